Background: an optimization exercise with open tools, aiming at small area. Do not read the settings as production practice.
Where RTL was checked, it was by simulation tests only, not by an equivalence proof against the original.
Order is by start time. A run may have started before the one above it ended, and the first run may already hold edits.
Not every run is shown, and edits may drop behaviour that the tests do not exercise.
Only the layout flow was run in run 6; the RTL was not checked for function there.
Power figures rest on the tool's default switching activity, not on a simulated workload.

--- config.mk ---
export PLATFORM = sky130hd
export DESIGN_NAME = uart_codec
export DESIGN_NICKNAME = uart_codec
export VERILOG_FILES = /design/flow/design.v
export SDC_FILE = /design/flow/constraint.sdc
export NUM_CORES = 4
export LEC_CHECK = 0
export CAP_MARGIN = 20
export CORE_MARGIN = 2
export CORE_UTILIZATION = 40
export PLACE_DENSITY = 0.6
export SLEW_MARGIN = 20
--- constraint.sdc ---
create_clock -name core_clock -period 10.0 [get_ports {clk}]
set_input_delay 2.0000 -clock core_clock [delete_from_list [all_inputs] [get_ports {clk}]]
set_output_delay 2.0000 -clock core_clock [all_outputs]
set_load 0.01 [all_outputs]
--- design.v ---
module ascii2hex
(
    input 	rst,  
    input 	clk,   
    input 	[7:0] pd0,pd1,pd2,pd3,
    output 	[15:0] rpd
);
reg [3:0] nb0,nb1,nb2,nb3;
assign rpd = {nb0,nb1,nb2,nb3};
always@(negedge rst, posedge clk)
begin
	if (rst == 0)    
		begin
			nb0 <= 0;	nb1 <= 0;	nb2 <= 0;	nb3 <= 0;
		end
	else
		begin
			if ((pd0[7:4] == 3) & (pd0[3:0] < 10))
				nb0 <= pd0[3:0];
			else if ((pd0[7:4] == 4) & (pd0[3:0] > 0) & (pd0[3:0] < 7))
				nb0 <= pd0[3:0] + 9;
			if ((pd1[7:4] == 3) & (pd1[3:0] < 10))
				nb1 <= pd1[3:0];
			else if ((pd1[7:4] == 4) & (pd1[3:0] > 0) & (pd1[3:0] < 7))
				nb1 <= pd1[3:0] + 9;
			if ((pd2[7:4] == 3) & (pd2[3:0] < 10))
				nb2 <= pd2[3:0];
			else if ((pd2[7:4] == 4) & (pd2[3:0] > 0) & (pd2[3:0] < 7))
				nb2 <= pd2[3:0] + 9;
			if ((pd3[7:4] == 3) & (pd3[3:0] < 10))
				nb3 <= pd3[3:0];
			else if ((pd3[7:4] == 4) & (pd3[3:0] > 0) & (pd3[3:0] < 7))
				nb3 <= pd3[3:0] + 9;
		end
end
endmodule
module hex2ascii
(
    input 	rst,  
    input 	clk,   
    input 	[15:0] sw,
    output 	reg [7:0] pd0,pd1,pd2,pd3
);
wire [3:0] nb0,nb1,nb2,nb3;
assign nb0 = sw[15:12];
assign nb1 = sw[11:08];
assign nb2 = sw[07:04];
assign nb3 = sw[03:00];
always@(negedge rst, posedge clk)
begin
	if (rst == 0)    
		begin
			pd0 <= 8'hff;	pd1 <= 8'hff;	pd2 <= 8'hff;	pd3 <= 8'hff;
		end
	else
		begin
			if (nb0 < 10)	
				pd0 <= {4'h3, nb0};
			else
				begin
					pd0[7:4] <= 4'h4; 
					pd0[3:0] <= (nb0 - 9);
				end
			if (nb1 < 10)	
				pd1 <= {4'h3, nb1};
			else	
				begin
					pd1[7:4] <= 4'h4; 
					pd1[3:0] <= (nb1 - 9);
				end
			if (nb2 < 10)	
				pd2 <= {4'h3, nb2};
			else
				begin
					pd2[7:4] <= 4'h4; 
					pd2[3:0] <= (nb2 - 9);
				end
			if (nb3 < 10)	
				pd3 <= {4'h3, nb3};
			else			
				begin
					pd3[7:4] <= 4'h4; 
					pd3[3:0] <= (nb3 - 9);
				end
		end
end
endmodule
module debounce(
    input rst,clk,
    input btnr,
    output reg key
    );
reg [15:0] cnt;  
reg pls_1k0,pls_1k1;
reg btn0,btn1;
reg [4:0] btn_cnt;  
always@(negedge rst, posedge clk)
begin
    if (rst == 0)
        begin
            btn0 <= 0;  btn1 <= 0;  btn_cnt <= 0;   key <= 0;         
        end
    else if (pls_1k0 & ~pls_1k1)
        begin
            btn0 <= btnr;   btn1 <= btn0;
            if (btn0 ^ btn1)
                btn_cnt <= 0;
            else if (btn_cnt < 30)
                btn_cnt <= btn_cnt + 1;
            if (btn_cnt == 29)
                key <= btn1;
        end
end
always@(negedge rst, posedge clk)
begin
    if (rst == 0)
        begin
            cnt <= 60000;   pls_1k0 <= 0; pls_1k1 <= 0;
        end
    else 
        begin
            pls_1k1 <= pls_1k0;
            if (cnt < 49)    
                cnt <= cnt + 1;
            else
                begin
                    cnt <= 0;
                    pls_1k0 <= ~pls_1k0;    
                end   
        end         
end    
endmodule
module tx232(
    input   rst,clk,
    input   txck,tstart,
    input   [7:0] txpd,
    output  reg txsd
    );
reg [7:0] tpd;
reg [3:0] bcnt;
reg tc0,tc1;
wire tcenr,tcenf;
reg st0,st1;
wire sten;
always@(negedge rst, posedge clk)
begin
    if (rst == 0)
        begin
            tc0 <= 0;   tc1 <= 0;
        end
    else
        begin
            tc0 <= txck;   tc1 <= tc0;
        end
end        
assign tcenr = (tc0 & ~tc1);     
assign tcenf = (tc1 & ~tc0);         
always@(negedge rst, posedge clk)
begin
    if (rst == 0)
        begin
            st0 <= 0;   st1 <= 0;
        end
    else if (tcenf)
        begin
            st0 <= tstart;   st1 <= st0;
        end
end        
assign sten = (st0 & ~st1);
always@(negedge rst, posedge clk)
begin
    if (rst == 0)
        tpd <= 8'hff;
    else if (tcenr & sten)
        tpd <= txpd;
end
always@(negedge rst, posedge clk)
begin
    if (rst == 0)
        bcnt <= 4'hf;
    else if (tcenr)
        if (sten)
            bcnt <= 0;
        else if (bcnt < 9)
            bcnt <= bcnt + 1;
        else
            bcnt <= 4'hf;
end
always@(negedge rst, posedge clk)
begin
    if (rst == 0)
        txsd <= 1;
    else if (tcenf)
        case (bcnt)
        4'd0    :   txsd <= 0;
        4'd1    :   txsd <= tpd[0];
        4'd2    :   txsd <= tpd[1];
        4'd3    :   txsd <= tpd[2];
        4'd4    :   txsd <= tpd[3];
        4'd5    :   txsd <= tpd[4];
        4'd6    :   txsd <= tpd[5];
        4'd7    :   txsd <= tpd[6];
        4'd8    :   txsd <= tpd[7];
        default :   txsd <= 1;
        endcase
end       
endmodule
module tx232_ctl(
    input   rst,clk,
    input   txck,start,
    input   [7:0] pd0,pd1,pd2,pd3,
    output  reg tstart,
    output  reg [7:0] txpd
    );
reg [3:0] bcnt;
reg [2:0] bycnt;
reg tc0,tc1;
wire tcenf,tcenr;
reg st0,st1;
wire sten;
always@(negedge rst, posedge clk)
begin
    if (rst == 0)
        begin
            tc0 <= 0;   tc1 <= 0;
        end
    else
        begin
            tc0 <= txck;   tc1 <= tc0;
        end
end        
assign tcenr = (tc0 & ~tc1);     
assign tcenf = (tc1 & ~tc0);         
always@(negedge rst, posedge clk)
begin
    if (rst == 0)
        begin
            st0 <= 0;   st1 <= 0;
        end
    else if (tcenf)
        begin
            st0 <= start;   st1 <= st0;
        end
end        
assign sten = (st0 & ~st1);  
always@(negedge rst, posedge clk)
begin
    if (rst == 0)
        begin
            bcnt <= 4'hf;   bycnt <= 3'h7;
        end
    else if (tcenr)
        if (sten)
            begin
                bcnt <= 4'h0;   bycnt <= 3'h0;
            end
        else if (bcnt < 9)
            bcnt <= bcnt + 1;
        else
            if (bycnt < 3)
                begin
                    bcnt <= 0;  bycnt <= bycnt + 1;
                end
            else
                begin
                    bcnt <= 4'hf;   bycnt <= 3'h7;
                end                
end
always@(negedge rst, posedge clk)
begin
    if (rst == 0)
        begin
            txpd <= 8'hff;  tstart <= 0;
        end
    else if (tcenf)
        begin
            case (bycnt)
            3'h0    : txpd <= pd0;
            3'h1    : txpd <= pd1;
            3'h2    : txpd <= pd2;
            3'h3    : txpd <= pd3;
            default : txpd <= 8'hff;
            endcase
            if ((bcnt >= 4) & (bcnt <= 5))
                tstart <= 1;
            else
                tstart <= 0;
        end
end
endmodule
module uart_tx(
    input   rst,clk,
    input   txck,start,
    input   [7:0] pd0,pd1,pd2,pd3,
    output  txsd
    );
wire tstart;
wire [7:0] txpd;
tx232_ctl u_tx232_ctl
(
.rst    (rst    ),
.clk    (clk    ),
.txck   (txck   ),
.start  (start  ),
.pd0    (pd0    ),
.pd1    (pd1    ),
.pd2    (pd2    ),
.pd3    (pd3    ),
.tstart (tstart ),
.txpd   (txpd   )
);
tx232 u_tx232
(
.rst    (rst    ),
.clk    (clk    ),
.txck   (txck   ),
.tstart (tstart ),
.txpd   (txpd   ),
.txsd   (txsd   )
);
endmodule
module rx232_pd
    (
    input   rst,clk,
    input   rxck,rxsd,
    output  reg rxen,rnpd,
    output  reg [7:0] rxpd
    );
reg [7:0] pd;
reg rxc0,rxc1;
reg [3:0] bcnt,rcnt;
reg rxsdi;
always@(negedge rst, posedge clk)
begin
    if (rst == 0)
        begin
            rxc0 <= 0;   rxc1 <= 0;
        end
    else
        begin
            rxc0 <= rxck;   rxc1 <= rxc0;
        end
end          
always@(negedge rst, posedge clk)
begin
    if (rst == 0)
        begin
            bcnt <= 4'hf;   rxsdi <= 1;
        end
    else if (rxc0 & ~rxc1)
        begin
            rxsdi <= rxsd;
            if ((bcnt >= 9) & (rxsd == 0))
                bcnt <= 0;
            else if (bcnt < 15)
                bcnt <= bcnt + 1;
        end
end
always@(negedge rst, posedge clk)
begin
    if (rst == 0)
        pd <= 8'hff;
    else if (rxc1 & ~rxc0)
        case (bcnt)
        4'd1    :   pd[0] <= rxsdi;
        4'd2    :   pd[1] <= rxsdi;
        4'd3    :   pd[2] <= rxsdi;
        4'd4    :   pd[3] <= rxsdi;
        4'd5    :   pd[4] <= rxsdi;
        4'd6    :   pd[5] <= rxsdi;
        4'd7    :   pd[6] <= rxsdi;
        4'd8    :   pd[7] <= rxsdi;
        endcase
end     
always@(negedge rst, posedge clk)
begin
    if (rst == 0)
        rcnt <= 4'hf;   
    else if (rxc1 & ~rxc0)
        if ((bcnt == 9) & (rxsd == 1))   
            rcnt <= 0;
        else if (rcnt < 15)
            rcnt <= rcnt + 1;
end
always@(negedge rst, posedge clk)
begin
    if (rst == 0)
        begin
            rxen <= 0;   
            rnpd <= 0;   
            rxpd <= 8'hff;
        end
    else if (rxc0 & ~rxc1)
        begin
            if (rcnt < 10)  
                rxen <= 1;
            else  
                rxen <= 0;
            if ((rcnt >= 3) & (rcnt <= 4))
                rnpd <= 1;
            else
                rnpd <= 0;
            if (rcnt == 0)
                rxpd <= pd;
            else if (rcnt > 9)
                rxpd <= 8'hff;
        end 
end
endmodule
module rx232_rcv
    (
    input   rst,clk,
    input   rxen,rnpd,
    input   [7:0] rxpd,
    output  reg rcv_done,
    output  reg [7:0] rpd0,rpd1,rpd2,rpd3
    );
reg [7:0] pd0,pd1,pd2;
reg rx0,rx1;
reg rn0,rn1;
reg [2:0] bycnt;
always@(negedge rst, posedge clk)
begin
    if (rst == 0)
        begin
            rx0 <= 0;   rx1 <= 0;
            rn0 <= 0;   rn1 <= 0;            
        end
    else
        begin
            rx0 <= rxen;   rx1 <= rx0;
            rn0 <= rnpd;   rn1 <= rn0;
        end
end          
always@(negedge rst, posedge clk)
begin
    if (rst == 0)
        bycnt <= 3'h7;
    else 
        if (rx0 & ~rx1)
            bycnt <= 0;
        else if (rn1 & ~rn0)
            bycnt <= bycnt + 1;
        else if (rxen == 0)
            bycnt <= 3'h7;
end
always@(negedge rst, posedge clk)
begin
    if (rst == 0)
        begin
            pd0 <= 8'hff;   pd1 <= 8'hff;   pd2 <= 8'hff;   
        end
    else 
        if (rn0 & ~rn1)
            case (bycnt)
            3'd0    : pd0 <= rxpd;
            3'd1    : pd1 <= rxpd;
            3'd2    : pd2 <= rxpd;
            endcase
end     
always@(negedge rst, posedge clk)
begin
    if (rst == 0)
        begin
            rpd0 <= 8'hff;   rpd1 <= 8'hff;   rpd2 <= 8'hff;   rpd3 <= 8'hff;    
        end
    else 
        if ((rn0 & ~rn1) & (bycnt == 3))
            begin
                rpd0 <= pd0;   
                rpd1 <= pd1;   
                rpd2 <= pd2;   
                rpd3 <= rxpd; 
            end
end     
always@(negedge rst, posedge clk)
begin
    if (rst == 0)
        rcv_done <= 0;   
    else if (bycnt == 4)
        rcv_done <= 1;
    else 
        rcv_done <= 0; 
end     
endmodule
module uart_rx(
    input   rst,clk,
    input   rxck,rxsd,
    output  rcv_done,
    output  [7:0] rpd0,rpd1,rpd2,rpd3
    );
wire rxen,rnpd;
wire [7:0] rxpd;
rx232_pd u_rx232_pd
(
.rst    (rst    ),
.clk    (clk    ),
.rxck   (rxck   ),
.rxsd   (rxsd   ),
.rxen   (rxen   ),
.rnpd   (rnpd   ),
.rxpd   (rxpd   )
);
rx232_rcv u_rx232_rcv
(
.rst        (rst    ),
.clk        (clk    ),
.rxen       (rxen   ),
.rnpd       (rnpd   ),
.rxpd       (rxpd   ),
.rcv_done   (rcv_done   ),
.rpd0       (rpd0       ),
.rpd1       (rpd1       ),
.rpd2       (rpd2       ),
.rpd3       (rpd3       )
);
endmodule
module uart_codec
    (    input 	btnl,  
    input 	clk,   
    input 	btnr,  
    input 	btnd,  
    input 	[15:0] sw,
    input	rxsd,rxck,
    output  reg txck,
    output  txsd,
    output	[6:0] seg,
    output  dp,
    output	[3:0] an,
    output 	reg [15:0] led
    );
wire 	rst;
wire 	key;
reg 	k0,k1,lsel;
wire   [7:0] pd0,pd1,pd2,pd3;
reg   	[5:0] cnt;	 
wire 	rcv_done;
wire 	start;
wire 	[7:0]	rlength,rpd0,rpd1,rpd2,rpd3;
wire 	[15:0]	rpd;
assign seg = 7'b1111111;	 
assign dp = 0;	 
assign an = {lsel,~lsel,~lsel,lsel};
always@(negedge rst, posedge clk)
begin
	if (rst == 0)
		led <= 0;	
	else if (lsel == 0)
		led <= sw;
	else
		led = rpd;
end
always@(negedge rst, posedge clk)
begin
	if (rst == 0)
		begin
			cnt <= 0;	txck <= 0;
		end
	else 
		if (cnt < 49)
			cnt <= cnt + 1;
		else	
			begin	
				cnt <= 0;
				txck <= ~txck;
			end
end
always@(negedge rst, posedge clk)
begin
	if (rst == 0)
		begin
			lsel <= 0;	k0 <= 0;	k1 <= 0;
		end
	else 
		begin
			k0 <= key;	k1 <= k0;
			if (k0 & ~k1)
				lsel <= ~lsel;
		end
end
ascii2hex u_ascii2hex
(
.rst		(rst		),
.clk		(clk		),
.pd0		(rpd0		),
.pd1		(rpd1		),
.pd2		(rpd2		),
.pd3		(rpd3		),
.rpd		(rpd		)
);
uart_rx u_uart_rx
(
.rst    (rst    ),
.clk    (clk    ),
.rxck   (rxck   ),
.rxsd   (rxsd   ),
.rcv_done   (rcv_done   ),
.rpd0       (rpd0       ),
.rpd1       (rpd1       ),
.rpd2       (rpd2       ),
.rpd3       (rpd3       )
);
hex2ascii u_hex2ascii
(
.rst		(rst		),
.clk		(clk		),
.sw	    	(sw	    	),
.pd0		(pd0		),
.pd1		(pd1		),
.pd2		(pd2		),
.pd3		(pd3		)
);
uart_tx u_uart_tx
(
.rst    (rst    ),
.clk    (clk    ),
.txck   (txck   ),
.start  (start  ),
.pd0    (pd0    ),
.pd1    (pd1    ),
.pd2    (pd2    ),
.pd3    (pd3    ),
.txsd   (txsd   )
);
debounce u_debounce0
(
.rst        (rst        ),
.clk        (clk        ),
.btnr  		(btnr  		),
.key  		(start  	)
);
debounce u_debounce1
(
.rst        (rst        ),
.clk        (clk        ),
.btnr  		(btnd  		),
.key  		(key	  	)
);
assign rst = ~btnl;
endmodule
--- run.sh ---
#!/bin/bash
# synth_recipe.tcl (not shown) runs the flow's synth.tcl, then flattens the netlist and writes it again
# the make line also repeats each setting of config.mk as NAME=value (left out here)
make -C /OpenROAD-flow-scripts/flow DESIGN_CONFIG=/design/flow/config.mk WORK_HOME=/design/flow/orfs CLKGATE_MAP_FILE= SYNTH_SCRIPT=/design/flow/synth_recipe.tcl finish
==> out/metrics.yaml, run 1 <==
final_layout:
  register_area_mm2: 0.00629
  fill_cells: 2443
  drive_above_1_share_pct: 29.5
  final_nets: 1036
  diodes: 0
  syn_to_final_growth_pct: 15.4
  multi_input_area_mm2: 0.00421
clock_network:
  cts_htree_levels: 1
  ctsResizeCount: 0
  tritoncts: "built"
  clock_tree.root_cell: "clkbuf_16"
  numCtsBuffers: 26
  numClockSinks: 244
  cts_max_path_buffers: 3
  ctsHoldBuffers: 0
  cts_setup_buffers: 0
  clk_pin_slew_ns: 0.06
  clk_latency_ns: 0.53
global_routing:
  grtUsageTotal_pct: 14.2
  grt_use_met3_pct: 2.17
  grt_pass1_vias: 6693
  antenna_found_initial: 0
  grt_max_degree: 113
  grtUsageMet2_pct: 23.7
  grt_pass1_wl_mm: 33.6
  overflow: 0
  top_usage_layer: "met2"
  grt_use_met1_pct: 19.8
drt:
  vias_per_cell: 5.03
  antenna_left: 0
  post_drt_wl_per_cell_um: 14.8
  firstDrtPassIters: 5
  vias: 6674
  drt-total-wl_mm: 19.7
  drc: 0
  drtIter0Drc: 302
floorplanning:
  start_util_pct: 40.4
  die_h_um: 169
  die_w_um: 169
  core_area_mm2: 0.0268
  rows: 60
  boundaryPins: 52
  die_area_mm2: 0.0284
place:
  dpl.hpwl_mm: 13.1
  post-place-ws_ns: 5.90
  gp_congestion: 0.746
  io_buffers: 43
sta:
  worst_slack_ns: 5.79
  setup_viol: 0
  worst_pin_slew_ns: 0.926
  tns_ns: 0
  period_share_pct: 42.1
  fin_crit_ns: 4.21
  final_hold_viol_count: 0
  relSlewSlack_pct: 38.2
  drv_slew: 0
  fin_skew_ns: 0.0136
  rsz0062_at_grt: "false"
  fmax_ghz: 0.238
synthesis:
  seq_area_frac_synth_pct: 58.1
  synth_commonest_cells: "dfstp_2, dfrtp_1, mux2_2"
  synth.distinct_cells: 57
  synthFlopType: "dfstp_2"
  synth_warnings: 8
  yosysTopAreaCell: "dfstp_2"
  synthTopCellsByArea: "dfstp_2, dfrtp_1, mux2_2"
  ys_ff_latch: 244
  synth_most_common_cell: "dfstp_2"
  postSynth.asyncResetShare_pct: 100
  syn_inst: 895
  syn_area_per_cell_um2: 12.1
  syn_area_mm2: 0.0108
  synth_edf_count: 0
  synth_top_area_share_pct: 36.2
power_and_ir_drop:
  combPwrFrac_pct: 14.7
  p_leak_nw: 5.20
  p_sw_mw: 0.744
  pwr_density_cell_mw_per_mm2: 223
  p_int_mw: 2.04
  ir_drop_v: 0.000131
  seqPwrFrac_pct: 51.4
  p_sw_share_pct: 26.7
  p_clk_share_pct: 33.9
flow_run:
  drv_cap: 0
run_status:
  status: "complete, no violations"
critical_path:
  worstSetupEndpointType: "output pin"
  reg2reg_depth: 5
  cp.arrival_ns: 2.21
  crit_type: "reg2out"
  crit_fanout: 27
  startpoint_type: "register"
  worst_ep_required_time_ns: 8.00
hold_path:
  hold_path_class: "reg2reg"
  whs_path_depth: 0
critical path, cell delays in order (launching register included):
cell	delay [ns]
dfrtp_1	0.95
inv_1	0.20
clkdlybuf4s50_1	0.53
power by group through the flow:
stage	Sequential (mW)	Clock, mW	Combinational (mW)
6_report	1.43	0.945	0.410
5_1_grt	1.47	1.02	0.472
4_1_cts	1.44	0.975	0.418
3_5_place_dp	1.45	0	0.414
3_3_place_gp	1.45	0	0.402
2_1_floorplan	1.38	0	0.349
state kept, by name, indices dropped and copies added (netlist names), 6 cells and up:
signal                      count
u_uart_tx.u_tx232_ctl.txpd      7
u_hex2ascii.pd1                 6
u_uart_rx.u_rx232_rcv.rpd3      8
u_uart_rx.u_rx232_pd.pd         8
u_debounce0.cnt                16
u_uart_rx.u_rx232_pd.rxpd       8
cnt                             6
u_uart_rx.u_rx232_rcv.pd0       8
u_debounce1.cnt                16
u_uart_rx.u_rx232_rcv.pd2       8
u_uart_rx.u_rx232_rcv.pd1       8
u_hex2ascii.pd0                 7
u_uart_tx.u_tx232.tpd           7
u_uart_rx.u_rx232_rcv.rpd1      8
u_hex2ascii.pd3                 6
led                            16
u_hex2ascii.pd2                 6
u_uart_rx.u_rx232_rcv.rpd2      8
u_uart_rx.u_rx232_rcv.rpd0      8
logic make-up after synthesis:
logic type,Yosys count,share of synthesized area (%)
xor+xnor,27,2.18
simple gates,220,10.0
compound gates,165,10.4
other cells,2,0.0694
buf+inv,95,3.94
mux,94,9.72
flops,244,58.1
fa+ha+maj,48,5.55
metal layers:
metal	wire length [um]	part of all wire [%]
met5	0	0
met2	9360	48
met3	586	3.0
met1	9290	47
met4	427	2.2
per-stage QoR:
stage	util (%)	power (mW)	hold WS [ns]	instance area [um^2]	instances
floorplan	-	1.73	0.347	10900	922
global placement	43.4	1.85	0.354	11600	1279
detailed placement	43.4	1.86	0.358	11600	1279
CTS	46.6	2.83	0.366	12500	1327
global route	46.6	2.95	0.386	12500	1327
finish	46.6	2.79	0.360	12500	1327
worst paths after layout:
path | startpoint | endpoint | slack, ns
worst max-delay path | lsel | an[1] | 5.79
worst min-delay path | u_uart_rx.u_rx232_rcv.rx0 | u_uart_rx.u_rx232_rcv.rx1 | 0.36
worst max register to register | u_uart_rx.u_rx232_rcv.rpd0[0] | u_ascii2hex.nb0[0] | 8.21
worst min register to register | u_uart_rx.u_rx232_rcv.rx0 | u_uart_rx.u_rx232_rcv.rx1 | 0.36
max in group asynchronous | btnl | u_ascii2hex.nb0[0] | 6.55
min in group asynchronous | btnl | led[2] | 2.03
placed cells by master, fill, tap and decap left out, types with 11 or more instances in the layout:
cell type,synthesis,final
a21oi_1,51,51
clkbuf_16,0,27
clkdlybuf4s50_1,0,43
conb_1,2,29
dfrtp_1,95,95
dfstp_2,149,149
ha_1,48,48
inv_1,63,62
mux2_2,85,85
nand2_1,60,60
nand3_1,23,23
nor2_1,63,63
nor2b_1,21,21
o21ai_0,32,32
o22a_1,12,12
o31ai_1,11,11
xnor2_1,18,18
layout make-up:
cell class | instances | area share, %
tap | 341 | 3.41
inverter | 63 | 1.95
clock buffer | 40 | 6.20
clock inverter | 8 | 0.641
timing repair buffer | 48 | 3.75
sequential | 244 | 50.4
multi-input combinational | 583 | 33.7
==> run 2: changes to the inputs <==
==> design.v (replaced) <==
module uart_codec
    (    input 	btnl,  
    input 	clk,   
    input 	btnr,  
    input 	btnd,  
    input 	[15:0] sw,
    input	rxsd,rxck,
    output  reg txck,
    output  reg txsd,
    output	[6:0] seg,
    output  dp,
    output	[3:0] an,
    output 	reg [15:0] led
    );
wire rst = btnl;
reg [5:0] cnt;
wire tick_g = (cnt == 6'd0) & ~txck;    
wire tick_f = (cnt == 6'd1) & ~txck;    
wire tick_r = (cnt == 6'd1) &  txck;    
wire tick_l = (cnt == 6'd3) & ~txck;    
always @(posedge clk or posedge rst)
    if (rst) begin
        cnt <= 0; txck <= 0;
    end else if (cnt == 6'd49) begin
        cnt <= 0; txck <= ~txck;
    end else
        cnt <= cnt + 1'b1;
reg r0, r1, rkey; reg [4:0] rbc;
reg d0, d1, dkey; reg [4:0] dbc;
always @(posedge clk or posedge rst)
    if (rst) begin
        r0 <= 0; r1 <= 0; rbc <= 0; rkey <= 0;
        d0 <= 0; d1 <= 0; dbc <= 0; dkey <= 0;
    end else if (tick_f) begin
        r0 <= btnr; r1 <= r0;
        if (r0 ^ r1) rbc <= 0; else if (rbc != 5'd29) rbc <= rbc + 1'b1;
        if (rbc == 5'd29) rkey <= r1;
        d0 <= btnd; d1 <= d0;
        if (d0 ^ d1) dbc <= 0; else if (dbc != 5'd29) dbc <= dbc + 1'b1;
        if (dbc == 5'd29) dkey <= d1;
    end
reg k0, k1, lsel;
always @(posedge clk or posedge rst)
    if (rst) begin
        k0 <= 0; k1 <= 0; lsel <= 0;
    end else begin
        k0 <= dkey; k1 <= k0;
        if (k0 & ~k1) lsel <= ~lsel;
    end
assign seg = 7'b1111111;
assign dp  = 1'b0;
assign an  = {lsel, ~lsel, ~lsel, lsel};
reg st0, st1;
always @(posedge clk or posedge rst)
    if (rst) begin
        st0 <= 0; st1 <= 0;
    end else if (tick_f) begin
        st0 <= rkey; st1 <= st0;
    end
wire sten = st0 & ~st1;
reg [3:0] tb; reg [1:0] tby;
wire tld = (tb == 4'd5) | (tb == 4'd10);
always @(posedge clk or posedge rst)
    if (rst) begin
        tb <= 4'd15; tby <= 0;
    end else if (tick_r) begin
        if (sten) begin
            tb <= (tb == 4'd4) ? 4'd10 : 4'd0; tby <= 0;
        end else if (tb == 4'd10)
            tb <= 4'd1;
        else if (tb < 4'd9)
            tb <= tb + 1'b1;
        else if (tb == 4'd9) begin
            if (tby != 2'd3) begin
                tb <= 0; tby <= tby + 1'b1;
            end else
                tb <= 4'd15;
        end
    end
reg [3:0] tc;       
reg [3:0] tnib;
reg tnx;
wire [3:0] sw_nib = (tby == 2'd0) ? sw[15:12] : (tby == 2'd1) ? sw[11:8] :
                    (tby == 2'd2) ? sw[7:4] : sw[3:0];
wire       tlet = (tnib > 4'd9);
wire [3:0] tlo  = tlet ? (tnib - 4'd9) : tnib;
wire [7:0] tch  = {1'b0, tlet, ~tlet, ~tlet, tlo};
reg tbit;
always @* begin
    case (tc)
    4'd0: tbit = 1'b0;
    4'd1: tbit = tch[0];
    4'd2: tbit = tch[1];
    4'd3: tbit = tch[2];
    4'd4: tbit = tch[3];
    4'd5: tbit = tch[4];
    4'd6: tbit = tch[5];
    4'd7: tbit = tch[6];
    4'd8: tbit = tch[7];
    default: tbit = 1'b1;
    endcase
end
always @(posedge clk)
    if (tick_g) begin
        tnx <= tbit;
        if (tld) tnib <= sw_nib;
    end
always @(posedge clk or posedge rst)
    if (rst) begin
        tc <= 4'd9; txsd <= 1'b1;
    end else begin
        if (tick_f) txsd <= tnx;
        if (tick_r) begin
            if (tld) tc <= 0;
            else if (tc != 4'd9) tc <= tc + 1'b1;
        end
    end
reg rxc0, rxc1, rxsdi;
reg [3:0] rb;       
reg [3:0] rc;       
reg [7:0] pd;
reg rxen, rnpd;
reg rxv; reg [3:0] rxn;    
wire rrise = rxc0 & ~rxc1;
wire rfall = rxc1 & ~rxc0;
wire pd_dig = (pd[7:4] == 4'd3) & (pd[3:0] < 4'd10);
wire pd_let = (pd[7:4] == 4'd4) & (pd[3:0] > 4'd0) & (pd[3:0] < 4'd7);
always @(posedge clk or posedge rst)
    if (rst) begin
        rxc0 <= 0; rxc1 <= 0;
        rxsdi <= 1; rb <= 4'd10; rc <= 4'd10;
        rxen <= 0; rnpd <= 0; rxv <= 0;
    end else begin
        rxc0 <= rxck; rxc1 <= rxc0;
        if (rrise) begin
            rxsdi <= rxsd;
            if ((rb >= 4'd9) & ~rxsd) rb <= 0;
            else if (rb != 4'd10) rb <= rb + 1'b1;
            rxen <= (rc < 4'd10);
            rnpd <= (rc == 4'd3) | (rc == 4'd4);
            if (rc == 4'd0) rxv <= pd_dig | pd_let;
            else if (rc == 4'd10) rxv <= 1'b0;
        end
        if (rfall) begin
            if ((rb == 4'd9) & rxsd) rc <= 0;
            else if (rc != 4'd10) rc <= rc + 1'b1;
        end
    end
always @(posedge clk) begin
    if (rfall)
        case (rb)
        4'd1: pd[0] <= rxsdi;
        4'd2: pd[1] <= rxsdi;
        4'd3: pd[2] <= rxsdi;
        4'd4: pd[3] <= rxsdi;
        4'd5: pd[4] <= rxsdi;
        4'd6: pd[5] <= rxsdi;
        4'd7: pd[6] <= rxsdi;
        4'd8: pd[7] <= rxsdi;
        default: ;
        endcase
    if (rrise & (rc == 4'd0))
        rxn <= pd_let ? (pd[3:0] + 4'd9) : pd[3:0];
end
reg rx0, rx1, rn0, rn1, upd;
reg [2:0] rby;
reg v0, v1, v2;
reg [3:0] n0, n1, n2;
reg [3:0] nb0, nb1, nb2, nb3;
wire rnr = rn0 & ~rn1;
always @(posedge clk or posedge rst)
    if (rst) begin
        rx0 <= 0; rx1 <= 0; rn0 <= 0; rn1 <= 0; upd <= 0;
        rby <= 3'd7; v0 <= 0; v1 <= 0; v2 <= 0;
        nb0 <= 0; nb1 <= 0; nb2 <= 0; nb3 <= 0;
    end else begin
        rx0 <= rxen; rx1 <= rx0; rn0 <= rnpd; rn1 <= rn0;
        if (rx0 & ~rx1) rby <= 0;
        else if (rn1 & ~rn0) rby <= rby + 1'b1;
        else if (~rxen) rby <= 3'd7;
        if (rnr) begin
            if (rby == 3'd0) v0 <= rxv;
            if (rby == 3'd1) v1 <= rxv;
            if (rby == 3'd2) v2 <= rxv;
        end
        upd <= rnr & (rby == 3'd3);
        if (upd) begin
            if (v0) nb0 <= n0;
            if (v1) nb1 <= n1;
            if (v2) nb2 <= n2;
            if (rxv) nb3 <= rxn;
        end
    end
always @(posedge clk)
    if (rnr) begin
        if (rby == 3'd0) n0 <= rxn;
        if (rby == 3'd1) n1 <= rxn;
        if (rby == 3'd2) n2 <= rxn;
    end
always @(posedge clk or posedge rst)
    if (rst) led <= 0;
    else if (lsel) led <= {nb0, nb1, nb2, nb3};
    else led <= sw;
endmodule
--- a/config.mk
+++ b/config.mk
@@ -7,6 +7,6 @@
 export LEC_CHECK = 0
 export CAP_MARGIN = 20
 export CORE_MARGIN = 2
-export CORE_UTILIZATION = 40
-export PLACE_DENSITY = 0.6
+export CORE_UTILIZATION = 85
+export PLACE_DENSITY = 0.9
 export SLEW_MARGIN = 20
==> out/metrics.yaml, run 2 <==
synthesis:
  synthTopCellsByArea: "dfrtp_1, edfxtp_1, mux2_2"
  seq_area_frac_synth_pct: 54.4  # -3.7 points
  synth_top_area_share_pct: 33.5  # -2.6 points
  postSynth.asyncResetShare_pct: 76.8  # -23 points
  synth.distinct_cells: 65  # +14%
  syn_inst: 523  # -42%
  synth_warnings: 1  # -7
  synth_most_common_cell: "dfrtp_1"
  syn_area_mm2: 0.00605  # -44%
  syn_area_per_cell_um2: 11.6  # -4.4%
  synthFlopType: "dfrtp_1"
  synth_edf_count: 29  # +29
  ys_ff_latch: 125  # -49%
  synth_commonest_cells: "dfrtp_1, nand2_1, mux2_2"
  yosysTopAreaCell: "dfrtp_1"
run_status:
  error: "[ERROR GPL-0301] Utilization 100.683 % exceeds 100%."
  status: "stopped before the end"
  lastStage: "global placement"
floorplanning:
  rows: 30  # -50%
  die_w_um: 88.3  # -48%
  die_h_um: 88.3  # -48%
  boundaryPins: 52  # unchanged
  start_util_pct: 88.5  # +48 points
place:
  io_buffers: 43  # unchanged
[run 2: cell types whose count changed after synthesis, sizes merged, moves of 13 or more]
cell and delta:
dfrtp -14, ha -13, mux2 -47, nor2 -48, inv -29, edfxtp +29, dfstp -134, xnor2 -13
buf -13, nand2 -17, a21oi -28
[run 2: cells by family after synthesis]
| kind of cell | share of synthesized area, % |
|---|---|
| multiplexers | 8.98 |
| AO/OA/AOI/OAI | 9.81 |
| XOR/XNOR | 1.30 |
| AND/OR/NAND/NOR | 13.7 |
| adder cells (fa/ha/maj) | 7.24 |
| other | 0.124 |
| flip-flops | 54.4 |
| buffers and inverters | 4.37 |
==> run 3: changes to the inputs <==
--- a/config.mk
+++ b/config.mk
@@ -7,6 +7,6 @@
 export LEC_CHECK = 0
 export CAP_MARGIN = 20
 export CORE_MARGIN = 2
-export CORE_UTILIZATION = 85
-export PLACE_DENSITY = 0.9
+export CORE_UTILIZATION = 70
+export PLACE_DENSITY = 0.8
 export SLEW_MARGIN = 20
==> out/metrics.yaml, run 3 <==
hold_path:
  hold_path_class: "reg2reg"
sta:
  worst_pin_slew_ns: 0.868
  tns_ns: 0
  setup_viol: 0
  worst_slack_ns: 5.82
  period_share_pct: 41.8
  drv_slew: 0
  relSlewSlack_pct: 42.1
  fin_crit_ns: 4.18
  fmax_ghz: 0.239
  rsz0062_at_grt: "false"
  hold_ws_ns: 0.374
  final_hold_viol_count: 0
  fin_skew_ns: 0.00579
critical_path:
  cp.depth: 2
  crit_type: "reg2out"
  worst_ep_required_time_ns: 8.00
  critPathSlowestCell: "dfrtp_1"
  worstSetupEndpointType: "output pin"
  r2r-end: "tby[0]"
  crit_fanout: 19
  reg2reg_slack_ns: 7.86
  endpoint: "an[1]"
  cp_slowest_stage_delay_ns: 0.86
  crit_path_cell_trace: "inv_1 > clkdlybuf4s50_1"
  reg2reg_depth: 5
  cp.arrival_ns: 2.18
  startpoint_type: "register"
  reg2reg_from: "tb[0]"
  cp.buffers_inverters: 2
  crit_family: "flip-flops"
  worstSetupStartpoint: "lsel"
place:
  gp_congestion: 0.890
  io_buffers: 43  # unchanged
  place_inst: 654
  post-place-ws_ns: 6.34
  placed_area_mm2: 0.00651
  dpl.hpwl_mm: 7.71
floorplanning:
  core_area_mm2: 0.00830
  die_h_um: 96.9  # +9.7%
  die_area_mm2: 0.00940
  start_util_pct: 72.8  # -16 points
  die_w_um: 96.9  # +9.7%
  boundaryPins: 52  # unchanged
  rows: 33  # +10%
clock_network:
  numClockSinks: 125
  ctsResizeCount: 0
  numCtsBuffers: 17
  clk_pin_slew_ns: 0.06
  cts_htree_levels: 4
  ctsHoldBuffers: 0
  tritoncts: "built"
  clock_tree.root_cell: "clkbuf_8"
  cts_max_path_buffers: 2
  cts_setup_buffers: 0
  clk_latency_ns: 0.51
synthesis:
  synth_commonest_cells: "dfrtp_1, nand2_1, mux2_2"
  seq_area_frac_synth_pct: 54.4  # unchanged
  synth_top_area_share_pct: 33.5  # unchanged
  ys_ff_latch: 125  # unchanged
  synth_warnings: 1  # unchanged
  synthTopCellsByArea: "dfrtp_1, edfxtp_1, mux2_2"
  synth_most_common_cell: "dfrtp_1"
  syn_area_per_cell_um2: 11.6  # unchanged
  synth.distinct_cells: 65  # unchanged
  yosysTopAreaCell: "dfrtp_1"
  synthFlopType: "dfrtp_1"
  postSynth.asyncResetShare_pct: 76.8  # unchanged
  synth_edf_count: 29  # unchanged
  syn_inst: 523  # unchanged
  syn_area_mm2: 0.00605  # unchanged
final_layout:
  drive_above_1_share_pct: 16.9
  final_nets: 625
  syn_to_final_growth_pct: 17.8
  fill_cells: 418
  largest_register_ffs: 16
  final_common_cell: "dfrtp_1"
  regMostFlops: "led"
  final_cells: 685
  top_regs: "led: 16 flops, pd: 8 flops, cnt: 6 flops"
  final_cell_mix: "dfrtp_1, nand2_1, clkdlybuf4s50_1"
  diodes: 0
  fin_util_pct: 85.8
  design_area_mm2: 0.00712
power_and_ir_drop:
  ir_drop_v: 0.000144
  pwr_density_cell_mw_per_mm2: 192
  power_mw: 1.37
  p_leak_nw: 3.07
drt:
  firstDrtPassIters: 4
  antenna_left: 0
  post_drt_wl_per_cell_um: 17.0
  vias_per_cell: 5.99
  drt-total-wl_mm: 11.6
  vias: 4101
  drc: 0
  drtIter0Drc: 220
global_routing:
  antenna_found_initial: 0
  grt_max_degree: 51
  grtUsageTotal_pct: 26.5
  overflow: 0
  grt_pass1_wl_mm: 19.9
  grt_pass1_vias: 4276
run_status:
  status: "complete, no violations"
flow_run:
  drv_cap: 0
-- run 3: cell counts after synthesis --
No cell type changed its count.
-- run 3: worst min path at each step --
stage               start  end  slack, ns  cells past startpoint
floorplan              k0   k1       0.35                      0
global placement       k0   k1       0.35                      0
detailed placement   rnpd  rn0       0.36                      0
CTS                   rx0  rx1       0.37                      0
global route          rx0  rx1       0.39                      0
finish                 k0   k1       0.37                      0
-- run 3: logic make-up (layout without fill, tap and decap cells) --
group | after synthesis | in the layout | synth area share (%)
simple gates | 152 | 152 | 13.7
flops | 125 | 125 | 54.4
fa+ha+maj | 35 | 35 | 7.24
xor+xnor | 9 | 9 | 1.30
buf+inv | 58 | 109 | 4.37
other cells | 2 | 8 | 0.124
mux | 49 | 49 | 8.98
compound gates | 93 | 93 | 9.81
-- run 3: layout make-up --
cell class / count / area (um^2) / area share (%)
well taps: 105 / 131 / 1.85
clock buffers: 19 / 453 / 6.36
repair buffers: 44 / 438 / 6.15
flip-flops and latches: 125 / 3290 / 46.2
inverters: 34 / 129 / 1.81
clock inverters: 12 / 158 / 2.21
multi-input cells: 346 / 2520 / 35.4
-- run 3: power by group --
part | total, mW | internal [mW] | switching [mW] | leakage, nW
clock network | 0.626 | 0.402 | 0.224 | 0.301
logic | 0.137 | 0.0648 | 0.0725 | 1.31
registers | 0.606 | 0.566 | 0.0402 | 1.46
total | 1.37 | 1.03 | 0.336 | 3.07
-- run 3: metal layers --
layer,track usage (%),vias to the layer above,routed length (um)
met5,0,-,0
met2,45.2,121,5920
met3,5.78,33,478
met1,32.4,2011,4890
met4,12.0,0,342
li1,-,1936,-
==> run 4: changes to the inputs <==
--- a/config.mk
+++ b/config.mk
@@ -8,5 +8,8 @@
 export CAP_MARGIN = 20
 export CORE_MARGIN = 2
 export CORE_UTILIZATION = 70
+export CTS_BUF_LIST = sky130_fd_sc_hd__clkbuf_8
+export CTS_CLUSTER_DIAMETER = 300
+export CTS_CLUSTER_SIZE = 60
 export PLACE_DENSITY = 0.8
 export SLEW_MARGIN = 20
==> out/metrics.yaml, run 4 <==
run_status:
  status: "complete, no violations"
global_routing:
  top_usage_layer: "met2"
  grtUsageMet2_pct: 43.1  # -2.2 points
  grt_use_met3_pct: 6.36  # +0.58 points
  grt_pass1_vias: 4205  # -1.7%
  grtUsageTotal_pct: 25.6  # -0.94 points
  grt_use_met1_pct: 31.5  # -0.87 points
  overflow: 0  # unchanged
  grt_max_degree: 51  # unchanged
  antenna_found_initial: 0  # unchanged
  grt_pass1_wl_mm: 19.2  # -3.3%
final_layout:
  diodes: 0  # unchanged
  largest_register_ffs: 16  # unchanged
  drive_above_1_share_pct: 16.9  # unchanged
  final_common_cell: "dfrtp_1"
  regMostFlops: "led"
  final_cell_mix: "dfrtp_1, nand2_1, clkdlybuf4s50_1"
  syn_to_final_growth_pct: 14.9
  fin_util_pct: 83.7  # -2.1 points
  final_nets: 625  # unchanged
  top_regs: "led: 16 flops, pd: 8 flops, cnt: 6 flops"
clock_network:
  numClockSinks: 125  # unchanged
  ctsHoldBuffers: 0  # unchanged
  tritoncts: "built"
  clk_pin_slew_ns: 0.07  # about the same
  clk_latency_ns: 0.43  # -0.08 ns
  cts_max_path_buffers: 2  # unchanged
  cts_htree_levels: 4  # unchanged
  numCtsBuffers: 17  # unchanged
  ctsResizeCount: 0  # unchanged
  clock_tree.root_cell: "clkbuf_8"
  cts_setup_buffers: 0  # unchanged
drt:
  firstDrtPassIters: 5  # +1
  drt-total-wl_mm: 11.2  # -3.8%
  antenna_left: 0  # unchanged
  vias: 4038  # -1.5%
  post_drt_wl_per_cell_um: 16.3  # -3.8%
  drtIter0Drc: 207  # -5.9%
  drc: 0  # unchanged
  vias_per_cell: 5.89  # -1.5%
sta:
  fmax_ghz: 0.248  # +3.6%
  worst_pin_slew_ns: 0.851  # -0.0166 ns
  worst_slack_ns: 5.97  # +0.145 ns
  tns_ns: 0  # unchanged
  fin_crit_ns: 4.03  # -0.145 ns
  relSlewSlack_pct: 43.2  # +1.0 points
  fin_skew_ns: 0.00873  # +0.00295 ns
  setup_viol: 0  # unchanged
  final_hold_viol_count: 0  # unchanged
  period_share_pct: 40.3  # -1.4 points
  drv_slew: 0  # unchanged
  rsz0062_at_grt: "false"
place:
  dpl.hpwl_mm: 7.71  # unchanged
  io_buffers: 43  # unchanged
  post-place-ws_ns: 6.34  # unchanged
  gp_congestion: 0.890  # unchanged
synthesis:
  yosysTopAreaCell: "dfrtp_1"
  ys_ff_latch: 125  # unchanged
  syn_inst: 523  # unchanged
  synthFlopType: "dfrtp_1"
  synthTopCellsByArea: "dfrtp_1, edfxtp_1, mux2_2"
  synth.distinct_cells: 65  # unchanged
  seq_area_frac_synth_pct: 54.4  # unchanged
  synth_edf_count: 29  # unchanged
  synth_most_common_cell: "dfrtp_1"
  syn_area_per_cell_um2: 11.6  # unchanged
  synth_commonest_cells: "dfrtp_1, nand2_1, mux2_2"
  synth_top_area_share_pct: 33.5  # unchanged
  postSynth.asyncResetShare_pct: 76.8  # unchanged
  syn_area_mm2: 0.00605  # unchanged
  synth_warnings: 1  # unchanged
critical_path:
  worstSetupStartpoint: "lsel"
  reg2reg_from: "tb[0]"
  reg2reg_slack_ns: 7.82  # -0.04 ns
  cp.arrival_ns: 2.03  # -0.15 ns
  critPathSlowestCell: "dfrtp_1"
  cp.buffers_inverters: 2  # unchanged
  crit_family: "flip-flops"
  crit_fanout: 19  # unchanged
  worst_ep_required_time_ns: 8.00  # about the same
  cp_slowest_stage_delay_ns: 0.83  # -0.03 ns
  worstSetupEndpointType: "output pin"
  startpoint_type: "register"
  cp.depth: 2  # unchanged
  crit_type: "reg2out"
  r2r-end: "tby[1]"
  crit_path_cell_trace: "inv_1 > clkdlybuf4s50_1"
  reg2reg_depth: 5  # unchanged
  endpoint: "an[1]"
floorplanning:
  core_area_mm2: 0.00830  # unchanged
  die_area_mm2: 0.00940  # unchanged
  die_w_um: 96.9  # unchanged
  die_h_um: 96.9  # unchanged
  boundaryPins: 52  # unchanged
  rows: 33  # unchanged
  start_util_pct: 72.8  # unchanged
power_and_ir_drop:
  p_int_mw: 0.908  # -12%
  combPwrFrac_pct: 10.9  # +0.9 points
  p_sw_share_pct: 25.4  # +0.80 points
  pwr_density_cell_mw_per_mm2: 175  # -8.9%
  p_sw_mw: 0.309  # -8.2%
  ir_drop_v: 0.000127  # -12%
  p_clk_share_pct: 39.5  # -6.2 points
  seqPwrFrac_pct: 49.6  # +5.3 points
  p_leak_nw: 2.99  # -2.6%
hold_path:
  hold_path_class: "reg2reg"
flow_run:
  drv_cap: 0  # unchanged
[run 4: cell counts after synthesis]
Identical to the previous run, type by type.
[run 4: logic make-up (layout without fill, tap and decap cells)]
family                     after synthesis  in the layout  synth area share [%]
adders and majority gates               35             35                  7.24
DFF                                    125            125                  54.4
muxes                                   49             49                  8.98
buffers and inverters                   58            109                  4.37
and+or+nand+nor                        152            152                  13.7
xor gates and xnor gates                 9              9                  1.30
AOI/OAI and AO/OA                       93             93                  9.81
other                                    2              8                 0.124
[run 4: layer usage]
| layer | up-vias | wire length [um] |
|---|---|---|
| met5 | - | 0 |
| met3 | 30 | 484 |
| met1 | 1965 | 4750 |
| met4 | 0 | 309 |
| met2 | 116 | 5640 |
| li1 | 1927 | - |
[run 4: layout make-up]
type | count | area (um^2)
well taps | 105 | 131
flip-flops and latches | 125 | 3290
clock buffers | 18 | 248
clock inverters | 13 | 188
repair buffers | 44 | 438
inverters | 34 | 129
multi-input cells | 346 | 2520
fillers | 456 | 1360
[run 4: per-stage QoR]
step                      hold slack, ns  power, mW  cells  cell area (um^2)
after floorplan                    0.347      0.699    529              6070
after global placement             0.354      0.733    654              6500
after detailed placement           0.364      0.747    654              6510
after CTS                          0.380       1.22    685              6940
after global routing               0.389       1.27    685              6940
final                              0.375       1.22    685              6940
[run 4: how the worst min path moves through the flow]
stage	startpoint	endpoint	cells after the start	slack [ns]
global route	rx0	rx1	0	0.39
global placement	k0	k1	0	0.35
CTS	k0	k1	0	0.38
detailed placement	rnpd	rn0	0	0.36
finish	rx0	rx1	0	0.37
floorplan	k0	k1	0	0.35
[run 4: power groups by stage]
stage	registers, mW	clock network, mW	logic (mW)
6_report	0.603	0.481	0.133
5_1_grt	0.609	0.506	0.156
4_1_cts	0.603	0.487	0.135
3_5_place_dp	0.613	0	0.134
3_3_place_gp	0.608	0	0.125
2_1_floorplan	0.598	0	0.101
[run 4: worst reg2reg max path, stage by stage, from the launching register on]
cell	delay, ns
dfstp_2	0.58
inv_1	0.09
ha_1	0.30
or4_1	0.55
or3b_1	0.40
o22ai_1	0.17
==> run 5: changes to the inputs <==
--- a/config.mk
+++ b/config.mk
@@ -8,8 +8,8 @@
 export CAP_MARGIN = 20
 export CORE_MARGIN = 2
 export CORE_UTILIZATION = 70
-export CTS_BUF_LIST = sky130_fd_sc_hd__clkbuf_8
-export CTS_CLUSTER_DIAMETER = 300
-export CTS_CLUSTER_SIZE = 60
+export CTS_BUF_LIST = sky130_fd_sc_hd__clkbuf_4
+export CTS_CLUSTER_DIAMETER = 150
+export CTS_CLUSTER_SIZE = 30
 export PLACE_DENSITY = 0.8
 export SLEW_MARGIN = 20
==> out/metrics.yaml, run 5 <==
sta:
  fin_skew_ns: 0.0173  # +0.00859 ns
  period_share_pct: 41.2  # +0.91 points
  fmax_ghz: 0.243  # -2.2%
  rsz0062_at_grt: "false"
  worst_pin_slew_ns: 0.860  # +0.00821 ns
  final_hold_viol_count: 0  # unchanged
  relSlewSlack_pct: 42.6  # -0.55 points
  fin_crit_ns: 4.12  # +0.0914 ns
  tns_ns: 0  # unchanged
  drv_slew: 0  # unchanged
  setup_viol: 0  # unchanged
synthesis:
  synth.distinct_cells: 65  # unchanged
  synth_commonest_cells: "dfrtp_1, nand2_1, mux2_2"
  synth_warnings: 1  # unchanged
  synth_edf_count: 29  # unchanged
  synthFlopType: "dfrtp_1"
  synth_most_common_cell: "dfrtp_1"
  seq_area_frac_synth_pct: 54.4  # unchanged
  ys_ff_latch: 125  # unchanged
  postSynth.asyncResetShare_pct: 76.8  # unchanged
  syn_area_mm2: 0.00605  # unchanged
  yosysTopAreaCell: "dfrtp_1"
  syn_inst: 523  # unchanged
  synth_top_area_share_pct: 33.5  # unchanged
  syn_area_per_cell_um2: 11.6  # unchanged
  synthTopCellsByArea: "dfrtp_1, edfxtp_1, mux2_2"
place:
  dpl.hpwl_mm: 7.71  # unchanged
  io_buffers: 43  # unchanged
  gp_congestion: 0.890  # unchanged
critical_path:
  worstSetupEndpointType: "output pin"
  cp.arrival_ns: 2.12  # +0.09 ns
  crit_family: "flip-flops"
  crit_type: "reg2out"
  critPathSlowestCell: "dfrtp_1"
  crit_path_cell_trace: "inv_1 > clkdlybuf4s50_1"
  worst_ep_required_time_ns: 8.00  # about the same
  cp.buffers_inverters: 2  # unchanged
  startpoint_type: "register"
  crit_fanout: 19  # unchanged
  cp_slowest_stage_delay_ns: 0.83  # about the same
clock_network:
  tritoncts: "built"
  cts_htree_levels: 4  # unchanged
  cts_max_path_buffers: 2  # unchanged
  clock_tree.root_cell: "clkbuf_4"
  ctsResizeCount: 0  # unchanged
  numCtsBuffers: 17  # unchanged
  clk_latency_ns: 0.51  # +0.08 ns
  numClockSinks: 125  # unchanged
  cts_setup_buffers: 0  # unchanged
  ctsHoldBuffers: 0  # unchanged
  clk_pin_slew_ns: 0.11  # +0.04 ns
floorplanning:
  die_w_um: 96.9  # unchanged
  rows: 33  # unchanged
  core_area_mm2: 0.00830  # unchanged
  start_util_pct: 72.8  # unchanged
  die_h_um: 96.9  # unchanged
  boundaryPins: 52  # unchanged
  die_area_mm2: 0.00940  # unchanged
drt:
  drtIter0Drc: 205  # -0.97%
  antenna_left: 0  # unchanged
  vias_per_cell: 5.91  # +0.27%
  drc: 0  # unchanged
  top_layer: "met4"
  vias: 4049  # +0.27%
  drt-total-wl_mm: 10.9  # -2.1%
  firstDrtPassIters: 5  # unchanged
  drt-met1-wl_mm: 4.74  # -0.21%
  post_drt_wl_per_cell_um: 16.0  # -2.1%
  wl_met3_um: 495  # +2.3%
  route.met2.wl_mm: 5.44  # -3.6%
final_layout:
  drive_above_1_share_pct: 16.7  # -0.17 points
  regMostFlops: "led"
  syn_to_final_growth_pct: 12.9
  top_regs: "led: 16 flops, pd: 8 flops, cnt: 6 flops"
  final_nets: 625  # unchanged
  final_cell_mix: "dfrtp_1, nand2_1, clkdlybuf4s50_1"
  fin_util_pct: 82.3  # -1.4 points
  final_common_cell: "dfrtp_1"
  largest_register_ffs: 16  # unchanged
  diodes: 0  # unchanged
power_and_ir_drop:
  pwr_density_cell_mw_per_mm2: 165  # -5.8%
  ir_drop_v: 0.000128  # +0.75%
  p_leak_nw: 2.94  # -1.7%
  power_mw: 1.13  # -7.4%
global_routing:
  overflow: 0  # unchanged
  grt_pass1_wl_mm: 18.9  # -1.6%
  grt_pass1_vias: 4108  # -2.3%
  grt_max_degree: 51  # unchanged
  antenna_found_initial: 0  # unchanged
  grtUsageTotal_pct: 25.0  # -0.55 points
flow_run:
  drv_cap: 0  # unchanged
hold_path:
  hold_path_class: "reg2reg"
run_status:
  status: "complete, no violations"
==> run 5: changes by cell type in the layout (fill, tap and decap cells not counted) <==
cell      change
clkbuf_4     +17
clkinv_1      +1
clkbuf_8     -18
==> run 5: area by class of cell <==
cell class,count,area (um^2)
clock buffers,17,128
multi-input cells,346,2520
flip-flops and latches,125,3290
well taps,105,131
clock inverters,14,191
repair buffers,44,438
fillers,498,1470
inverters,34,129
==> run 5: cell families (layout without fill, tap and decap cells) <==
group | after synthesis | count (layout) | share of synthesized area, %
adder cells (fa/ha/maj) | 35 | 35 | 7.24
other | 2 | 8 | 0.124
XOR/XNOR | 9 | 9 | 1.30
AND/OR/NAND/NOR | 152 | 152 | 13.7
flip-flops | 125 | 125 | 54.4
buffers and inverters | 58 | 109 | 4.37
multiplexers | 49 | 49 | 8.98
AO/OA/AOI/OAI | 93 | 93 | 9.81
==> run 5: routing by layer <==
layer | up-vias | global-route usage [%]
met5 | - | 0
met4 | 0 | 10.9
met3 | 29 | 6.14
met2 | 115 | 40.8
met1 | 1972 | 32.1
li1 | 1933 | -
==> run 5: worst paths after layout <==
kind | start | endpoint | slack [ns] | cells past startpoint
worst max register to register | tb[0] | tby[1] | 7.81 | 5
worst min-delay path | k0 | k1 | 0.37 | 0
max in group asynchronous | btnl | st1 | 6.96 | 3
worst max-delay path | lsel | an[1] | 5.88 | 2
worst min register to register | k0 | k1 | 0.37 | 0
min in group asynchronous | btnl | rc[0] | 1.94 | 2
==> run 5: power breakdown <==
group          switching (mW)  internal [mW]
registers              0.0382          0.565
clock network           0.191          0.199
logic                  0.0700         0.0645
total                   0.299          0.828
==> run 5: through the flow <==
step	hold slack (ns)	worst slack, ns	std cells	instance area (um^2)
finish	0.367	5.88	685	6830
global route	0.400	5.72	685	6830
CTS	0.377	5.82	685	6830
detailed placement	0.364	6.34	654	6510
global placement	0.354	6.41	654	6500
floorplan	0.347	5.52	529	6070
==> run 6: changes to the inputs <==
--- a/design.v
+++ b/design.v
@@ -1,61 +1,33 @@
-module uart_codec
-    (    input 	btnl,  
-    input 	clk,   
-    input 	btnr,  
-    input 	btnd,  
-    input 	[15:0] sw,
-    input	rxsd,rxck,
-    output  reg txck,
-    output  reg txsd,
-    output	[6:0] seg,
-    output  dp,
-    output	[3:0] an,
-    output 	reg [15:0] led
-    );
-wire rst = btnl;
-reg [5:0] cnt;
-wire tick_g = (cnt == 6'd0) & ~txck;    
-wire tick_f = (cnt == 6'd1) & ~txck;    
-wire tick_r = (cnt == 6'd1) &  txck;    
-wire tick_l = (cnt == 6'd3) & ~txck;    
-always @(posedge clk or posedge rst)
-    if (rst) begin
-        cnt <= 0; txck <= 0;
-    end else if (cnt == 6'd49) begin
-        cnt <= 0; txck <= ~txck;
-    end else
-        cnt <= cnt + 1'b1;
-reg r0, r1, rkey; reg [4:0] rbc;
-reg d0, d1, dkey; reg [4:0] dbc;
-always @(posedge clk or posedge rst)
-    if (rst) begin
-        r0 <= 0; r1 <= 0; rbc <= 0; rkey <= 0;
-        d0 <= 0; d1 <= 0; dbc <= 0; dkey <= 0;
-    end else if (tick_f) begin
-        r0 <= btnr; r1 <= r0;
-        if (r0 ^ r1) rbc <= 0; else if (rbc != 5'd29) rbc <= rbc + 1'b1;
-        if (rbc == 5'd29) rkey <= r1;
-        d0 <= btnd; d1 <= d0;
-        if (d0 ^ d1) dbc <= 0; else if (dbc != 5'd29) dbc <= dbc + 1'b1;
-        if (dbc == 5'd29) dkey <= d1;
-    end
-reg k0, k1, lsel;
-always @(posedge clk or posedge rst)
-    if (rst) begin
-        k0 <= 0; k1 <= 0; lsel <= 0;
-    end else begin
-        k0 <= dkey; k1 <= k0;
-        if (k0 & ~k1) lsel <= ~lsel;
-    end
-assign seg = 7'b1111111;
-assign dp  = 1'b0;
-assign an  = {lsel, ~lsel, ~lsel, lsel};
+module debounce(
+    input  rst, clk, tick,
+    input  btn,
+    output reg key
+    );
+reg b0, b1;
+reg [4:0] cnt;
+always @(posedge clk or posedge rst)
+    if (rst) begin
+        b0 <= 0; b1 <= 0; cnt <= 0; key <= 0;
+    end else if (tick) begin
+        b0 <= btn; b1 <= b0;
+        if (b0 ^ b1) cnt <= 0;
+        else if (cnt != 5'd29) cnt <= cnt + 1'b1;
+        if (cnt == 5'd29) key <= b1;
+    end
+endmodule
+module uart_tx(
+    input  rst, clk,
+    input  tick_g, tick_f, tick_r,
+    input  start,
+    input  [15:0] sw,
+    output reg txsd
+    );
 reg st0, st1;
 always @(posedge clk or posedge rst)
     if (rst) begin
         st0 <= 0; st1 <= 0;
     end else if (tick_f) begin
-        st0 <= rkey; st1 <= st0;
+        st0 <= start; st1 <= st0;
     end
 wire sten = st0 & ~st1;
 reg [3:0] tb; reg [1:0] tby;
@@ -77,7 +49,7 @@
                 tb <= 4'd15;
         end
     end
-reg [3:0] tc;       
+reg [3:0] tc;
 reg [3:0] tnib;
 reg tnx;
 wire [3:0] sw_nib = (tby == 2'd0) ? sw[15:12] : (tby == 2'd1) ? sw[11:8] :
@@ -115,35 +87,43 @@
             else if (tc != 4'd9) tc <= tc + 1'b1;
         end
     end
+endmodule
+module uart_rx(
+    input  rst, clk,
+    input  rxck, rxsd,
+    output [15:0] rpd
+    );
 reg rxc0, rxc1, rxsdi;
 reg [3:0] rb;       
-reg [3:0] rc;       
+reg [3:0] rc;
 reg [7:0] pd;
-reg rxen, rnpd;
 reg rxv; reg [3:0] rxn;    
 wire rrise = rxc0 & ~rxc1;
 wire rfall = rxc1 & ~rxc0;
+wire rc_z  = (rc == 4'd0) | (rc == 4'd12);
+wire rc_hi = (rc == 4'd10) | (rc == 4'd11);
+wire rxen  = rxc1 ? ~rc_hi : ~((rc == 4'd11) | (rc == 4'd12));
+wire rnpd  = rxc1 ? ((rc == 4'd3) | (rc == 4'd4)) : ((rc == 4'd4) | (rc == 4'd5));
 wire pd_dig = (pd[7:4] == 4'd3) & (pd[3:0] < 4'd10);
 wire pd_let = (pd[7:4] == 4'd4) & (pd[3:0] > 4'd0) & (pd[3:0] < 4'd7);
 always @(posedge clk or posedge rst)
     if (rst) begin
         rxc0 <= 0; rxc1 <= 0;
-        rxsdi <= 1; rb <= 4'd10; rc <= 4'd10;
-        rxen <= 0; rnpd <= 0; rxv <= 0;
+        rxsdi <= 1; rb <= 4'd10; rc <= 4'd11;
+        rxv <= 0;
     end else begin
         rxc0 <= rxck; rxc1 <= rxc0;
         if (rrise) begin
             rxsdi <= rxsd;
             if ((rb >= 4'd9) & ~rxsd) rb <= 0;
             else if (rb != 4'd10) rb <= rb + 1'b1;
-            rxen <= (rc < 4'd10);
-            rnpd <= (rc == 4'd3) | (rc == 4'd4);
-            if (rc == 4'd0) rxv <= pd_dig | pd_let;
-            else if (rc == 4'd10) rxv <= 1'b0;
+            if (rc_z) rxv <= pd_dig | pd_let;
+            else if (rc_hi) rxv <= 1'b0;
         end
         if (rfall) begin
-            if ((rb == 4'd9) & rxsd) rc <= 0;
-            else if (rc != 4'd10) rc <= rc + 1'b1;
+            if ((rb == 4'd9) & rxsd) rc <= rc_hi ? 4'd12 : 4'd0;
+            else if (rc_z) rc <= 4'd1;
+            else if (rc != 4'd11) rc <= rc + 1'b1;
         end
     end
 always @(posedge clk) begin
@@ -159,7 +139,7 @@
         4'd8: pd[7] <= rxsdi;
         default: ;
         endcase
-    if (rrise & (rc == 4'd0))
+    if (rrise & rc_z)
         rxn <= pd_let ? (pd[3:0] + 4'd9) : pd[3:0];
 end
 reg rx0, rx1, rn0, rn1, upd;
@@ -197,8 +177,55 @@
         if (rby == 3'd1) n1 <= rxn;
         if (rby == 3'd2) n2 <= rxn;
     end
+assign rpd = {nb0, nb1, nb2, nb3};
+endmodule
+module uart_codec
+    (    input 	btnl,  
+    input 	clk,   
+    input 	btnr,  
+    input 	btnd,  
+    input 	[15:0] sw,
+    input	rxsd,rxck,
+    output  reg txck,
+    output  txsd,
+    output	[6:0] seg,
+    output  dp,
+    output	[3:0] an,
+    output 	reg [15:0] led
+    );
+wire rst = btnl;
+reg [5:0] cnt;
+wire tick_g = (cnt == 6'd0) & ~txck;    
+wire tick_f = (cnt == 6'd1) & ~txck;    
+wire tick_r = (cnt == 6'd1) &  txck;    
+wire tick_l = (cnt == 6'd3) & ~txck;    
+always @(posedge clk or posedge rst)
+    if (rst) begin
+        cnt <= 0; txck <= 0;
+    end else if (cnt == 6'd49) begin
+        cnt <= 0; txck <= ~txck;
+    end else
+        cnt <= cnt + 1'b1;
+wire start, key;
+debounce u_debounce0 (.rst(rst), .clk(clk), .tick(tick_f), .btn(btnr), .key(start));
+debounce u_debounce1 (.rst(rst), .clk(clk), .tick(tick_f), .btn(btnd), .key(key));
+reg kp, lsel;
+always @(posedge clk or posedge rst)
+    if (rst) begin
+        kp <= 0; lsel <= 0;
+    end else if (tick_l) begin
+        kp <= key;
+        if (key & ~kp) lsel <= ~lsel;
+    end
+assign seg = 7'b1111111;
+assign dp  = 1'b0;
+assign an  = {lsel, ~lsel, ~lsel, lsel};
+uart_tx u_uart_tx (.rst(rst), .clk(clk), .tick_g(tick_g), .tick_f(tick_f), .tick_r(tick_r),
+                   .start(start), .sw(sw), .txsd(txsd));
+wire [15:0] rpd;
+uart_rx u_uart_rx (.rst(rst), .clk(clk), .rxck(rxck), .rxsd(rxsd), .rpd(rpd));
 always @(posedge clk or posedge rst)
     if (rst) led <= 0;
-    else if (lsel) led <= {nb0, nb1, nb2, nb3};
+    else if (lsel) led <= rpd;
     else led <= sw;
 endmodule
==> flow/run.sh (new file) <==
#!/bin/bash
# Standard layout, with two changes: ports buffered with the smallest
# buffer, and clock tree synthesis without dummy balancing loads.
set -euo pipefail
bash standard.sh finish \
  "BUFFER_PORTS_ARGS=-buffer_cell sky130_fd_sc_hd__buf_1" \
  "CTS_ARGS=-sink_clustering_enable -repair_clock_nets -dont_use_dummy_load -sink_clustering_size 30 -sink_clustering_max_diameter 150 -buf_list sky130_fd_sc_hd__clkbuf_8" \
  > standard_flow.log 2>&1
==> standard.sh (new file) <==
#!/bin/bash
# synth_recipe.tcl (not shown) runs the flow's synth.tcl, then flattens the netlist and writes it again
# the make line also repeats each setting of config.mk as NAME=value (left out here)
make -C /OpenROAD-flow-scripts/flow DESIGN_CONFIG=/design/flow/config.mk WORK_HOME=/design/flow/orfs CLKGATE_MAP_FILE= SYNTH_SCRIPT=/design/flow/synth_recipe.tcl "${@:-finish}"
removed: run.sh
==> out/metrics.yaml, run 6 <==
synthesis:
  synth_commonest_cells: "dfrtp_1, mux2_2, inv_1"
  synth_edf_count: 29  # unchanged
  synth.distinct_cells: 69  # +6.2%
  syn_area_per_cell_um2: 11.7  # +1.3%
  ys_ff_latch: 122  # -2.4%
  synthFlopType: "dfrtp_1"
  seq_area_frac_synth_pct: 52.8  # -1.6 points
  synth_most_common_cell: "dfrtp_1"
  syn_inst: 520  # -0.57%
  synth_warnings: 4  # +3
  syn_area_mm2: 0.00609  # +0.75%
  synth_top_area_share_pct: 31.6  # -1.9 points
  yosysTopAreaCell: "dfrtp_1"
  synthTopCellsByArea: "dfrtp_1, edfxtp_1, mux2_2"
  postSynth.asyncResetShare_pct: 76.2  # -0.57 points
drt:
  drtIter0Drc: 189  # -7.8%
  drt-met1-wl_mm: 4.72  # -0.27%
  wl_met3_um: 456  # -7.9%
  post_drt_wl_per_cell_um: 15.7  # -1.8%
  drc: 0  # unchanged
  firstDrtPassIters: 7  # +2
  vias_per_cell: 5.93  # +0.30%
  vias: 3984  # -1.6%
  top_layer: "met4"
  drt-total-wl_mm: 10.6  # -3.6%
  route.met2.wl_mm: 5.16  # -5.1%
  antenna_left: 0  # unchanged
clock_network:
  clk_latency_ns: 0.43  # -0.08 ns
  clk_pin_slew_ns: 0.05  # -0.06 ns
  clock_tree.root_cell: "clkbuf_8"
  cts_htree_levels: 4  # unchanged
  cts_setup_buffers: 0  # unchanged
  ctsHoldBuffers: 0  # unchanged
  tritoncts: "built"
  numClockSinks: 122  # -2.4%
  ctsResizeCount: 0  # unchanged
  numCtsBuffers: 17  # unchanged
  cts_max_path_buffers: 2  # unchanged
hold_path:
  hold_path_end: "u_uart_rx.rx1"
  whs_path_depth: 0  # unchanged
  worstHoldStart: "u_uart_rx.rx0"
  hold_path_class: "reg2reg"
place:
  dpl.hpwl_mm: 7.75  # +0.55%
  place_inst: 655  # +0.15%
  gp_congestion: 0.858  # -3.7%
  io_buffers: 43  # unchanged
global_routing:
  overflow: 0  # unchanged
  grt_max_degree: 54  # +5.9%
  grt_pass1_vias: 3862  # -6.0%
  antenna_found_initial: 0  # unchanged
  grt_pass1_wl_mm: 17.7  # -6.3%
  grtUsageTotal_pct: 23.5  # -1.5 points
floorplanning:
  core_area_mm2: 0.00859  # +3.5%
  rows: 34  # +3.0%
  die_area_mm2: 0.00946  # +0.71%
  start_util_pct: 70.9  # -2.0 points
  die_w_um: 97.3  # +0.36%
  die_h_um: 97.3  # +0.36%
  boundaryPins: 52  # unchanged
final_layout:
  final_common_cell: "dfrtp_1"
  diodes: 0  # unchanged
  final_cells: 672  # -1.9%
  largest_register_ffs: 16  # unchanged
  final_nets: 623  # -0.32%
  syn_to_final_growth_pct: 6.84
  regMostFlops: "led"
  top_regs: "led: 16 flops, u_uart_rx.pd: 8 flops, cnt: 6 flops"
  fin_util_pct: 75.7  # -6.5 points
  final_cell_mix: "dfrtp_1, mux2_2, buf_1"
  drive_above_1_share_pct: 16.8  # +0.12 points
sta:
  final_hold_viol_count: 0  # unchanged
  drv_slew: 0  # unchanged
  fin_skew_ns: 0.0291  # +0.0118 ns
  hold_ws_ns: 0.378  # +0.0112 ns
  worst_pin_slew_ns: 0.779  # -0.0801 ns
  setup_viol: 0  # unchanged
  fmax_ghz: 0.271  # +12%
  tns_ns: 0  # unchanged
  fin_crit_ns: 3.69  # -0.429 ns
  period_share_pct: 36.9  # -4.3 points
  relSlewSlack_pct: 48.0  # +5.4 points
  rsz0062_at_grt: "false"
critical_path:
  worst_ep_required_time_ns: 8.00  # about the same
  reg2reg_depth: 6  # +1
  crit_type: "reg2out"
  crit_fanout: 19  # unchanged
  reg2reg_slack_ns: 7.67  # -0.14 ns
  cp_slowest_stage_delay_ns: 0.84  # about the same
  critPathSlowestCell: "dfrtp_1"
  reg2reg_from: "cnt[1]"
  worstSetupEndpointType: "output pin"
  crit_family: "flip-flops"
  cp.arrival_ns: 1.69  # -0.43 ns
  startpoint_type: "register"
  cp.buffers_inverters: 2  # unchanged
  crit_path_cell_trace: "inv_1 > buf_1"
  r2r-end: "u_uart_tx.tby[0]"
power_and_ir_drop:
  p_sw_mw: 0.287  # -3.9%
  p_sw_share_pct: 26.8  # +0.28 points
  p_clk_share_pct: 28.0  # -6.6 points
  power_mw: 1.07  # -5.0%
  seqPwrFrac_pct: 57.4  # +3.9 points
  combPwrFrac_pct: 14.6  # +2.7 points
  ir_drop_v: 0.000132  # +2.9%
  p_leak_nw: 2.79  # -5.2%
  p_int_mw: 0.784  # -5.3%
  pwr_density_cell_mw_per_mm2: 165  # -0.27%
run_status:
  status: "complete, no violations"
flow_run:
  drv_cap: 0  # unchanged
run 6: routing by layer:
metal,track usage [%],vias to the layer above
li1,-,1929
met1,30.5,1936
met2,38.0,102
met3,5.83,17
met4,10.1,0
met5,0,-
run 6: how the worst max path moves through the flow:
| stage | start | cells past startpoint | slack [ns] | to |
|---|---|---|---|---|
| CTS | lsel | 2 | 6.26 | an[1] |
| detailed placement | lsel | 2 | 6.71 | an[1] |
| global route | lsel | 2 | 6.18 | an[1] |
| finish | lsel | 2 | 6.31 | an[1] |
| floorplan | btnl | 1 | 5.61 | cnt[0] |
| global placement | lsel | 2 | 6.74 | an[2] |
run 6: kinds of logic after synthesis:
family / after synthesis / synth area share [%]
compound gates: 99 / 11.0
xor+xnor: 11 / 1.58
fa+ha+maj: 35 / 7.19
buf+inv: 60 / 4.66
flops: 122 / 52.8
mux: 55 / 10.0
other cells: 2 / 0.123
simple gates: 136 / 12.6
run 6: area by class of cell:
class	instances	area [um^2]
multi-input combinational	344	2610
clock buffer	17	234
sequential	122	3220
tap	108	135
fill	588	2090
timing repair buffer	44	169
inverter	37	140
run 6: power by group through the flow:
stage	combinational (mW)	sequential (mW)	clock (mW)
4_1_cts	0.158	0.615	0.307
3_3_place_gp	0.151	0.619	0
3_5_place_dp	0.156	0.623	0
6_report	0.157	0.615	0.299
5_1_grt	0.183	0.622	0.329
2_1_floorplan	0.127	0.608	0
run 6: per-stage QoR:
stage	cell area, um^2	setup WS, ns
after floorplan	6110	5.61
after global placement	6270	6.74
after detailed placement	6270	6.71
after CTS	6510	6.26
after global routing	6510	6.18
final	6510	6.31
==> run 7: changes to the inputs <==
--- a/design.v
+++ b/design.v
@@ -5,14 +5,15 @@
     );
 reg b0, b1;
 reg [4:0] cnt;
+wire c29 = (cnt == 5'b11000);
 always @(posedge clk or posedge rst)
     if (rst) begin
         b0 <= 0; b1 <= 0; cnt <= 0; key <= 0;
     end else if (tick) begin
         b0 <= btn; b1 <= b0;
         if (b0 ^ b1) cnt <= 0;
-        else if (cnt != 5'd29) cnt <= cnt + 1'b1;
-        if (cnt == 5'd29) key <= b1;
+        else if (~c29) cnt <= {cnt[3:0], ~(cnt[4] ^ cnt[2])};
+        if (c29) key <= b1;
     end
 endmodule
 module uart_tx(
@@ -93,7 +94,7 @@
     input  rxck, rxsd,
     output [15:0] rpd
     );
-reg rxc0, rxc1, rxsdi;
+reg rxc0, rxc1;
 reg [3:0] rb;       
 reg [3:0] rc;
 reg [7:0] pd;
@@ -109,16 +110,12 @@
 always @(posedge clk or posedge rst)
     if (rst) begin
         rxc0 <= 0; rxc1 <= 0;
-        rxsdi <= 1; rb <= 4'd10; rc <= 4'd11;
-        rxv <= 0;
+        rb <= 4'd10; rc <= 4'd11;
     end else begin
         rxc0 <= rxck; rxc1 <= rxc0;
         if (rrise) begin
-            rxsdi <= rxsd;
             if ((rb >= 4'd9) & ~rxsd) rb <= 0;
             else if (rb != 4'd10) rb <= rb + 1'b1;
-            if (rc_z) rxv <= pd_dig | pd_let;
-            else if (rc_hi) rxv <= 1'b0;
         end
         if (rfall) begin
             if ((rb == 4'd9) & rxsd) rc <= rc_hi ? 4'd12 : 4'd0;
@@ -127,20 +124,14 @@
         end
     end
 always @(posedge clk) begin
-    if (rfall)
-        case (rb)
-        4'd1: pd[0] <= rxsdi;
-        4'd2: pd[1] <= rxsdi;
-        4'd3: pd[2] <= rxsdi;
-        4'd4: pd[3] <= rxsdi;
-        4'd5: pd[4] <= rxsdi;
-        4'd6: pd[5] <= rxsdi;
-        4'd7: pd[6] <= rxsdi;
-        4'd8: pd[7] <= rxsdi;
-        default: ;
-        endcase
+    if (rrise & (rb < 4'd8))
+        pd <= {rxsd, pd[7:1]};
     if (rrise & rc_z)
         rxn <= pd_let ? (pd[3:0] + 4'd9) : pd[3:0];
+    if (rrise & rc_z)
+        rxv <= pd_dig | pd_let;
+    else if (rrise & rc_hi)
+        rxv <= 1'b0;
 end
 reg rx0, rx1, rn0, rn1, upd;
 reg [2:0] rby;
@@ -195,17 +186,18 @@
     );
 wire rst = btnl;
 reg [5:0] cnt;
-wire tick_g = (cnt == 6'd0) & ~txck;    
-wire tick_f = (cnt == 6'd1) & ~txck;    
-wire tick_r = (cnt == 6'd1) &  txck;    
-wire tick_l = (cnt == 6'd3) & ~txck;    
+wire c49 = (cnt == 6'b100000);
+wire tick_g = (cnt == 6'b000000) & ~txck;    
+wire tick_f = (cnt == 6'b000001) & ~txck;    
+wire tick_r = (cnt == 6'b000001) &  txck;    
+wire tick_l = (cnt == 6'b000111) & ~txck;    
 always @(posedge clk or posedge rst)
     if (rst) begin
         cnt <= 0; txck <= 0;
-    end else if (cnt == 6'd49) begin
-        cnt <= 0; txck <= ~txck;
-    end else
-        cnt <= cnt + 1'b1;
+    end else begin
+        cnt <= {cnt[4:0], ~(cnt[5] ^ cnt[4]) ^ (cnt == 6'b110001)};
+        if (c49) txck <= ~txck;
+    end
 wire start, key;
 debounce u_debounce0 (.rst(rst), .clk(clk), .tick(tick_f), .btn(btnr), .key(start));
 debounce u_debounce1 (.rst(rst), .clk(clk), .tick(tick_f), .btn(btnd), .key(key));
==> flow/run.sh (replaced) <==
#!/bin/bash
# The standard layout (standard.sh), with three changes:
#  - synthesis maps combinational logic with an area-oriented ABC script
#    (flow/my_synth.tcl; otherwise the standard synthesis script),
#  - every port is buffered with the smallest buffer, sky130_fd_sc_hd__buf_1,
#  - clock tree synthesis inserts no dummy balancing loads.
# Output of the whole run goes to standard_flow.log; each tool's own log is
# under orfs/logs/.
set -euo pipefail
bash standard.sh finish \
  "SYNTH_SCRIPT=$PWD/flow/my_synth.tcl" \
  "BUFFER_PORTS_ARGS=-buffer_cell sky130_fd_sc_hd__buf_1" \
  "CTS_ARGS=${CTS_ARGS_OVERRIDE:--sink_clustering_enable -repair_clock_nets -dont_use_dummy_load -buf_list sky130_fd_sc_hd__clkbuf_4 sky130_fd_sc_hd__clkbuf_8}" \
  > standard_flow.log 2>&1
==> flow/my_synth.tcl (new file) <==
# synth_recipe.tcl (the standard synthesis) with one change: the combinational
# mapping uses an area-oriented ABC script. Flip-flop mapping is unchanged.
proc synth {args} { yosys synth -nofsm -noshare {*}$args }
proc abc {args} {
  set out {}
  set skip 0
  foreach a $args {
    if {$skip} { set skip 0; continue }
    if {$a in {-script -D -constr}} { set skip 1; continue }
    lappend out $a
  }
  yosys abc -script "+strash;dc2;dch,-f;amap" {*}$out
}
source $::env(SCRIPTS_DIR)/synth.tcl
# left out here: clear keep_hierarchy, flatten, clean up, hide names made inside functions, write 1_2_yosys.v
==> config.mk (replaced) <==
export PLATFORM = sky130hd
export DESIGN_NAME = uart_codec
export DESIGN_NICKNAME = uart_codec
export VERILOG_FILES = /design/flow/design.v
export SDC_FILE = /design/flow/constraint.sdc
export NUM_CORES = 4
export LEC_CHECK = 0
export CAP_MARGIN = 20
export CORE_MARGIN = 2
export CORE_UTILIZATION = 60
export PLACE_DENSITY = 0.7
export SLEW_MARGIN = 20
==> out/metrics.yaml, run 7 <==
run_status:
  status: "stopped before the end"
  error: "[ERROR STA-0564] clock_tree_synthesis positional arguments not supported."
  lastStage: "clock tree synthesis"
place:
  io_buffers: 43  # unchanged
  placed_area_mm2: 0.00575  # -8.3%
  dpl.hpwl_mm: 6.84  # -12%
  place_inst: 689  # +5.2%
  gp_congestion: 0.919  # +7.2%
synthesis:
  synth_warnings: 4  # unchanged
  yosysTopAreaCell: "dfrtp_1"
  synth_fa_ha_area_share_pct: 7.05  # -0.14 points
  synth_xor_area_share_pct: 0  # -1.6 points
  synth_top_family_by_area: "compound AO/OA/AOI/OAI gates"
  syn_area_mm2: 0.00551  # -9.6%
  synth_top_area_share_pct: 34.5  # +2.9 points
  synth_most_common_cell: "clkinv_1"
  syn_area_per_cell_um2: 10.2  # -13%
  ys_ff_latch: 121  # -0.82%
  synth_simple_gate_area_share_pct: 11.3  # -1.3 points
  seq_area_frac_synth_pct: 58.1  # +5.2 points
  synth_commonest_cells: "clkinv_1, dfrtp_1, nor2_1"
  muxShareOfSynthArea_pct: 0  # -10 points
  synth_compound_area_share_pct: 15.6  # +4.7 points
  synth_edf_count: 30  # +3.4%
  synth.distinct_cells: 38  # -45%
  syn_inst: 542  # +4.2%
  synthFlopType: "dfrtp_1"
  postSynth.asyncResetShare_pct: 75.2  # -1.0 points
  synthTopCellsByArea: "dfrtp_1, edfxtp_1, dfstp_2"
floorplanning:
  die_w_um: 99.8  # +2.6%
  rows: 34  # unchanged
  die_h_um: 99.8  # +2.6%
  boundaryPins: 52  # unchanged
  start_util_pct: 62.5  # -8.4 points
-- run 7: through the flow --
| step | hold WS, ns | setup slack, ns |
|---|---|---|
| detailed placement | 0.374 | 6.50 |
| global placement | 0.356 | 6.67 |
| floorplan | 0.347 | 6.49 |
-- run 7: kinds of logic after synthesis --
family	after synthesis
AND/OR/NAND/NOR	146
AO/OA/AOI/OAI	139
other	2
flip-flops	121
buffers and inverters	103
adder cells (fa/ha/maj)	31
-- run 7: power groups by stage --
stage,clock (mW),sequential [mW],combinational [mW]
floorplan,0,0.633,0.151
global placement,0,0.640,0.184
detailed placement,0,0.643,0.193
-- run 7: worst min-delay path by stage --
stage | end | depth (start not counted)
detailed placement | u_uart_rx.rx1 | 0
global placement | u_uart_rx.rx1 | 0
floorplan | u_uart_rx.rx1 | 0
==> run 8: changes to the inputs <==
--- a/flow/run.sh
+++ b/flow/run.sh
@@ -10,5 +10,5 @@
 bash standard.sh finish \
   "SYNTH_SCRIPT=$PWD/flow/my_synth.tcl" \
   "BUFFER_PORTS_ARGS=-buffer_cell sky130_fd_sc_hd__buf_1" \
-  "CTS_ARGS=${CTS_ARGS_OVERRIDE:--sink_clustering_enable -repair_clock_nets -dont_use_dummy_load -buf_list sky130_fd_sc_hd__clkbuf_4 sky130_fd_sc_hd__clkbuf_8}" \
+  "CTS_ARGS=${CTS_ARGS_OVERRIDE:--sink_clustering_enable -repair_clock_nets -dont_use_dummy_load -buf_list sky130_fd_sc_hd__clkbuf_4 -sink_buffer_max_cap_derate 0.7}" \
   > standard_flow.log 2>&1
==> out/metrics.yaml, run 8 <==
clock_network:
  numCtsBuffers: 17
  cts_max_path_buffers: 2
  cts_htree_levels: 4
  clk_pin_slew_ns: 0.08
  clock_tree.root_cell: "clkbuf_4"
  ctsHoldBuffers: 0
  tritoncts: "built"
  clk_latency_ns: 0.49
  numClockSinks: 121
  cts_setup_buffers: 0
  ctsResizeCount: 0
synthesis:
  ys_ff_latch: 121  # unchanged
  yosysTopAreaCell: "dfrtp_1"
  synth_top_area_share_pct: 34.5  # unchanged
  synth_commonest_cells: "clkinv_1, dfrtp_1, nor2_1"
  seq_area_frac_synth_pct: 58.1  # unchanged
  synthFlopType: "dfrtp_1"
  synth_warnings: 4  # unchanged
  syn_inst: 542  # unchanged
  synthTopCellsByArea: "dfrtp_1, edfxtp_1, dfstp_2"
  synth_edf_count: 30  # unchanged
  synth.distinct_cells: 38  # unchanged
  synth_most_common_cell: "clkinv_1"
  postSynth.asyncResetShare_pct: 75.2  # unchanged
  syn_area_per_cell_um2: 10.2  # unchanged
  syn_area_mm2: 0.00551  # unchanged
place:
  gp_congestion: 0.919  # unchanged
  dpl.hpwl_mm: 6.84  # unchanged
  placed_area_mm2: 0.00575  # unchanged
  io_buffers: 43  # unchanged
floorplanning:
  start_util_pct: 62.5  # unchanged
  die_w_um: 99.8  # unchanged
  die_h_um: 99.8  # unchanged
  boundaryPins: 52  # unchanged
  core_area_mm2: 0.00881
  die_area_mm2: 0.00996
  rows: 34  # unchanged
hold_path:
  hold_path_class: "reg2reg"
power_and_ir_drop:
  p_clk_share_pct: 21.2
  pwr_density_cell_mw_per_mm2: 178
  power_mw: 1.05
  p_sw_mw: 0.309
  seqPwrFrac_pct: 60.5
  p_sw_share_pct: 29.5
  combPwrFrac_pct: 18.2
  p_leak_nw: 2.39
  ir_drop_v: 0.000112
  p_int_mw: 0.738
sta:
  final_hold_viol_count: 0
  rsz0062_at_grt: "false"
  drv_slew: 0
  fin_skew_ns: 0.0344
  fmax_ghz: 0.255
  fin_crit_ns: 3.92
  relSlewSlack_pct: 47.8
  period_share_pct: 39.2
  setup_viol: 0
  worst_pin_slew_ns: 0.779
  tns_ns: 0
drt:
  antenna_left: 0
  post_drt_wl_per_cell_um: 13.3
  drt-total-wl_mm: 9.42
  drtIter0Drc: 156
  drc: 0
  vias_per_cell: 5.47
  firstDrtPassIters: 4
  vias: 3863
critical_path:
  crit_path_cell_trace: "clkinv_1 > buf_1"
  worstSetupEndpointType: "output pin"
  reg2reg_slack_ns: 7.47
  cp.arrival_ns: 1.92
  crit_type: "reg2out"
  worst_ep_required_time_ns: 8.00
  crit_fanout: 32
  cp_slowest_stage_delay_ns: 0.66
  startpoint_type: "register"
  critPathSlowestCell: "clkinv_1"
final_layout:
  drive_above_1_share_pct: 5.69
  largest_register_ffs: 16
  final_nets: 653
  syn_to_final_growth_pct: 6.77
  final_cell_mix: "clkinv_1, dfrtp_1, nor2_1"
  diodes: 0
  final_common_cell: "clkinv_1"
  regMostFlops: "led"
  design_area_mm2: 0.00588
  top_regs: "led: 16 flops, u_uart_rx.pd: 8 flops, cnt: 6 flops"
flow_run:
  drv_cap: 0
global_routing:
  antenna_found_initial: 0
  overflow: 0
  grt_max_degree: 63
  grtUsageTotal_pct: 21.2
  grt_pass1_wl_mm: 16.8
  grt_pass1_vias: 3798
run_status:
  status: "complete, no violations"
## run 8: cell counts after synthesis
No cell type changed its count.
## run 8: per-stage QoR
stage / util [%] / cells / hold WS [ns] / setup slack (ns)
after CTS: 66.8 / 706 / 0.379 / 6.05
after detailed placement: 65.3 / 689 / 0.374 / 6.50
after floorplan: - / 548 / 0.347 / 6.49
final: 66.8 / 706 / 0.377 / 6.08
after global placement: 65.3 / 689 / 0.356 / 6.67
after global routing: 66.8 / 706 / 0.395 / 5.88
## run 8: area by class of cell
cell class	instances	area (um^2)
inverter	92	347
fill	738	2930
timing repair buffer	44	169
clock buffer	17	128
sequential	121	3200
multi-input combinational	324	1900
tap	108	135
## run 8: cell families (layout without fill, tap and decap cells)
family                     count (synthesis)  count (layout)  share of synthesized area (%)
buffers and inverters                    103             153                           7.77
adders and majority gates                 31              31                           7.05
and+or+nand+nor                          146             146                           11.3
DFF                                      121             121                           58.1
other                                      2               8                          0.136
AOI/OAI and AO/OA                        139             139                           15.6
## run 8: critical path: cells and delay by family (launching register included)
kind	cells	cell delay [ns]
buf+inv	2	0.98
flops	1	0.45
## run 8: power groups by stage
stage | Combinational, mW | Clock (mW) | Sequential, mW
finish | 0.191 | 0.222 | 0.634
global route | 0.226 | 0.248 | 0.643
CTS | 0.194 | 0.229 | 0.633
detailed placement | 0.193 | 0 | 0.643
global placement | 0.184 | 0 | 0.640
floorplan | 0.151 | 0 | 0.633
## run 8: path summary, 6_finish.rpt
kind,start,endpoint,cells past startpoint
max in group asynchronous,btnl,u_uart_rx.upd,3
hold reg to reg,u_uart_rx.rx0,u_uart_rx.rx1,0
setup / recovery,lsel,an[2],2
min in group asynchronous,btnl,u_debounce1.cnt[4],2
hold / removal,u_uart_rx.rx0,u_uart_rx.rx1,0
setup reg to reg,cnt[3],u_debounce1.cnt[2],5
## run 8: routing by layer
| metal | track usage (%) | up-vias | wire length, um |
|---|---|---|---|
| li1 | - | 1962 | - |
| met1 | 28.3 | 1788 | 4440 |
| met2 | 34.0 | 103 | 4420 |
| met3 | 5.57 | 10 | 446 |
| met4 | 7.90 | 0 | 106 |
| met5 | 0 | - | 0 |
==> run 9: changes to the inputs <==
--- a/flow/run.sh
+++ b/flow/run.sh
@@ -10,5 +10,5 @@
 bash standard.sh finish \
   "SYNTH_SCRIPT=$PWD/flow/my_synth.tcl" \
   "BUFFER_PORTS_ARGS=-buffer_cell sky130_fd_sc_hd__buf_1" \
-  "CTS_ARGS=${CTS_ARGS_OVERRIDE:--sink_clustering_enable -repair_clock_nets -dont_use_dummy_load -buf_list sky130_fd_sc_hd__clkbuf_4 -sink_buffer_max_cap_derate 0.7}" \
+  "CTS_ARGS=-sink_clustering_enable -repair_clock_nets -dont_use_dummy_load -buf_list sky130_fd_sc_hd__clkbuf_4 -sink_buffer_max_cap_derate 0.7" \
   > standard_flow.log 2>&1
--- a/flow/my_synth.tcl
+++ b/flow/my_synth.tcl
@@ -9,7 +9,7 @@
     if {$a in {-script -D -constr}} { set skip 1; continue }
     lappend out $a
   }
-  yosys abc -script "+strash;dc2;dch,-f;amap" {*}$out
+  yosys abc -script "+strash;dc2;dch,-f;amap;strash;dc2;dch,-f;amap" {*}$out
 }
 source $::env(SCRIPTS_DIR)/synth.tcl
 # left out here: clear keep_hierarchy, flatten, clean up, hide names made inside functions, write 1_2_yosys.v
==> out/metrics.yaml, run 9 <==
run_status:
  status: "complete, no violations"
synthesis:
  synth_most_common_cell: "clkinv_1"
  synthFlopType: "dfrtp_1"
  synth_warnings: 4  # unchanged
  synth_commonest_cells: "clkinv_1, dfrtp_1, nand2_1, nor2_1, o21ai_0"
  syn_area_mm2: 0.00546  # -0.80%
  yosysTopAreaCell: "dfrtp_1"
  syn_area_per_cell_um2: 10.9  # +6.9%
  muxShareOfSynthArea_pct: 0  # unchanged
  synth_top_family_by_area: "compound AO/OA/AOI/OAI gates"
  synth_edf_count: 30  # unchanged
  ys_ff_latch: 121  # unchanged
  syn_inst: 503  # -7.2%
  synthTopCellsByArea: "dfrtp_1, edfxtp_1, dfstp_2"
  seq_area_frac_synth_pct: 58.5  # +0.47 points
  synth_compound_area_share_pct: 17.1  # +1.5 points
  synth_xor_area_share_pct: 0  # unchanged
  synth_simple_gate_area_share_pct: 9.81  # -1.5 points
  synth_top_area_share_pct: 34.8  # +0.28 points
  postSynth.asyncResetShare_pct: 75.2  # unchanged
  synth_fa_ha_area_share_pct: 7.10  # +0.056 points
  synth.distinct_cells: 40  # +5.3%
clock_network:
  clk_latency_ns: 0.49  # about the same
  cts_setup_buffers: 0  # unchanged
  ctsResizeCount: 0  # unchanged
  clk_pin_slew_ns: 0.10  # +0.02 ns
  tritoncts: "built"
  cts_htree_levels: 4  # unchanged
  numClockSinks: 121  # unchanged
  cts_max_path_buffers: 2  # unchanged
  clock_tree.root_cell: "clkbuf_4"
  numCtsBuffers: 17  # unchanged
  ctsHoldBuffers: 0  # unchanged
drt:
  drc: 0  # unchanged
  firstDrtPassIters: 4  # unchanged
  drt-total-wl_mm: 10.1  # +7.4%
  post_drt_wl_per_cell_um: 15.2  # +14%
  antenna_left: 0  # unchanged
  vias_per_cell: 5.69  # +4.0%
  drtIter0Drc: 147  # -5.8%
  vias: 3797  # -1.7%
global_routing:
  grt_max_degree: 62  # -1.6%
  grtUsageMet2_pct: 37.0  # +3.0 points
  grt_use_met3_pct: 6.18  # +0.61 points
  grt_pass1_vias: 3779  # -0.50%
  overflow: 0  # unchanged
  antenna_found_initial: 0  # unchanged
  grt_pass1_wl_mm: 17.2  # +2.6%
  top_usage_layer: "met2"
  grt_use_met1_pct: 28.6  # +0.33 points
  grtUsageTotal_pct: 22.2  # +0.98 points
place:
  gp_congestion: 0.880  # -4.3%
  placed_area_mm2: 0.00571  # -0.76%
  post-place-ws_ns: 6.52  # +0.0147 ns
  place_inst: 650  # -5.7%
  dpl.hpwl_mm: 7.74  # +13%
  io_buffers: 43  # unchanged
sta:
  setup_viol: 0  # unchanged
  tns_ns: 0  # unchanged
  worst_slack_ns: 6.04  # -0.0391 ns
  drv_slew: 0  # unchanged
  relSlewSlack_pct: 37.9  # -9.8 points
  rsz0062_at_grt: "false"
  fin_skew_ns: 0.0529  # +0.0185 ns
  worst_pin_slew_ns: 0.919  # +0.140 ns
  period_share_pct: 39.6  # +0.39 points
  fin_crit_ns: 3.96  # +0.0391 ns
  fmax_ghz: 0.252  # -0.99%
  final_hold_viol_count: 0  # unchanged
power_and_ir_drop:
  p_leak_nw: 2.37  # -0.84%
  pwr_density_cell_mw_per_mm2: 179  # +0.32%
  power_mw: 1.04  # -0.43%
  ir_drop_v: 0.000110  # -1.6%
final_layout:
  design_area_mm2: 0.00583  # -0.74%
  diodes: 0  # unchanged
  drive_above_1_share_pct: 6.08  # +0.40 points
  top_regs: "led: 16 flops, u_uart_rx.pd: 8 flops, cnt: 6 flops"
  syn_to_final_growth_pct: 6.83  # about the same
  regMostFlops: "led"
  final_cells: 667  # -5.5%
  final_cell_mix: "clkinv_1, dfrtp_1, buf_1"
  final_common_cell: "clkinv_1"
  final_nets: 614  # -6.0%
  largest_register_ffs: 16  # unchanged
critical_path:
  cp.arrival_ns: 1.96  # +0.04 ns
  worstSetupEndpointType: "output pin"
  crit_type: "reg2out"
  worstSetupStartpoint: "lsel"
  worst_ep_required_time_ns: 8.00  # about the same
  startpoint_type: "register"
  reg2reg_from: "u_uart_tx.tb[0]"
  crit_fanout: 23  # -28%
floorplanning:
  die_h_um: 99.4  # -0.39%
  boundaryPins: 52  # unchanged
  start_util_pct: 62.3  # -0.20 points
  die_w_um: 99.4  # -0.39%
  die_area_mm2: 0.00988  # -0.77%
  rows: 34  # unchanged
  core_area_mm2: 0.00876  # -0.48%
hold_path:
  worstHoldStart: "u_uart_rx.rx0"
  hold_path_class: "reg2reg"
flow_run:
  drv_cap: 0  # unchanged
run 9: changes by cell type in the layout (fill, tap and decap cells not counted), moves of 3 or more:
cell | before | now
nand2_1 | 44 | 37
a22o_1 | 1 | 13
a32o_1 | 4 | 0
clkinv_1 | 91 | 83
o32ai_1 | 11 | 6
o22a_1 | 2 | 20
a31oi_1 | 7 | 4
nor2_1 | 68 | 37
nand3_1 | 9 | 5
a21oi_1 | 42 | 17
nor3_1 | 4 | 12
nand4_1 | 2 | 5
run 9: through the flow:
stage	utilization (%)	hold WS (ns)
floorplan	-	0.347
global placement	65.1	0.354
detailed placement	65.1	0.358
CTS	66.6	0.402
global route	66.6	0.424
finish	66.6	0.398
run 9: path summary, 6_finish.rpt:
check                                      to  slack (ns)  cells after the start
setup / recovery                        an[1]        6.04                      2
hold / removal                  u_uart_rx.rx1        0.40                      0
setup reg to reg              u_uart_tx.tc[3]        7.21                      7
hold reg to reg                 u_uart_rx.rx1        0.40                      0
max in group asynchronous              led[8]        7.34                      3
min in group asynchronous  u_debounce1.cnt[2]        1.51                      2
run 9: layout make-up:
type                       instances  area, um^2
sequential                       121        3200
fill                             682        2930
multi-input combinational        293        1890
inverter                          84         317
timing repair buffer              44         169
tap                              108         135
clock buffer                      17         128
run 9: logic make-up after synthesis:
group | Yosys count
other | 2
AO/OA/AOI/OAI | 137
AND/OR/NAND/NOR | 117
flip-flops | 121
adder cells (fa/ha/maj) | 31
buffers and inverters | 95
run 9: critical path: stages, from the launching register on:
cell,delay (ns)
dfrtp_1,0.74
clkinv_1,0.53
buf_1,0.25
run 9: layer usage:
| layer | up-vias | share of wire, % |
|---|---|---|
| met5 | - | 0 |
| li1 | 1878 | - |
| met3 | 7 | 3.6 |
| met2 | 76 | 50 |
| met1 | 1836 | 45 |
| met4 | 0 | 0.86 |
run 9: report_power, final:
group | switching (mW) | leakage (nW) | internal (mW)
sequential | 0.0540 | 1.39 | 0.588
clock | 0.140 | 0.0782 | 0.0778
combinational | 0.103 | 0.893 | 0.0783
==> run 10: changes to the inputs <==
--- a/design.v
+++ b/design.v
@@ -23,71 +23,56 @@
     input  [15:0] sw,
     output reg txsd
     );
-reg st0, st1;
-always @(posedge clk or posedge rst)
-    if (rst) begin
-        st0 <= 0; st1 <= 0;
-    end else if (tick_f) begin
-        st0 <= start; st1 <= st0;
-    end
-wire sten = st0 & ~st1;
-reg [3:0] tb; reg [1:0] tby;
-wire tld = (tb == 4'd5) | (tb == 4'd10);
-always @(posedge clk or posedge rst)
-    if (rst) begin
-        tb <= 4'd15; tby <= 0;
+reg st0;
+localparam [3:0] S0 = 4'b0000, S4 = 4'b1110, S5 = 4'b1101, S6 = 4'b1011,
+                 S7 = 4'b0110, S8 = 4'b1100, S9 = 4'b1001,
+                 S1 = 4'b0001, S2 = 4'b0011, S3 = 4'b0111,
+                 TB_P = 4'b1000, TB_I = 4'b1111;
+reg [3:0] tb;
+reg [2:0] tby;
+always @(posedge clk or posedge rst)
+    if (rst) begin
+        st0 <= 0; tb <= TB_I; tby <= 0;
     end else if (tick_r) begin
-        if (sten) begin
-            tb <= (tb == 4'd4) ? 4'd10 : 4'd0; tby <= 0;
-        end else if (tb == 4'd10)
-            tb <= 4'd1;
-        else if (tb < 4'd9)
-            tb <= tb + 1'b1;
-        else if (tb == 4'd9) begin
-            if (tby != 2'd3) begin
-                tb <= 0; tby <= tby + 1'b1;
-            end else
-                tb <= 4'd15;
-        end
-    end
-reg [3:0] tc;
+        st0 <= start;
+        if (tb == TB_I) begin
+            if (start & ~st0) tb <= TB_P;
+        end else if (tb == TB_P) begin
+            tb <= S0; tby <= 0;
+        end else if (tb == S9) begin
+            tb <= S0; tby <= tby + 1'b1;
+        end else if ((tb == S5) & (tby == 3'd4))
+            tb <= TB_I;
+        else
+            tb <= {tb[2:0], ~(tb[3] ^ tb[2])};
+    end
 reg [3:0] tnib;
-reg tnx;
-wire [3:0] sw_nib = (tby == 2'd0) ? sw[15:12] : (tby == 2'd1) ? sw[11:8] :
-                    (tby == 2'd2) ? sw[7:4] : sw[3:0];
+wire [3:0] sw_nib = (tby == 3'd0) ? sw[15:12] : (tby == 3'd1) ? sw[11:8] :
+                    (tby == 3'd2) ? sw[7:4] : sw[3:0];
+always @(posedge clk)
+    if (tick_g & (tb == S5)) tnib <= sw_nib;
 wire       tlet = (tnib > 4'd9);
 wire [3:0] tlo  = tlet ? (tnib - 4'd9) : tnib;
 wire [7:0] tch  = {1'b0, tlet, ~tlet, ~tlet, tlo};
+wire       tdat = (tby != 3'd0);    
 reg tbit;
 always @* begin
-    case (tc)
-    4'd0: tbit = 1'b0;
-    4'd1: tbit = tch[0];
-    4'd2: tbit = tch[1];
-    4'd3: tbit = tch[2];
-    4'd4: tbit = tch[3];
-    4'd5: tbit = tch[4];
-    4'd6: tbit = tch[5];
-    4'd7: tbit = tch[6];
-    4'd8: tbit = tch[7];
+    case (tb)
+    S6: tbit = 1'b0;
+    S7: tbit = tch[0];
+    S8: tbit = tch[1];
+    S9: tbit = tch[2];
+    S0: tbit = ~tdat | tch[3];
+    S1: tbit = ~tdat | tch[4];
+    S2: tbit = ~tdat | tch[5];
+    S3: tbit = ~tdat | tch[6];
+    S4: tbit = ~tdat | tch[7];
     default: tbit = 1'b1;
     endcase
 end
-always @(posedge clk)
-    if (tick_g) begin
-        tnx <= tbit;
-        if (tld) tnib <= sw_nib;
-    end
-always @(posedge clk or posedge rst)
-    if (rst) begin
-        tc <= 4'd9; txsd <= 1'b1;
-    end else begin
-        if (tick_f) txsd <= tnx;
-        if (tick_r) begin
-            if (tld) tc <= 0;
-            else if (tc != 4'd9) tc <= tc + 1'b1;
-        end
-    end
+always @(posedge clk or posedge rst)
+    if (rst) txsd <= 1'b1;
+    else if (tick_f) txsd <= tbit;
 endmodule
 module uart_rx(
     input  rst, clk,
@@ -97,7 +82,8 @@
 reg rxc0, rxc1;
 reg [3:0] rb;       
 reg [3:0] rc;
-reg [7:0] pd;
+reg [3:0] lo;        
+reg h0, h1;          
 reg rxv; reg [3:0] rxn;    
 wire rrise = rxc0 & ~rxc1;
 wire rfall = rxc1 & ~rxc0;
@@ -105,8 +91,8 @@
 wire rc_hi = (rc == 4'd10) | (rc == 4'd11);
 wire rxen  = rxc1 ? ~rc_hi : ~((rc == 4'd11) | (rc == 4'd12));
 wire rnpd  = rxc1 ? ((rc == 4'd3) | (rc == 4'd4)) : ((rc == 4'd4) | (rc == 4'd5));
-wire pd_dig = (pd[7:4] == 4'd3) & (pd[3:0] < 4'd10);
-wire pd_let = (pd[7:4] == 4'd4) & (pd[3:0] > 4'd0) & (pd[3:0] < 4'd7);
+wire pd_dig = h1 &  h0 & (lo < 4'd10);
+wire pd_let = h1 & ~h0 & (lo > 4'd0) & (lo < 4'd7);
 always @(posedge clk or posedge rst)
     if (rst) begin
         rxc0 <= 0; rxc1 <= 0;
@@ -124,10 +110,16 @@
         end
     end
 always @(posedge clk) begin
-    if (rrise & (rb < 4'd8))
-        pd <= {rxsd, pd[7:1]};
+    if (rrise & (rb < 4'd4))
+        lo <= {rxsd, lo[3:1]};
+    if (rrise & (rb == 4'd4)) begin
+        h0 <= rxsd; h1 <= 1'b1;
+    end
+    if (rrise & (rb == 4'd5)) h1 <= h1 & (rxsd == h0);
+    if (rrise & (rb == 4'd6)) h1 <= h1 & (rxsd != h0);
+    if (rrise & (rb == 4'd7)) h1 <= h1 & ~rxsd;
     if (rrise & rc_z)
-        rxn <= pd_let ? (pd[3:0] + 4'd9) : pd[3:0];
+        rxn <= pd_let ? (lo + 4'd9) : lo;
     if (rrise & rc_z)
         rxv <= pd_dig | pd_let;
     else if (rrise & rc_hi)
==> flow/run.sh (replaced) <==
#!/bin/bash
# The standard layout (standard.sh), with three changes:
#  - synthesis maps combinational logic for area (no adder cells, an
#    area-oriented ABC script)
#    (flow/my_synth.tcl; otherwise the standard synthesis script),
#  - every port is buffered with the smallest buffer, sky130_fd_sc_hd__buf_1,
#  - clock tree synthesis inserts no dummy balancing loads.
# Output of the whole run goes to standard_flow.log; each tool's own log is
# under orfs/logs/.
set -euo pipefail
bash standard.sh finish \
  "SYNTH_SCRIPT=$PWD/flow/my_synth.tcl" \
  "BUFFER_PORTS_ARGS=-buffer_cell sky130_fd_sc_hd__buf_1" \
  "CTS_ARGS=-sink_clustering_enable -repair_clock_nets -dont_use_dummy_load -buf_list sky130_fd_sc_hd__clkbuf_8" \
  > standard_flow.log 2>&1
==> flow/my_synth.tcl (replaced) <==
# synth_recipe.tcl (the standard synthesis) with area-oriented changes to the
# combinational mapping only; flip-flop mapping, names and flattening are as in
# the standard synthesis:
#  - adders are left to ABC instead of being mapped to half/full adder cells
#    (no ADDER_MAP_FILE, no Kogge-Stone carry map),
#  - ABC maps with an area-oriented script.
proc synth {args} { yosys synth -nofsm -noshare {*}$args }
proc abc {args} {
  set out {}
  set skip 0
  foreach a $args {
    if {$skip} { set skip 0; continue }
    if {$a in {-script -D -constr}} { set skip 1; continue }
    lappend out $a
  }
  yosys abc -script "+strash;dc2;dch,-f;amap;strash;dc2;dch,-f;amap" {*}$out
}
set ::env(ADDER_MAP_FILE) ""
set ::env(SYNTH_OPERATIONS_ARGS) "-noshare"
source $::env(SCRIPTS_DIR)/synth.tcl
# left out here: clear keep_hierarchy, flatten, clean up, hide names made inside functions, write 1_2_yosys.v
==> out/metrics.yaml, run 10 <==
run_status:
  status: "complete, no violations"
final_layout:
  fin_util_pct: 68.1  # +1.5 points
  fill_cells: 613  # -10%
  final_cells: 619  # -7.2%
  final_nets: 541  # -12%
  syn_to_final_growth_pct: 9.93
  regMostFlops: "led"
  final_common_cell: "dfrtp_1"
  final_cell_mix: "dfrtp_1, clkinv_1, nor2_1"
  design_area_mm2: 0.00526  # -9.8%
  multi_input_area_mm2: 0.00146  # -23%
  diodes: 0  # unchanged
  largest_register_ffs: 16  # unchanged
  drive_above_1_share_pct: 6.19  # +0.11 points
  register_area_mm2: 0.00300  # -6.0%
  top_regs: "led: 16 flops, cnt: 6 flops"
clock_network:
  tritoncts: "built"
  clk_pin_slew_ns: 0.05  # -0.05 ns
  clock_tree.root_cell: "clkbuf_8"
  cts_max_path_buffers: 2  # unchanged
  cts_htree_levels: 4  # unchanged
  numCtsBuffers: 17  # unchanged
  cts_setup_buffers: 0  # unchanged
  ctsHoldBuffers: 0  # unchanged
  clk_latency_ns: 0.41  # -0.08 ns
  numClockSinks: 114  # -5.8%
  ctsResizeCount: 0  # unchanged
synthesis:
  synth_warnings: 4  # unchanged
  syn_inst: 461  # -8.3%
  ys_ff_latch: 114  # -5.8%
  postSynth.asyncResetShare_pct: 76.3  # +1.1 points
  synth_commonest_cells: "dfrtp_1, clkinv_1, nor2_1"
  yosysTopAreaCell: "dfrtp_1"
  seq_area_frac_synth_pct: 62.8  # +4.2 points
  syn_area_per_cell_um2: 10.4  # -4.4%
  synth.distinct_cells: 39  # -2.5%
  syn_area_mm2: 0.00479  # -12%
  synthTopCellsByArea: "dfrtp_1, edfxtp_1, dfstp_2"
  synth_most_common_cell: "dfrtp_1"
  synthFlopType: "dfrtp_1"
  synth_edf_count: 27  # -10%
  synth_top_area_share_pct: 38.7  # +3.9 points
power_and_ir_drop:
  pwr_density_cell_mw_per_mm2: 208  # +16%
  seqPwrFrac_pct: 56.9  # -4.7 points
  p_int_mw: 0.788  # +5.9%
  p_clk_share_pct: 26.8  # +5.9 points
  ir_drop_v: 0.000132  # +20%
  p_leak_nw: 2.07  # -12%
  power_mw: 1.09  # +4.8%
  p_sw_share_pct: 27.8  # -0.74 points
  p_sw_mw: 0.304  # +2.1%
  combPwrFrac_pct: 16.3  # -1.1 points
hold_path:
  worstHoldStart: "u_uart_rx.rx0"
  hold_path_class: "reg2reg"
  hold_path_end: "u_uart_rx.rx1"
  whs_path_depth: 0  # unchanged
critical_path:
  cp.buffers_inverters: 2  # unchanged
  crit_family: "buffers and inverters"
  crit_type: "reg2out"
  cp_slowest_stage_delay_ns: 0.68  # -0.06 ns
  startpoint_type: "register"
  crit_fanout: 20  # -13%
  worstSetupEndpointType: "output pin"
  crit_path_cell_trace: "clkinv_1 > buf_1"
  reg2reg_slack_ns: 7.32  # +0.11 ns
  cp.arrival_ns: 1.93  # -0.03 ns
  reg2reg_from: "cnt[3]"
  critPathSlowestCell: "dfrtp_1"
  r2r-end: "u_uart_tx.tb[2]"
  worst_ep_required_time_ns: 8.00  # about the same
  reg2reg_depth: 7  # unchanged
global_routing:
  grt_pass1_vias: 3192  # -16%
  antenna_found_initial: 0  # unchanged
  grtUsageTotal_pct: 20.9  # -1.3 points
  overflow: 0  # unchanged
  grt_pass1_wl_mm: 14.1  # -18%
  grt_max_degree: 88  # +42%
sta:
  fin_skew_ns: 0.0201  # -0.0328 ns
  fin_crit_ns: 3.93  # -0.0357 ns
  worst_slack_ns: 6.07  # +0.0357 ns
  worst_pin_slew_ns: 0.812  # -0.107 ns
  fmax_ghz: 0.255  # +0.91%
  relSlewSlack_pct: 45.5  # +7.6 points
  rsz0062_at_grt: "false"
  tns_ns: 0  # unchanged
  drv_slew: 0  # unchanged
  hold_ws_ns: 0.370  # -0.0278 ns
  final_hold_viol_count: 0  # unchanged
  setup_viol: 0  # unchanged
  period_share_pct: 39.3  # -0.36 points
drt:
  post_drt_wl_per_cell_um: 13.5  # -11%
  drc: 0  # unchanged
  firstDrtPassIters: 4  # unchanged
  drtIter0Drc: 183  # +24%
  vias_per_cell: 5.47  # -3.9%
  antenna_left: 0  # unchanged
  vias: 3386  # -11%
  drt-total-wl_mm: 8.38  # -17%
floorplanning:
  rows: 32  # -5.9%
  die_w_um: 93.3  # -6.1%
  die_h_um: 93.3  # -6.1%
  boundaryPins: 52  # unchanged
  core_area_mm2: 0.00773  # -12%
  die_area_mm2: 0.00871  # -12%
  start_util_pct: 61.9  # -0.37 points
place:
  dpl.hpwl_mm: 6.09  # -21%
  io_buffers: 43  # unchanged
  post-place-ws_ns: 5.93  # -0.590 ns
  placed_area_mm2: 0.00502  # -12%
  gp_congestion: 0.940  # +6.7%
  place_inst: 602  # -7.4%
flow_run:
  drv_cap: 0  # unchanged
run 10: worst max-delay path by stage:
stage	start	end	slack (ns)	depth (start not counted)
CTS	lsel	an[2]	6.08	2
floorplan	rxsd	u_uart_rx.rc[2]	6.43	8
global placement	rxsd	u_uart_rx.rc[2]	6.04	9
global route	lsel	an[1]	5.87	2
detailed placement	rxsd	u_uart_rx.rc[2]	5.93	9
finish	lsel	an[2]	6.07	2
run 10: per-layer routing:
layer	track usage [%]	vias to the layer above	part of all wire, %	wire length [um]
met5	0	-	0	0
met4	8.46	0	2.1	173
met2	33.0	78	47	3950
met3	6.53	15	4.4	366
met1	27.1	1586	46	3890
li1	-	1707	-	-
run 10: power groups by stage:
stage | sequential (mW) | clock, mW | combinational [mW]
after global placement | 0.625 | 0 | 0.170
after CTS | 0.621 | 0.299 | 0.180
after detailed placement | 0.629 | 0 | 0.179
after global routing | 0.630 | 0.320 | 0.202
final | 0.622 | 0.292 | 0.178
after floorplan | 0.613 | 0 | 0.144
run 10: cell families (layout without fill, tap and decap cells):
group / Yosys count / count (layout) / synth area share [%]
buffers and inverters: 81 / 131 / 7.21
other: 2 / 8 / 0.157
AOI/OAI and AO/OA: 126 / 126 / 17.2
and+or+nand+nor: 138 / 138 / 12.7
DFF: 114 / 114 / 62.8
run 10: worst register-to-register path: cells and delay by family, from the launching register on:
kind	cells	cell delay, ns
buffers and inverters	1	0.18
flip-flops	1	0.38
AO/OA/AOI/OAI	2	0.72
AND/OR/NAND/NOR	4	1.33
run 10: layout make-up:
type | instances | share of cell area [%]
sequential | 114 | 57.1
inverter | 70 | 5.02
clock buffer | 17 | 4.45
multi-input combinational | 272 | 27.7
tap | 102 | 2.43
timing repair buffer | 44 | 3.28
==> run 11: changes to the inputs <==
--- a/flow/run.sh
+++ b/flow/run.sh
@@ -11,5 +11,5 @@
 bash standard.sh finish \
   "SYNTH_SCRIPT=$PWD/flow/my_synth.tcl" \
   "BUFFER_PORTS_ARGS=-buffer_cell sky130_fd_sc_hd__buf_1" \
-  "CTS_ARGS=-sink_clustering_enable -repair_clock_nets -dont_use_dummy_load -buf_list sky130_fd_sc_hd__clkbuf_8" \
+  "CTS_ARGS=-sink_clustering_enable -repair_clock_nets -dont_use_dummy_load -buf_list sky130_fd_sc_hd__clkbuf_4 -sink_buffer_max_cap_derate 0.3" \
   > standard_flow.log 2>&1
==> out/metrics.yaml, run 11 <==
floorplanning:
  boundaryPins: 52  # unchanged
  die_w_um: 93.3  # unchanged
  start_util_pct: 61.9  # unchanged
  rows: 32  # unchanged
  die_area_mm2: 0.00871  # unchanged
  core_area_mm2: 0.00773  # unchanged
  die_h_um: 93.3  # unchanged
sta:
  worst_pin_slew_ns: 0.841  # +0.0293 ns
  drv_slew: 0  # unchanged
  fmax_ghz: 0.250  # -1.7%
  relSlewSlack_pct: 43.5  # -2.0 points
  setup_viol: 0  # unchanged
  fin_crit_ns: 3.99  # +0.0679 ns
  tns_ns: 0  # unchanged
  final_hold_viol_count: 0  # unchanged
  rsz0062_at_grt: "false"
  worst_slack_ns: 6.01  # -0.0679 ns
  fin_skew_ns: 0.0324  # +0.0124 ns
  period_share_pct: 39.9  # +0.68 points
global_routing:
  grtUsageTotal_pct: 20.6  # -0.33 points
  overflow: 0  # unchanged
  grt_use_met1_pct: 27.0  # -0.11 points
  grt_pass1_wl_mm: 13.9  # -1.0%
  grt_max_degree: 88  # unchanged
  grt_pass1_vias: 3162  # -0.94%
  antenna_found_initial: 0  # unchanged
  grtUsageMet2_pct: 32.6  # -0.42 points
  grt_use_met3_pct: 5.56  # -0.97 points
  top_usage_layer: "met2"
flow_run:
  drv_cap: 0  # unchanged
synthesis:
  ys_ff_latch: 114  # unchanged
  synth.distinct_cells: 39  # unchanged
  synth_most_common_cell: "dfrtp_1"
  synthTopCellsByArea: "dfrtp_1, edfxtp_1, dfstp_2"
  postSynth.asyncResetShare_pct: 76.3  # unchanged
  synth_compound_area_share_pct: 17.2  # unchanged
  synth_warnings: 4  # unchanged
  synth_top_area_share_pct: 38.7  # unchanged
  syn_area_mm2: 0.00479  # unchanged
  syn_area_per_cell_um2: 10.4  # unchanged
  synth_xor_area_share_pct: 0  # unchanged
  synth_edf_count: 27  # unchanged
  synthFlopType: "dfrtp_1"
  synth_simple_gate_area_share_pct: 12.7  # unchanged
  syn_inst: 461  # unchanged
  muxShareOfSynthArea_pct: 0  # unchanged
  synth_top_family_by_area: "compound AO/OA/AOI/OAI gates"
  synth_commonest_cells: "dfrtp_1, clkinv_1, nor2_1"
  seq_area_frac_synth_pct: 62.8  # unchanged
  yosysTopAreaCell: "dfrtp_1"
  synth_fa_ha_area_share_pct: 0  # unchanged
drt:
  post_drt_wl_per_cell_um: 13.4  # -0.82%
  drt-total-wl_mm: 8.31  # -0.82%
  antenna_left: 0  # unchanged
  vias_per_cell: 5.47  # about the same
  drc: 0  # unchanged
  vias: 3389  # +0.089%
  drtIter0Drc: 192  # +4.9%
  firstDrtPassIters: 4  # unchanged
critical_path:
  crit_fanout: 20  # unchanged
  crit_type: "reg2out"
  startpoint_type: "register"
  cp.arrival_ns: 1.99  # +0.06 ns
  worst_ep_required_time_ns: 8.00  # about the same
  worstSetupEndpointType: "output pin"
power_and_ir_drop:
  p_leak_nw: 2.03  # -2.1%
  p_sw_share_pct: 28.9  # +1.1 points
  seqPwrFrac_pct: 61.6  # +4.7 points
  combPwrFrac_pct: 17.7  # +1.4 points
  p_int_mw: 0.716  # -9.2%
  ir_drop_v: 0.000123  # -6.8%
  p_clk_share_pct: 20.7  # -6.1 points
  pwr_density_cell_mw_per_mm2: 195  # -5.9%
  p_sw_mw: 0.291  # -4.3%
final_layout:
  final_cell_mix: "dfrtp_1, clkinv_1, nor2_1"
  design_area_mm2: 0.00516  # -2.0%
  regMostFlops: "led"
  syn_to_final_growth_pct: 7.71
  drive_above_1_share_pct: 6.19  # unchanged
  final_cells: 619  # unchanged
  final_nets: 541  # unchanged
  largest_register_ffs: 16  # unchanged
  top_regs: "led: 16 flops, cnt: 6 flops"
  final_common_cell: "dfrtp_1"
  diodes: 0  # unchanged
clock_network:
  clk_latency_ns: 0.48  # +0.07 ns
  clock_tree.root_cell: "clkbuf_4"
  ctsResizeCount: 0  # unchanged
  tritoncts: "built"
  numCtsBuffers: 17  # unchanged
  cts_htree_levels: 4  # unchanged
  cts_max_path_buffers: 2  # unchanged
  clk_pin_slew_ns: 0.07  # +0.02 ns
  numClockSinks: 114  # unchanged
  cts_setup_buffers: 0  # unchanged
  ctsHoldBuffers: 0  # unchanged
place:
  dpl.hpwl_mm: 6.09  # unchanged
  place_inst: 602  # unchanged
  placed_area_mm2: 0.00502  # unchanged
  post-place-ws_ns: 5.93  # unchanged
  io_buffers: 43  # unchanged
  gp_congestion: 0.940  # unchanged
run_status:
  status: "complete, no violations"
hold_path:
  hold_path_class: "reg2reg"
-- run 11: cell counts after synthesis --
Identical to the previous run, type by type.
-- run 11: area by class of cell --
type | instances | area (um^2)
Sequential cell | 114 | 3000
Fill cell | 631 | 2570
Multi-Input combinational cell | 272 | 1460
Inverter | 70 | 264
Timing Repair Buffer | 44 | 173
Clock buffer | 17 | 128
Tap cell | 102 | 128
-- run 11: final timing paths --
| check | from | end | slack [ns] | depth (start not counted) |
|---|---|---|---|---|
| max | lsel | an[2] | 6.01 | 2 |
| min | u_uart_rx.rx0 | u_uart_rx.rx1 | 0.38 | 0 |
| max reg2reg | cnt[3] | u_uart_tx.tb[2] | 7.31 | 7 |
| min reg2reg | u_uart_rx.rx0 | u_uart_rx.rx1 | 0.38 | 0 |
| max in group asynchronous | btnl | u_uart_rx.v1 | 7.75 | 3 |
| min in group asynchronous | btnl | u_uart_rx.rb[2] | 1.71 | 3 |
-- run 11: kinds of logic (layout without fill, tap and decap cells) --
kind of cell	after synthesis	in the layout
AOI/OAI and AO/OA	126	126
buffers and inverters	81	131
DFF	114	114
other	2	8
and+or+nand+nor	138	138
-- run 11: through the flow --
stage | utilization (%) | hold WS (ns) | power (mW)
floorplan | - | 0.347 | 0.756
global placement | 65.0 | 0.357 | 0.795
detailed placement | 65.0 | 0.362 | 0.808
CTS | 66.7 | 0.380 | 1.01
global route | 66.7 | 0.399 | 1.07
finish | 66.7 | 0.376 | 1.01
-- run 11: per-layer routing --
metal,part of all wire [%],up-vias
met2,47,84
met5,0,-
li1,-,1713
met3,4.3,20
met1,46,1572
met4,2.4,0
-- run 11: power by group through the flow --
| stage | Combinational (mW) | Sequential (mW) | Clock [mW] |
|---|---|---|---|
| after floorplan | 0.144 | 0.613 | 0 |
| after global placement | 0.170 | 0.625 | 0 |
| after detailed placement | 0.179 | 0.629 | 0 |
| after CTS | 0.180 | 0.619 | 0.216 |
| after global routing | 0.202 | 0.629 | 0.236 |
| final | 0.178 | 0.620 | 0.209 |
-- run 11: worst max-delay path: stages, from the launching register on --
cell and delay (ns):
dfrtp_1 0.68, clkinv_1 0.58, buf_1 0.27
==> run 12: changes to the inputs <==
--- a/flow/run.sh
+++ b/flow/run.sh
@@ -11,5 +11,5 @@
 bash standard.sh finish \
   "SYNTH_SCRIPT=$PWD/flow/my_synth.tcl" \
   "BUFFER_PORTS_ARGS=-buffer_cell sky130_fd_sc_hd__buf_1" \
-  "CTS_ARGS=-sink_clustering_enable -repair_clock_nets -dont_use_dummy_load -buf_list sky130_fd_sc_hd__clkbuf_4 -sink_buffer_max_cap_derate 0.3" \
+  "CTS_ARGS=-sink_clustering_enable -repair_clock_nets -dont_use_dummy_load -buf_list {sky130_fd_sc_hd__clkbuf_4 sky130_fd_sc_hd__clkbuf_8}" \
   > standard_flow.log 2>&1
==> out/metrics.yaml, run 12 <==
sta:
  fmax_ghz: 0.255  # +1.7%
  rsz0062_at_grt: "false"
  worst_pin_slew_ns: 0.812  # -0.0293 ns
  drv_slew: 0  # unchanged
  final_hold_viol_count: 0  # unchanged
  fin_crit_ns: 3.93  # -0.0679 ns
  period_share_pct: 39.3  # -0.68 points
  tns_ns: 0  # unchanged
  setup_viol: 0  # unchanged
  relSlewSlack_pct: 45.5  # +2.0 points
  fin_skew_ns: 0.0201  # -0.0124 ns
critical_path:
  reg2reg_depth: 7  # unchanged
  crit_fanout: 20  # unchanged
  r2r-end: "u_uart_tx.tb[2]"
  worstSetupStartpoint: "lsel"
  worstSetupEndpointType: "output pin"
  endpoint: "an[2]"
  cp.arrival_ns: 1.93  # -0.06 ns
  startpoint_type: "register"
  crit_type: "reg2out"
  reg2reg_slack_ns: 7.32  # about the same
  worst_ep_required_time_ns: 8.00  # about the same
  reg2reg_from: "cnt[3]"
final_layout:
  largest_register_ffs: 16  # unchanged
  syn_to_final_growth_pct: 9.93
  multi_input_area_mm2: 0.00146  # unchanged
  register_area_mm2: 0.00300  # unchanged
  fin_util_pct: 68.1  # +1.4 points
  diodes: 0  # unchanged
  final_cell_mix: "dfrtp_1, clkinv_1, nor2_1"
  regMostFlops: "led"
  drive_above_1_share_pct: 6.19  # unchanged
  final_nets: 541  # unchanged
  fill_cells: 613  # -2.9%
  design_area_mm2: 0.00526  # +2.1%
  final_cells: 619  # unchanged
  top_regs: "led: 16 flops, cnt: 6 flops"
  final_common_cell: "dfrtp_1"
synthesis:
  seq_area_frac_synth_pct: 62.8  # unchanged
  postSynth.asyncResetShare_pct: 76.3  # unchanged
  synth_top_area_share_pct: 38.7  # unchanged
  synth_edf_count: 27  # unchanged
  synth_warnings: 4  # unchanged
  yosysTopAreaCell: "dfrtp_1"
  syn_area_per_cell_um2: 10.4  # unchanged
  syn_area_mm2: 0.00479  # unchanged
  synth.distinct_cells: 39  # unchanged
  synthFlopType: "dfrtp_1"
  syn_inst: 461  # unchanged
  synthTopCellsByArea: "dfrtp_1, edfxtp_1, dfstp_2"
  synth_commonest_cells: "dfrtp_1, clkinv_1, nor2_1"
  synth_most_common_cell: "dfrtp_1"
  ys_ff_latch: 114  # unchanged
hold_path:
  hold_path_class: "reg2reg"
place:
  placed_area_mm2: 0.00502  # unchanged
  dpl.hpwl_mm: 6.09  # unchanged
  gp_congestion: 0.940  # unchanged
  place_inst: 602  # unchanged
  io_buffers: 43  # unchanged
drt:
  post_drt_wl_per_cell_um: 13.5  # +0.83%
  drc: 0  # unchanged
  firstDrtPassIters: 4  # unchanged
  vias_per_cell: 5.47  # about the same
  vias: 3386  # -0.089%
  drtIter0Drc: 183  # -4.7%
  drt-total-wl_mm: 8.38  # +0.83%
  antenna_left: 0  # unchanged
global_routing:
  grt_pass1_wl_mm: 14.1  # +1.0%
  antenna_found_initial: 0  # unchanged
  grt_max_degree: 88  # unchanged
  grt_pass1_vias: 3192  # +0.95%
  overflow: 0  # unchanged
  grtUsageTotal_pct: 20.9  # +0.33 points
clock_network:
  ctsResizeCount: 0  # unchanged
  tritoncts: "built"
  numClockSinks: 114  # unchanged
  clk_latency_ns: 0.41  # -0.07 ns
  clk_pin_slew_ns: 0.05  # -0.02 ns
  ctsHoldBuffers: 0  # unchanged
  numCtsBuffers: 17  # unchanged
  cts_setup_buffers: 0  # unchanged
  cts_htree_levels: 4  # unchanged
  cts_max_path_buffers: 2  # unchanged
  clock_tree.root_cell: "clkbuf_8"
floorplanning:
  rows: 32  # unchanged
  boundaryPins: 52  # unchanged
  die_area_mm2: 0.00871  # unchanged
  start_util_pct: 61.9  # unchanged
  die_h_um: 93.3  # unchanged
  core_area_mm2: 0.00773  # unchanged
  die_w_um: 93.3  # unchanged
power_and_ir_drop:
  p_leak_nw: 2.07  # +2.2%
  pwr_density_cell_mw_per_mm2: 208  # +6.3%
  ir_drop_v: 0.000132  # +7.3%
flow_run:
  drv_cap: 0  # unchanged
run_status:
  status: "complete, no violations"
[run 12: how the worst min path moves through the flow]
stage,slack (ns),depth (start not counted),endpoint,from
3_3_place_gp,0.36,0,u_uart_rx.rx1,u_uart_rx.rx0
6_report,0.37,0,u_uart_rx.rx1,u_uart_rx.rx0
5_1_grt,0.39,0,u_uart_rx.rx1,u_uart_rx.rx0
3_5_place_dp,0.36,0,u_uart_rx.rx1,u_uart_rx.rx0
2_1_floorplan,0.35,0,u_uart_rx.rx1,u_uart_rx.rx0
4_1_cts,0.37,0,u_uart_rx.rx1,u_uart_rx.rx0
[run 12: metrics by stage]
| step | hold slack, ns | total power [mW] | setup slack, ns |
|---|---|---|---|
| 2_1_floorplan | 0.347 | 0.756 | 6.43 |
| 3_3_place_gp | 0.357 | 0.795 | 6.04 |
| 3_5_place_dp | 0.362 | 0.808 | 5.93 |
| 4_1_cts | 0.374 | 1.10 | 6.08 |
| 5_1_grt | 0.393 | 1.15 | 5.87 |
| 6_report | 0.370 | 1.09 | 6.07 |
[run 12: routing by layer]
metal	part of all wire, %	wire [um]	GRT usage (%)
met5	0	0	0
met4	2.1	173	8.46
met3	4.4	366	6.53
met2	47	3950	33.0
met1	46	3890	27.1
[run 12: worst max-delay path, cell delays in order (launching register included)]
cell,delay [ns]
dfrtp_1,0.68
clkinv_1,0.58
buf_1,0.27
[run 12: where the power goes]
group	internal [mW]	switching, mW
combinational	0.0740	0.104
sequential	0.566	0.0561
clock	0.149	0.144
total	0.788	0.304
[run 12: layout make-up]
class | count | area share (%)
clock buffers | 17 | 4.45
repair buffers | 44 | 3.28
flip-flops and latches | 114 | 57.1
well taps | 102 | 2.43
multi-input cells | 272 | 27.7
inverters | 70 | 5.02
[run 12: kinds of logic (layout without fill, tap and decap cells)]
family / after synthesis / after routing / share of synthesized area [%]
AO/OA/AOI/OAI: 126 / 126 / 17.2
buffers and inverters: 81 / 131 / 7.21
flip-flops: 114 / 114 / 62.8
other: 2 / 8 / 0.157
AND/OR/NAND/NOR: 138 / 138 / 12.7
==> run 13: changes to the inputs <==
--- a/flow/run.sh
+++ b/flow/run.sh
@@ -11,5 +11,5 @@
 bash standard.sh finish \
   "SYNTH_SCRIPT=$PWD/flow/my_synth.tcl" \
   "BUFFER_PORTS_ARGS=-buffer_cell sky130_fd_sc_hd__buf_1" \
-  "CTS_ARGS=-sink_clustering_enable -repair_clock_nets -dont_use_dummy_load -buf_list {sky130_fd_sc_hd__clkbuf_4 sky130_fd_sc_hd__clkbuf_8}" \
+  "CTS_ARGS=-sink_clustering_enable -repair_clock_nets -dont_use_dummy_load -buf_list sky130_fd_sc_hd__clkbuf_8 -sink_clustering_size 40 -sink_clustering_max_diameter 300 -sink_clustering_levels 1" \
   > standard_flow.log 2>&1
==> out/metrics.yaml, run 13 <==
hold_path:
  whs_path_depth: 0  # unchanged
  hold_path_class: "reg2reg"
  worstHoldStart: "u_uart_rx.rx0"
final_layout:
  fill_cells: 613  # unchanged
  final_cell_mix: "dfrtp_1, clkinv_1, nor2_1"
  diodes: 0  # unchanged
  final_nets: 541  # unchanged
  syn_to_final_growth_pct: 9.93  # unchanged
  regMostFlops: "led"
  largest_register_ffs: 16  # unchanged
  final_common_cell: "dfrtp_1"
  fin_util_pct: 68.1  # unchanged
  design_area_mm2: 0.00526  # unchanged
  drive_above_1_share_pct: 6.19  # unchanged
  top_regs: "led: 16 flops, cnt: 6 flops"
critical_path:
  crit_family: "buffers and inverters"
  cp.depth: 2  # unchanged
  worst_ep_required_time_ns: 8.00  # about the same
  r2r-end: "u_uart_tx.tb[2]"
  critPathSlowestCell: "dfrtp_1"
  crit_path_cell_trace: "clkinv_1 > buf_1"
  worstSetupEndpointType: "output pin"
  cp_slowest_stage_delay_ns: 0.68  # about the same
  startpoint_type: "register"
  cp.buffers_inverters: 2  # unchanged
  reg2reg_depth: 7  # unchanged
  reg2reg_slack_ns: 7.32  # about the same
  endpoint: "an[2]"
  reg2reg_from: "cnt[3]"
  crit_type: "reg2out"
  worstSetupStartpoint: "lsel"
  cp.arrival_ns: 1.93  # about the same
  crit_fanout: 20  # unchanged
clock_network:
  cts_max_path_buffers: 2  # unchanged
  numClockSinks: 114  # unchanged
  numCtsBuffers: 17  # unchanged
  cts_htree_levels: 4  # unchanged
  tritoncts: "built"
  ctsHoldBuffers: 0  # unchanged
  cts_setup_buffers: 0  # unchanged
  clock_tree.root_cell: "clkbuf_8"
  ctsResizeCount: 0  # unchanged
  clk_pin_slew_ns: 0.05  # about the same
  clk_latency_ns: 0.41  # about the same
drt:
  top_layer: "met4"
  vias_per_cell: 5.47  # unchanged
  firstDrtPassIters: 4  # unchanged
  drt-total-wl_mm: 8.38  # unchanged
  post_drt_wl_per_cell_um: 13.5  # unchanged
  drt-met1-wl_mm: 3.89  # unchanged
  route.met2.wl_mm: 3.95  # unchanged
  drc: 0  # unchanged
  vias: 3386  # unchanged
  drtIter0Drc: 183  # unchanged
  wl_met3_um: 366  # unchanged
  antenna_left: 0  # unchanged
synthesis:
  syn_area_per_cell_um2: 10.4  # unchanged
  syn_inst: 461  # unchanged
  syn_area_mm2: 0.00479  # unchanged
  synth_most_common_cell: "dfrtp_1"
  synth.distinct_cells: 39  # unchanged
  ys_ff_latch: 114  # unchanged
  synth_top_area_share_pct: 38.7  # unchanged
  seq_area_frac_synth_pct: 62.8  # unchanged
  yosysTopAreaCell: "dfrtp_1"
  synthFlopType: "dfrtp_1"
  synth_commonest_cells: "dfrtp_1, clkinv_1, nor2_1"
  postSynth.asyncResetShare_pct: 76.3  # unchanged
  synth_warnings: 4  # unchanged
  synth_edf_count: 27  # unchanged
  synthTopCellsByArea: "dfrtp_1, edfxtp_1, dfstp_2"
floorplanning:
  core_area_mm2: 0.00773  # unchanged
  die_h_um: 93.3  # unchanged
  rows: 32  # unchanged
  start_util_pct: 61.9  # unchanged
  die_area_mm2: 0.00871  # unchanged
  die_w_um: 93.3  # unchanged
  boundaryPins: 52  # unchanged
power_and_ir_drop:
  pwr_density_cell_mw_per_mm2: 208  # unchanged
  p_leak_nw: 2.07  # unchanged
  ir_drop_v: 0.000132  # unchanged
global_routing:
  grtUsageTotal_pct: 20.9  # unchanged
  overflow: 0  # unchanged
  grt_pass1_vias: 3192  # unchanged
  grt_max_degree: 88  # unchanged
  antenna_found_initial: 0  # unchanged
  grt_pass1_wl_mm: 14.1  # unchanged
place:
  gp_congestion: 0.940  # unchanged
  dpl.hpwl_mm: 6.09  # unchanged
  placed_area_mm2: 0.00502  # unchanged
  io_buffers: 43  # unchanged
sta:
  worst_pin_slew_ns: 0.812  # unchanged
  fin_crit_ns: 3.93  # unchanged
  tns_ns: 0  # unchanged
  period_share_pct: 39.3  # unchanged
  drv_slew: 0  # unchanged
  fin_skew_ns: 0.0201  # unchanged
  rsz0062_at_grt: "false"
  relSlewSlack_pct: 45.5  # unchanged
  fmax_ghz: 0.255  # unchanged
  final_hold_viol_count: 0  # unchanged
  setup_viol: 0  # unchanged
run_status:
  status: "complete, no violations"
flow_run:
  drv_cap: 0  # unchanged
==> run 13: cell counts after synthesis <==
Identical to the previous run, type by type.
==> run 13: how the worst min path moves through the flow <==
stage / endpoint / slack, ns
after global routing: u_uart_rx.rx1 / 0.39
after CTS: u_uart_rx.rx1 / 0.37
after global placement: u_uart_rx.rx1 / 0.36
after detailed placement: u_uart_rx.rx1 / 0.36
after floorplan: u_uart_rx.rx1 / 0.35
final: u_uart_rx.rx1 / 0.37
==> run 13: per-layer routing <==
layer / GRT usage (%) / up-vias
met5: 0 / -
met4: 8.46 / 0
met3: 6.53 / 15
met2: 33.0 / 78
met1: 27.1 / 1586
li1: - / 1707
==> run 13: area by class of cell <==
class	count	area, um^2	area share, %
clock buffers	17	234	4.45
inverters	70	264	5.02
multi-input cells	272	1460	27.7
flip-flops and latches	114	3000	57.1
well taps	102	128	2.43
repair buffers	44	173	3.28
==> run 13: metrics by stage <==
step,hold WS [ns],instances,setup WS [ns],total power [mW]
2_1_floorplan,0.347,467,6.43,0.756
3_3_place_gp,0.357,602,6.04,0.795
3_5_place_dp,0.362,602,5.93,0.808
4_1_cts,0.374,619,6.08,1.10
5_1_grt,0.393,619,5.87,1.15
6_report,0.370,619,6.07,1.09
==> run 13: power breakdown <==
group / internal, mW / switching, mW
clock: 0.149 / 0.144
combinational: 0.0740 / 0.104
sequential: 0.566 / 0.0561
==> run 13: cells by family after synthesis <==
group	synth area share, %
compound gates	17.2
buf+inv	7.21
flops	62.8
other cells	0.157
simple gates	12.7
==> run 14: changes to the inputs <==
--- a/flow/run.sh
+++ b/flow/run.sh
@@ -11,5 +11,5 @@
 bash standard.sh finish \
   "SYNTH_SCRIPT=$PWD/flow/my_synth.tcl" \
   "BUFFER_PORTS_ARGS=-buffer_cell sky130_fd_sc_hd__buf_1" \
-  "CTS_ARGS=-sink_clustering_enable -repair_clock_nets -dont_use_dummy_load -buf_list sky130_fd_sc_hd__clkbuf_8 -sink_clustering_size 40 -sink_clustering_max_diameter 300 -sink_clustering_levels 1" \
+  "CTS_ARGS=-sink_clustering_enable -repair_clock_nets -dont_use_dummy_load -buf_list sky130_fd_sc_hd__clkbuf_16 -sink_clustering_size 40 -sink_clustering_max_diameter 300" \
   > standard_flow.log 2>&1
==> out/metrics.yaml, run 14 <==
power_and_ir_drop:
  ir_drop_v: 0.000159  # +20%
  p_leak_nw: 2.16  # +4.2%
  pwr_density_cell_mw_per_mm2: 232  # +12%
  power_mw: 1.26  # +16%
critical_path:
  startpoint_type: "register"
  endpoint: "an[2]"
  worstSetupStartpoint: "lsel"
  reg2reg_slack_ns: 7.28  # -0.04 ns
  reg2reg_depth: 7  # unchanged
  worstSetupEndpointType: "output pin"
  reg2reg_from: "cnt[3]"
  worst_ep_required_time_ns: 8.00  # about the same
  r2r-end: "u_uart_tx.tb[2]"
  cp.arrival_ns: 1.96  # +0.03 ns
  crit_fanout: 20  # unchanged
  crit_type: "reg2out"
drt:
  firstDrtPassIters: 4  # unchanged
  drt-total-wl_mm: 9.01  # +7.5%
  post_drt_wl_per_cell_um: 14.6  # +7.5%
  vias_per_cell: 5.60  # +2.4%
  vias: 3467  # +2.4%
  drc: 0  # unchanged
  drtIter0Drc: 188  # +2.7%
  antenna_left: 0  # unchanged
synthesis:
  syn_area_per_cell_um2: 10.4  # unchanged
  synth_commonest_cells: "dfrtp_1, clkinv_1, nor2_1"
  synth.distinct_cells: 39  # unchanged
  synthTopCellsByArea: "dfrtp_1, edfxtp_1, dfstp_2"
  seq_area_frac_synth_pct: 62.8  # unchanged
  yosysTopAreaCell: "dfrtp_1"
  synth_top_area_share_pct: 38.7  # unchanged
  postSynth.asyncResetShare_pct: 76.3  # unchanged
  ys_ff_latch: 114  # unchanged
  syn_area_mm2: 0.00479  # unchanged
  synth_edf_count: 27  # unchanged
  synth_warnings: 4  # unchanged
  syn_inst: 461  # unchanged
  synthFlopType: "dfrtp_1"
  synth_most_common_cell: "dfrtp_1"
place:
  gp_congestion: 0.940  # unchanged
  post-place-ws_ns: 5.93  # unchanged
  io_buffers: 43  # unchanged
  placed_area_mm2: 0.00502  # unchanged
  dpl.hpwl_mm: 6.09  # unchanged
clock_network:
  numClockSinks: 114  # unchanged
  clk_pin_slew_ns: 0.04  # about the same
  clock_tree.root_cell: "clkbuf_16"
  cts_setup_buffers: 0  # unchanged
  numCtsBuffers: 17  # unchanged
  tritoncts: "built"
  cts_htree_levels: 4  # unchanged
  ctsResizeCount: 0  # unchanged
  clk_latency_ns: 0.40  # about the same
  cts_max_path_buffers: 2  # unchanged
  ctsHoldBuffers: 0  # unchanged
global_routing:
  grtUsageMet2_pct: 36.4  # +3.4 points
  grtUsageTotal_pct: 22.7  # +1.8 points
  top_usage_layer: "met2"
  grt_max_degree: 88  # unchanged
  antenna_found_initial: 0  # unchanged
  overflow: 0  # unchanged
  grt_pass1_wl_mm: 15.1  # +7.3%
  grt_use_met3_pct: 6.61  # +0.081 points
  grt_use_met1_pct: 29.1  # +1.9 points
  grt_pass1_vias: 3311  # +3.7%
final_layout:
  syn_to_final_growth_pct: 13.9
  fin_util_pct: 70.6  # +2.5 points
  final_nets: 541  # unchanged
  final_common_cell: "dfrtp_1"
  design_area_mm2: 0.00545  # +3.6%
  top_regs: "led: 16 flops, cnt: 6 flops"
  largest_register_ffs: 16  # unchanged
  drive_above_1_share_pct: 6.19  # unchanged
  final_cell_mix: "dfrtp_1, clkinv_1, nor2_1"
  fill_cells: 571  # -6.9%
  diodes: 0  # unchanged
  regMostFlops: "led"
sta:
  drv_slew: 0  # unchanged
  fmax_ghz: 0.253  # -0.77%
  fin_skew_ns: 0.0176  # -0.00249 ns
  fin_crit_ns: 3.96  # +0.0306 ns
  worst_slack_ns: 6.04  # -0.0306 ns
  rsz0062_at_grt: "false"
  tns_ns: 0  # unchanged
  relSlewSlack_pct: 43.1  # -2.4 points
  final_hold_viol_count: 0  # unchanged
  period_share_pct: 39.6  # +0.31 points
  setup_viol: 0  # unchanged
  worst_pin_slew_ns: 0.848  # +0.0360 ns
floorplanning:
  die_h_um: 93.3  # unchanged
  rows: 32  # unchanged
  core_area_mm2: 0.00773  # unchanged
  start_util_pct: 61.9  # unchanged
  die_w_um: 93.3  # unchanged
  boundaryPins: 52  # unchanged
  die_area_mm2: 0.00871  # unchanged
hold_path:
  worstHoldStart: "u_uart_rx.rx0"
  hold_path_class: "reg2reg"
flow_run:
  drv_cap: 0  # unchanged
run_status:
  status: "complete, no violations"
## run 14: final cells by class
type,count,area (um^2),area share (%)
flip-flops and latches,114,3000,55.1
multi-input cells,272,1460,26.8
repair buffers,44,173,3.17
clock buffers,17,425,7.80
well taps,102,128,2.34
inverters,70,264,4.84
## run 14: cell families (layout without fill, tap and decap cells)
group	count (synthesis)	count (layout)	synth area share [%]
compound gates	126	126	17.2
buf+inv	81	131	7.21
flops	114	114	62.8
simple gates	138	138	12.7
other cells	2	8	0.157
## run 14: power breakdown
group	switching [mW]	internal, mW
combinational	0.107	0.0742
clock	0.168	0.292
sequential	0.0575	0.567
total	0.332	0.933
## run 14: worst min-delay path by stage
stage	to	cells after the start
floorplan	u_uart_rx.rx1	0
global placement	u_uart_rx.rx1	0
detailed placement	u_uart_rx.rx1	0
CTS	u_uart_rx.rx1	0
global route	u_uart_rx.rx1	0
finish	u_uart_rx.rx1	0
## run 14: stage by stage
step,std cells,hold WS (ns)
after floorplan,467,0.347
after global placement,602,0.357
after detailed placement,602,0.362
after CTS,619,0.372
after global routing,619,0.391
final,619,0.370
## run 14: critical path, stage by stage, from the launching register on
cell and delay [ns]:
dfrtp_1 0.67, clkinv_1 0.62, buf_1 0.28
## run 14: metal layers
metal  vias up  share of wire [%]
met2       110                 50
met1      1625                 44
met4         0                1.9
met3        13                4.6
li1       1719                  -
met5         -                  0
==> run 15: changes to the inputs <==
--- a/flow/run.sh
+++ b/flow/run.sh
@@ -11,5 +11,5 @@
 bash standard.sh finish \
   "SYNTH_SCRIPT=$PWD/flow/my_synth.tcl" \
   "BUFFER_PORTS_ARGS=-buffer_cell sky130_fd_sc_hd__buf_1" \
-  "CTS_ARGS=-sink_clustering_enable -repair_clock_nets -dont_use_dummy_load -buf_list sky130_fd_sc_hd__clkbuf_16 -sink_clustering_size 40 -sink_clustering_max_diameter 300" \
+  "CTS_ARGS=-sink_clustering_enable -repair_clock_nets -dont_use_dummy_load -buf_list sky130_fd_sc_hd__clkbuf_4 -sink_buffer_max_cap_derate 0.5" \
   > standard_flow.log 2>&1
==> out/metrics.yaml, run 15 <==
drt:
  antenna_left: 0  # unchanged
  drt-total-wl_mm: 8.31  # -7.8%
  vias_per_cell: 5.47  # -2.2%
  firstDrtPassIters: 4  # unchanged
  vias: 3389  # -2.2%
  post_drt_wl_per_cell_um: 13.4  # -7.8%
  drc: 0  # unchanged
  drtIter0Drc: 192  # +2.1%
final_layout:
  final_cell_mix: "dfrtp_1, clkinv_1, nor2_1"
  drive_above_1_share_pct: 6.19  # unchanged
  top_regs: "led: 16 flops, cnt: 6 flops"
  syn_to_final_growth_pct: 7.71
  design_area_mm2: 0.00516  # -5.5%
  final_nets: 541  # unchanged
  diodes: 0  # unchanged
  fin_util_pct: 66.7  # -3.9 points
  largest_register_ffs: 16  # unchanged
  regMostFlops: "led"
  final_common_cell: "dfrtp_1"
clock_network:
  clock_tree.root_cell: "clkbuf_4"
  ctsResizeCount: 0  # unchanged
  tritoncts: "built"
  cts_max_path_buffers: 2  # unchanged
  numCtsBuffers: 17  # unchanged
  cts_htree_levels: 4  # unchanged
  numClockSinks: 114  # unchanged
  cts_setup_buffers: 0  # unchanged
  clk_pin_slew_ns: 0.07  # +0.03 ns
  ctsHoldBuffers: 0  # unchanged
  clk_latency_ns: 0.48  # +0.08 ns
power_and_ir_drop:
  ir_drop_v: 0.000123  # -23%
  p_leak_nw: 2.03  # -6.1%
  pwr_density_cell_mw_per_mm2: 195  # -16%
sta:
  rsz0062_at_grt: "false"
  relSlewSlack_pct: 43.5  # +0.45 points
  fmax_ghz: 0.250  # -0.93%
  final_hold_viol_count: 0  # unchanged
  tns_ns: 0  # unchanged
  fin_crit_ns: 3.99  # +0.0373 ns
  drv_slew: 0  # unchanged
  worst_pin_slew_ns: 0.841  # -0.00667 ns
  setup_viol: 0  # unchanged
  fin_skew_ns: 0.0324  # +0.0149 ns
  period_share_pct: 39.9  # +0.37 points
place:
  placed_area_mm2: 0.00502  # unchanged
  dpl.hpwl_mm: 6.09  # unchanged
  gp_congestion: 0.940  # unchanged
  io_buffers: 43  # unchanged
synthesis:
  synth_warnings: 4  # unchanged
  postSynth.asyncResetShare_pct: 76.3  # unchanged
  synth_most_common_cell: "dfrtp_1"
  yosysTopAreaCell: "dfrtp_1"
  synth.distinct_cells: 39  # unchanged
  synth_fa_ha_area_share_pct: 0  # unchanged
  synth_simple_gate_area_share_pct: 12.7  # unchanged
  muxShareOfSynthArea_pct: 0  # unchanged
  syn_inst: 461  # unchanged
  synth_top_area_share_pct: 38.7  # unchanged
  syn_area_mm2: 0.00479  # unchanged
  synthFlopType: "dfrtp_1"
  synth_compound_area_share_pct: 17.2  # unchanged
  synthTopCellsByArea: "dfrtp_1, edfxtp_1, dfstp_2"
  ys_ff_latch: 114  # unchanged
  synth_commonest_cells: "dfrtp_1, clkinv_1, nor2_1"
  seq_area_frac_synth_pct: 62.8  # unchanged
  synth_xor_area_share_pct: 0  # unchanged
  syn_area_per_cell_um2: 10.4  # unchanged
  synth_edf_count: 27  # unchanged
  synth_top_family_by_area: "compound AO/OA/AOI/OAI gates"
global_routing:
  grtUsageTotal_pct: 20.6  # -2.1 points
  grt_pass1_vias: 3162  # -4.5%
  grt_max_degree: 88  # unchanged
  overflow: 0  # unchanged
  grt_pass1_wl_mm: 13.9  # -7.8%
  antenna_found_initial: 0  # unchanged
hold_path:
  hold_path_class: "reg2reg"
floorplanning:
  start_util_pct: 61.9  # unchanged
  boundaryPins: 52  # unchanged
  die_w_um: 93.3  # unchanged
  rows: 32  # unchanged
  die_area_mm2: 0.00871  # unchanged
  core_area_mm2: 0.00773  # unchanged
  die_h_um: 93.3  # unchanged
critical_path:
  crit_fanout: 20  # unchanged
  startpoint_type: "register"
  reg2reg_slack_ns: 7.31  # +0.03 ns
  cp.arrival_ns: 1.99  # +0.03 ns
  crit_path_cell_trace: "clkinv_1 > buf_1"
  worstSetupEndpointType: "output pin"
  cp_slowest_stage_delay_ns: 0.68  # about the same
  critPathSlowestCell: "dfrtp_1"
  cp.buffers_inverters: 2  # unchanged
  worst_ep_required_time_ns: 8.00  # about the same
  crit_family: "buffers and inverters"
  crit_type: "reg2out"
run_status:
  status: "complete, no violations"
flow_run:
  drv_cap: 0  # unchanged
==> run 15: cell families after synthesis <==
logic type / after synthesis
AOI/OAI and AO/OA: 126
buffers and inverters: 81
DFF: 114
and+or+nand+nor: 138
other: 2
==> run 15: final cells by class <==
| cell class | count | area, um^2 |
|---|---|---|
| tap | 102 | 128 |
| clock buffer | 17 | 128 |
| timing repair buffer | 44 | 173 |
| inverter | 70 | 264 |
| sequential | 114 | 3000 |
| multi-input combinational | 272 | 1460 |
| fill | 631 | 2570 |
==> run 15: per-stage QoR <==
step | setup WS, ns | power (mW) | cells | hold slack, ns
after floorplan | 6.43 | 0.756 | 467 | 0.347
after global placement | 6.04 | 0.795 | 602 | 0.357
after detailed placement | 5.93 | 0.808 | 602 | 0.362
after CTS | 6.00 | 1.01 | 619 | 0.380
after global routing | 5.79 | 1.07 | 619 | 0.399
final | 6.01 | 1.01 | 619 | 0.376
==> run 15: final timing paths <==
| kind | start | endpoint | cells past startpoint |
|---|---|---|---|
| setup / recovery | lsel | an[2] | 2 |
| hold / removal | u_uart_rx.rx0 | u_uart_rx.rx1 | 0 |
| setup reg to reg | cnt[3] | u_uart_tx.tb[2] | 7 |
| hold reg to reg | u_uart_rx.rx0 | u_uart_rx.rx1 | 0 |
| max in group asynchronous | btnl | u_uart_rx.v1 | 3 |
| min in group asynchronous | btnl | u_uart_rx.rb[2] | 3 |
==> run 15: power by group <==
| group | leakage, nW | internal, mW | switching [mW] |
|---|---|---|---|
| Clock | 0.0782 | 0.0777 | 0.131 |
| Sequential | 1.31 | 0.564 | 0.0560 |
| Combinational | 0.646 | 0.0741 | 0.104 |
| Total | 2.03 | 0.716 | 0.291 |
==> run 15: worst reg2reg max path: stages (launching register included) <==
cell      delay, ns
dfrtp_1        0.39
nand2b_1       0.15
or3_1          0.36
or3_1          0.42
o31ai_1        0.58
clkinv_1       0.18
or3_1          0.40
o22ai_1        0.15
==> run 15: routing by layer <==
metal | GRT usage (%) | routed length, um | vias to the layer above
met4 | 8.70 | 196 | 0
met1 | 27.0 | 3860 | 1572
met2 | 32.6 | 3900 | 84
met3 | 5.56 | 360 | 20
met5 | 0 | 0 | -
li1 | - | - | 1713
==> run 16: changes to the inputs <==
--- a/flow/my_synth.tcl
+++ b/flow/my_synth.tcl
@@ -3,7 +3,8 @@
 # the standard synthesis:
 #  - adders are left to ABC instead of being mapped to half/full adder cells
 #    (no ADDER_MAP_FILE, no Kogge-Stone carry map),
-#  - ABC maps with an area-oriented script.
+#  - ABC maps with an area-oriented script (deepsyn AIG optimisation with a
+#    fixed no-improvement limit, so the result is deterministic, then amap).
 proc synth {args} { yosys synth -nofsm -noshare {*}$args }
 proc abc {args} {
   set out {}
@@ -13,7 +14,7 @@
     if {$a in {-script -D -constr}} { set skip 1; continue }
     lappend out $a
   }
-  yosys abc -script "+strash;dc2;dch,-f;amap;strash;dc2;dch,-f;amap" {*}$out
+  yosys abc -script "+strash;&get,-n;&deepsyn,-J,500;&put;dch,-f;amap;strash;dc2;dch,-f;amap" {*}$out
 }
 set ::env(ADDER_MAP_FILE) ""
 set ::env(SYNTH_OPERATIONS_ARGS) "-noshare"
==> out/metrics.yaml, run 16 <==
place:
  io_buffers: 43  # unchanged
  dpl.hpwl_mm: 5.88  # -3.5%
  place_inst: 575  # -4.5%
  gp_congestion: 0.896  # -4.6%
synthesis:
  syn_area_mm2: 0.00466  # -2.7%
  synthFlopType: "dfrtp_1"
  postSynth.asyncResetShare_pct: 76.3  # unchanged
  synth_edf_count: 27  # unchanged
  seq_area_frac_synth_pct: 64.5  # +1.7 points
  synth_commonest_cells: "dfrtp_1, clkinv_1, nor2_1"
  synth.distinct_cells: 35  # -10%
  syn_area_per_cell_um2: 10.7  # +3.4%
  syn_inst: 434  # -5.9%
  synth_most_common_cell: "dfrtp_1"
  synth_warnings: 4  # unchanged
  synth_top_area_share_pct: 39.7  # +1.1 points
  yosysTopAreaCell: "dfrtp_1"
  ys_ff_latch: 114  # unchanged
  synthTopCellsByArea: "dfrtp_1, edfxtp_1, dfstp_2"
clock_network:
  clk_latency_ns: 0.50  # +0.02 ns
  cts_htree_levels: 4  # unchanged
  numClockSinks: 114  # unchanged
  numCtsBuffers: 17  # unchanged
  clk_pin_slew_ns: 0.08  # about the same
  tritoncts: "built"
  cts_max_path_buffers: 2  # unchanged
  ctsResizeCount: 0  # unchanged
  cts_setup_buffers: 0  # unchanged
  ctsHoldBuffers: 0  # unchanged
  clock_tree.root_cell: "clkbuf_4"
final_layout:
  fill_cells: 616  # -2.4%
  multi_input_area_mm2: 0.00135  # -7.5%
  largest_register_ffs: 16  # unchanged
  final_cells: 592  # -4.4%
  syn_to_final_growth_pct: 7.92
  register_area_mm2: 0.00300  # unchanged
  final_nets: 514  # -5.0%
  final_common_cell: "dfrtp_1"
  drive_above_1_share_pct: 6.53  # +0.34 points
  regMostFlops: "led"
  diodes: 0  # unchanged
  final_cell_mix: "dfrtp_1, clkinv_1, nor2_1"
  top_regs: "led: 16 flops, cnt: 6 flops"
critical_path:
  startpoint_type: "register"
  crit_fanout: 21  # +5.0%
  crit_type: "reg2out"
  cp.arrival_ns: 2.10  # +0.11 ns
  worst_ep_required_time_ns: 8.00  # about the same
  worstSetupEndpointType: "output pin"
floorplanning:
  rows: 32  # unchanged
  core_area_mm2: 0.00761  # -1.6%
  die_w_um: 92.1  # -1.3%
  start_util_pct: 61.3  # -0.70 points
  die_h_um: 92.1  # -1.3%
  boundaryPins: 52  # unchanged
  die_area_mm2: 0.00849  # -2.5%
global_routing:
  antenna_found_initial: 0  # unchanged
  grt_pass1_vias: 3133  # -0.92%
  grt_max_degree: 88  # unchanged
  overflow: 0  # unchanged
  grtUsageTotal_pct: 21.0  # +0.45 points
  grt_pass1_wl_mm: 13.7  # -1.6%
drt:
  drt-total-wl_mm: 8.02  # -3.5%
  vias_per_cell: 5.49  # +0.36%
  vias: 3253  # -4.0%
  antenna_left: 0  # unchanged
  drtIter0Drc: 185  # -3.6%
  firstDrtPassIters: 4  # unchanged
  post_drt_wl_per_cell_um: 13.6  # +0.90%
  drc: 0  # unchanged
sta:
  tns_ns: 0  # unchanged
  hold_ws_ns: 0.371  # -0.00459 ns
  drv_slew: 0  # unchanged
  rsz0062_at_grt: "false"
  period_share_pct: 41.0  # +1.1 points
  relSlewSlack_pct: 30.0  # -14 points
  final_hold_viol_count: 0  # unchanged
  fmax_ghz: 0.244  # -2.6%
  setup_viol: 0  # unchanged
  fin_skew_ns: 0.0437  # +0.0112 ns
  worst_pin_slew_ns: 1.04  # +0.199 ns
  fin_crit_ns: 4.10  # +0.107 ns
power_and_ir_drop:
  p_leak_nw: 2.01  # -1.1%
  ir_drop_v: 0.000152  # +24%
  pwr_density_cell_mw_per_mm2: 190  # -2.5%
flow_run:
  drv_cap: 0  # unchanged
hold_path:
  hold_path_class: "reg2reg"
run_status:
  status: "complete, no violations"
run 16: cell count changes in the layout (fill, tap and decap cells not counted), moves of 4 or more:
cell      previous run  this run
clkinv_1            69        64
a21oi_1             26        17
o21ai_0             28        24
nor3_1              19        10
o221ai_1             1         7
nor4_1               1         5
o22ai_1             23        16
run 16: kinds of logic after synthesis:
family	Yosys count	share of synthesized area, %
AO/OA/AOI/OAI	108	15.9
buffers and inverters	76	7.01
flip-flops	114	64.5
AND/OR/NAND/NOR	134	12.5
other	2	0.161
run 16: path summary, 6_finish.rpt:
path	cells past startpoint	from	slack (ns)	end
min in group asynchronous	3	btnl	1.69	u_uart_rx.rb[2]
max	2	lsel	5.90	an[1]
max reg2reg	8	cnt[3]	7.23	u_uart_tx.tby[2]
min reg2reg	0	cnt[3]	0.37	cnt[4]
min	0	cnt[3]	0.37	cnt[4]
max in group asynchronous	3	btnl	7.79	u_uart_rx.rc[2]
run 16: cell type report:
| cell class | count | area share [%] |
|---|---|---|
| well taps | 102 | 2.54 |
| clock buffers | 17 | 2.54 |
| inverters | 65 | 4.88 |
| flip-flops and latches | 114 | 59.7 |
| multi-input cells | 250 | 26.9 |
| repair buffers | 44 | 3.43 |
run 16: routing by layer:
layer / wire [um] / vias to the layer above / global-route usage [%]
li1: - / 1624 / -
met1: 3600 / 1510 / 25.7
met2: 3810 / 102 / 33.8
met3: 424 / 17 / 7.31
met4: 190 / 0 / 9.95
met5: 0 / - / 0
run 16: power by group:
group | leakage (nW) | total, mW | switching [mW] | internal [mW]
Clock | 0.0782 | 0.208 | 0.131 | 0.0775
Combinational | 0.609 | 0.147 | 0.0870 | 0.0604
Sequential | 1.32 | 0.601 | 0.0462 | 0.555
Total | 2.01 | 0.957 | 0.264 | 0.693
run 16: through the flow:
| step | total power, mW | cell area (um^2) | utilization, % | setup WS (ns) |
|---|---|---|---|---|
| after floorplan | 0.716 | 4680 | - | 6.57 |
| after global placement | 0.750 | 4900 | 64.4 | 6.56 |
| after detailed placement | 0.758 | 4900 | 64.4 | 6.43 |
| after CTS | 0.966 | 5020 | 66.1 | 5.89 |
| after global routing | 1.02 | 5030 | 66.1 | 5.75 |
| final | 0.957 | 5030 | 66.1 | 5.90 |
run 16: critical path, cell delays in order (launching register included):
cell and delay [ns]:
dfrtp_1 0.73, clkinv_1 0.63, buf_1 0.27
==> run 17: changes to the inputs <==
--- a/flow/my_synth.tcl
+++ b/flow/my_synth.tcl
@@ -14,7 +14,7 @@
     if {$a in {-script -D -constr}} { set skip 1; continue }
     lappend out $a
   }
-  yosys abc -script "+strash;&get,-n;&deepsyn,-J,500;&put;dch,-f;amap;strash;dc2;dch,-f;amap" {*}$out
+  yosys abc -script "+strash;&get,-n;&deepsyn,-J,500;&put;dch,-f;amap,-F,4,-A,10;strash;dc2;dch,-f;amap,-F,4,-A,10" {*}$out
 }
 set ::env(ADDER_MAP_FILE) ""
 set ::env(SYNTH_OPERATIONS_ARGS) "-noshare"
==> out/metrics.yaml, run 17 <==
run_status:
  status: "complete, no violations"
floorplanning:
  boundaryPins: 52  # unchanged
  start_util_pct: 61.1  # -0.16 points
  rows: 32  # unchanged
  die_h_um: 92.0  # -0.13%
  die_w_um: 92.0  # -0.13%
  die_area_mm2: 0.00846  # -0.26%
  core_area_mm2: 0.00761  # unchanged
sta:
  fin_skew_ns: 0.0316  # -0.0121 ns
  relSlewSlack_pct: 49.5  # +19 points
  fin_crit_ns: 3.96  # -0.141 ns
  worst_slack_ns: 6.04  # +0.141 ns
  period_share_pct: 39.6  # -1.4 points
  tns_ns: 0  # unchanged
  final_hold_viol_count: 0  # unchanged
  drv_slew: 0  # unchanged
  worst_pin_slew_ns: 0.752  # -0.289 ns
  rsz0062_at_grt: "false"
  setup_viol: 0  # unchanged
  fmax_ghz: 0.252  # +3.6%
drt:
  drc: 0  # unchanged
  vias_per_cell: 5.48  # -0.30%
  antenna_left: 0  # unchanged
  firstDrtPassIters: 4  # unchanged
  drtIter0Drc: 162  # -12%
  post_drt_wl_per_cell_um: 13.2  # -2.2%
  drt-total-wl_mm: 7.67  # -4.4%
  vias: 3172  # -2.5%
synthesis:
  synthTopCellsByArea: "dfrtp_1, edfxtp_1, dfstp_2"
  ys_ff_latch: 114  # unchanged
  synth.distinct_cells: 42  # +20%
  postSynth.asyncResetShare_pct: 76.3  # unchanged
  syn_inst: 421  # -3.0%
  yosysTopAreaCell: "dfrtp_1"
  syn_area_per_cell_um2: 11.0  # +2.8%
  seq_area_frac_synth_pct: 64.6  # +0.17 points
  syn_area_mm2: 0.00465  # -0.27%
  synth_edf_count: 27  # unchanged
  synth_top_area_share_pct: 39.8  # +0.11 points
  synth_warnings: 4  # unchanged
  synth_most_common_cell: "dfrtp_1"
  synth_commonest_cells: "dfrtp_1, clkinv_1, nor2_1"
  synthFlopType: "dfrtp_1"
clock_network:
  cts_htree_levels: 4  # unchanged
  clk_pin_slew_ns: 0.09  # about the same
  clk_latency_ns: 0.49  # about the same
  cts_setup_buffers: 0  # unchanged
  ctsHoldBuffers: 0  # unchanged
  numClockSinks: 114  # unchanged
  clock_tree.root_cell: "clkbuf_4"
  ctsResizeCount: 0  # unchanged
  cts_max_path_buffers: 2  # unchanged
  tritoncts: "built"
  numCtsBuffers: 17  # unchanged
final_layout:
  diodes: 0  # unchanged
  syn_to_final_growth_pct: 8.00  # about the same
  final_cell_mix: "dfrtp_1, clkinv_1, buf_1"
  fill_cells: 618  # +0.32%
  multi_input_area_mm2: 0.00135  # -0.46%
  regMostFlops: "led"
  drive_above_1_share_pct: 6.92  # +0.39 points
  largest_register_ffs: 16  # unchanged
  final_common_cell: "dfrtp_1"
  top_regs: "led: 16 flops, cnt: 6 flops"
  register_area_mm2: 0.00300  # unchanged
  final_nets: 501  # -2.5%
critical_path:
  startpoint_type: "register"
  crit_type: "reg2out"
  reg2reg_depth: 7  # -1
  cp.buffers_inverters: 2  # unchanged
  reg2reg_from: "cnt[3]"
  worstSetupEndpointType: "output pin"
  reg2reg_slack_ns: 7.25  # +0.02 ns
  crit_fanout: 20  # -4.8%
  crit_family: "buffers and inverters"
  crit_path_cell_trace: "clkinv_1 > buf_1"
  cp_slowest_stage_delay_ns: 0.69  # -0.04 ns
  worst_ep_required_time_ns: 8.00  # about the same
  cp.arrival_ns: 1.96  # -0.14 ns
  r2r-end: "u_uart_tx.tby[2]"
  critPathSlowestCell: "dfrtp_1"
place:
  dpl.hpwl_mm: 5.64  # -4.1%
  gp_congestion: 0.910  # +1.5%
  post-place-ws_ns: 6.56  # +0.121 ns
  io_buffers: 43  # unchanged
global_routing:
  grtUsageTotal_pct: 20.0  # -1.0 points
  grt_max_degree: 88  # unchanged
  grt_pass1_vias: 2986  # -4.7%
  grt_pass1_wl_mm: 13.1  # -4.6%
  overflow: 0  # unchanged
  antenna_found_initial: 0  # unchanged
power_and_ir_drop:
  power_mw: 0.931  # -2.8%
  pwr_density_cell_mw_per_mm2: 185  # -2.6%
  p_leak_nw: 2.01  # about the same
  ir_drop_v: 0.000128  # -16%
hold_path:
  hold_path_class: "reg2reg"
  hold_path_end: "u_uart_rx.rx1"
  worstHoldStart: "u_uart_rx.rx0"
  whs_path_depth: 0  # unchanged
flow_run:
  drv_cap: 0  # unchanged
-- run 17: how the worst max path moves through the flow --
stage               startpoint  endpoint  cells after the start
floorplan                 btnl    cnt[0]                      1
global placement          lsel     an[2]                      2
detailed placement        lsel     an[2]                      2
CTS                       lsel     an[2]                      2
global route              lsel     an[1]                      2
finish                    lsel     an[2]                      2
-- run 17: stage by stage --
stage          cell area [um^2]  hold slack (ns)  util (%)  std cells
4_1_cts                    5010            0.370      65.9        579
6_report                   5020            0.371      66.0        579
5_1_grt                    5020            0.394      66.0        579
2_1_floorplan              4670            0.347         -        427
3_3_place_gp               4880            0.352      64.2        562
3_5_place_dp               4880            0.357      64.2        562
-- run 17: cells by family (layout without fill, tap and decap cells) --
group,count (synthesis),in the layout,share of synthesized area (%)
AO/OA/AOI/OAI,116,116,17.4
flip-flops,114,114,64.6
AND/OR/NAND/NOR,114,114,10.9
other,2,8,0.162
buffers and inverters,75,125,6.95
-- run 17: routing by layer --
| metal | wire [um] | global-route usage [%] | vias up |
|---|---|---|---|
| li1 | - | - | 1599 |
| met1 | 3440 | 25.2 | 1475 |
| met2 | 3680 | 31.6 | 86 |
| met3 | 449 | 7.31 | 12 |
| met4 | 106 | 8.33 | 0 |
| met5 | 0 | 0 | - |
-- run 17: layout make-up --
type	count	share of cell area, %
well taps	102	2.54
multi-input cells	238	26.8
repair buffers	44	3.44
flip-flops and latches	114	59.9
clock buffers	17	2.54
inverters	64	4.81
-- run 17: report_power, final --
part           internal, mW  switching, mW
registers             0.548         0.0418
clock network        0.0776          0.131
logic                0.0553         0.0767
total                 0.681          0.250
==> run 18: changes to the inputs <==
--- a/design.v
+++ b/design.v
@@ -89,7 +89,6 @@
 wire rfall = rxc1 & ~rxc0;
 wire rc_z  = (rc == 4'd0) | (rc == 4'd12);
 wire rc_hi = (rc == 4'd10) | (rc == 4'd11);
-wire rxen  = rxc1 ? ~rc_hi : ~((rc == 4'd11) | (rc == 4'd12));
 wire rnpd  = rxc1 ? ((rc == 4'd3) | (rc == 4'd4)) : ((rc == 4'd4) | (rc == 4'd5));
 wire pd_dig = h1 &  h0 & (lo < 4'd10);
 wire pd_let = h1 & ~h0 & (lo > 4'd0) & (lo < 4'd7);
@@ -125,7 +124,7 @@
     else if (rrise & rc_hi)
         rxv <= 1'b0;
 end
-reg rx0, rx1, rn0, rn1, upd;
+reg rn0, rn1, upd;
 reg [2:0] rby;
 reg v0, v1, v2;
 reg [3:0] n0, n1, n2;
@@ -133,14 +132,13 @@
 wire rnr = rn0 & ~rn1;
 always @(posedge clk or posedge rst)
     if (rst) begin
-        rx0 <= 0; rx1 <= 0; rn0 <= 0; rn1 <= 0; upd <= 0;
+        rn0 <= 0; rn1 <= 0; upd <= 0;
         rby <= 3'd7; v0 <= 0; v1 <= 0; v2 <= 0;
         nb0 <= 0; nb1 <= 0; nb2 <= 0; nb3 <= 0;
     end else begin
-        rx0 <= rxen; rx1 <= rx0; rn0 <= rnpd; rn1 <= rn0;
-        if (rx0 & ~rx1) rby <= 0;
+        rn0 <= rnpd; rn1 <= rn0;
+        if (rrise & (rc == 4'd12)) rby <= 0;
         else if (rn1 & ~rn0) rby <= rby + 1'b1;
-        else if (~rxen) rby <= 3'd7;
         if (rnr) begin
             if (rby == 3'd0) v0 <= rxv;
             if (rby == 3'd1) v1 <= rxv;
--- a/flow/run.sh
+++ b/flow/run.sh
@@ -11,5 +11,5 @@
 bash standard.sh finish \
   "SYNTH_SCRIPT=$PWD/flow/my_synth.tcl" \
   "BUFFER_PORTS_ARGS=-buffer_cell sky130_fd_sc_hd__buf_1" \
-  "CTS_ARGS=-sink_clustering_enable -repair_clock_nets -dont_use_dummy_load -buf_list sky130_fd_sc_hd__clkbuf_4 -sink_buffer_max_cap_derate 0.5" \
+  "CTS_ARGS=-sink_clustering_enable -repair_clock_nets -dont_use_dummy_load -buf_list sky130_fd_sc_hd__clkbuf_8" \
   > standard_flow.log 2>&1
==> out/metrics.yaml, run 18 <==
power_and_ir_drop:
  seqPwrFrac_pct: 62.6  # -0.8 points
  p_leak_nw: 1.91  # -4.9%
  p_clk_share_pct: 21.1  # -1.3 points
  combPwrFrac_pct: 16.3  # +2.1 points
  p_sw_mw: 0.266  # +6.5%
  p_sw_share_pct: 27.2  # +0.37 points
  p_int_mw: 0.712  # +4.5%
  ir_drop_v: 0.000119  # -7.6%
  pwr_density_cell_mw_per_mm2: 199  # +7.1%
clock_network:
  clk_latency_ns: 0.36  # -0.13 ns
  ctsResizeCount: 0  # unchanged
  tritoncts: "built"
  cts_setup_buffers: 0  # unchanged
  clk_pin_slew_ns: 0.10  # about the same
  clock_tree.root_cell: "clkbuf_8"
  numClockSinks: 112  # -1.8%
  numCtsBuffers: 9  # -8
  cts_max_path_buffers: 2  # unchanged
  cts_htree_levels: 3  # -1
  ctsHoldBuffers: 0  # unchanged
final_layout:
  final_cell_mix: "dfrtp_1, clkinv_1, buf_1"
  regMostFlops: "led"
  final_common_cell: "dfrtp_1"
  syn_to_final_growth_pct: 7.99  # about the same
  final_nets: 476  # -5.0%
  largest_register_ffs: 16  # unchanged
  top_regs: "led: 16 flops, cnt: 6 flops"
  diodes: 0  # unchanged
  drive_above_1_share_pct: 5.53  # -1.4 points
  design_area_mm2: 0.00492  # -1.9%
  fill_cells: 591  # -4.4%
synthesis:
  seq_area_frac_synth_pct: 64.8  # +0.16 points
  ys_ff_latch: 112  # -1.8%
  synthFlopType: "dfrtp_1"
  synth_top_area_share_pct: 39.5  # -0.32 points
  synthTopCellsByArea: "dfrtp_1, edfxtp_1, dfstp_2"
  synth_edf_count: 27  # unchanged
  synth.distinct_cells: 37  # -12%
  syn_inst: 404  # -4.0%
  syn_area_per_cell_um2: 11.3  # +2.2%
  synth_warnings: 4  # unchanged
  syn_area_mm2: 0.00456  # -1.9%
  postSynth.asyncResetShare_pct: 75.9  # -0.42 points
  yosysTopAreaCell: "dfrtp_1"
  synth_most_common_cell: "dfrtp_1"
  synth_commonest_cells: "dfrtp_1, clkinv_1, nor2_1"
floorplanning:
  die_h_um: 91.2  # -0.92%
  core_area_mm2: 0.00729  # -4.1%
  boundaryPins: 52  # unchanged
  die_w_um: 91.2  # -0.92%
  rows: 31  # -3.1%
  start_util_pct: 62.5  # +1.4 points
  die_area_mm2: 0.00831  # -1.8%
drt:
  vias: 3081  # -2.9%
  drt-total-wl_mm: 7.68  # +0.18%
  antenna_left: 0  # unchanged
  drtIter0Drc: 145  # -10%
  firstDrtPassIters: 7  # +3
  vias_per_cell: 5.59  # +2.1%
  post_drt_wl_per_cell_um: 13.9  # +5.3%
  drc: 0  # unchanged
critical_path:
  worst_ep_required_time_ns: 8.00  # about the same
  cp.arrival_ns: 1.85  # -0.11 ns
  worstSetupEndpointType: "output pin"
  reg2reg_slack_ns: 7.50  # +0.25 ns
  r2r-end: "u_uart_tx.tby[2]"
  crit_type: "reg2out"
  reg2reg_depth: 8  # +1
  crit_fanout: 26  # +30%
  reg2reg_from: "cnt[3]"
  startpoint_type: "register"
hold_path:
  hold_path_end: "cnt[4]"
  worstHoldStart: "cnt[3]"
  hold_path_class: "reg2reg"
  whs_path_depth: 0  # unchanged
sta:
  worst_pin_slew_ns: 0.944  # +0.193 ns
  tns_ns: 0  # unchanged
  rsz0062_at_grt: "false"
  period_share_pct: 38.5  # -1.1 points
  fmax_ghz: 0.259  # +2.8%
  fin_skew_ns: 0.0271  # -0.00442 ns
  final_hold_viol_count: 0  # unchanged
  relSlewSlack_pct: 36.6  # -13 points
  setup_viol: 0  # unchanged
  fin_crit_ns: 3.85  # -0.107 ns
  drv_slew: 0  # unchanged
global_routing:
  grt_max_degree: 86  # -2.3%
  grt_pass1_vias: 2995  # +0.30%
  overflow: 0  # unchanged
  antenna_found_initial: 0  # unchanged
  grtUsageTotal_pct: 20.3  # +0.31 points
  grt_pass1_wl_mm: 13.5  # +3.3%
flow_run:
  drv_cap: 0  # unchanged
run_status:
  status: "complete, no violations"
place:
  io_buffers: 43  # unchanged
  dpl.hpwl_mm: 5.56  # -1.4%
  gp_congestion: 0.845  # -7.1%
  placed_area_mm2: 0.00479  # -1.9%
==> run 18: cell types whose count changed after synthesis, sizes merged, moves of 4 or more <==
cell | before | now
nor2 | 41 | 33
nand2 | 32 | 25
o22a | 12 | 19
nor3 | 15 | 11
==> run 18: cell families after synthesis <==
kind of cell	count (synthesis)	share of synthesized area, %
AO/OA/AOI/OAI	119	18.6
buffers and inverters	78	7.33
flip-flops	112	64.8
other	2	0.165
AND/OR/NAND/NOR	93	9.14
==> run 18: worst max-delay path by stage <==
stage                     endpoint  slack, ns  from  cells after the start
final                        an[2]       6.15  lsel                      2
after global routing         an[1]       6.00  lsel                      2
after CTS                    an[2]       6.14  lsel                      2
after detailed placement     an[2]       6.51  lsel                      2
after global placement       an[1]       6.59  lsel                      2
after floorplan             cnt[0]       6.60  btnl                      1
==> run 18: power by group through the flow <==
stage | clock network (mW) | registers (mW) | logic (mW)
final | 0.207 | 0.612 | 0.159
after global routing | 0.234 | 0.623 | 0.184
after CTS | 0.211 | 0.611 | 0.161
after detailed placement | 0 | 0.621 | 0.160
after global placement | 0 | 0.618 | 0.154
after floorplan | 0 | 0.607 | 0.131
==> run 18: critical path, cell delays in order, from the launching register on <==
cell and delay, ns:
dfrtp_1 0.77, clkinv_1 0.51, buf_1 0.24
==> run 18: area by class of cell <==
cell class                      instances  area [um^2]  area share, %
Sequential cell                       112         2950           60.0
Timing Repair Buffer                   44          173           3.51
Multi-Input combinational cell        220         1290           26.3
Inverter                               67          253           5.13
Tap cell                               99          124           2.52
Clock buffer                            9          124           2.52
==> run 18: layer usage <==
metal	global-route usage [%]	vias up	wire length [um]
li1	-	1535	-
met1	28.3	1446	3490
met2	32.1	85	3630
met3	3.98	15	394
met4	7.70	0	163
met5	0	-	0
==> run 18: stage by stage <==
step                      setup slack [ns]  power [mW]  std cells  hold slack [ns]  util, %
after global placement                6.59       0.772        542            0.375     65.7
after detailed placement              6.51       0.781        542            0.381     65.7
final                                 6.15       0.977        551            0.406     67.5
after floorplan                       6.60       0.737        410            0.359        -
after CTS                             6.14       0.984        551            0.408     67.4
after global routing                  6.00        1.04        551            0.434     67.5

-- static timing again, ports no longer ideal --
The results above use ideal ports. As a check the final layouts listed here were re-extracted and re-timed, cells and wires unchanged.
Step 1: set_driving_cell puts a clkbuf_16 on clk and a buf_2 on each other input, an assumption about the parent block.
Step 2 times the ports against the registers' clock, not the clock port: input delays grow and output delays shrink by t, the midpoint of the rising clock arrivals with the driver on.
Slacks: ideal / step 1 / step 2; pairs: ideal / step 1.
run	t, ns	setup slack, ns	worst setup path at the end	cell pins on the clock port's net
run 1	0.571	5.795 / 5.747 / 6.004	input, reset recovery	1
run 3	0.544	5.824 / 5.791 / 6.335	register to output	1
run 4	0.457	5.969 / 5.934 / 6.391	register to output	1
run 5	0.536	5.877 / 5.847 / 6.384	register to output	1
run 6	0.447	6.307 / 6.270 / 6.717	register to output	1
run 8	0.506	6.077 / 6.047 / 6.500	input to register	1
run 9	0.494	6.038 / 6.007 / 6.501	register to output	1
run 10	0.428	6.073 / 6.043 / 5.897	input to register	1
run 11	0.488	6.005 / 5.977 / 5.873	input to register	1
run 12	0.428	6.073 / 6.043 / 5.897	input to register	1
run 13	0.428	6.073 / 6.043 / 5.897	input to register	1
run 14	0.425	6.043 / 6.007 / 5.898	input to register	1
run 15	0.488	6.005 / 5.977 / 5.873	input to register	1
run 16	0.503	5.899 / 5.871 / 6.374	register to output	1
run 17	0.499	6.039 / 6.015 / 6.514	register to output	1
run 18	0.374	6.146 / 6.117 / 6.491	register to output	1
After both steps every run listed still meets setup and hold. Setup slack includes reset recovery checks.
